What follows belongs to an exercise in optimizing a design on an open flow for small area, a short achievable clock period and few clock cycles per item; a production flow would make more cautious choices.
Where RTL was checked, it was by simulation tests only, not by an equivalence proof against the original.
The runs stand in the order in which they began. Some may have run side by side, so a run need not build on the results above it, and the first need not be the original design.
Some runs may be left out. An edit can pass the tests and still lose a function that they never use.
The RTL of runs 2, 4, 6, 20 and 21 was laid out without a check of its function.
No driver is modelled on the clock port, so clocking that relies on it looks cheaper here than on a real chip.
Power is estimated from default activity; no workload was simulated.

## design/flow/config.mk

```make
export PLATFORM = sky130hd
export DESIGN_NAME = top
export DESIGN_NICKNAME = top
export VERILOG_FILES = /design/flow/design.v
export SDC_FILE = /design/flow/constraint.sdc
export NUM_CORES = 4
export LEC_CHECK = 0
export CAP_MARGIN = 20
export CORE_MARGIN = 2
export CORE_UTILIZATION = 40
export SLEW_MARGIN = 20
```

## design/flow/constraint.sdc

```tcl
create_clock -name core_clock -period 3.5 [get_ports {clk}]
set_input_delay 0.7000 -clock core_clock [delete_from_list [all_inputs] [get_ports {clk}]]
set_output_delay 0.7000 -clock core_clock [all_outputs]
set_load 0.01 [all_outputs]
```

## design/flow/design.v

```verilog
`default_nettype none
module fifo #(
    DEPTH_BITS = 2,
    WIDTH = 8
) (
    input wire clk,
    input wire rst,
    input wire             in_valid,
    input wire [WIDTH-1:0] in_data,
    output reg             in_ready,
    output reg             out_valid,
    output reg [WIDTH-1:0] out_data,
    input wire             out_ready
);
    reg [WIDTH-1:0] buffer [1<<DEPTH_BITS];
    reg [DEPTH_BITS:0] write_addr;
    reg [DEPTH_BITS:0] read_addr;
    wire in_transfer = in_valid && in_ready;
    wire out_transfer = out_valid && out_ready;
    wire [DEPTH_BITS:0] write_limit = read_addr ^ (1 << DEPTH_BITS);
    assign in_ready = write_addr != write_limit;
    assign out_valid = read_addr != write_addr;
    assign out_data = buffer[read_addr[DEPTH_BITS-1:0]];
    always @(posedge clk) begin
        if (rst) begin
            read_addr <= 0;
            write_addr <= 0;
        end else begin
            if (in_transfer) begin
                buffer[write_addr[DEPTH_BITS-1:0]] <= in_data;
                write_addr <= write_addr + 1'b1;
            end
            if (out_transfer) begin
                read_addr <= read_addr + 1'b1;
            end
        end
    end
endmodule
module multiplier #(
    WIDTH = 4
) (
    input wire clk,
    input wire rst,
    input wire               in_valid,
    input wire [2*WIDTH-1:0] in_data,
    output reg               in_ready,
    output reg               out_valid,
    output reg [2*WIDTH-1:0] out_data,
    input wire               out_ready
);
    reg [2*WIDTH-1:0] acc;
    reg [2*WIDTH-1:0] a;
    reg [  WIDTH-1:0] b;
    wire [WIDTH-1:0] in_a;
    wire [WIDTH-1:0] in_b;
    assign {in_b, in_a} = in_data;
    wire done = b == 0;
    assign out_data = acc;
    assign out_valid = (!in_ready) && done;
    always @(posedge clk) begin
        if (b[0]) begin
            acc <= acc + a;
        end
        b <= b >> 1;
        a <= a << 1;
        if (in_ready && in_valid) begin
            {a, b} <= in_a < in_b ? {in_b, in_a} : {in_a, in_b};
            acc <= 0;
            in_ready <= 0;
        end
        if (out_ready && out_valid) begin
            in_ready <= 1;
        end
        if (rst) begin
            in_ready <= 1;
            acc <= 0;
        end
    end
endmodule
module lane #(
    WIDTH = 4,
    DEPTH_BITS = 2
) (
    input wire clk,
    input wire rst,
    input wire               in_valid,
    input wire [2*WIDTH-1:0] in_data,
    output reg               in_ready,
    output reg               out_valid,
    output reg [2*WIDTH-1:0] out_data,
    input wire               out_ready
);
    wire               mult_in_valid;
    wire [2*WIDTH-1:0] mult_in_data;
    wire               mult_in_ready;
    wire               mult_out_valid;
    wire [2*WIDTH-1:0] mult_out_data;
    wire               mult_out_ready;
    fifo #(.WIDTH(2*WIDTH), .DEPTH_BITS(DEPTH_BITS)) in_fifo (
        .clk(clk),
        .rst(rst),
        .in_valid(in_valid),
        .in_data(in_data),
        .in_ready(in_ready),
        .out_valid(mult_in_valid),
        .out_data(mult_in_data),
        .out_ready(mult_in_ready)
    );
    fifo #(.WIDTH(2*WIDTH), .DEPTH_BITS(DEPTH_BITS)) out_fifo (
        .clk(clk),
        .rst(rst),
        .out_valid(out_valid),
        .out_data(out_data),
        .out_ready(out_ready),
        .in_valid(mult_out_valid),
        .in_data(mult_out_data),
        .in_ready(mult_out_ready)
    );
    multiplier #(.WIDTH(WIDTH)) multiplier (
        .clk(clk),
        .rst(rst),
        .in_valid(mult_in_valid),
        .in_data(mult_in_data),
        .in_ready(mult_in_ready),
        .out_valid(mult_out_valid),
        .out_data(mult_out_data),
        .out_ready(mult_out_ready)
    );
endmodule
module top #(
    WIDTH = 4
) (
    input wire clk,
    input wire rst,
    input wire               in_valid,
    input wire [WIDTH*4-1:0] in_data,
    output reg               in_ready,
    output reg               out_valid,
    output reg [WIDTH*4-1:0] out_data,
    input wire               out_ready
);
    wire fifo_out_valid;
    wire fifo_in_ready;
    wire               lane_in_valid;
    wire [WIDTH*4-1:0] lane_in_data;
    wire [        1:0] lane_in_ready;
    wire [        1:0] lane_out_valid;
    wire [WIDTH*4-1:0] lane_out_data;
    wire               lane_out_ready;
    assign lane_in_valid = fifo_out_valid & (&lane_in_ready);
    assign lane_out_ready = fifo_in_ready & (&lane_out_valid);
    fifo #(.WIDTH(WIDTH*4)) input_fifo (
        .clk(clk), .rst(rst),
        .in_valid(in_valid),
        .in_data(in_data),
        .in_ready(in_ready),
        .out_valid(fifo_out_valid),
        .out_data(lane_in_data),
        .out_ready(&lane_in_ready)
    );
    lane lane [1:0] (
        .clk(clk), .rst(rst),
        .in_valid(lane_in_valid),
        .in_data(lane_in_data),
        .in_ready(lane_in_ready),
        .out_valid(lane_out_valid),
        .out_data(lane_out_data),
        .out_ready(lane_out_ready)
    );
    fifo #(.WIDTH(WIDTH*4)) output_fifo (
        .clk(clk), .rst(rst),
        .in_valid(&lane_out_valid),
        .in_data(lane_out_data),
        .in_ready(fifo_in_ready),
        .out_valid(out_valid),
        .out_data(out_data),
        .out_ready(out_ready)
    );
endmodule
```

## design/flow/run.sh

```bash
#!/bin/bash
# synth_recipe.tcl (not shown) runs the flow's synth.tcl, then flattens the netlist and writes it again
# the make line also repeats each setting of config.mk as NAME=value (left out here)
make -C /OpenROAD-flow-scripts/flow DESIGN_CONFIG=/design/flow/config.mk WORK_HOME=/design/flow/orfs CLKGATE_MAP_FILE= SYNTH_SCRIPT=/design/flow/synth_recipe.tcl finish
```

==> run summary, run 1 <==
* Critical Path RT at 3.89 ns
* TritonCTS Buffers at 37
* CP arrival at 3.26 ns
* Slew @ Worst Pin at 0.885 ns
* TritonRoute pass-1 iters at 4
* Final antenna-violating net count at 0
* Avg Inst Size Synth at 16.6 µm²
* Sequential area share after synthesis at 68.2%
* Io pins at 38
* Die Ht at 191 µm
* Ys Warns at 11
* Diode count at 0
* Cts repair resizes at 0
* Net count after synthesis at 912
* Root Buffer: clkbuf_16
* Worst R2R Path Depth at 7
* Filler cells at 2987
* RSZ-0062 raised after global routing: false
* TritonCTS clock tree: built
* Most common cell in the netlist: edfxtp_1
* Routed vias/inst at 4.92
* Largest net degree at the start of global routing at 32
* Critical path launch point type: flop
* Mapped Cells at 840
* R2R setup slack at 0.62 ns
* Clock Skew at 0.00806 ns
* FFs w/ async S/R, synth at 0%
* Synth unique cells at 44
* Total grt overflow at 0
* Detailed Route WL at 22400 µm
* Final setup violation count at 0
* DIE WIDTH at 191 µm
* Drt wl/cell at 16.2 µm
* Die area at 0.0363 mm²
* Final slew viol count at 0
* Cell taking the most area after synthesis: edfxtp_1
* Vias in the first global route at 7108
* Initial DRC count at 287
* Status: finished clean
* Power Dens Cells at 754 mW/mm²
* Share of layout cells above drive strength 1 at 12.6%
* Crit. End Element: flop
* Vias post-DR at 6800
* Leakage power at 5.57 nW
* Clock-pin slew on the worst setup and hold paths at 0.06 ns
* Crit path time final at 2.88 ns
* WS Path Type: reg2reg
* Hold-fix buffers, CTS at 0
* Worst-path fanout max at 8
* Worst hold path endpoint: lane[1].multiplier.b[0]$_DFF_P_
* F_max at 348 MHz
* GP Congestion at 0.756
* Dpl hpwl at 14600 µm
* Max cap viols at 0
* Synth top cells by count: edfxtp_1, dfxtp_1, nor2_1
* Nets at 971
* First-pass GRT wire length at 36700 µm
* Row Count at 68
* Top cells by area, synth: edfxtp_1, dfxtp_1, mux4_2
* Peak VDD IR at 0.349 mV
* Clk sinks at 346
* Synth Cell Area at 0.0139 mm²
* P&R area growth vs syn at 14.7%
* Relative slew slack at 41.0%
* Final cycle utilization of the critical path at 82.2%
* Number of I/O port buffers at 37
* Initial Util at 40.5%
* Setup TNS at 0 ns
* Top FF cell, synth: edfxtp_1
* Hold Path Depth at 2
* Core Box Area at 0.0344 mm²
* DP Cell Count at 1315
* Reg2reg end: lane[0].multiplier.a[2]$_DFF_P_
* Max clock buf depth at 3
* Tot GR Track Use at 12.6%
* Drc violations at 0
* Final cell count without fillers at 1383
* Final hold vios at 0
* Number of setup buffers added after CTS at 0
* Clock Latency Late Sink at 0.50 ns
* H-Tree Depth at 2
* Post-synth top area share at 55.3%
* Initial antenna violation count at 0
* Yosys reg bits at 346
* Hold Startpoint: lane[1].multiplier.b[1]$_DFF_P_
* Post-synth EDFFs at 256
* Min-Delay Path Class: reg2reg
[routing by layer]
layer | GRT usage, % | part of all wire (%)
met2 | 21.7 | 49
met5 | 0 | 0
met4 | 3.25 | 1.8
met1 | 16.5 | 46
met3 | 2.36 | 3.5
[per-stage QoR]
| step | total power [W] | cell area, µm² | worst slack [ns] | hold WS [ns] | utilization (%) |
|---|---|---|---|---|---|
| final | 0.0120 | 16000 | 0.624 | 0.447 | 46.4 |
| after global routing | 0.0127 | 16000 | 0.425 | 0.491 | 46.4 |
| after CTS | 0.0122 | 16000 | 0.566 | 0.446 | 46.4 |
| after detailed placement | 0.00843 | 14800 | 0.604 | 0.433 | 43.0 |
| after global placement | 0.00837 | 14800 | 0.719 | 0.442 | 43.0 |
| after floorplan | 0.00780 | 13900 | 1.03 | 0.416 | - |
[critical path, cell delays in order (launching register included)]
cell,delay [ns]
dfxtp_1,0.61
mux4_1,0.67
ha_1,0.37
a21oi_1,0.37
nand2_1,0.14
a41o_1,0.33
mux2i_1,0.19
a21oi_1,0.08
[cell families after synthesis]
kind of cell / count (synthesis) / synth area share [%]
buf+inv: 54 / 1.70
simple gates: 181 / 6.33
compound gates: 62 / 2.83
fa+ha+maj: 52 / 4.78
flops: 346 / 68.2
mux: 98 / 13.2
xor+xnor: 47 / 2.96
[state kept, by name, summed over array words and instances, names as in the netlist, 6 cells and up, named ones only]
| name | count |
|---|---|
| lane.multiplier.b | 8 |
| lane.multiplier.a | 16 |
| input_fifo.buffer | 64 |
| lane.in_fifo.write_addr | 6 |
| lane.in_fifo.read_addr | 6 |
| lane.multiplier.acc | 16 |
| output_fifo.buffer | 64 |
| lane.out_fifo.read_addr | 6 |
| lane.in_fifo.buffer | 64 |
| lane.out_fifo.buffer | 64 |
| lane.out_fifo.write_addr | 6 |
[placed cells by master, fill, tap and decap left out, types with 11 or more instances in the layout]
cell / instances
clkbuf_16: 39
clkdlybuf4s50_1: 36
xnor2_1: 30
edfxtp_1: 256
mux2i_1: 33
inv_1: 25
clkbuf_1: 14
nand3_1: 17
mux4_2: 50
ha_1: 50
nand2_1: 29
xor2_1: 17
dfxtp_1: 90
a21oi_1: 25
mux4_1: 14
buf_4: 11
nor2_1: 69
and2_1: 20
[area by class of cell]
class	instances	area, µm²	share of cell area (%)
inverter	26	97.6	0.611
clock buffer	58	1100	6.87
tap	455	569	3.57
multi-input combinational	440	4190	26.2
clock inverter	10	75.1	0.470
timing repair buffer	48	448	2.81
sequential	346	9490	59.4
[power breakdown]
| group | switching [W] | internal (W) |
|---|---|---|
| Sequential | 0.000403 | 0.00507 |
| Combinational | 0.00157 | 0.00128 |
| Clock | 0.00149 | 0.00223 |
[how the worst max path moves through the flow]
stage          from                              end  slack (ns)  depth (start not counted)
3_3_place_gp   flop  lane[1].multiplier.b[1]$_DFF_P_        0.72                          7
5_1_grt        flop  lane[0].multiplier.b[1]$_DFF_P_        0.43                          7
6_report       flop  lane[0].multiplier.a[2]$_DFF_P_        0.62                          7
3_5_place_dp   flop  lane[0].multiplier.a[2]$_DFF_P_        0.60                          7
2_1_floorplan  flop  lane[0].multiplier.a[1]$_DFF_P_        1.03                          9
4_1_cts        flop                      out_data[1]        0.57                          3
Testbench counts, summed over its fixed seeds: cycles 13,946, items 3,200.
==> inputs of run 2 (changes only) <==
==> design/flow/design.v (replaced) <==
`default_nettype none
module top #(
    parameter WIDTH = 4
) (
    input wire clk,
    input wire rst,
    input wire               in_valid,
    input wire [WIDTH*4-1:0] in_data,
    output wire              in_ready,
    output reg               out_valid,
    output reg [WIDTH*4-1:0] out_data,
    input wire               out_ready
);
    wire [WIDTH-1:0] a0 = in_data[WIDTH-1:0];
    wire [WIDTH-1:0] b0 = in_data[2*WIDTH-1:WIDTH];
    wire [WIDTH-1:0] a1 = in_data[3*WIDTH-1:2*WIDTH];
    wire [WIDTH-1:0] b1 = in_data[4*WIDTH-1:3*WIDTH];
    wire [2*WIDTH-1:0] p0 = a0 * b0;
    wire [2*WIDTH-1:0] p1 = a1 * b1;
    assign in_ready = out_ready;
    always @(posedge clk) begin
        if (rst) begin
            out_valid <= 1'b0;
        end else if (out_ready) begin
            out_valid <= in_valid;
        end
        if (out_ready) begin
            out_data <= {p1, p0};
        end
    end
endmodule
==> run 2 against run 1 <==
Effect of this change:
- sequential power decreased by 95%
- critical endpoint is now out_data[14]$_DFFE_PP_
- maximum frequency decreased by 11%
- sequential cell count decreased by 329
- count of clock-buffer cells in the layout decreased by 54
- global-route usage increased by 0.68 points
- synthesized cell count decreased by 85%
- register-to-register slack improved by 2.3 ns
==> run summary, run 2 <==
* Status: finished clean
* Detailed Route WL at 2480 µm
* Largest regs: out_data: 16 flops, out_valid: 1 flops
* Row Count at 21
* Clock Latency Late Sink at 0.28 ns
* Hold-fix buffers, CTS at 0
* TritonCTS clock tree: built
* Clk pwr share at 17.0%
* Critical Path RT at 3.56 ns
* Top cells by area, synth: edfxtp_1, ha_1, fa_1
* Diode count at 0
* Max cap viols at 0
* Final Util at 58.1%
* Top reg by flops: out_data
* Area after DPL at 0.00193 mm²
* Top FF cell, synth: edfxtp_1
* Final antenna-violating net count at 0
* Net count after synthesis at 178
* CP arrival at 3.30 ns
* Crit. End Element: flop
* GP Congestion at 0.706
* Total grt overflow at 0
* F_max at 309 MHz
* DIE WIDTH at 63.3 µm
* Hold Slack at 0.525 ns
* Tot GR Track Use at 13.3%
* Vias post-DR at 1057
* Largest net degree at the start of global routing at 18
* Clock-pin slew on the worst setup and hold paths at 0.10 ns
* Routed vias/inst at 4.70
* Final hold vios at 0
* Cell taking the most area after synthesis: edfxtp_1
* Switching Share at 28.5%
* Peak VDD IR at 0.219 mV
* Drc violations at 0
* Number of setup buffers added after CTS at 0
* Most common cell in the netlist: ha_1
* Die Ht at 63.3 µm
* Sequential area share after synthesis at 35.5%
* Clk sinks at 17
* Drt wl/cell at 11.0 µm
* Leakage power at 0.921 nW
* Final Cell Area at 0.00195 mm²
* Filler cells at 326
* Crit path time final at 3.24 ns
* Final setup violation count at 0
* P&R area growth vs syn at 38.6%
* Yosys reg bits at 17
* DP Cell Count at 221
* H-Tree Depth at 1
* Nets at 232
* Share of layout cells above drive strength 1 at 11.7%
* Post-synth EDFFs at 16
* Synth unique cells at 18
* Worst-path fanout max at 2
* Clock Skew at 0 ns
* Synth top cells by count: ha_1, and2_1, inv_1
* Ys Warns at 1
* Max clock buf depth at 2
* Initial antenna violation count at 0
* Sequential Power Share at 43.2%
* Mapped Cells at 126
* Relative slew slack at 84.1%
* Root Buffer: clkbuf_4
* Multi-input gate area at 833 µm²
* Most frequent cells in the layout: clkdlybuf4s50_1, ha_1, and2_1
* Critical path launch point type: input pin
* Final cycle utilization of the critical path at 92.6%
* Seq. cell area at 500 µm²
* Min-Delay Path Class: reg2reg
* Design Power at 0.000623 W
* Cell internal pwr at 0.000446 W
* Number of I/O port buffers at 37
* Max reg flops at 16
* Slew @ Worst Pin at 0.239 ns
* Core Box Area at 0.00336 mm²
* TritonRoute pass-1 iters at 3
* RSZ-0062 raised after global routing: false
* Vias in the first global route at 1030
* Cts repair resizes at 0
* Power Dens Cells at 319 mW/mm²
* Post-synth top area share at 34.1%
* Initial DRC count at 19
* TritonCTS Buffers at 3
* First-pass GRT wire length at 4220 µm
* Commonest non-fill, non-tap cell in the layout: clkdlybuf4s50_1
* FFs w/ async S/R, synth at 0%
* Die area at 0.00401 mm²
* Final cell count without fillers at 225
* Final slew viol count at 0
* Io pins at 38
* WS Path Type: in2reg
* Dpl hpwl at 2160 µm
* Psw at 0.000178 W
* Avg Inst Size Synth at 11.2 µm²
* Synth Cell Area at 0.00141 mm²
* Initial Util at 41.9%
* Combinational Power Share at 39.9%
run 2: path summary, 6_finish.rpt:
path,startpoint,endpoint,slack [ns],cells past startpoint
worst max-delay path,in_data[15],out_data[14]$_DFFE_PP_,0.26,11
worst min-delay path,out_valid$_SDFFE_PP0P_,out_valid$_SDFFE_PP0P_,0.52,2
worst max register to register,out_valid$_SDFFE_PP0P_,out_valid$_SDFFE_PP0P_,2.90,2
worst min register to register,out_valid$_SDFFE_PP0P_,out_valid$_SDFFE_PP0P_,0.52,2
run 2: cell families (layout without fill, tap and decap cells):
logic type                 after synthesis  in the layout  synth area share (%)
muxes                                    1              1                 0.711
and+or+nand+nor                         33             33                  12.3
adders and majority gates               32             32                  32.7
xor gates and xnor gates                 8              8                  4.97
AOI/OAI and AO/OA                       16             16                  8.44
buffers and inverters                   19             72                  5.33
DFF                                     17             17                  35.5
run 2: final cells by class:
type | count | area share, %
multi-input cells | 90 | 42.7
well taps | 46 | 2.95
clock buffers | 4 | 1.35
inverters | 18 | 3.46
flip-flops and latches | 17 | 25.6
repair buffers | 50 | 24.0
run 2: worst max-delay path, stage by stage:
cell             delay [ns]
clkdlybuf4s50_1        0.49
nand2_1                0.08
fa_1                   0.53
inv_1                  0.05
fa_1                   0.56
inv_1                  0.06
fa_1                   0.44
inv_1                  0.07
a21o_1                 0.11
a21oi_1                0.07
xnor2_1                0.12
run 2: metal layers:
metal / vias up / wire length [µm] / global-route usage, %
met5: - / 0 / 0
met4: 0 / 44 / 5.71
met3: 4 / 118 / 3.04
met2: 29 / 1280 / 23.3
met1: 495 / 1030 / 15.5
li1: 529 / - / -
run 2: metrics by stage:
stage          TNS (ns)  setup slack (ns)
2_1_floorplan         0             0.524
3_3_place_gp     -0.101           -0.0567
3_5_place_dp     -0.196           -0.0738
4_1_cts               0             0.246
5_1_grt               0             0.111
6_report              0             0.260
run 2: power by group through the flow:
stage / logic, W / clock network, W / registers (W)
detailed placement: 0.000252 / 0 / 0.000275
CTS: 0.000253 / 0.000110 / 0.000270
floorplan: 0.000115 / 0 / 0.000291
finish: 0.000248 / 0.000106 / 0.000269
global placement: 0.000249 / 0 / 0.000274
global route: 0.000278 / 0.000117 / 0.000273
==> inputs of run 3 (changes only) <==
--- a/design/flow/design.v
+++ b/design/flow/design.v
@@ -13,8 +13,103 @@
 );
-    wire [WIDTH-1:0] a0 = in_data[WIDTH-1:0];
-    wire [WIDTH-1:0] b0 = in_data[2*WIDTH-1:WIDTH];
-    wire [WIDTH-1:0] a1 = in_data[3*WIDTH-1:2*WIDTH];
-    wire [WIDTH-1:0] b1 = in_data[4*WIDTH-1:3*WIDTH];
-    wire [2*WIDTH-1:0] p0 = a0 * b0;
-    wire [2*WIDTH-1:0] p1 = a1 * b1;
+    wire [3:0] a0 = in_data[3:0];
+    wire [3:0] b0 = in_data[7:4];
+    wire [3:0] a1 = in_data[11:8];
+    wire [3:0] b1 = in_data[15:12];
+    wire [7:0] p0, p1;
+    wire m0_pp00 = a0[0] & b0[0];
+    wire m0_pp01 = a0[0] & b0[1];
+    wire m0_pp02 = a0[0] & b0[2];
+    wire m0_pp03 = a0[0] & b0[3];
+    wire m0_pp10 = a0[1] & b0[0];
+    wire m0_pp11 = a0[1] & b0[1];
+    wire m0_pp12 = a0[1] & b0[2];
+    wire m0_pp13 = a0[1] & b0[3];
+    wire m0_pp20 = a0[2] & b0[0];
+    wire m0_pp21 = a0[2] & b0[1];
+    wire m0_pp22 = a0[2] & b0[2];
+    wire m0_pp23 = a0[2] & b0[3];
+    wire m0_pp30 = a0[3] & b0[0];
+    wire m0_pp31 = a0[3] & b0[1];
+    wire m0_pp32 = a0[3] & b0[2];
+    wire m0_pp33 = a0[3] & b0[3];
+    wire m0_hs0 = m0_pp03 ^ m0_pp12;
+    wire m0_hc0 = m0_pp03 & m0_pp12;
+    wire m0_hs1 = m0_pp13 ^ m0_pp22;
+    wire m0_hc1 = m0_pp13 & m0_pp22;
+    wire m0_hs2 = m0_pp02 ^ m0_pp11;
+    wire m0_hc2 = m0_pp02 & m0_pp11;
+    wire m0_fs3 = m0_hs0 ^ m0_pp21 ^ m0_pp30;
+    wire m0_fc3 = (m0_hs0 & m0_pp21) | (m0_hs0 & m0_pp30) | (m0_pp21 & m0_pp30);
+    wire m0_fs4 = m0_hc0 ^ m0_hs1 ^ m0_pp31;
+    wire m0_fc4 = (m0_hc0 & m0_hs1) | (m0_hc0 & m0_pp31) | (m0_hs1 & m0_pp31);
+    wire m0_fs5 = m0_hc1 ^ m0_pp23 ^ m0_pp32;
+    wire m0_fc5 = (m0_hc1 & m0_pp23) | (m0_hc1 & m0_pp32) | (m0_pp23 & m0_pp32);
+    wire [7:0] m0_ra = {1'b0, m0_fc5, m0_fc4, m0_fc3, m0_hc2, m0_hs2, m0_pp01, m0_pp00};
+    wire [7:0] m0_rb = {1'b0, m0_pp33, m0_fs5, m0_fs4, m0_fs3, m0_pp20, m0_pp10, 1'b0};
+    wire [8:0] m0_c;
+    assign m0_c[0] = 1'b0;
+    assign p0[0] = m0_ra[0] ^ m0_rb[0] ^ m0_c[0];
+    assign m0_c[1] = (m0_ra[0] & m0_rb[0]) | (m0_ra[0] & m0_c[0]) | (m0_rb[0] & m0_c[0]);
+    assign p0[1] = m0_ra[1] ^ m0_rb[1] ^ m0_c[1];
+    assign m0_c[2] = (m0_ra[1] & m0_rb[1]) | (m0_ra[1] & m0_c[1]) | (m0_rb[1] & m0_c[1]);
+    assign p0[2] = m0_ra[2] ^ m0_rb[2] ^ m0_c[2];
+    assign m0_c[3] = (m0_ra[2] & m0_rb[2]) | (m0_ra[2] & m0_c[2]) | (m0_rb[2] & m0_c[2]);
+    assign p0[3] = m0_ra[3] ^ m0_rb[3] ^ m0_c[3];
+    assign m0_c[4] = (m0_ra[3] & m0_rb[3]) | (m0_ra[3] & m0_c[3]) | (m0_rb[3] & m0_c[3]);
+    assign p0[4] = m0_ra[4] ^ m0_rb[4] ^ m0_c[4];
+    assign m0_c[5] = (m0_ra[4] & m0_rb[4]) | (m0_ra[4] & m0_c[4]) | (m0_rb[4] & m0_c[4]);
+    assign p0[5] = m0_ra[5] ^ m0_rb[5] ^ m0_c[5];
+    assign m0_c[6] = (m0_ra[5] & m0_rb[5]) | (m0_ra[5] & m0_c[5]) | (m0_rb[5] & m0_c[5]);
+    assign p0[6] = m0_ra[6] ^ m0_rb[6] ^ m0_c[6];
+    assign m0_c[7] = (m0_ra[6] & m0_rb[6]) | (m0_ra[6] & m0_c[6]) | (m0_rb[6] & m0_c[6]);
+    assign p0[7] = m0_ra[7] ^ m0_rb[7] ^ m0_c[7];
+    assign m0_c[8] = (m0_ra[7] & m0_rb[7]) | (m0_ra[7] & m0_c[7]) | (m0_rb[7] & m0_c[7]);
+    wire m1_pp00 = a1[0] & b1[0];
+    wire m1_pp01 = a1[0] & b1[1];
+    wire m1_pp02 = a1[0] & b1[2];
+    wire m1_pp03 = a1[0] & b1[3];
+    wire m1_pp10 = a1[1] & b1[0];
+    wire m1_pp11 = a1[1] & b1[1];
+    wire m1_pp12 = a1[1] & b1[2];
+    wire m1_pp13 = a1[1] & b1[3];
+    wire m1_pp20 = a1[2] & b1[0];
+    wire m1_pp21 = a1[2] & b1[1];
+    wire m1_pp22 = a1[2] & b1[2];
+    wire m1_pp23 = a1[2] & b1[3];
+    wire m1_pp30 = a1[3] & b1[0];
+    wire m1_pp31 = a1[3] & b1[1];
+    wire m1_pp32 = a1[3] & b1[2];
+    wire m1_pp33 = a1[3] & b1[3];
+    wire m1_hs0 = m1_pp03 ^ m1_pp12;
+    wire m1_hc0 = m1_pp03 & m1_pp12;
+    wire m1_hs1 = m1_pp13 ^ m1_pp22;
+    wire m1_hc1 = m1_pp13 & m1_pp22;
+    wire m1_hs2 = m1_pp02 ^ m1_pp11;
+    wire m1_hc2 = m1_pp02 & m1_pp11;
+    wire m1_fs3 = m1_hs0 ^ m1_pp21 ^ m1_pp30;
+    wire m1_fc3 = (m1_hs0 & m1_pp21) | (m1_hs0 & m1_pp30) | (m1_pp21 & m1_pp30);
+    wire m1_fs4 = m1_hc0 ^ m1_hs1 ^ m1_pp31;
+    wire m1_fc4 = (m1_hc0 & m1_hs1) | (m1_hc0 & m1_pp31) | (m1_hs1 & m1_pp31);
+    wire m1_fs5 = m1_hc1 ^ m1_pp23 ^ m1_pp32;
+    wire m1_fc5 = (m1_hc1 & m1_pp23) | (m1_hc1 & m1_pp32) | (m1_pp23 & m1_pp32);
+    wire [7:0] m1_ra = {1'b0, m1_fc5, m1_fc4, m1_fc3, m1_hc2, m1_hs2, m1_pp01, m1_pp00};
+    wire [7:0] m1_rb = {1'b0, m1_pp33, m1_fs5, m1_fs4, m1_fs3, m1_pp20, m1_pp10, 1'b0};
+    wire [8:0] m1_c;
+    assign m1_c[0] = 1'b0;
+    assign p1[0] = m1_ra[0] ^ m1_rb[0] ^ m1_c[0];
+    assign m1_c[1] = (m1_ra[0] & m1_rb[0]) | (m1_ra[0] & m1_c[0]) | (m1_rb[0] & m1_c[0]);
+    assign p1[1] = m1_ra[1] ^ m1_rb[1] ^ m1_c[1];
+    assign m1_c[2] = (m1_ra[1] & m1_rb[1]) | (m1_ra[1] & m1_c[1]) | (m1_rb[1] & m1_c[1]);
+    assign p1[2] = m1_ra[2] ^ m1_rb[2] ^ m1_c[2];
+    assign m1_c[3] = (m1_ra[2] & m1_rb[2]) | (m1_ra[2] & m1_c[2]) | (m1_rb[2] & m1_c[2]);
+    assign p1[3] = m1_ra[3] ^ m1_rb[3] ^ m1_c[3];
+    assign m1_c[4] = (m1_ra[3] & m1_rb[3]) | (m1_ra[3] & m1_c[3]) | (m1_rb[3] & m1_c[3]);
+    assign p1[4] = m1_ra[4] ^ m1_rb[4] ^ m1_c[4];
+    assign m1_c[5] = (m1_ra[4] & m1_rb[4]) | (m1_ra[4] & m1_c[4]) | (m1_rb[4] & m1_c[4]);
+    assign p1[5] = m1_ra[5] ^ m1_rb[5] ^ m1_c[5];
+    assign m1_c[6] = (m1_ra[5] & m1_rb[5]) | (m1_ra[5] & m1_c[5]) | (m1_rb[5] & m1_c[5]);
+    assign p1[6] = m1_ra[6] ^ m1_rb[6] ^ m1_c[6];
+    assign m1_c[7] = (m1_ra[6] & m1_rb[6]) | (m1_ra[6] & m1_c[6]) | (m1_rb[6] & m1_c[6]);
+    assign p1[7] = m1_ra[7] ^ m1_rb[7] ^ m1_c[7];
+    assign m1_c[8] = (m1_ra[7] & m1_rb[7]) | (m1_ra[7] & m1_c[7]) | (m1_rb[7] & m1_c[7]);
     assign in_ready = out_ready;
==> design/flow/flow/run.sh (new file) <==
#!/bin/bash
# Standard ORFS layout with three changes:
#  - synthesis maps the logic with flow/abc.script instead of ORFS's ABC
#    script (the registers and their names are those of the standard
#    synthesis, which this flow otherwise runs unchanged);
#  - full adders are not extracted into fa/ha cells, so ABC maps the adder
#    trees itself;
#  - the port buffers are plain small buffers, not the delay buffers that
#    buffer_ports picks by default.
set -euo pipefail
W=$PWD
cat > "$W/own_synth.tcl" <<EOT
proc abc {args} {
  set i [lsearch -exact \$args -script]
  if {\$i >= 0} { lset args [expr {\$i + 1}] $W/flow/abc.script }
  yosys abc {*}\$args
}
source $W/synth_recipe.tcl
EOT
bash standard.sh "SYNTH_SCRIPT=$W/own_synth.tcl" "ADDER_MAP_FILE=" \
  "BUFFER_PORTS_ARGS=-buffer_cell sky130_fd_sc_hd__buf_1" finish > flow.log 2>&1
==> design/flow/flow/abc.script (new file) <==
strash
dch
map
topo
upsize
dnsize
==> design/flow/standard.sh (new file) <==
#!/bin/bash
# synth_recipe.tcl (not shown) runs the flow's synth.tcl, then flattens the netlist and writes it again
# the make line also repeats each setting of config.mk as NAME=value (left out here)
make -C /OpenROAD-flow-scripts/flow DESIGN_CONFIG=/design/flow/config.mk WORK_HOME=/design/flow/orfs CLKGATE_MAP_FILE= SYNTH_SCRIPT=/design/flow/synth_recipe.tcl "${@:-finish}"
removed: design/flow/run.sh
==> run 3 against run 2 <==
Effect of this change:
- register-to-register slack is essentially flat
- sequential share of layout area grew 4.6 points
- wire length is 13% higher
- first-iteration DRC count rose by 110%
- clock skew unchanged
- still clean on timing, DRC and antenna
- critical path depth did not move
- synthesized cell count up 51%
- critical path type unchanged
- maximum frequency rose by 51%
==> run summary, run 3 <==
* Status: finished clean
* Crit. End Element: flop
* Worst-path fanout max at 7
* Vias post-DR at 1356
* Mapped Cells at 190
* Total grt overflow at 0
* Cts repair resizes at 0
* Critical Path RT at 3.53 ns
* Clock Latency Late Sink at 0.28 ns
* Final Util at 48.8%
* Final setup violation count at 0
* Commonest non-fill, non-tap cell in the layout: nand2_1
* Die Ht at 63.8 µm
* Final cycle utilization of the critical path at 61.2%
* Sequential area share after synthesis at 35.0%
* Max cap viols at 0
* Final hold vios at 0
* Largest regs: out_data: 16 flops, out_valid: 1 flops
* Filler cells at 352
* Min-Delay Path Class: reg2reg
* Xor-xnor portion of the synthesized cell area at 6.12%
* Initial DRC count at 39
* GP Congestion at 0.806
* RSZ-0062 raised after global routing: false
* Net count after synthesis at 210
* Nets at 252
* Hold-fix buffers, CTS at 0
* Diode count at 0
* Crit path time final at 2.14 ns
* Final slew viol count at 0
* CP arrival at 2.18 ns
* Area after DPL at 0.00163 mm²
* Clock Skew at 0 ns
* Vias in the first global route at 1238
* H-Tree Depth at 1
* Top FF cell, synth: edfxtp_1
* Final cell count without fillers at 277
* Adder-Cell Fraction of Synth Area at 0%
* WS Path Type: in2reg
* Critical path launch point type: input pin
* Ys Warns at 1
* Slew @ Worst Pin at 0.425 ns
* Avg Inst Size Synth at 7.53 µm²
* Synth Area in Simple Gates at 33.2%
* Drc violations at 0
* Clk sinks at 17
* Tot GR Track Use at 15.0%
* Root Buffer: clkbuf_4
* Synth unique cells at 31
* Largest family of logic cells by synthesized area: simple AND/OR/NAND/NOR gates
* Number of setup buffers added after CTS at 0
* Top reg by flops: out_data
* Post-synth top area share at 33.6%
* Detailed Route WL at 2790 µm
* Post-synthesis compound-gate area fraction at 18.7%
* Peak VDD IR at 0.121 mV
* Post-synth EDFFs at 16
* Dpl hpwl at 2330 µm
* Setup TNS at 0 ns
* Routed vias/inst at 4.90
* P&R area growth vs syn at 15.7%
* DIE WIDTH at 63.8 µm
* Share of layout cells above drive strength 1 at 8.23%
* Cell taking the most area after synthesis: edfxtp_1
* Drt wl/cell at 10.1 µm
* Core Box Area at 0.00339 mm²
* TritonCTS clock tree: built
* Initial Util at 42.2%
* Row Count at 21
* Final Cell Area at 0.00165 mm²
* Synth top cells by count: nand2_1, clkinv_1, nor2_1
* Final antenna-violating net count at 0
* Most common cell in the netlist: nand2_1
* Clock-pin slew on the worst setup and hold paths at 0.09 ns
* First-pass GRT wire length at 5090 µm
* Mux cell area share after synthesis at 0.700%
* TritonRoute pass-1 iters at 4
* Max clock buf depth at 2
* Die area at 0.00407 mm²
* F_max at 467 MHz
* Synth Cell Area at 0.00143 mm²
* TritonCTS Buffers at 3
* Top cells by area, synth: edfxtp_1, nand2_1, clkinv_1
* Max reg flops at 16
* Number of I/O port buffers at 37
* Initial antenna violation count at 0
* Yosys reg bits at 17
* Leakage power at 0.652 nW
* Relative slew slack at 71.4%
* Most frequent cells in the layout: nand2_1, buf_1, clkinv_1, nor2_1, edfxtp_1
* Io pins at 38
* DP Cell Count at 273
* Largest net degree at the start of global routing at 19
* Power Dens Cells at 323 mW/mm²
* FFs w/ async S/R, synth at 0%
==> run 3: final cells by class <==
| class | count | area [µm²] | area share, % |
|---|---|---|---|
| flip-flops and latches | 17 | 500 | 30.3 |
| repair buffers | 38 | 146 | 8.85 |
| well taps | 46 | 57.6 | 3.48 |
| clock buffers | 3 | 22.5 | 1.36 |
| inverters | 22 | 82.6 | 4.99 |
| clock inverters | 1 | 5.00 | 0.303 |
| multi-input cells | 150 | 840 | 50.8 |
==> run 3: path summary, 6_finish.rpt <==
path / depth (start not counted) / from / slack, ns / to
worst min register to register: 2 / out_valid$_SDFFE_PP0P_ / 0.51 / out_valid$_SDFFE_PP0P_
worst max register to register: 2 / out_valid$_SDFFE_PP0P_ / 2.91 / out_valid$_SDFFE_PP0P_
worst max-delay path: 11 / in_data[14] / 1.36 / out_data[15]$_DFFE_PP_
worst min-delay path: 2 / out_valid$_SDFFE_PP0P_ / 0.51 / out_valid$_SDFFE_PP0P_
==> run 3: critical path: stages <==
cell	delay, ns
buf_1	0.25
nand2_1	0.14
nand2_2	0.12
nand2_1	0.07
o21ai_2	0.06
nand3_1	0.12
nand3_1	0.14
nand3_2	0.12
a21boi_2	0.23
o21ai_1	0.09
o2bb2ai_1	0.13
==> run 3: stage by stage <==
| step | worst slack [ns] | hold slack [ns] | total power, W |
|---|---|---|---|
| global route | 1.13 | 0.559 | 0.000577 |
| global placement | 1.06 | 0.483 | 0.000442 |
| floorplan | 1.57 | 0.528 | 0.000385 |
| CTS | 1.39 | 0.523 | 0.000540 |
| finish | 1.36 | 0.513 | 0.000534 |
| detailed placement | 1.09 | 0.500 | 0.000442 |
==> run 3: power by group <==
group          switching [W]  leakage (nW)  internal [W]
combinational       0.000113         0.471     0.0000638
clock              0.0000561        0.0177     0.0000423
sequential        0.00000552         0.164      0.000254
total               0.000174         0.652      0.000360
==> run 3: logic make-up after synthesis <==
family | Yosys count
muxes | 1
and+or+nand+nor | 103
AOI/OAI and AO/OA | 36
buffers and inverters | 23
xor gates and xnor gates | 10
DFF | 17
==> run 3: routing by layer <==
| metal | GRT usage [%] | share of wire, % | wire, µm |
|---|---|---|---|
| met1 | 21.3 | 54 | 1500 |
| met3 | 1.23 | 6.0 | 168 |
| met5 | 0 | 0 | 0 |
| met2 | 24.5 | 39 | 1100 |
| met4 | 4.35 | 0.75 | 21 |
Testbench counts for the RTL of run 3, summed over its fixed seeds: cycles 3,208, items 3,200.
==> inputs of run 4 (changes only) <==
--- a/design/flow/design.v
+++ b/design/flow/design.v
@@ -48,20 +48,56 @@
     wire [7:0] m0_rb = {1'b0, m0_pp33, m0_fs5, m0_fs4, m0_fs3, m0_pp20, m0_pp10, 1'b0};
-    wire [8:0] m0_c;
-    assign m0_c[0] = 1'b0;
-    assign p0[0] = m0_ra[0] ^ m0_rb[0] ^ m0_c[0];
-    assign m0_c[1] = (m0_ra[0] & m0_rb[0]) | (m0_ra[0] & m0_c[0]) | (m0_rb[0] & m0_c[0]);
-    assign p0[1] = m0_ra[1] ^ m0_rb[1] ^ m0_c[1];
-    assign m0_c[2] = (m0_ra[1] & m0_rb[1]) | (m0_ra[1] & m0_c[1]) | (m0_rb[1] & m0_c[1]);
-    assign p0[2] = m0_ra[2] ^ m0_rb[2] ^ m0_c[2];
-    assign m0_c[3] = (m0_ra[2] & m0_rb[2]) | (m0_ra[2] & m0_c[2]) | (m0_rb[2] & m0_c[2]);
-    assign p0[3] = m0_ra[3] ^ m0_rb[3] ^ m0_c[3];
-    assign m0_c[4] = (m0_ra[3] & m0_rb[3]) | (m0_ra[3] & m0_c[3]) | (m0_rb[3] & m0_c[3]);
-    assign p0[4] = m0_ra[4] ^ m0_rb[4] ^ m0_c[4];
-    assign m0_c[5] = (m0_ra[4] & m0_rb[4]) | (m0_ra[4] & m0_c[4]) | (m0_rb[4] & m0_c[4]);
-    assign p0[5] = m0_ra[5] ^ m0_rb[5] ^ m0_c[5];
-    assign m0_c[6] = (m0_ra[5] & m0_rb[5]) | (m0_ra[5] & m0_c[5]) | (m0_rb[5] & m0_c[5]);
-    assign p0[6] = m0_ra[6] ^ m0_rb[6] ^ m0_c[6];
-    assign m0_c[7] = (m0_ra[6] & m0_rb[6]) | (m0_ra[6] & m0_c[6]) | (m0_rb[6] & m0_c[6]);
-    assign p0[7] = m0_ra[7] ^ m0_rb[7] ^ m0_c[7];
-    assign m0_c[8] = (m0_ra[7] & m0_rb[7]) | (m0_ra[7] & m0_c[7]) | (m0_rb[7] & m0_c[7]);
+    wire [7:0] m0_g0 = m0_ra & m0_rb;
+    wire [7:0] m0_t0 = m0_ra ^ m0_rb;
+    wire [7:0] m0_g1, m0_t1;
+    assign m0_g1[0] = m0_g0[0];
+    assign m0_t1[0] = m0_t0[0];
+    assign m0_g1[1] = m0_g0[1] | (m0_t0[1] & m0_g0[0]);
+    assign m0_t1[1] = m0_t0[1] & m0_t0[0];
+    assign m0_g1[2] = m0_g0[2] | (m0_t0[2] & m0_g0[1]);
+    assign m0_t1[2] = m0_t0[2] & m0_t0[1];
+    assign m0_g1[3] = m0_g0[3] | (m0_t0[3] & m0_g0[2]);
+    assign m0_t1[3] = m0_t0[3] & m0_t0[2];
+    assign m0_g1[4] = m0_g0[4] | (m0_t0[4] & m0_g0[3]);
+    assign m0_t1[4] = m0_t0[4] & m0_t0[3];
+    assign m0_g1[5] = m0_g0[5] | (m0_t0[5] & m0_g0[4]);
+    assign m0_t1[5] = m0_t0[5] & m0_t0[4];
+    assign m0_g1[6] = m0_g0[6] | (m0_t0[6] & m0_g0[5]);
+    assign m0_t1[6] = m0_t0[6] & m0_t0[5];
+    assign m0_g1[7] = m0_g0[7] | (m0_t0[7] & m0_g0[6]);
+    assign m0_t1[7] = m0_t0[7] & m0_t0[6];
+    wire [7:0] m0_g2, m0_t2;
+    assign m0_g2[0] = m0_g1[0];
+    assign m0_t2[0] = m0_t1[0];
+    assign m0_g2[1] = m0_g1[1];
+    assign m0_t2[1] = m0_t1[1];
+    assign m0_g2[2] = m0_g1[2] | (m0_t1[2] & m0_g1[0]);
+    assign m0_t2[2] = m0_t1[2] & m0_t1[0];
+    assign m0_g2[3] = m0_g1[3] | (m0_t1[3] & m0_g1[1]);
+    assign m0_t2[3] = m0_t1[3] & m0_t1[1];
+    assign m0_g2[4] = m0_g1[4] | (m0_t1[4] & m0_g1[2]);
+    assign m0_t2[4] = m0_t1[4] & m0_t1[2];
+    assign m0_g2[5] = m0_g1[5] | (m0_t1[5] & m0_g1[3]);
+    assign m0_t2[5] = m0_t1[5] & m0_t1[3];
+    assign m0_g2[6] = m0_g1[6] | (m0_t1[6] & m0_g1[4]);
+    assign m0_t2[6] = m0_t1[6] & m0_t1[4];
+    assign m0_g2[7] = m0_g1[7] | (m0_t1[7] & m0_g1[5]);
+    assign m0_t2[7] = m0_t1[7] & m0_t1[5];
+    wire [7:0] m0_g3, m0_t3;
+    assign m0_g3[0] = m0_g2[0];
+    assign m0_t3[0] = m0_t2[0];
+    assign m0_g3[1] = m0_g2[1];
+    assign m0_t3[1] = m0_t2[1];
+    assign m0_g3[2] = m0_g2[2];
+    assign m0_t3[2] = m0_t2[2];
+    assign m0_g3[3] = m0_g2[3];
+    assign m0_t3[3] = m0_t2[3];
+    assign m0_g3[4] = m0_g2[4] | (m0_t2[4] & m0_g2[0]);
+    assign m0_t3[4] = m0_t2[4] & m0_t2[0];
+    assign m0_g3[5] = m0_g2[5] | (m0_t2[5] & m0_g2[1]);
+    assign m0_t3[5] = m0_t2[5] & m0_t2[1];
+    assign m0_g3[6] = m0_g2[6] | (m0_t2[6] & m0_g2[2]);
+    assign m0_t3[6] = m0_t2[6] & m0_t2[2];
+    assign m0_g3[7] = m0_g2[7] | (m0_t2[7] & m0_g2[3]);
+    assign m0_t3[7] = m0_t2[7] & m0_t2[3];
+    assign p0 = m0_t0 ^ {m0_g3[6:0], 1'b0};
     wire m1_pp00 = a1[0] & b1[0];
@@ -96,20 +132,56 @@
     wire [7:0] m1_rb = {1'b0, m1_pp33, m1_fs5, m1_fs4, m1_fs3, m1_pp20, m1_pp10, 1'b0};
-    wire [8:0] m1_c;
-    assign m1_c[0] = 1'b0;
-    assign p1[0] = m1_ra[0] ^ m1_rb[0] ^ m1_c[0];
-    assign m1_c[1] = (m1_ra[0] & m1_rb[0]) | (m1_ra[0] & m1_c[0]) | (m1_rb[0] & m1_c[0]);
-    assign p1[1] = m1_ra[1] ^ m1_rb[1] ^ m1_c[1];
-    assign m1_c[2] = (m1_ra[1] & m1_rb[1]) | (m1_ra[1] & m1_c[1]) | (m1_rb[1] & m1_c[1]);
-    assign p1[2] = m1_ra[2] ^ m1_rb[2] ^ m1_c[2];
-    assign m1_c[3] = (m1_ra[2] & m1_rb[2]) | (m1_ra[2] & m1_c[2]) | (m1_rb[2] & m1_c[2]);
-    assign p1[3] = m1_ra[3] ^ m1_rb[3] ^ m1_c[3];
-    assign m1_c[4] = (m1_ra[3] & m1_rb[3]) | (m1_ra[3] & m1_c[3]) | (m1_rb[3] & m1_c[3]);
-    assign p1[4] = m1_ra[4] ^ m1_rb[4] ^ m1_c[4];
-    assign m1_c[5] = (m1_ra[4] & m1_rb[4]) | (m1_ra[4] & m1_c[4]) | (m1_rb[4] & m1_c[4]);
-    assign p1[5] = m1_ra[5] ^ m1_rb[5] ^ m1_c[5];
-    assign m1_c[6] = (m1_ra[5] & m1_rb[5]) | (m1_ra[5] & m1_c[5]) | (m1_rb[5] & m1_c[5]);
-    assign p1[6] = m1_ra[6] ^ m1_rb[6] ^ m1_c[6];
-    assign m1_c[7] = (m1_ra[6] & m1_rb[6]) | (m1_ra[6] & m1_c[6]) | (m1_rb[6] & m1_c[6]);
-    assign p1[7] = m1_ra[7] ^ m1_rb[7] ^ m1_c[7];
-    assign m1_c[8] = (m1_ra[7] & m1_rb[7]) | (m1_ra[7] & m1_c[7]) | (m1_rb[7] & m1_c[7]);
+    wire [7:0] m1_g0 = m1_ra & m1_rb;
+    wire [7:0] m1_t0 = m1_ra ^ m1_rb;
+    wire [7:0] m1_g1, m1_t1;
+    assign m1_g1[0] = m1_g0[0];
+    assign m1_t1[0] = m1_t0[0];
+    assign m1_g1[1] = m1_g0[1] | (m1_t0[1] & m1_g0[0]);
+    assign m1_t1[1] = m1_t0[1] & m1_t0[0];
+    assign m1_g1[2] = m1_g0[2] | (m1_t0[2] & m1_g0[1]);
+    assign m1_t1[2] = m1_t0[2] & m1_t0[1];
+    assign m1_g1[3] = m1_g0[3] | (m1_t0[3] & m1_g0[2]);
+    assign m1_t1[3] = m1_t0[3] & m1_t0[2];
+    assign m1_g1[4] = m1_g0[4] | (m1_t0[4] & m1_g0[3]);
+    assign m1_t1[4] = m1_t0[4] & m1_t0[3];
+    assign m1_g1[5] = m1_g0[5] | (m1_t0[5] & m1_g0[4]);
+    assign m1_t1[5] = m1_t0[5] & m1_t0[4];
+    assign m1_g1[6] = m1_g0[6] | (m1_t0[6] & m1_g0[5]);
+    assign m1_t1[6] = m1_t0[6] & m1_t0[5];
+    assign m1_g1[7] = m1_g0[7] | (m1_t0[7] & m1_g0[6]);
+    assign m1_t1[7] = m1_t0[7] & m1_t0[6];
+    wire [7:0] m1_g2, m1_t2;
+    assign m1_g2[0] = m1_g1[0];
+    assign m1_t2[0] = m1_t1[0];
+    assign m1_g2[1] = m1_g1[1];
+    assign m1_t2[1] = m1_t1[1];
+    assign m1_g2[2] = m1_g1[2] | (m1_t1[2] & m1_g1[0]);
+    assign m1_t2[2] = m1_t1[2] & m1_t1[0];
+    assign m1_g2[3] = m1_g1[3] | (m1_t1[3] & m1_g1[1]);
+    assign m1_t2[3] = m1_t1[3] & m1_t1[1];
+    assign m1_g2[4] = m1_g1[4] | (m1_t1[4] & m1_g1[2]);
+    assign m1_t2[4] = m1_t1[4] & m1_t1[2];
+    assign m1_g2[5] = m1_g1[5] | (m1_t1[5] & m1_g1[3]);
+    assign m1_t2[5] = m1_t1[5] & m1_t1[3];
+    assign m1_g2[6] = m1_g1[6] | (m1_t1[6] & m1_g1[4]);
+    assign m1_t2[6] = m1_t1[6] & m1_t1[4];
+    assign m1_g2[7] = m1_g1[7] | (m1_t1[7] & m1_g1[5]);
+    assign m1_t2[7] = m1_t1[7] & m1_t1[5];
+    wire [7:0] m1_g3, m1_t3;
+    assign m1_g3[0] = m1_g2[0];
+    assign m1_t3[0] = m1_t2[0];
+    assign m1_g3[1] = m1_g2[1];
+    assign m1_t3[1] = m1_t2[1];
+    assign m1_g3[2] = m1_g2[2];
+    assign m1_t3[2] = m1_t2[2];
+    assign m1_g3[3] = m1_g2[3];
+    assign m1_t3[3] = m1_t2[3];
+    assign m1_g3[4] = m1_g2[4] | (m1_t2[4] & m1_g2[0]);
+    assign m1_t3[4] = m1_t2[4] & m1_t2[0];
+    assign m1_g3[5] = m1_g2[5] | (m1_t2[5] & m1_g2[1]);
+    assign m1_t3[5] = m1_t2[5] & m1_t2[1];
+    assign m1_g3[6] = m1_g2[6] | (m1_t2[6] & m1_g2[2]);
+    assign m1_t3[6] = m1_t2[6] & m1_t2[2];
+    assign m1_g3[7] = m1_g2[7] | (m1_t2[7] & m1_g2[3]);
+    assign m1_t3[7] = m1_t2[7] & m1_t2[3];
+    assign p1 = m1_t0 ^ {m1_g3[6:0], 1'b0};
     assign in_ready = out_ready;
==> design/flow/flow/abc.script (replaced) <==
strash
&get -n
&st
&if -g -K 4
&st
&dch
&nf
&put
buffer
upsize
dnsize
==> run 4 against run 3 <==
Effect of this change:
- still clean on timing, DRC and antenna
- global-route usage shrank 0.34 points
- core utilization shrank 1.4 points
- non-clock buffer count is the same
- synthesized area shrank 5.7%
- total power grew 2.7%
- first-iteration DRC count is the same
- worst hold slack gained 0.0036 ns
- cell count shrank 19%
- maximum frequency shrank 10%
- critical path depth shrank 5
==> run summary, run 4 <==
* Avg Inst Size Synth at 9.63 µm²
* Drc violations at 0
* Max cap viols at 0
* First-pass GRT wire length at 4190 µm
* Largest regs: out_data: 16 flops, out_valid: 1 flops
* Worst-path fanout max at 10
* Net count after synthesis at 160
* Clk sinks at 17
* Final Cell Area at 0.00156 mm²
* Drt wl/cell at 12.3 µm
* Clock Latency Late Sink at 0.28 ns
* Top FF cell, synth: edfxtp_1
* Most frequent cells in the layout: buf_1, nand2_1, edfxtp_1
* Final antenna-violating net count at 0
* TritonCTS Buffers at 3
* Number of setup buffers added after CTS at 0
* Die area at 0.00385 mm²
* Detailed Route WL at 2770 µm
* FFs w/ async S/R, synth at 0%
* Initial DRC count at 39
* Initial antenna violation count at 0
* Mapped Cells at 140
* Core Box Area at 0.00328 mm²
* Synth top cells by count: nand2_1, edfxtp_1, nand4_1
* Clock Skew at 0 ns
* Row Count at 21
* Hold-fix buffers, CTS at 0
* Psw at 0.000175 W
* Dpl hpwl at 2150 µm
* Switching Share at 31.9%
* Crit path time final at 2.38 ns
* WS Path Type: in2reg
* Final hold vios at 0
* Synth unique cells at 31
* Io pins at 38
* Status: finished clean
* Commonest non-fill, non-tap cell in the layout: buf_1
* CP arrival at 2.42 ns
* Final setup violation count at 0
* Max reg flops at 16
* Final slew viol count at 0
* Cell taking the most area after synthesis: edfxtp_1
* Share of layout cells above drive strength 1 at 7.26%
* Max clock buf depth at 2
* Critical path launch point type: input pin
* Area after DPL at 0.00153 mm²
* Most common cell in the netlist: nand2_1
* Post-synth top area share at 35.6%
* TritonCTS clock tree: built
* Diode count at 0
* Power Dens Cells at 352 mW/mm²
* Leakage power at 0.570 nW
* Design Power at 0.000548 W
* Relative slew slack at 72.0%
* Vias post-DR at 1195
* Ys Warns at 1
* TritonRoute pass-1 iters at 4
* Nets at 200
* Yosys reg bits at 17
* Top cells by area, synth: edfxtp_1, nand2_1, xnor2_1
* Initial Util at 41.1%
* Crit. End Element: flop
* Combinational Power Share at 33.2%
* Cts repair resizes at 0
* Clk pwr share at 18.7%
* Peak VDD IR at 0.236 mV
* Setup TNS at 0 ns
* R2R setup slack at 2.91 ns
* H-Tree Depth at 1
* Routed vias/inst at 5.31
* P&R area growth vs syn at 15.4%
* Slew @ Worst Pin at 0.416 ns
* RSZ-0062 raised after global routing: false
* Total grt overflow at 0
* DIE WIDTH at 62.1 µm
* Tot GR Track Use at 14.7%
* Vias in the first global route at 980
* Sequential Power Share at 48.1%
* Cell internal pwr at 0.000373 W
* GP Congestion at 0.823
* F_max at 419 MHz
* Synth Cell Area at 0.00135 mm²
* Post-synth EDFFs at 16
* Root Buffer: clkbuf_4
* Clock-pin slew on the worst setup and hold paths at 0.10 ns
* Min-Delay Path Class: reg2reg
* Top reg by flops: out_data
* Largest net degree at the start of global routing at 18
* Filler cells at 330
* Die Ht at 62.1 µm
* Sequential area share after synthesis at 37.1%
* Critical Path RT at 3.54 ns
* Final cycle utilization of the critical path at 68.1%
* Number of I/O port buffers at 37
run 4: layout make-up:
type	count	area (µm²)	share of cell area [%]
clock buffer	3	22.5	1.45
clock inverter	1	5.00	0.322
multi-input combinational	120	825	53.0
sequential	17	500	32.2
tap	46	57.6	3.70
timing repair buffer	38	146	9.41
run 4: power groups by stage:
stage / Sequential (W) / Combinational (W) / Clock [W]
floorplan: 0.000284 / 0.000111 / 0
global placement: 0.000268 / 0.000178 / 0
detailed placement: 0.000269 / 0.000182 / 0
CTS: 0.000264 / 0.000183 / 0.000108
global route: 0.000267 / 0.000204 / 0.000112
finish: 0.000264 / 0.000182 / 0.000103
run 4: worst max-delay path, stage by stage:
cell and delay, ns:
buf_1 0.33, nand4_1 0.27, xor3_2 0.50, xnor2_1 0.15
o31a_1 0.33, xnor2_1 0.14
run 4: logic make-up after synthesis:
group	Yosys count	synth area share (%)
flops	17	37.1
fa+ha+maj	4	3.15
mux	1	0.742
compound gates	34	18.0
xor+xnor	22	16.7
buf+inv	3	1.76
simple gates	59	22.5
run 4: through the flow:
step | setup slack, ns | utilization, % | std cells | hold WS (ns)
after global placement | 0.941 | 46.6 | 221 | 0.473
after detailed placement | 0.852 | 46.6 | 221 | 0.504
after floorplan | 1.17 | - | 140 | 0.528
after CTS | 1.15 | 47.4 | 225 | 0.530
final | 1.12 | 47.4 | 225 | 0.516
after global routing | 1.03 | 47.4 | 225 | 0.582
run 4: final timing paths:
| check | startpoint | to | cells after the start |
|---|---|---|---|
| setup / recovery | in_data[9] | out_data[14]$_DFFE_PP_ | 6 |
| hold / removal | out_valid$_SDFFE_PP0P_ | out_valid$_SDFFE_PP0P_ | 2 |
| setup reg to reg | out_valid$_SDFFE_PP0P_ | out_valid$_SDFFE_PP0P_ | 2 |
| hold reg to reg | out_valid$_SDFFE_PP0P_ | out_valid$_SDFFE_PP0P_ | 2 |
run 4: per-layer routing:
layer | track usage [%] | up-vias | part of all wire (%)
li1 | - | 624 | -
met4 | 3.65 | 0 | 0.69
met2 | 22.5 | 28 | 44
met3 | 3.73 | 2 | 4.6
met1 | 20.8 | 541 | 51
met5 | 0 | - | 0
==> inputs of run 5 (changes only) <==
==> design/flow/design.v: back to that of run 3 <==
==> design/flow/flow/abc.script (replaced) <==
strash
dch
map
topo
upsize
dnsize
--- a/design/flow/config.mk
+++ b/design/flow/config.mk
@@ -10,2 +10,3 @@
 export CORE_UTILIZATION = 40
+export SETUP_SLACK_MARGIN = 1.75
 export SLEW_MARGIN = 20
==> run 5 against run 4 <==
Effect of this change:
- total power increased by 17%
- maximum frequency grew 28%
- worst setup slack improved by 0.52 ns
- core utilization up 23 points
- synthesized cell count increased by 36%
- sequential cell count stayed put
- cell count grew 36%
- largest power group is now combinational logic
- register-to-register slack barely moved
- global-route usage rose by 5.3 points
==> run summary, run 5 <==
* Avg Inst Size Synth at 7.53 µm²
* Top FF cell, synth: edfxtp_1
* Max clock buf depth at 2
* TritonCTS clock tree: built
* Combinational Power Share at 44.1%
* Final hold vios at 0
* Nets at 280
* Routed vias/inst at 5.35
* Initial Util at 42.2%
* First-pass GRT wire length at 6560 µm
* RSZ-0062 raised after global routing: true
* Relative slew slack at 62.6%
* Clk sinks at 17
* Final Cell Area at 0.00238 mm²
* Crit path cell chain: buf_12 -> nand4_4 -> clkinv_2 -> nand3_2 -> o2bb2ai_2 -> nand2_1 -> nand2_2 -> a21boi_4 -> o21ai_1 -> o2bb2ai_1
* Share of layout cells above drive strength 1 at 45.9%
* P&R area growth vs syn at 66.6%
* Switching Share at 33.6%
* Post-synth EDFFs at 16
* Vias in the first global route at 1490
* Ys Warns at 1
* Hold-fix buffers, CTS at 0
* Final setup violation count at 0
* Setup TNS at 0 ns
* Detailed Route WL at 4170 µm
* Final setup margin at 1.63 ns
* Final cell count without fillers at 305
* Leakage power at 0.998 nW
* Cell internal pwr at 0.000427 W
* Total grt overflow at 0
* Number of I/O port buffers at 37
* Dpl hpwl at 2510 µm
* WS Path Type: in2reg
* Synth unique cells at 31
* Power Dens Cells at 270 mW/mm²
* Min-Delay Path Class: reg2reg
* Largest regs: out_data: 16 flops, out_valid: 1 flops
* Post-synth top area share at 33.6%
* WP buf/inv at 2
* Final slew viol count at 0
* Die area at 0.00407 mm²
* Sequential area share after synthesis at 35.0%
* Initial antenna violation count at 0
* F_max at 535 MHz
* Largest net degree at the start of global routing at 18
* Setup WS pre-CTS at 1.02 ns
* Clock Latency Late Sink at 0.28 ns
* Drt wl/cell at 13.7 µm
* TritonCTS Buffers at 3
* CP arrival at 1.91 ns
* Psw at 0.000216 W
* Max cap viols at 0
* Max reg flops at 16
* Slew @ Worst Pin at 0.556 ns
* Yosys reg bits at 17
* Row Count at 21
* Clock Skew at 0 ns
* Critical Path RT at 3.54 ns
* DP Cell Count at 273
* Vias post-DR at 1632
* Status: finished clean
* Synth top cells by count: nand2_1, clkinv_1, nor2_1
* CP peak stage delay at 0.20 ns
* Cell taking the most area after synthesis: edfxtp_1
* Top reg by flops: out_data
* Most frequent cells in the layout: nand2_1, buf_1, buf_4
* Mapped Cells at 190
* Clock-pin slew on the worst setup and hold paths at 0.09 ns
* Crit. End Element: flop
* Synth Cell Area at 0.00143 mm²
* Diode count at 0
* CP top delay family: compound AO/OA/AOI/OAI gates
* Slowest-stage cell, CP: a21boi_4
* Clk pwr share at 15.5%
* Crit path time final at 1.87 ns
* GP Congestion at 0.820
* Root Buffer: clkbuf_4
* Final cycle utilization of the critical path at 53.4%
* Net count after synthesis at 210
* Core Box Area at 0.00339 mm²
* Tot GR Track Use at 20.0%
* FFs w/ async S/R, synth at 0%
* Drc violations at 0
* Critical path launch point type: input pin
* Top cells by area, synth: edfxtp_1, nand2_1, clkinv_1
* Peak VDD IR at 0.0994 mV
* Initial DRC count at 68
* Final antenna-violating net count at 0
* Worst-path fanout max at 6
* DIE WIDTH at 63.8 µm
* Sequential Power Share at 40.4%
* Commonest non-fill, non-tap cell in the layout: nand2_1
* TritonRoute pass-1 iters at 4
* H-Tree Depth at 1
* Area after DPL at 0.00168 mm²
* Die Ht at 63.8 µm
* Final Util at 70.3%
* Most common cell in the netlist: nand2_1
* Io pins at 38
-- run 5: cell count changes after synthesis, moves of 4 or more --
cell	delta
nand2_1	+26
a22oi_1	-6
nor2_1	+14
nand4_1	-4
o21ai_1	+4
xor2_1	-8
o2bb2ai_1	+4
nand3_1	+8
a22o_1	-4
clkinv_1	+21
a31oi_1	-6
-- run 5: layer usage --
metal  vias to the layer above  share of wire [%]  global-route usage (%)
met3                         4                4.3                    2.29
met1                       748                 45                    27.0
met5                         -                  0                       0
li1                        812                  -                       -
met4                         0               0.82                    7.07
met2                        68                 50                    33.1
-- run 5: per-stage QoR --
step | total power, W | hold slack, ns
6_report | 0.000643 | 0.504
5_1_grt | 0.000684 | 0.547
4_1_cts | 0.000608 | 0.513
3_5_place_dp | 0.000452 | 0.491
3_3_place_gp | 0.000452 | 0.488
2_1_floorplan | 0.000391 | 0.528
-- run 5: repair_timing --
| item | CTS | global route |
|---|---|---|
| gates cloned | 0 | 0 |
| endpoints found under the setup margin | 11 | 9 |
| gates resized for setup | 88 | 44 |
| pin swaps | 25 | 28 |
| buffers inserted | 21 | 7 |
-- run 5: final timing paths --
check | endpoint | slack, ns | cells after the start | start
setup reg to reg | out_valid$_SDFFE_PP0P_ | 2.92 | 2 | out_valid$_SDFFE_PP0P_
setup / recovery | out_data[15]$_DFFE_PP_ | 1.63 | 10 | in_data[8]
hold / removal | out_valid$_SDFFE_PP0P_ | 0.50 | 2 | out_valid$_SDFFE_PP0P_
hold reg to reg | out_valid$_SDFFE_PP0P_ | 0.50 | 2 | out_valid$_SDFFE_PP0P_
-- run 5: cells by family after synthesis --
family	count (synthesis)	synth area share [%]
buffers and inverters	23	6.30
xor gates and xnor gates	10	6.12
AOI/OAI and AO/OA	36	18.7
muxes	1	0.700
DFF	17	35.0
and+or+nand+nor	103	33.2
-- run 5: power by group through the flow --
| stage | Clock, W | Combinational, W | Sequential [W] |
|---|---|---|---|
| 3_5_place_dp | 0 | 0.000186 | 0.000266 |
| 6_report | 0.0000998 | 0.000284 | 0.000260 |
| 4_1_cts | 0.000105 | 0.000242 | 0.000261 |
| 2_1_floorplan | 0 | 0.000112 | 0.000279 |
| 5_1_grt | 0.000114 | 0.000308 | 0.000262 |
| 3_3_place_gp | 0 | 0.000186 | 0.000265 |
-- run 5: final cells by class --
cell class	instances	area, µm²
inverters	22	100
fillers	243	1010
flip-flops and latches	17	500
clock buffers	4	26.3
repair buffers	66	572
well taps	46	57.6
multi-input cells	150	1130
-- run 5: worst min-delay path: cells and delay by family (launching register included) --
kind	cells	cell delay [ns]
DFF	1	0.33
muxes	1	0.06
and+or+nand+nor	1	0.08
Testbench counts for the RTL of run 5, summed over its fixed seeds: cycles 3,208, items 3,200.
==> inputs of run 6 (changes only) <==
==> design/flow/design.v: back to that of run 4 <==
==> design/flow/flow/abc.script (replaced) <==
strash
&get -n
&st
&if -g -K 4
&st
&dch
&nf
&put
buffer
upsize
dnsize
==> run 6 against run 5 <==
Effect of this change:
- register-to-register slack barely moved
- core utilization fell by 7.5 points
- still clean on timing, DRC and antenna
- worst setup slack got worse by 0.25 ns
- clock skew did not move
- first-iteration DRC count fell by 47%
- global-route usage fell by 3.0 points
- combinational power fell by 7%
- critical endpoint is now out_data[6]$_DFFE_PP_
- highest routed layer unchanged
- synthesized cell count fell by 26%
- count of clock-buffer cells in the layout did not move
- wire length fell by 17%
- maximum frequency fell by 12%
==> run summary, run 6 <==
* Vias post-DR at 1354
* Top cells by area, synth: edfxtp_1, nand2_1, xnor2_1
* Initial DRC count at 36
* Final Util at 62.8%
* Status: finished clean
* Max reg flops at 16
* CP arrival at 2.15 ns
* Largest net degree at the start of global routing at 18
* Avg Inst Size Synth at 9.63 µm²
* Metal2 WL at 1690 µm
* Initial antenna violation count at 0
* Initial Util at 41.1%
* Max clock buf depth at 2
* Ys Warns at 1
* Clock Skew at 0 ns
* Die area at 0.00385 mm²
* Mapped Cells at 140
* Final slew viol count at 0
* Final hold vios at 0
* Final setup margin at 1.38 ns
* Dpl hpwl at 2220 µm
* Most common cell in the netlist: nand2_1
* Hold-fix buffers, CTS at 0
* Clk pwr share at 15.4%
* Synth top cells by count: nand2_1, edfxtp_1, nand4_1
* Post-synth EDFFs at 16
* Worst R2R Path Depth at 2
* Clock Latency Late Sink at 0.28 ns
* Commonest non-fill, non-tap cell in the layout: nand2_1
* Yosys reg bits at 17
* WS Path Type: in2reg
* Nets at 218
* Power Dens Cells at 303 mW/mm²
* Diode count at 0
* Io pins at 38
* Sequential Power Share at 42.1%
* Crit path time final at 2.12 ns
* Top FF cell, synth: edfxtp_1
* Drt wl/cell at 14.2 µm
* Switching Share at 30.7%
* Final setup violation count at 0
* Combinational Power Share at 42.5%
* Hold Startpoint: out_valid$_SDFFE_PP0P_
* Hold Path Depth at 2
* Routed vias/inst at 5.57
* Leakage power at 0.800 nW
* Detailed Route WL at 3440 µm
* Critical path launch point type: input pin
* Min-Delay Path Class: reg2reg
* TritonRoute pass-1 iters at 4
* GP Congestion at 0.840
* Worst-path fanout max at 7
* Slew @ Worst Pin at 0.500 ns
* Cell internal pwr at 0.000433 W
* Setup WS pre-CTS at 0.825 ns
* F_max at 473 MHz
* Post-synth top area share at 35.6%
* Design Power at 0.000625 W
* Vias in the first global route at 1071
* Cell taking the most area after synthesis: edfxtp_1
* First-pass GRT wire length at 4840 µm
* TritonCTS clock tree: built
* Row Count at 21
* Net count after synthesis at 160
* Worst R2R Start: out_valid$_SDFFE_PP0P_
* Clock-pin slew on the worst setup and hold paths at 0.08 ns
* Most frequent cells in the layout: nand2_1, buf_1, edfxtp_1
* Sequential area share after synthesis at 37.1%
* Critical path origin: in_data[7]
* Final cycle utilization of the critical path at 60.4%
* Max cap viols at 0
* Synth unique cells at 31
* Die Ht at 62.1 µm
* H-Tree Depth at 1
* Share of layout cells above drive strength 1 at 37.6%
* Drc violations at 0
* Critical Path RT at 3.53 ns
* Setup TNS at 0 ns
* FFs w/ async S/R, synth at 0%
* Largest regs: out_data: 16 flops, out_valid: 1 flops
* Number of I/O port buffers at 37
* Psw at 0.000192 W
* Core Box Area at 0.00328 mm²
* Clk sinks at 17
* DR WL met3 at 189 µm
* Peak VDD IR at 0.111 mV
* Total grt overflow at 0
* RSZ-0062 raised after global routing: true
* Max layer used: met4
* DIE WIDTH at 62.1 µm
* Crit. End Element: flop
* Synth Cell Area at 0.00135 mm²
* P&R area growth vs syn at 53.0%
* Tot GR Track Use at 17.0%
* Top reg by flops: out_data
* Final antenna-violating net count at 0
* Relative slew slack at 66.3%
* Root Buffer: clkbuf_4
* Metal-1 WL at 1540 µm
* TritonCTS Buffers at 3
==> run 6: cell count changes after synthesis, moves of 6 or more <==
cell      previous run  this run
a22oi_1              2         8
nor2_1              21         7
nand2_1             50        24
xor2_1               2        10
nand3_1             12         4
clkinv_1            21         0
a31oi_1              0         6
==> run 6: power by group through the flow <==
stage	Combinational [W]	Sequential [W]	Clock, W
detailed placement	0.000194	0.000268	0
global route	0.000288	0.000266	0.000108
floorplan	0.000124	0.000284	0
global placement	0.000191	0.000268	0
finish	0.000265	0.000263	0.0000964
CTS	0.000237	0.000263	0.000102
==> run 6: final cells by class <==
class	count	area, µm²
Fill cell	275	1220
Multi-Input combinational cell	120	995
Sequential cell	17	500
Timing Repair Buffer	56	484
Tap cell	46	57.6
Clock buffer	4	26.3
==> run 6: stage by stage <==
| step | cells | instance area [µm²] | hold slack (ns) |
|---|---|---|---|
| 2_1_floorplan | 140 | 1420 | 0.528 |
| 3_3_place_gp | 221 | 1590 | 0.472 |
| 3_5_place_dp | 221 | 1590 | 0.491 |
| 4_1_cts | 236 | 1890 | 0.511 |
| 5_1_grt | 243 | 2060 | 0.569 |
| 6_report | 243 | 2060 | 0.500 |
==> run 6: worst max-delay path: stages <==
cell	delay, ns
buf_8	0.09
nand4_1	0.12
buf_4	0.16
xor3_2	0.44
xnor2_1	0.16
o31a_1	0.33
xnor2_1	0.14
==> run 6: timing repair <==
action                                  CTS  global route
setup buffers                            11             6
endpoints found under the setup margin   11            11
gates resized for setup                  61            21
pin swaps                                20            18
cloned                                    0             1
==> run 6: per-layer routing <==
metal,vias to the layer above,global-route usage [%]
met5,-,0
met2,52,26.8
met4,0,6.69
met3,2,2.28
met1,640,23.5
li1,660,-
==> run 6: cell families after synthesis <==
group / after synthesis / share of synthesized area [%]
mux: 1 / 0.742
buf+inv: 3 / 1.76
flops: 17 / 37.1
simple gates: 59 / 22.5
xor+xnor: 22 / 16.7
compound gates: 34 / 18.0
fa+ha+maj: 4 / 3.15
==> run 6: final timing paths <==
kind | endpoint | slack, ns
min | out_valid$_SDFFE_PP0P_ | 0.50
max | out_data[6]$_DFFE_PP_ | 1.38
min reg2reg | out_valid$_SDFFE_PP0P_ | 0.50
max reg2reg | out_valid$_SDFFE_PP0P_ | 2.93
==> inputs of run 7 (changes only) <==
==> design/flow/design.v: back to that of run 3 <==
==> design/flow/flow/abc.script (replaced) <==
strash
&get -n
&st
&if -g -K 4
&st
&dch
&put
map -D 1300
upsize -D 1300
dnsize -D 1300
--- a/design/flow/config.mk
+++ b/design/flow/config.mk
@@ -10,3 +10,2 @@
 export CORE_UTILIZATION = 40
-export SETUP_SLACK_MARGIN = 1.75
 export SLEW_MARGIN = 20
==> run 7 against run 6 <==
Effect of this change:
- global-route usage fell by 3.2 points
- largest power group is now registers
- maximum frequency is 0.24% lower
- worst setup slack got worse by 0.0051 ns
- combinational power decreased by about 40%
- sequential power is essentially flat
- non-clock buffer count fell by 18
- highest routed layer unchanged
- wire length down 33%
- via count is 17% lower
==> run summary, run 7 <==
* Dpl hpwl at 1990 µm
* Sequential area share after synthesis at 39.8%
* Initial DRC count at 19
* WS Path Type: in2reg
* TritonCTS clock tree: built
* Crit path time final at 2.12 ns
* Ys Warns at 1
* Cts repair resizes at 0
* Initial antenna violation count at 0
* Clock Skew at 0 ns
* Max clock buf depth at 2
* RSZ-0062 raised after global routing: false
* Worst-path fanout max at 4
* Crit path cell chain: buf_1 -> clkinv_1 -> o21ai_0 -> nand2_1 -> xnor2_1 -> o21ai_1 -> a21boi_4 -> a21boi_2 -> o21bai_2 -> xnor2_1
* Commonest non-fill, non-tap cell in the layout: nand2_1
* Die Ht at 60.1 µm
* Die area at 0.00361 mm²
* Drc violations at 0
* Clock-pin slew on the worst setup and hold paths at 0.09 ns
* Max reg flops at 16
* Initial Util at 41.6%
* Post-synth EDFFs at 16
* Post-synth top area share at 38.2%
* Critical path launch point type: input pin
* Number of I/O port buffers at 37
* Drt wl/cell at 9.20 µm
* Final setup violation count at 0
* CP dominant cell by count: xnor2_1
* Cell taking the most area after synthesis: edfxtp_1
* Final antenna-violating net count at 0
* Final Cell Area at 0.00148 mm²
* Slowest-stage cell, CP: o21ai_0
* Leakage power at 0.565 nW
* Top cells by area, synth: edfxtp_1, nand2_1, xnor2_1
* Root Buffer: clkbuf_4
* Top reg by flops: out_data
* H-Tree Depth at 1
* CP arrival at 2.16 ns
* Synth top cells by count: nand2_1, clkinv_1, nor2_1
* Clock Latency Late Sink at 0.28 ns
* Most frequent cells in the layout: nand2_1, buf_1, clkinv_1
* Yosys reg bits at 17
* Min-Delay Path Class: reg2reg
* Power Dens Cells at 352 mW/mm²
* TritonCTS Buffers at 3
* Relative slew slack at 81.4%
* Final slew viol count at 0
* Clk sinks at 17
* Number of setup buffers added after CTS at 0
* First-pass GRT wire length at 3820 µm
* Share of layout cells above drive strength 1 at 6.34%
* Io pins at 38
* Mapped Cells at 164
* Synth unique cells at 25
* Crit. End Element: flop
* Max cap viols at 0
* DIE WIDTH at 60.1 µm
* F_max at 472 MHz
* Vias post-DR at 1129
* Critical Path RT at 3.54 ns
* Avg Inst Size Synth at 7.68 µm²
* CP peak stage delay at 0.25 ns
* Total grt overflow at 0
* Vias in the first global route at 991
* Final cycle utilization of the critical path at 60.6%
* Routed vias/inst at 4.53
* Top FF cell, synth: edfxtp_1
* Setup TNS at 0 ns
* Tot GR Track Use at 13.8%
* Area after DPL at 0.00145 mm²
* Peak VDD IR at 0.105 mV
* Largest net degree at the start of global routing at 18
* Synth Cell Area at 0.00126 mm²
* Hold-fix buffers, CTS at 0
* Status: finished clean
* Most common cell in the netlist: nand2_1
* Diode count at 0
* Row Count at 20
* Slew @ Worst Pin at 0.276 ns
* TritonRoute pass-1 iters at 4
* Final hold vios at 0
* FFs w/ async S/R, synth at 0%
* Largest regs: out_data: 16 flops, out_valid: 1 flops
* Nets at 226
* Filler cells at 306
* GP Congestion at 0.921
* P&R area growth vs syn at 17.5%
* Net count after synthesis at 184
* Core Box Area at 0.00303 mm²
* Detailed Route WL at 2290 µm
[run 7: worst paths after layout]
kind,from,slack (ns),end,depth (start not counted)
worst max register to register,out_valid$_SDFFE_PP0P_,2.91,out_valid$_SDFFE_PP0P_,2
worst min-delay path,out_valid$_SDFFE_PP0P_,0.52,out_valid$_SDFFE_PP0P_,2
worst max-delay path,in_data[12],1.38,out_data[14]$_DFFE_PP_,10
worst min register to register,out_valid$_SDFFE_PP0P_,0.52,out_valid$_SDFFE_PP0P_,2
[run 7: cell families after synthesis]
kind of cell	Yosys count	share of synthesized area (%)
buffers and inverters	23	7.16
xor gates and xnor gates	17	11.8
muxes	1	0.795
and+or+nand+nor	80	26.7
DFF	17	39.8
AOI/OAI and AO/OA	26	13.7
[run 7: through the flow]
stage / power (W) / setup WS (ns) / hold slack [ns] / util, % / cells
detailed placement: 0.000426 / 1.07 / 0.509 / 48.0 / 245
finish: 0.000520 / 1.38 / 0.518 / 48.8 / 249
global route: 0.000557 / 1.22 / 0.541 / 48.8 / 249
CTS: 0.000525 / 1.39 / 0.534 / 48.8 / 249
global placement: 0.000422 / 1.14 / 0.473 / 48.0 / 245
floorplan: 0.000378 / 1.41 / 0.528 / - / 164
[run 7: critical path, delay by kind of cell]
family / cells / cell delay (ns)
buffers and inverters: 2 / 0.25
AO/OA/AOI/OAI: 5 / 0.80
AND/OR/NAND/NOR: 1 / 0.10
XOR/XNOR: 2 / 0.32
[run 7: power by group]
part | internal, W | total (W) | switching, W
sequential | 0.000255 | 0.000260 | 0.00000547
clock | 0.0000442 | 0.000100 | 0.0000557
combinational | 0.0000619 | 0.000160 | 0.0000982
total | 0.000361 | 0.000520 | 0.000159
[run 7: cell type report]
class	instances	area [µm²]	share of cell area, %
sequential	17	500	33.8
tap	44	55.1	3.72
inverter	22	82.6	5.58
clock buffer	4	26.3	1.78
timing repair buffer	38	146	9.90
multi-input combinational	124	668	45.2
[run 7: per-layer routing]
metal / track usage [%] / wire (µm)
met3: 1.08 / 159
met5: 0 / 0
met1: 19.3 / 1190
met2: 21.7 / 921
met4: 6.03 / 17
Testbench counts for the RTL of run 7, summed over its fixed seeds: cycles 3,208, items 3,200.
==> inputs of run 8 (changes only) <==
--- a/design/flow/flow/run.sh
+++ b/design/flow/flow/run.sh
@@ -20,2 +20,2 @@
 bash standard.sh "SYNTH_SCRIPT=$W/own_synth.tcl" "ADDER_MAP_FILE=" \
-  "BUFFER_PORTS_ARGS=-buffer_cell sky130_fd_sc_hd__buf_1" finish > flow.log 2>&1
+  "BUFFER_PORTS_ARGS=-buffer_cell sky130_fd_sc_hd__buf_2" finish > flow.log 2>&1
==> run 8 against run 7 <==
Effect of this change:
- worst hold slack lost 0.013 ns
- cell count shrank 0.40%
- combinational power grew 6%
- count of clock-buffer cells in the layout shrank 1
- non-clock buffer count shrank 1
- still clean
- via count grew 1.2%
==> run summary, run 8 <==
* Status: finished clean
* Sequential area share after synthesis at 39.8%
* Final hold vios at 0
* Crit path cell chain: buf_2 -> nand2_1 -> nor2_1 -> nor2_1 -> o21ai_2 -> a21boi_4 -> a21boi_2 -> o21bai_2 -> xnor2_1
* Worst hold path endpoint: out_valid$_SDFFE_PP0P_
* Clock Latency Late Sink at 0.28 ns
* Vias post-DR at 1143
* Row Count at 20
* TritonRoute pass-1 iters at 4
* Leakage power at 0.666 nW
* P&R area growth vs syn at 20.7%
* Final setup violation count at 0
* Design Power at 0.000530 W
* Relative slew slack at 74.0%
* Yosys reg bits at 17
* Final Cell Area at 0.00152 mm²
* Critical Path RT at 3.54 ns
* Critical path launch point type: input pin
* Most frequent cells in the layout: nand2_1, buf_2, clkinv_1
* Drc violations at 0
* Number of I/O port buffers at 37
* Share of layout cells above drive strength 1 at 24.5%
* WS Path Type: in2reg
* GP Congestion at 0.933
* Avg Inst Size Synth at 7.68 µm²
* Worst R2R Start: out_valid$_SDFFE_PP0P_
* Post-synth top area share at 38.2%
* Net count after synthesis at 184
* Die area at 0.00361 mm²
* Reg2reg end: out_valid$_SDFFE_PP0P_
* Area after DPL at 0.00149 mm²
* Cell taking the most area after synthesis: edfxtp_1
* F_max at 485 MHz
* Core Box Area at 0.00303 mm²
* Vias in the first global route at 1002
* Setup WS pre-CTS at 1.13 ns
* Commonest non-fill, non-tap cell in the layout: nand2_1
* Root Buffer: clkbuf_4
* Slowest-stage cell, CP: nor2_1
* Worst-path fanout max at 5
* Crit. End Element: flop
* Most common cell in the netlist: nand2_1
* Final slew viol count at 0
* Tot GR Track Use at 14.4%
* Detailed Route WL at 2410 µm
* Total grt overflow at 0
* CP arrival at 2.11 ns
* Initial Util at 41.6%
* Clock-pin slew on the worst setup and hold paths at 0.10 ns
* Top reg by flops: out_data
* DP Cell Count at 244
* R2R setup slack at 2.92 ns
* Max clock buf depth at 2
* Initial antenna violation count at 0
* DIE WIDTH at 60.1 µm
* Synth top cells by count: nand2_1, clkinv_1, nor2_1
* WP buf/inv at 1
* RSZ-0062 raised after global routing: false
* Synth unique cells at 25
* Top cells by area, synth: edfxtp_1, nand2_1, xnor2_1
* Crit path time final at 2.06 ns
* Cts repair resizes at 0
* Io pins at 38
* Max reg flops at 16
* Largest regs: out_data: 16 flops, out_valid: 1 flops
* Dpl hpwl at 2050 µm
* Power Dens Cells at 349 mW/mm²
* CP top delay family: compound AO/OA/AOI/OAI gates
* Final cycle utilization of the critical path at 58.9%
* Hold Path Depth at 2
* Initial DRC count at 28
* Hold-fix buffers, CTS at 0
* Setup TNS at 0 ns
* TritonCTS Buffers at 3
* Clk sinks at 17
* Min-Delay Path Class: reg2reg
* Clock Skew at 0 ns
* Peak VDD IR at 0.102 mV
* Die Ht at 60.1 µm
* Final antenna-violating net count at 0
* CP dominant cell by count: nor2_1
* H-Tree Depth at 1
* CP peak stage delay at 0.27 ns
* Hold Startpoint: out_valid$_SDFFE_PP0P_
* First-pass GRT wire length at 4000 µm
* Slew @ Worst Pin at 0.390 ns
* Worst R2R Path Depth at 2
* Synth Cell Area at 0.00126 mm²
* Number of setup buffers added after CTS at 0
* Ys Warns at 1
* Post-synth EDFFs at 16
* FFs w/ async S/R, synth at 0%
* Top FF cell, synth: edfxtp_1
* Largest net degree at the start of global routing at 19
* Nets at 225
* Drt wl/cell at 9.71 µm
* Mapped Cells at 164
* Max cap viols at 0
* Routed vias/inst at 4.61
* Diode count at 0
* Final setup margin at 1.44 ns
* Final cell count without fillers at 248
* TritonCTS clock tree: built
[run 8: cell counts after synthesis]
Identical to the previous run, type by type.
[run 8: tightest hold or removal path, delay by kind of cell, from the launching register on]
family,cells,cell delay [ns]
AND/OR/NAND/NOR,1,0.08
multiplexers,1,0.06
flip-flops,1,0.33
[run 8: cell type report]
class | count | area, µm²
fill | 295 | 1510
multi-input combinational | 124 | 668
sequential | 17 | 500
timing repair buffer | 37 | 185
inverter | 22 | 82.6
tap | 44 | 55.1
clock buffer | 3 | 22.5
clock inverter | 1 | 5.00
[run 8: logic make-up after synthesis]
family                    after synthesis  share of synthesized area [%]
xor gates and xnor gates               17                           11.8
muxes                                   1                          0.795
AOI/OAI and AO/OA                      26                           13.7
buffers and inverters                  23                           7.16
and+or+nand+nor                        80                           26.7
DFF                                    17                           39.8
[run 8: power by group]
| group | internal, W | switching (W) |
|---|---|---|
| Sequential | 0.000255 | 0.00000455 |
| Combinational | 0.0000710 | 0.0000992 |
| Clock | 0.0000424 | 0.0000582 |
[run 8: layer usage]
metal | share of wire (%) | GRT usage [%] | routed length, µm | vias up
li1 | - | - | - | 612
met2 | 42 | 23.6 | 1010 | 38
met1 | 51 | 19.4 | 1220 | 491
met4 | 1.0 | 5.71 | 25 | 0
met3 | 6.2 | 1.30 | 149 | 2
met5 | 0 | 0 | 0 | -
[run 8: worst max path at each step]
stage	start	endpoint	slack, ns	cells past startpoint
floorplan	in_data[12]	out_data[14]$_DFFE_PP_	1.41	9
global placement	in_data[12]	out_data[14]$_DFFE_PP_	1.18	10
detailed placement	in_data[12]	out_data[14]$_DFFE_PP_	1.13	10
CTS	in_data[12]	out_data[14]$_DFFE_PP_	1.45	10
global route	in_data[12]	out_data[15]$_DFFE_PP_	1.21	11
finish	in_data[9]	out_data[14]$_DFFE_PP_	1.44	9
[run 8: through the flow]
| stage | util (%) | hold slack, ns |
|---|---|---|
| after floorplan | - | 0.528 |
| after global placement | 49.3 | 0.469 |
| after detailed placement | 49.3 | 0.494 |
| after CTS | 50.2 | 0.515 |
| after global routing | 50.2 | 0.525 |
| final | 50.2 | 0.505 |
==> inputs of run 9 (changes only) <==
--- a/design/flow/config.mk
+++ b/design/flow/config.mk
@@ -10,2 +10,3 @@
 export CORE_UTILIZATION = 40
+export SETUP_SLACK_MARGIN = 1.5
 export SLEW_MARGIN = 20
==> run 9 against run 8 <==
Effect of this change:
- clock power about the same
- worst hold slack gained 0.0046 ns
- total power grew 7.3%
- non-clock buffer count up 3
- core utilization is 8.6 points higher
- cell count grew 1.2%
- sequential power about the same
- synthesized cell count is the same
- register-to-register slack hardly changed
- clock skew unchanged
==> run summary, run 9 <==
* Status: finished clean
* Slew @ Worst Pin at 0.379 ns
* Crit path time final at 1.97 ns
* TritonRoute pass-1 iters at 4
* Clock Skew at 0 ns
* Min-Delay Path Class: reg2reg
* RSZ-0062 raised after global routing: false
* Largest regs: out_data: 16 flops, out_valid: 1 flops
* Ys Warns at 1
* Net count after synthesis at 184
* Max clock buf depth at 2
* Peak VDD IR at 0.108 mV
* Die Ht at 60.1 µm
* Top FF cell, synth: edfxtp_1
* Final antenna-violating net count at 0
* Final setup margin at 1.53 ns
* Share of layout cells above drive strength 1 at 48.8%
* P&R area growth vs syn at 41.3%
* Total grt overflow at 0
* Largest net degree at the start of global routing at 19
* Mapped Cells at 164
* Vias post-DR at 1210
* FFs w/ async S/R, synth at 0%
* Drc violations at 0
* Core Box Area at 0.00303 mm²
* Final slew viol count at 0
* Post-synth top area share at 38.2%
* Setup TNS at 0 ns
* Worst-path fanout max at 4
* Clk sinks at 17
* Drt wl/cell at 10.7 µm
* TritonCTS clock tree: built
* Most frequent cells in the layout: nand2_1, buf_2, edfxtp_1
* Yosys reg bits at 17
* Max cap viols at 0
* Detailed Route WL at 2700 µm
* Critical Path RT at 3.54 ns
* Cell taking the most area after synthesis: edfxtp_1
* Diode count at 0
* CP arrival at 2.01 ns
* Clock-pin slew on the worst setup and hold paths at 0.09 ns
* Post-synth EDFFs at 16
* Nets at 228
* Setup WS pre-CTS at 1.17 ns
* Final cycle utilization of the critical path at 56.2%
* Leakage power at 0.769 nW
* Vias in the first global route at 993
* Io pins at 38
* Root Buffer: clkbuf_4
* Hold-fix buffers, CTS at 0
* Synth top cells by count: nand2_1, clkinv_1, nor2_1
* Slowest-stage cell, CP: or2_1
* Sequential area share after synthesis at 39.8%
* GP Congestion at 0.880
* Top cells by area, synth: edfxtp_1, nand2_1, xnor2_1
* Power Dens Cells at 320 mW/mm²
* CP peak stage delay at 0.23 ns
* Synth Cell Area at 0.00126 mm²
* Avg Inst Size Synth at 7.68 µm²
* Crit. End Element: flop
* Final hold vios at 0
* Most common cell in the netlist: nand2_1
* Synth unique cells at 25
* Dpl hpwl at 2140 µm
* First-pass GRT wire length at 4180 µm
* F_max at 508 MHz
* Clock Latency Late Sink at 0.28 ns
* TritonCTS Buffers at 3
* Initial Util at 41.6%
* Relative slew slack at 74.7%
* DIE WIDTH at 60.1 µm
* Die area at 0.00361 mm²
* Row Count at 20
* Critical path launch point type: input pin
* Max reg flops at 16
* Routed vias/inst at 4.82
* Initial antenna violation count at 0
* WS Path Type: in2reg
* Final setup violation count at 0
* Top reg by flops: out_data
* Commonest non-fill, non-tap cell in the layout: nand2_1
* Number of I/O port buffers at 37
* Initial DRC count at 18
* H-Tree Depth at 1
* Crit path cell chain: buf_2 -> clkinvlp_4 -> o21ai_1 -> nand2_1 -> xnor2_2 -> or2_1 -> a21boi_4 -> o21bai_2 -> xnor2_1
* Tot GR Track Use at 15.4%
## run 9: layout make-up
type                       count  area [µm²]
timing repair buffer          40         218
tap                           44        55.1
sequential                    17         500
fill                         279        1250
multi-input combinational    124         841
inverter                      22         138
clock buffer                   4        26.3
## run 9: metrics by stage
stage          utilization, %  std cells  hold slack, ns  area, µm²  power, W
6_report                 58.7        251           0.509       1780  0.000569
5_1_grt                  58.7        251           0.534       1780  0.000613
4_1_cts                  53.7        248           0.525       1630  0.000550
3_5_place_dp             52.6        244           0.500       1590  0.000451
3_3_place_gp             52.6        244           0.470       1590  0.000445
2_1_floorplan               -        164           0.528       1360  0.000388
## run 9: path summary, 6_finish.rpt
kind | start | to | slack, ns | cells after the start
min | out_valid$_SDFFE_PP0P_ | out_valid$_SDFFE_PP0P_ | 0.51 | 2
max reg2reg | out_valid$_SDFFE_PP0P_ | out_valid$_SDFFE_PP0P_ | 2.91 | 2
min reg2reg | out_valid$_SDFFE_PP0P_ | out_valid$_SDFFE_PP0P_ | 0.51 | 2
max | in_data[10] | out_data[14]$_DFFE_PP_ | 1.53 | 9
## run 9: critical path, delay by kind of cell
| family | cells | cell delay [ns] |
|---|---|---|
| AOI/OAI and AO/OA | 3 | 0.48 |
| and+or+nand+nor | 2 | 0.34 |
| buffers and inverters | 2 | 0.27 |
| xor gates and xnor gates | 2 | 0.22 |
## run 9: report_power, final
part	internal [W]	total [W]	leakage, nW	switching [W]
logic	0.0000895	0.000210	0.590	0.000120
clock network	0.0000442	0.0000985	0.0150	0.0000543
registers	0.000255	0.000260	0.164	0.00000552
total	0.000389	0.000569	0.769	0.000180
## run 9: repair_timing
action / 4_1_cts / 5_1_grt
gates cloned: 0 / 0
pin swaps: 1 / 12
setup buffers: 0 / 3
endpoints found under the setup margin: 3 / 7
resized for setup: 1 / 37
## run 9: cell families after synthesis
family	share of synthesized area (%)
flip-flops	39.8
AND/OR/NAND/NOR	26.7
multiplexers	0.795
XOR/XNOR	11.8
AO/OA/AOI/OAI	13.7
buffers and inverters	7.16
## run 9: layer usage
metal | vias to the layer above | track usage, % | wire, µm
met4 | 0 | 7.62 | 61
li1 | 620 | - | -
met5 | - | 0 | 0
met2 | 47 | 22.5 | 1220
met3 | 6 | 1.30 | 156
met1 | 537 | 22.5 | 1260
==> inputs of run 10 (changes only) <==
==> design/flow/flow/run.sh (replaced) <==
#!/bin/bash
# Standard ORFS layout (standard.sh) with these changes:
#  - synthesis maps the logic with flow/abc.script instead of ORFS's ABC
#    script; everything else in the standard synthesis is unchanged, so the
#    registers and their names are the standard synthesis's;
#  - full adders are not extracted into fa/ha cells, so ABC maps the adder
#    trees itself;
#  - every port gets a plain buf_2 buffer instead of the delay buffer that
#    buffer_ports picks by default, and after global placement
#    (flow/post_gpl.tcl) the output buffers that only drive an output port
#    are made buf_1.
# Each tool's full log is in orfs/logs/; make's output is in flow.log.
set -euo pipefail
W=$PWD
cat > "$W/own_synth.tcl" <<EOT
proc abc {args} {
  set i [lsearch -exact \$args -script]
  if {\$i >= 0} { lset args [expr {\$i + 1}] $W/flow/abc.script }
  yosys abc {*}\$args
}
source $W/synth_recipe.tcl
EOT
bash standard.sh "SYNTH_SCRIPT=$W/own_synth.tcl" "ADDER_MAP_FILE=" \
  "BUFFER_PORTS_ARGS=-buffer_cell sky130_fd_sc_hd__buf_2" \
  "POST_GLOBAL_PLACE_TCL=$W/flow/post_gpl.tcl" finish > flow.log 2>&1
==> design/flow/flow/post_gpl.tcl (new file) <==
# The output ports other than in_ready are driven from registers and have
# slack to spare: their port buffers can be the smallest buffer.
foreach port [get_ports {out_data[*] out_valid}] {
  foreach pin [get_pins -of_objects [get_nets -of_objects $port] -filter "direction == output"] {
    set inst [get_cells -of_objects $pin]
    if {[get_property [get_lib_cells -of_objects $inst] name] eq "sky130_fd_sc_hd__buf_2"} {
      puts "post_gpl: [get_full_name $inst] -> sky130_fd_sc_hd__buf_1"
      replace_cell $inst sky130_fd_sc_hd__buf_1
    }
  }
}
--- a/design/flow/config.mk
+++ b/design/flow/config.mk
@@ -10,3 +10,2 @@
 export CORE_UTILIZATION = 40
-export SETUP_SLACK_MARGIN = 1.5
 export SLEW_MARGIN = 20
==> run 10 against run 9 <==
Effect of this change:
- the run now fails in 3_3_place_gp
- synthesized cell count unchanged
- synthesized area unchanged
==> run summary, run 10 <==
* Top cells by area, synth: edfxtp_1, nand2_1, xnor2_1
* Xor-xnor portion of the synthesized cell area at 11.8%
* Post-synthesis compound-gate area fraction at 13.7%
* Net count after synthesis at 184
* Cell taking the most area after synthesis: edfxtp_1
* Number of I/O port buffers at 37
* Sequential area share after synthesis at 39.8%
* Largest family of logic cells by synthesized area: simple AND/OR/NAND/NOR gates
* Mux cell area share after synthesis at 0.795%
* Status: stopped before the end
* Initial Util at 41.6%
* Synth Cell Area at 0.00126 mm²
* Die Ht at 60.1 µm
* Mapped Cells at 164
* Synth unique cells at 25
* Last stage: 3_3_place_gp
* Most common cell in the netlist: nand2_1
* DIE WIDTH at 60.1 µm
* Run Error: [ERROR STA-0100] unsupported object type Port.
* Io pins at 38
* Synth Area in Simple Gates at 26.7%
* Yosys reg bits at 17
* Ys Warns at 1
* Post-synth top area share at 38.2%
* Row Count at 20
* Post-synth EDFFs at 16
* Adder-Cell Fraction of Synth Area at 0%
* Synth top cells by count: nand2_1, clkinv_1, nor2_1
* FFs w/ async S/R, synth at 0%
* Top FF cell, synth: edfxtp_1
* Avg Inst Size Synth at 7.68 µm²
-- run 10: kinds of logic after synthesis --
family,after synthesis
and+or+nand+nor,80
AOI/OAI and AO/OA,26
buffers and inverters,23
xor gates and xnor gates,17
DFF,17
muxes,1
==> inputs of run 11 (changes only) <==
--- a/design/flow/flow/post_gpl.tcl
+++ b/design/flow/flow/post_gpl.tcl
@@ -3,3 +3,4 @@
 foreach port [get_ports {out_data[*] out_valid}] {
-  foreach pin [get_pins -of_objects [get_nets -of_objects $port] -filter "direction == output"] {
+  set net [get_nets [get_full_name $port]]
+  foreach pin [get_pins -of_objects $net -filter "direction == output"] {
     set inst [get_cells -of_objects $pin]
==> run 11 against run 10 <==
Effect of this change:
- now clean on timing, DRC and antenna
- synthesized area unchanged
- synthesized cell count unchanged
==> run summary, run 11 <==
* Die Ht at 60.1 µm
* CP top delay family: compound AO/OA/AOI/OAI gates
* Die area at 0.00361 mm²
* Top reg by flops: out_data
* Clock Skew at 0 ns
* Avg Inst Size Synth at 7.68 µm²
* Xor-xnor portion of the synthesized cell area at 11.8%
* Drt wl/cell at 9.70 µm
* Max clock buf depth at 2
* Max reg flops at 16
* Final hold vios at 0
* WP buf/inv at 2
* Worst-path fanout max at 4
* Final cycle utilization of the critical path at 58.7%
* WS Path Type: in2reg
* Largest net degree at the start of global routing at 19
* Synth top cells by count: nand2_1, clkinv_1, nor2_1
* RSZ-0062 raised after global routing: false
* Crit. End Element: flop
* Critical Path RT at 3.55 ns
* Ys Warns at 1
* Cts repair resizes at 0
* Crit path cell chain: buf_2 -> clkinv_1 -> o21ai_0 -> nand2_1 -> xnor2_1 -> o21ai_1 -> a21boi_4 -> a21boi_2 -> o21bai_2 -> xnor2_1
* Design Power at 0.000523 W
* Leakage power at 0.618 nW
* CP peak stage delay at 0.23 ns
* Synth unique cells at 25
* Clock-pin slew on the worst setup and hold paths at 0.10 ns
* Status: finished clean
* First-pass GRT wire length at 4110 µm
* Number of setup buffers added after CTS at 0
* Post-synthesis compound-gate area fraction at 13.7%
* P&R area growth vs syn at 19.0%
* Slew @ Worst Pin at 0.384 ns
* Yosys reg bits at 17
* F_max at 487 MHz
* Post-synth top area share at 38.2%
* Clk sinks at 17
* Min-Delay Path Class: reg2reg
* Post-synth EDFFs at 16
* Mux cell area share after synthesis at 0.795%
* Initial antenna violation count at 0
* DIE WIDTH at 60.1 µm
* Tot GR Track Use at 15.0%
* Critical path launch point type: input pin
* Most common cell in the netlist: nand2_1
* Peak VDD IR at 0.103 mV
* Cell taking the most area after synthesis: edfxtp_1
* FFs w/ async S/R, synth at 0%
* Most frequent cells in the layout: nand2_1, clkinv_1, buf_2
* CP dominant cell by count: xnor2_1
* Filler cells at 304
* Power Dens Cells at 349 mW/mm²
* Total grt overflow at 0
* Largest regs: out_data: 16 flops, out_valid: 1 flops
* Max cap viols at 0
* Final antenna-violating net count at 0
* Dpl hpwl at 2030 µm
* Final setup violation count at 0
* Commonest non-fill, non-tap cell in the layout: nand2_1
* Row Count at 20
* Largest family of logic cells by synthesized area: simple AND/OR/NAND/NOR gates
* TritonCTS clock tree: built
* Sequential area share after synthesis at 39.8%
* Initial Util at 41.6%
* Slowest-stage cell, CP: o21ai_0
* Io pins at 38
* Nets at 225
* Clock Latency Late Sink at 0.28 ns
* TritonRoute pass-1 iters at 4
* Setup TNS at 0 ns
* Relative slew slack at 74.4%
* Number of I/O port buffers at 37
* Mapped Cells at 164
* Vias in the first global route at 1010
* Routed vias/inst at 4.60
* Core Box Area at 0.00303 mm²
* Root Buffer: clkbuf_4
* Top FF cell, synth: edfxtp_1
* Synth Area in Simple Gates at 26.7%
* Net count after synthesis at 184
* Hold-fix buffers, CTS at 0
* Initial DRC count at 20
* Vias post-DR at 1141
* Share of layout cells above drive strength 1 at 16.2%
* Detailed Route WL at 2410 µm
* Diode count at 0
* Top cells by area, synth: edfxtp_1, nand2_1, xnor2_1
* Synth Cell Area at 0.00126 mm²
* TritonCTS Buffers at 3
* Final slew viol count at 0
* Adder-Cell Fraction of Synth Area at 0%
* Crit path time final at 2.05 ns
* H-Tree Depth at 1
* CP arrival at 2.10 ns
* Drc violations at 0
==> run 11: cell counts after synthesis <==
Identical to the previous run, type by type.
==> run 11: area by class of cell <==
type	instances	area, µm²	area share (%)
clock buffers	3	22.5	1.50
clock inverters	1	5.00	0.334
inverters	22	82.6	5.51
multi-input cells	124	668	44.6
flip-flops and latches	17	500	33.4
well taps	44	55.1	3.68
repair buffers	37	164	10.9
==> run 11: worst paths after layout <==
| path | slack, ns | cells past startpoint | from | to |
|---|---|---|---|---|
| max reg2reg | 2.92 | 2 | out_valid$_SDFFE_PP0P_ | out_valid$_SDFFE_PP0P_ |
| min reg2reg | 0.51 | 2 | out_valid$_SDFFE_PP0P_ | out_valid$_SDFFE_PP0P_ |
| max | 1.45 | 10 | in_data[12] | out_data[14]$_DFFE_PP_ |
| min | 0.51 | 2 | out_valid$_SDFFE_PP0P_ | out_valid$_SDFFE_PP0P_ |
==> run 11: per-layer routing <==
| layer | vias to the layer above | share of wire (%) | global-route usage [%] |
|---|---|---|---|
| met5 | - | 0 | 0 |
| met3 | 2 | 5.0 | 1.30 |
| li1 | 610 | - | - |
| met4 | 0 | 1.0 | 6.67 |
| met2 | 32 | 42 | 23.8 |
| met1 | 497 | 52 | 20.6 |
==> run 11: per-stage QoR <==
stage	worst slack [ns]	hold slack, ns	std cells	util (%)	cell area, µm²
after floorplan	1.41	0.528	164	-	1260
after global placement	1.18	0.469	244	49.3	1490
after detailed placement	1.15	0.494	244	48.6	1470
after CTS	1.46	0.517	248	49.5	1500
after global routing	1.20	0.528	248	49.5	1500
final	1.45	0.506	248	49.5	1500
==> run 11: worst register-to-register path, stage by stage (launching register included) <==
cell	delay, ns
dfxtp_1	0.32
mux2i_1	0.11
nor2_1	0.05
==> run 11: cell families after synthesis <==
group / Yosys count
xor+xnor: 17
mux: 1
simple gates: 80
compound gates: 26
buf+inv: 23
flops: 17
==> run 11: power by group <==
group          leakage [nW]  internal [W]  switching, W
logic                 0.437     0.0000644     0.0000988
registers             0.164      0.000255    0.00000535
clock network        0.0177     0.0000424     0.0000574
total                 0.618      0.000362      0.000162
==> inputs of run 12 (changes only) <==
==> design/flow/flow/abc.script (replaced) <==
strash
&get -n
&st
&if -g -K 3
&st
&dch
&put
map -D 1300
upsize -D 1300
dnsize -D 1300
==> run 12 against run 11 <==
Effect of this change:
- still clean
- wire length decreased by 0.25%
- clock power about the same
- worst setup slack got worse by 0.047 ns
- worst hold slack worse by 0.0024 ns
- count of clock-buffer cells in the layout increased by 1
- critical endpoint unchanged
- largest power group unchanged
- highest routed layer unchanged
==> run summary, run 12 <==
* Status: finished clean
* Hold Slack at 0.503 ns
* Drc violations at 0
* Synth Cell Area at 0.00123 mm²
* Ys Warns at 1
* Mapped Cells at 160
* Final Cell Area at 0.00146 mm²
* Number of I/O port buffers at 37
* Commonest non-fill, non-tap cell in the layout: nand2_1
* TritonCTS Buffers at 3
* Most common cell in the netlist: nand2_1
* Filler cells at 317
* Clock-pin slew on the worst setup and hold paths at 0.09 ns
* DIE WIDTH at 59.5 µm
* P&R area growth vs syn at 18.2%
* Clock Latency Late Sink at 0.28 ns
* Top reg by flops: out_data
* Cell taking the most area after synthesis: edfxtp_1
* Max reg flops at 16
* Area after DPL at 0.00143 mm²
* Largest regs: out_data: 16 flops, out_valid: 1 flops
* RSZ-0062 raised after global routing: false
* Top FF cell, synth: edfxtp_1
* Worst-path fanout max at 4
* Nets at 221
* Final slew viol count at 0
* FFs w/ async S/R, synth at 0%
* Yosys reg bits at 17
* Post-synth EDFFs at 16
* Crit. End Element: flop
* Final cycle utilization of the critical path at 60.0%
* Leakage power at 0.614 nW
* Number of setup buffers added after CTS at 0
* Row Count at 20
* Synth top cells by count: nand2_1, edfxtp_1, clkinv_1
* Largest net degree at the start of global routing at 19
* Final Util at 48.5%
* WS Path Type: in2reg
* Min-Delay Path Class: reg2reg
* Net count after synthesis at 180
* Critical path launch point type: input pin
* First-pass GRT wire length at 4110 µm
* Final antenna-violating net count at 0
* Detailed Route WL at 2400 µm
* Drt wl/cell at 10.3 µm
* F_max at 476 MHz
* Most frequent cells in the layout: nand2_1, buf_2, buf_1
* Routed vias/inst at 4.81
* Crit path time final at 2.10 ns
* Final setup margin at 1.40 ns
* Vias in the first global route at 986
* Relative slew slack at 73.5%
* Sequential area share after synthesis at 40.6%
* Avg Inst Size Synth at 7.70 µm²
* Initial Util at 41.0%
* Slew @ Worst Pin at 0.398 ns
* Max clock buf depth at 2
* Final setup violation count at 0
* Die Ht at 59.5 µm
* Clk sinks at 17
* Io pins at 38
* Tot GR Track Use at 15.4%
* Hold-fix buffers, CTS at 0
* Setup WS pre-CTS at 1.10 ns
* TritonCTS clock tree: built
* Initial DRC count at 25
* CP arrival at 2.14 ns
* H-Tree Depth at 1
* Cts repair resizes at 0
* Setup TNS at 0 ns
* Total grt overflow at 0
* Peak VDD IR at 0.107 mV
* Final hold vios at 0
* Die area at 0.00354 mm²
* Initial antenna violation count at 0
* Core Box Area at 0.00300 mm²
* Diode count at 0
* Synth unique cells at 26
* Critical Path RT at 3.54 ns
* TritonRoute pass-1 iters at 4
* Top cells by area, synth: edfxtp_1, nand2_1, xor2_1
* Clock Skew at 0 ns
* Dpl hpwl at 2060 µm
* Root Buffer: clkbuf_4
* Vias post-DR at 1121
* Power Dens Cells at 353 mW/mm²
* Post-synth top area share at 39.0%
* Share of layout cells above drive strength 1 at 17.0%
* Max cap viols at 0
run 12: changes by cell type in the layout (fill, tap and decap cells not counted), moves of 4 or more:
cell / delta
xor2_1: +8
clkinv_1: -7
xnor2_1: -7
a21oi_1: -5
inv_2: +4
nor2_1: -4
run 12: worst paths after layout:
kind,start,to,slack (ns),cells after the start
max,in_data[12],out_data[14]$_DFFE_PP_,1.40,11
min,out_valid$_SDFFE_PP0P_,out_valid$_SDFFE_PP0P_,0.50,2
max reg2reg,out_valid$_SDFFE_PP0P_,out_valid$_SDFFE_PP0P_,2.92,2
min reg2reg,out_valid$_SDFFE_PP0P_,out_valid$_SDFFE_PP0P_,0.50,2
run 12: metal layers:
metal  global-route usage [%]  routed length, µm  part of all wire (%)
met4                     6.67                 48                   2.0
met2                     24.0               1070                    44
met3                     2.40                148                   6.2
met5                        0                  0                     0
met1                     21.0               1140                    47
run 12: kinds of logic after synthesis:
group | count (synthesis) | synth area share [%]
AOI/OAI and AO/OA | 23 | 11.7
DFF | 17 | 40.6
muxes | 1 | 0.812
xor gates and xnor gates | 18 | 12.8
and+or+nand+nor | 79 | 27.1
buffers and inverters | 22 | 7.00
run 12: area by class of cell:
class,instances,area (µm²),share of cell area (%)
multi-input combinational,121,646,44.3
sequential,17,500,34.4
timing repair buffer,37,164,11.3
inverter,21,78.8,5.41
tap,33,41.3,2.84
clock buffer,4,26.3,1.80
run 12: per-stage QoR:
stage,total power (W),std cells
finish,0.000514,233
global route,0.000552,233
CTS,0.000518,233
detailed placement,0.000419,229
global placement,0.000422,229
floorplan,0.000367,160
run 12: worst max-delay path: stages:
cell and delay, ns:
buf_2 0.09, clkinv_1 0.10, nor2_1 0.19, nand3_1 0.16, o21ai_0 0.12, o21ai_0 0.17, nand2_1 0.10, nand2_1 0.09
a21boi_2 0.19, o21ai_2 0.08, xor2_1 0.14
run 12: power by group:
| part | leakage, nW | switching (W) | internal [W] |
|---|---|---|---|
| combinational | 0.436 | 0.0000943 | 0.0000587 |
| sequential | 0.164 | 0.00000579 | 0.000255 |
| clock | 0.0150 | 0.0000567 | 0.0000442 |
| total | 0.614 | 0.000157 | 0.000358 |
==> inputs of run 13 (changes only) <==
==> design/flow/flow/abc.script (replaced) <==
strash
&get -n
&st
&if -g -K 5
&st
&dch
&put
map -D 1000
upsize -D 1000
dnsize -D 1000
==> run 13 against run 12 <==
Effect of this change:
- worst hold slack better by 0.0012 ns
- register-to-register slack hardly changed
- sequential power hardly changed
- synthesized cell count is 13% higher
- final area is 7.2% higher
- die area is 6.8% higher
- critical path depth is 9 lower
- worst setup slack better by 0.16 ns
- clock skew stayed put
- first-iteration DRC count grew to 3.0 times the previous value
- sequential cell count stayed put
- cell count is 13% higher
- critical path type is now in2out
==> run summary, run 13 <==
* Status: finished clean
* Cell taking the most area after synthesis: edfxtp_1
* Multi-input gate area at 736 µm²
* CP top delay family: buffers and inverters
* Synth Cell Area at 0.00132 mm²
* Avg Inst Size Synth at 7.35 µm²
* Hold-fix buffers, CTS at 0
* TritonCTS clock tree: built
* Root Buffer: clkbuf_4
* Die Ht at 61.5 µm
* WS Path Type: in2out
* Metal-1 WL at 1040 µm
* TritonRoute pass-1 iters at 4
* Ys Warns at 1
* Row Count at 20
* Crit. End Element: output pin
* Top cells by area, synth: edfxtp_1, nand2_1, nor2_1
* CP peak stage delay at 0.33 ns
* First-pass GRT wire length at 4040 µm
* Leakage power at 0.678 nW
* Filler cells at 313
* Routed vias/inst at 4.84
* Final setup violation count at 0
* Max layer used: met4
* Peak VDD IR at 0.102 mV
* Initial antenna violation count at 0
* Final hold vios at 0
* Critical path launch point type: input pin
* Most common cell in the netlist: nand2_1
* CP arrival at 1.25 ns
* Sequential area share after synthesis at 37.8%
* Vias in the first global route at 1097
* Top reg by flops: out_data
* Largest net degree at the start of global routing at 19
* Total grt overflow at 0
* Relative slew slack at 73.9%
* Core Box Area at 0.00310 mm²
* DIE WIDTH at 61.5 µm
* DR WL met3 at 89 µm
* Seq. cell area at 500 µm²
* Initial Util at 42.6%
* F_max at 514 MHz
* Cts repair resizes at 0
* Clk sinks at 17
* Clock Skew at 0 ns
* Top FF cell, synth: edfxtp_1
* Yosys reg bits at 17
* Tot GR Track Use at 14.2%
* Synth top cells by count: nand2_1, nor2_1, clkinv_1
* Number of setup buffers added after CTS at 0
* CP dominant cell by count: buf_2
* Diode count at 0
* Commonest non-fill, non-tap cell in the layout: nand2_1
* Max clock buf depth at 2
* TritonCTS Buffers at 3
* Critical Path RT at 2.80 ns
* Min-Delay Path Class: reg2reg
* RSZ-0062 raised after global routing: false
* Metal2 WL at 1330 µm
* Clock Latency Late Sink at 0.28 ns
* Net count after synthesis at 200
* Nets at 241
* Crit path time final at 1.95 ns
* Drt wl/cell at 9.44 µm
* WP buf/inv at 2
* FFs w/ async S/R, synth at 0%
* Post-synth EDFFs at 16
* Max cap viols at 0
* Slew @ Worst Pin at 0.392 ns
* P&R area growth vs syn at 18.1%
* Initial DRC count at 76
* Final Util at 50.3%
* Die area at 0.00378 mm²
* Power Dens Cells at 334 mW/mm²
* Drc violations at 0
* Final cycle utilization of the critical path at 55.6%
* Mapped Cells at 180
* Synth unique cells at 26
* Slowest-stage cell, CP: buf_2
* Number of I/O port buffers at 37
* Post-synth top area share at 36.3%
* Final antenna-violating net count at 0
* Largest regs: out_data: 16 flops, out_valid: 1 flops
* H-Tree Depth at 1
* Clock-pin slew on the worst setup and hold paths at 0.09 ns
* Crit path cell chain: buf_2 -> buf_2
* Final slew viol count at 0
* Dpl hpwl at 2060 µm
* Io pins at 38
* Setup TNS at 0 ns
* Most frequent cells in the layout: nand2_1, nor2_1, buf_2
* Vias post-DR at 1278
* Detailed Route WL at 2490 µm
* Worst-path fanout max at 18
* Share of layout cells above drive strength 1 at 18.2%
* Max reg flops at 16
==> run 13: cell count changes after synthesis, sizes merged, moves of 4 or more <==
cell	before	now
nand3	6	14
a21oi	1	6
nand2	51	65
nor2	14	22
a22oi	1	5
o21ai	16	4
xor2	13	4
a21boi	4	0
==> run 13: cell families after synthesis <==
group	synth area share, %
AND/OR/NAND/NOR	36.2
AO/OA/AOI/OAI	12.0
buffers and inverters	6.53
flip-flops	37.8
XOR/XNOR	6.62
multiplexers	0.757
==> run 13: worst paths after layout <==
path                       endpoint  slack [ns]                    from  cells after the start
min reg2reg  out_valid$_SDFFE_PP0P_        0.50  out_valid$_SDFFE_PP0P_                      2
max reg2reg  out_valid$_SDFFE_PP0P_        2.92  out_valid$_SDFFE_PP0P_                      2
max                        in_ready        1.55               out_ready                      2
min          out_valid$_SDFFE_PP0P_        0.50  out_valid$_SDFFE_PP0P_                      2
==> run 13: metrics by stage <==
step	std cells	hold WS, ns	power, W	setup WS [ns]	instance area [µm²]
finish	264	0.504	0.000521	1.55	1560
floorplan	180	0.528	0.000374	1.65	1320
global placement	260	0.469	0.000429	1.40	1560
global route	264	0.533	0.000555	1.50	1560
CTS	264	0.514	0.000529	1.53	1560
detailed placement	260	0.491	0.000426	1.38	1530
==> run 13: worst min-delay path, stage by stage (launching register included) <==
cell and delay [ns]:
dfxtp_1 0.33, mux2i_1 0.06, nor2_1 0.08
==> run 13: power by group <==
group | switching, W | total [W] | leakage (nW) | internal [W]
combinational | 0.0000994 | 0.000161 | 0.497 | 0.0000618
sequential | 0.00000563 | 0.000259 | 0.164 | 0.000253
clock | 0.0000586 | 0.000101 | 0.0177 | 0.0000424
total | 0.000164 | 0.000521 | 0.678 | 0.000357
==> run 13: routing by layer <==
metal  GRT usage (%)  vias up
met4            6.38        0
met3            1.26        4
met1            14.9      571
met2            28.1       27
met5               0        -
li1                -      676
==> run 13: cell type report <==
class	count	share of cell area, %
clock inverters	1	0.321
multi-input cells	141	47.1
well taps	44	3.53
inverters	21	5.05
clock buffers	3	1.44
repair buffers	37	10.5
flip-flops and latches	17	32.1
==> inputs of run 14 (changes only) <==
--- a/design/flow/flow/run.sh
+++ b/design/flow/flow/run.sh
@@ -8,5 +8,5 @@
 #  - every port gets a plain buf_2 buffer instead of the delay buffer that
-#    buffer_ports picks by default, and after global placement
-#    (flow/post_gpl.tcl) the output buffers that only drive an output port
-#    are made buf_1.
+#    buffer_ports picks by default; after global placement flow/post_gpl.tcl
+#    makes the buffers of ports with slack to spare buf_1, and out_ready's,
+#    which drives every register enable and in_ready, buf_4.
 # Each tool's full log is in orfs/logs/; make's output is in flow.log.
==> design/flow/flow/post_gpl.tcl (replaced) <==
# Port buffers, after global placement. buffer_ports gave every port a buf_2.
proc port_buffer {port} {
  set net [get_nets [get_full_name $port]]
  foreach pin [get_pins -of_objects $net] {
    set inst [get_cells -of_objects $pin]
    set cell [get_property [get_lib_cells -of_objects $inst] name]
    if {[string match sky130_fd_sc_hd__buf_* $cell]} { return $inst }
  }
  return ""
}
proc set_port_buffer {ports cell} {
  foreach port [get_ports $ports] {
    set inst [port_buffer $port]
    if {$inst ne ""} {
      puts "post_gpl: [get_full_name $port]: [get_full_name $inst] -> $cell"
      replace_cell $inst $cell
    }
  }
}
# The outputs driven straight from registers, and the inputs that only feed
# out_valid's register, have slack to spare: the smallest buffer will do.
set_port_buffer {out_data[*] out_valid rst in_valid} sky130_fd_sc_hd__buf_1
# out_ready drives every register's enable and, through in_ready's buffer,
# the in_ready port: a stronger buffer shortens the out_ready-to-in_ready path.
set_port_buffer {out_ready} sky130_fd_sc_hd__buf_4
==> run 14 against run 13 <==
Effect of this change:
- synthesized cell count did not move
- worst hold slack improved by 0.014 ns
- combinational power barely moved
- first-iteration DRC count fell by 17%
- worst setup slack improved by 0.13 ns
- global-route usage fell by 0.12 points
- critical path type is now in2reg
- largest cell class unchanged
- largest power group unchanged
- highest routed layer unchanged
==> run summary, run 14 <==
* Status: finished clean
* Vias post-DR at 1260
* Commonest non-fill, non-tap cell in the layout: nand2_1
* Vias in the first global route at 1093
* Row Count at 20
* Max clock buf depth at 2
* Final hold vios at 0
* Share of layout cells above drive strength 1 at 17.3%
* Number of setup buffers added after CTS at 0
* Yosys reg bits at 17
* Number of I/O port buffers at 37
* H-Tree Depth at 1
* TritonRoute pass-1 iters at 4
* Diode count at 0
* Root Buffer: clkbuf_4
* Min-Delay Path Class: reg2reg
* Cell taking the most area after synthesis: edfxtp_1
* Crit. End Element: flop
* Top cells by area, synth: edfxtp_1, nand2_1, nor2_1
* Filler cells at 330
* Drt wl/cell at 9.23 µm
* Final cell count without fillers at 264
* Leakage power at 0.673 nW
* Detailed Route WL at 2440 µm
* Peak VDD IR at 0.103 mV
* WS Path Type: in2reg
* Relative slew slack at 81.7%
* FFs w/ async S/R, synth at 0%
* Core Box Area at 0.00310 mm²
* Critical Path RT at 3.54 ns
* DIE WIDTH at 61.5 µm
* Final cycle utilization of the critical path at 51.9%
* Synth Cell Area at 0.00132 mm²
* Setup WS pre-CTS at 1.39 ns
* Max reg flops at 16
* First-pass GRT wire length at 4000 µm
* Die Ht at 61.5 µm
* Clock Latency Late Sink at 0.28 ns
* Initial Util at 42.6%
* Slew @ Worst Pin at 0.275 ns
* Drc violations at 0
* Final setup violation count at 0
* Top reg by flops: out_data
* CP arrival at 1.86 ns
* Final slew viol count at 0
* Clock-pin slew on the worst setup and hold paths at 0.09 ns
* Critical path launch point type: input pin
* Most common cell in the netlist: nand2_1
* Mapped Cells at 180
* Cts repair resizes at 0
* Clock Skew at 0 ns
* Power Dens Cells at 333 mW/mm²
* TritonCTS clock tree: built
* Final setup margin at 1.68 ns
* Total grt overflow at 0
* Initial DRC count at 63
* Initial antenna violation count at 0
* Hold-fix buffers, CTS at 0
* TritonCTS Buffers at 3
* Avg Inst Size Synth at 7.35 µm²
* F_max at 551 MHz
* Ys Warns at 1
* Sequential area share after synthesis at 37.8%
* Max cap viols at 0
* Dpl hpwl at 2070 µm
* Hold Slack at 0.518 ns
* Nets at 241
* Crit path time final at 1.82 ns
* Post-synth top area share at 36.3%
* Top FF cell, synth: edfxtp_1
* Most frequent cells in the layout: nand2_1, nor2_1, buf_1
* Die area at 0.00378 mm²
* Post-synth EDFFs at 16
* Final antenna-violating net count at 0
* Synth unique cells at 26
* Routed vias/inst at 4.77
* Setup TNS at 0 ns
* Largest net degree at the start of global routing at 19
* Net count after synthesis at 200
* DP Cell Count at 260
* Io pins at 38
* Largest regs: out_data: 16 flops, out_valid: 1 flops
* P&R area growth vs syn at 18.1%
* Tot GR Track Use at 14.1%
* Synth top cells by count: nand2_1, nor2_1, clkinv_1
* Clk sinks at 17
* RSZ-0062 raised after global routing: false
* Worst-path fanout max at 5
-- run 14: final timing paths --
kind	startpoint	to	cells after the start	slack (ns)
max reg2reg	out_valid$_SDFFE_PP0P_	out_valid$_SDFFE_PP0P_	2	2.91
min reg2reg	out_valid$_SDFFE_PP0P_	out_valid$_SDFFE_PP0P_	2	0.52
max	in_data[8]	out_data[14]$_DFFE_PP_	10	1.68
min	out_valid$_SDFFE_PP0P_	out_valid$_SDFFE_PP0P_	2	0.52
-- run 14: routing by layer --
layer	wire [µm]	global-route usage [%]	up-vias
li1	-	-	674
met1	996	14.4	555
met2	1310	28.3	27
met3	95	1.26	4
met4	36	6.38	0
met5	0	0	-
-- run 14: cells by family after synthesis --
family                 Yosys count  synth area share [%]
AO/OA/AOI/OAI                   23                  12.0
XOR/XNOR                        10                  6.62
buffers and inverters           22                  6.53
flip-flops                      17                  37.8
multiplexers                     1                 0.757
AND/OR/NAND/NOR                107                  36.2
-- run 14: area by class of cell --
class	count	area [µm²]	share of cell area, %
Clock buffer	3	22.5	1.44
Clock inverter	1	5.00	0.321
Sequential cell	17	500	32.1
Tap cell	44	55.1	3.53
Timing Repair Buffer	37	164	10.5
Inverter	21	78.8	5.05
Multi-Input combinational cell	141	736	47.1
-- run 14: per-stage QoR --
stage | total power, W | instance area [µm²] | util [%]
after global placement | 0.000429 | 1560 | 50.1
after CTS | 0.000528 | 1560 | 50.3
after detailed placement | 0.000426 | 1530 | 49.4
after floorplan | 0.000374 | 1320 | -
final | 0.000520 | 1560 | 50.3
after global routing | 0.000556 | 1560 | 50.3
-- run 14: report_power, final --
part,internal [W],switching (W),total (W)
logic,0.0000619,0.0000993,0.000161
registers,0.000253,0.00000550,0.000259
clock network,0.0000424,0.0000575,0.0000999
-- run 14: critical path, stage by stage --
cell and delay, ns:
buf_2 0.12, nand2_1 0.13, nor2_2 0.06, nor2_1 0.14, clkinv_1 0.10, a21oi_1 0.19, nand2_1 0.11, nand3_2 0.11
o2bb2ai_1 0.12, nand2_1 0.07
==> inputs of run 15 (changes only) <==
--- a/design/flow/flow/run.sh
+++ b/design/flow/flow/run.sh
@@ -24,2 +24,3 @@
   "BUFFER_PORTS_ARGS=-buffer_cell sky130_fd_sc_hd__buf_2" \
-  "POST_GLOBAL_PLACE_TCL=$W/flow/post_gpl.tcl" finish > flow.log 2>&1
+  "POST_GLOBAL_PLACE_TCL=$W/flow/post_gpl.tcl" \
+  "SETUP_SLACK_MARGIN=1.75" "SETUP_MOVE_SEQUENCE=sizeup,swap" finish > flow.log 2>&1
==> run 15 against run 14 <==
Effect of this change:
- via count rose by 1.7%
- count of clock-buffer cells in the layout is the same
- wire length grew 23%
- register-to-register slack is essentially flat
- sequential power about the same
- die area is the same
- total power is 13% higher
- synthesized area unchanged
- maximum frequency rose by 5.8%
- global-route usage rose by 2.6 points
- worst hold slack better by 0.0086 ns
- critical endpoint is now in_ready
==> run summary, run 15 <==
* Status: finished clean
* Dpl hpwl at 2370 µm
* Root Buffer: clkbuf_4
* Worst-path fanout max at 18
* RSZ-0062 raised after global routing: true
* TritonCTS Buffers at 3
* GRT Max-Usage Layer: met2
* Cell taking the most area after synthesis: edfxtp_1
* Setup WS pre-CTS at 1.37 ns
* F_max at 582 MHz
* CP top delay family: buffers and inverters
* Synth top cells by count: nand2_1, nor2_1, clkinv_1
* Die area at 0.00378 mm²
* Hold-fix buffers, CTS at 0
* Max reg flops at 16
* Io pins at 38
* Clock Latency Late Sink at 0.30 ns
* Crit path time final at 1.72 ns
* GR Util met3 at 2.73%
* Critical Path RT at 2.80 ns
* WP buf/inv at 2
* Avg Inst Size Synth at 7.35 µm²
* Drc violations at 0
* Grt met2 use at 27.8%
* Top FF cell, synth: edfxtp_1
* FFs w/ async S/R, synth at 0%
* Crit. End Element: output pin
* Top cells by area, synth: edfxtp_1, nand2_1, nor2_1
* Slowest-stage cell, CP: buf_8
* Sequential area share after synthesis at 37.8%
* Nets at 241
* Critical path launch point type: input pin
* Total grt overflow at 0
* Diode count at 0
* Final slew viol count at 0
* Final setup margin at 1.78 ns
* Synth Cell Area at 0.00132 mm²
* Core Box Area at 0.00310 mm²
* Grt met1 use at 22.5%
* Commonest non-fill, non-tap cell in the layout: nand2_1
* Synth unique cells at 26
* Clock Skew at 0 ns
* Min-Delay Path Class: reg2reg
* DIE WIDTH at 61.5 µm
* Yosys reg bits at 17
* Tot GR Track Use at 16.7%
* Vias in the first global route at 1123
* Crit path cell chain: buf_8 -> buf_2
* Peak VDD IR at 0.162 mV
* Final cell count without fillers at 264
* Share of layout cells above drive strength 1 at 45.9%
* Largest regs: out_data: 16 flops, out_valid: 1 flops
* Leakage power at 0.867 nW
* Hold Slack at 0.527 ns
* Row Count at 20
* Setup TNS at 0 ns
* TritonCTS clock tree: built
* Top reg by flops: out_data
* First-pass GRT wire length at 4740 µm
* Clk sinks at 17
* Final antenna-violating net count at 0
* Final setup violation count at 0
* Ys Warns at 1
* Number of I/O port buffers at 37
* Initial Util at 42.6%
* Final hold vios at 0
* Most common cell in the netlist: nand2_1
* Net count after synthesis at 200
* Clock-pin slew on the worst setup and hold paths at 0.12 ns
* Post-synth EDFFs at 16
* Vias post-DR at 1282
* Routed vias/inst at 4.86
* TritonRoute pass-1 iters at 4
* CP peak stage delay at 0.16 ns
* WS Path Type: in2out
* Initial antenna violation count at 0
* Mapped Cells at 180
* Drt wl/cell at 11.4 µm
* Die Ht at 61.5 µm
* Final cycle utilization of the critical path at 49.1%
* Max cap viols at 0
* H-Tree Depth at 1
* Post-synth top area share at 36.3%
* Largest net degree at the start of global routing at 19
* Power Dens Cells at 297 mW/mm²
* Most frequent cells in the layout: nand2_1, buf_1, nand2_4
* P&R area growth vs syn at 50.0%
* Detailed Route WL at 3000 µm
* Initial DRC count at 30
* DP Cell Count at 260
* Slew @ Worst Pin at 0.454 ns
* Relative slew slack at 69.6%
* CP arrival at 1.02 ns
* Max clock buf depth at 2
[run 15: cell counts after synthesis]
No cell type changed its count.
[run 15: kinds of logic (layout without fill, tap and decap cells)]
logic type      after synthesis  count (layout)  synth area share (%)
xor+xnor                     10              10                  6.62
buf+inv                      22              62                  6.53
flops                        17              17                  37.8
simple gates                107             107                  36.2
mux                           1               1                 0.757
compound gates               23              23                  12.0
[run 15: what timing repair did]
item / 4_1_cts / 5_1_grt
setup buffers: 0 / 0
endpoints found under the hold margin: 0 / 0
setup endpoints to repair: 3 / 8
resized for setup: 7 / 64
pin swaps: 2 / 26
[run 15: path summary, 6_finish.rpt]
path / start / endpoint / slack (ns) / cells after the start
setup / recovery: out_ready / in_ready / 1.78 / 2
hold / removal: out_valid$_SDFFE_PP0P_ / out_valid$_SDFFE_PP0P_ / 0.53 / 2
setup reg to reg: out_valid$_SDFFE_PP0P_ / out_valid$_SDFFE_PP0P_ / 2.91 / 2
hold reg to reg: out_valid$_SDFFE_PP0P_ / out_valid$_SDFFE_PP0P_ / 0.53 / 2
[run 15: final cells by class]
cell class                      instances  area [µm²]
Clock buffer                            3        22.5
Clock inverter                          1        5.00
Fill cell                             301        1120
Inverter                               21        88.8
Multi-Input combinational cell        141        1080
Sequential cell                        17         500
Tap cell                               44        55.1
Timing Repair Buffer                   37         233
[run 15: stage by stage]
step | area, µm² | total power, W | util, %
5_1_grt | 1980 | 0.000626 | 63.9
4_1_cts | 1780 | 0.000568 | 57.3
2_1_floorplan | 1520 | 0.000392 | -
6_report | 1980 | 0.000590 | 63.9
3_5_place_dp | 1730 | 0.000454 | 55.8
3_3_place_gp | 1750 | 0.000456 | 56.5
[run 15: power breakdown]
part / switching [W] / internal, W / total, W
sequential: 0.00000568 / 0.000253 / 0.000259
combinational: 0.000132 / 0.0000879 / 0.000220
clock: 0.0000688 / 0.0000425 / 0.000111
[run 15: metal layers]
layer,vias up,part of all wire [%],wire [µm]
li1,674,-,-
met1,574,46,1390
met2,30,49,1470
met3,4,4.1,123
met4,0,0.93,28
met5,-,0,0
==> inputs of run 16 (changes only) <==
--- a/design/flow/flow/run.sh
+++ b/design/flow/flow/run.sh
@@ -24,3 +24,2 @@
   "BUFFER_PORTS_ARGS=-buffer_cell sky130_fd_sc_hd__buf_2" \
-  "POST_GLOBAL_PLACE_TCL=$W/flow/post_gpl.tcl" \
-  "SETUP_SLACK_MARGIN=1.75" "SETUP_MOVE_SEQUENCE=sizeup,swap" finish > flow.log 2>&1
+  "POST_GLOBAL_PLACE_TCL=$W/flow/post_gpl.tcl" finish > flow.log 2>&1
--- a/design/flow/config.mk
+++ b/design/flow/config.mk
@@ -9,3 +9,4 @@
 export CORE_MARGIN = 2
-export CORE_UTILIZATION = 40
+export CORE_UTILIZATION = 65
+export PLACE_DENSITY = 0.75
 export SLEW_MARGIN = 20
==> run 16 against run 15 <==
Effect of this change:
- combinational power is 25% lower
- worst setup slack worse by 0.22 ns
- total power is 13% lower
- worst hold slack worse by 0.017 ns
- wire length is 18% lower
- die area is 36% lower
- synthesized cell count stayed put
- sequential power hardly changed
- sequential cell count stayed put
- final area is 22% lower
==> run summary, run 16 <==
* Die Ht at 49.1 µm
* TritonCTS Buffers at 3
* Top FF cell, synth: edfxtp_1
* Sequential area share after synthesis at 37.8%
* Yosys reg bits at 17
* Final hold vios at 0
* Avg Inst Size Synth at 7.35 µm²
* Tot GR Track Use at 23.1%
* Post-synth top area share at 36.3%
* FFs w/ async S/R, synth at 0%
* Min-Delay Path Class: reg2reg
* Xor-xnor portion of the synthesized cell area at 6.62%
* Max reg flops at 16
* H-Tree Depth at 1
* Relative slew slack at 80.1%
* Number of I/O port buffers at 37
* Vias post-DR at 1285
* Post-synthesis compound-gate area fraction at 12.0%
* F_max at 517 MHz
* First-pass GRT wire length at 4390 µm
* Diode count at 0
* Post-synth EDFFs at 16
* Power Dens Cells at 334 mW/mm²
* TritonCTS clock tree: built
* Synth Area in Simple Gates at 36.2%
* Root Buffer: clkbuf_4
* Worst hold path endpoint: out_valid$_SDFFE_PP0P_
* Setup TNS at 0 ns
* Detailed Route WL at 2460 µm
* Hold Startpoint: out_valid$_SDFFE_PP0P_
* Clk sinks at 17
* TritonRoute pass-1 iters at 4
* Reg2reg end: out_valid$_SDFFE_PP0P_
* Peak VDD IR at 0.214 mV
* Max clock buf depth at 2
* Initial antenna violation count at 0
* Area after DPL at 0.00151 mm²
* Initial DRC count at 37
* Vias in the first global route at 1108
* Share of layout cells above drive strength 1 at 16.8%
* Leakage power at 0.671 nW
* R2R setup slack at 2.92 ns
* Die area at 0.00241 mm²
* Top cells by area, synth: edfxtp_1, nand2_1, nor2_1
* Hold-fix buffers, CTS at 0
* Drc violations at 0
* Worst-path fanout max at 4
* Ys Warns at 1
* Clock-pin slew on the worst setup and hold paths at 0.08 ns
* Critical path launch point type: input pin
* Mux cell area share after synthesis at 0.757%
* Hold Path Depth at 2
* Mapped Cells at 180
* Routed vias/inst at 5.20
* Io pins at 38
* Cell taking the most area after synthesis: edfxtp_1
* Slew @ Worst Pin at 0.299 ns
* WS Path Type: in2reg
* Most common cell in the netlist: nand2_1
* Nets at 241
* Worst R2R Path Depth at 2
* Status: finished clean
* Synth unique cells at 26
* Crit path time final at 1.93 ns
* Clock Skew at 0 ns
* P&R area growth vs syn at 16.4%
* Initial Util at 68.1%
* Total grt overflow at 0
* Final Cell Area at 0.00154 mm²
* Largest regs: out_data: 16 flops, out_valid: 1 flops
* DIE WIDTH at 49.1 µm
* Net count after synthesis at 200
* Largest family of logic cells by synthesized area: simple AND/OR/NAND/NOR gates
* Synth top cells by count: nand2_1, nor2_1, clkinv_1
* Max cap viols at 0
* Most frequent cells in the layout: nand2_1, nor2_1, buf_1
* Number of setup buffers added after CTS at 0
* Filler cells at 152
* Top reg by flops: out_data
* Adder-Cell Fraction of Synth Area at 0%
* Final antenna-violating net count at 0
* CP arrival at 1.95 ns
* Critical Path RT at 3.52 ns
* Final cycle utilization of the critical path at 55.3%
* Core Box Area at 0.00194 mm²
* Final setup violation count at 0
* Largest net degree at the start of global routing at 19
* Drt wl/cell at 9.95 µm
* Commonest non-fill, non-tap cell in the layout: nand2_1
* Crit. End Element: flop
* RSZ-0062 raised after global routing: false
* Row Count at 16
* Dpl hpwl at 2180 µm
* Synth Cell Area at 0.00132 mm²
* Final slew viol count at 0
* Worst R2R Start: out_valid$_SDFFE_PP0P_
* Clock Latency Late Sink at 0.26 ns
* Cts repair resizes at 0
run 16: per-stage QoR:
stage | total power (W) | std cells | hold WS [ns] | setup WS, ns | util (%)
floorplan | 0.000374 | 180 | 0.528 | 1.65 | -
global placement | 0.000425 | 243 | 0.468 | 1.44 | 79.0
detailed placement | 0.000429 | 243 | 0.490 | 1.28 | 77.9
CTS | 0.000517 | 247 | 0.509 | 1.57 | 79.3
global route | 0.000548 | 247 | 0.576 | 1.45 | 79.3
finish | 0.000514 | 247 | 0.510 | 1.57 | 79.3
run 16: worst max path at each step:
stage / from / endpoint / slack [ns]
after detailed placement: in_data[5] / out_data[6]$_DFFE_PP_ / 1.28
final: in_data[4] / out_data[6]$_DFFE_PP_ / 1.57
after floorplan: in_data[4] / out_data[6]$_DFFE_PP_ / 1.65
after global placement: in_data[4] / out_data[6]$_DFFE_PP_ / 1.44
after CTS: in_data[5] / out_data[6]$_DFFE_PP_ / 1.57
after global routing: in_data[5] / out_data[6]$_DFFE_PP_ / 1.45
run 16: power breakdown:
group | total (W) | internal [W] | switching, W | leakage [nW]
Sequential | 0.000259 | 0.000253 | 0.00000578 | 0.164
Combinational | 0.000165 | 0.0000619 | 0.000103 | 0.492
Clock | 0.0000908 | 0.0000440 | 0.0000468 | 0.0150
Total | 0.000514 | 0.000359 | 0.000155 | 0.671
run 16: logic make-up (layout without fill, tap and decap cells):
group	Yosys count	after routing
DFF	17	17
muxes	1	1
and+or+nand+nor	107	107
xor gates and xnor gates	10	10
AOI/OAI and AO/OA	23	23
buffers and inverters	22	62
run 16: area by class of cell:
cell class | instances | area (µm²) | area share (%)
Clock buffer | 4 | 26.3 | 1.71
Tap cell | 27 | 33.8 | 2.20
Sequential cell | 17 | 500 | 32.5
Inverter | 21 | 78.8 | 5.12
Timing Repair Buffer | 37 | 164 | 10.7
Multi-Input combinational cell | 141 | 736 | 47.8
run 16: worst max-delay path, cell delays in order:
cell	delay [ns]
buf_2	0.12
and2_1	0.19
nand3_1	0.10
clkinv_1	0.08
nand2_1	0.08
nand2_1	0.10
nand2_1	0.12
nand4_2	0.14
nand3_2	0.11
o2bb2ai_1	0.14
nand2_1	0.09
run 16: layer usage:
metal,vias to the layer above,global-route usage [%],routed length (µm)
met5,-,0,0
met4,0,5.71,10
met3,2,2.15,143
met2,37,39.2,1130
met1,568,31.7,1170
li1,678,-,-
==> inputs of run 17 (changes only) <==
--- a/design/flow/config.mk
+++ b/design/flow/config.mk
@@ -9,4 +9,4 @@
 export CORE_MARGIN = 2
-export CORE_UTILIZATION = 65
-export PLACE_DENSITY = 0.75
+export CORE_UTILIZATION = 50
+export PLACE_DENSITY = 0.65
 export SLEW_MARGIN = 20
==> run 17 against run 16 <==
Effect of this change:
- worst hold slack gained 0.0053 ns
- combinational power is essentially flat
- cell count grew 1.2%
- via count shrank 3.8%
- non-clock buffer count is the same
- maximum frequency grew 5.7%
- core utilization shrank 17 points
- clock power grew 22%
- register-to-register slack is essentially flat
- worst setup slack gained 0.10 ns
==> run summary, run 17 <==
* Psw at 0.000174 W
* Row Count at 18
* Sequential area share after synthesis at 37.8%
* Mapped Cells at 180
* Synth Cell Area at 0.00132 mm²
* Critical path launch point type: input pin
* Top reg by flops: out_data
* FFs w/ async S/R, synth at 0%
* Final hold vios at 0
* Critical Path RT at 3.56 ns
* Die Ht at 55.4 µm
* Ys Warns at 1
* Cell taking the most area after synthesis: edfxtp_1
* Largest regs: out_data: 16 flops, out_valid: 1 flops
* Leakage power at 0.673 nW
* Largest net degree at the start of global routing at 19
* CP dominant cell by count: nand2_1
* Max clock buf depth at 2
* Worst R2R Start: out_valid$_SDFFE_PP0P_
* Crit path time final at 1.83 ns
* Final slew viol count at 0
* Sequential Power Share at 48.7%
* Synth top cells by count: nand2_1, nor2_1, clkinv_1
* Most common cell in the netlist: nand2_1
* Setup TNS at 0 ns
* Total grt overflow at 0
* Routed vias/inst at 4.94
* Vias post-DR at 1236
* First-pass GRT wire length at 4610 µm
* Critical path origin: in_data[5]
* Post-synth top area share at 36.3%
* TritonCTS clock tree: built
* Clock-pin slew on the worst setup and hold paths at 0.11 ns
* Number of I/O port buffers at 37
* Synth unique cells at 26
* Cts repair resizes at 0
* Worst Setup EP: out_data[6]$_DFFE_PP_
* TritonRoute pass-1 iters at 4
* Crit. End Element: flop
* CP top delay family: simple AND/OR/NAND/NOR gates
* Detailed Route WL at 2490 µm
* Slew @ Worst Pin at 0.287 ns
* Max reg flops at 16
* Peak VDD IR at 0.230 mV
* Clock Skew at 0 ns
* Diode count at 0
* Final Util at 61.8%
* Io pins at 38
* Initial Util at 52.9%
* Clk pwr share at 20.8%
* Net count after synthesis at 200
* Max cap viols at 0
* Post-synth EDFFs at 16
* Clk sinks at 17
* Reg2reg end: out_valid$_SDFFE_PP0P_
* Hold-fix buffers, CTS at 0
* Core Box Area at 0.00250 mm²
* Slowest-stage cell, CP: nor2_1
* Die area at 0.00307 mm²
* RSZ-0062 raised after global routing: false
* F_max at 546 MHz
* Top FF cell, synth: edfxtp_1
* Final antenna-violating net count at 0
* Number of setup buffers added after CTS at 0
* Commonest non-fill, non-tap cell in the layout: nand2_1
* Drc violations at 0
* CP peak stage delay at 0.17 ns
* Status: finished clean
* Final setup violation count at 0
* DIE WIDTH at 55.4 µm
* Final setup margin at 1.67 ns
* Relative slew slack at 80.9%
* Worst-path fanout max at 6
* Combinational Power Share at 30.4%
* Yosys reg bits at 17
* Vias in the first global route at 1120
* CP arrival at 1.89 ns
* WP buf/inv at 3
* TritonCTS Buffers at 3
* H-Tree Depth at 1
* Share of layout cells above drive strength 1 at 17.3%
* Clock Latency Late Sink at 0.30 ns
* P&R area growth vs syn at 16.7%
* Most frequent cells in the layout: nand2_1, nor2_1, buf_1
* Avg Inst Size Synth at 7.35 µm²
* Multi-input gate area at 736 µm²
* R2R setup slack at 2.92 ns
* Setup WS pre-CTS at 1.34 ns
* Nets at 241
* Worst R2R Path Depth at 2
* Drt wl/cell at 9.96 µm
* Seq. cell area at 500 µm²
* Tot GR Track Use at 18.2%
* WS Path Type: in2reg
* Filler cells at 224
* Top cells by area, synth: edfxtp_1, nand2_1, nor2_1
* Initial antenna violation count at 0
* Switching Share at 32.7%
* Root Buffer: clkbuf_4
* Min-Delay Path Class: reg2reg
* Power Dens Cells at 344 mW/mm²
* Initial DRC count at 31
* Cell internal pwr at 0.000358 W
* Crit path cell chain: buf_2 -> nand2_1 -> clkinv_1 -> nor2_1 -> clkinv_1 -> nand2_1 -> nand2_1 -> nand3_1 -> nand4_2 -> nand3_2 -> o2bb2ai_1 -> nand2_1
* Final cycle utilization of the critical path at 52.3%
* Dpl hpwl at 2100 µm
* CP Depth at 12
run 17: cell counts after synthesis:
No cell type changed its count.
run 17: area by class of cell:
class	instances	area share, %
clock buffers	3	1.46
well taps	30	2.43
flip-flops and latches	17	32.4
multi-input cells	141	47.6
repair buffers	37	10.6
inverters	21	5.11
clock inverters	1	0.324
run 17: cells by family (layout without fill, tap and decap cells):
family	count (synthesis)	after routing	share of synthesized area [%]
AND/OR/NAND/NOR	107	107	36.2
AO/OA/AOI/OAI	23	23	12.0
buffers and inverters	22	62	6.53
flip-flops	17	17	37.8
XOR/XNOR	10	10	6.62
multiplexers	1	1	0.757
run 17: per-stage QoR:
stage / cell area (µm²) / cells / power, W / hold WS, ns
2_1_floorplan: 1320 / 180 / 0.000374 / 0.528
6_report: 1540 / 250 / 0.000532 / 0.515
3_3_place_gp: 1540 / 246 / 0.000427 / 0.471
4_1_cts: 1540 / 250 / 0.000537 / 0.532
3_5_place_dp: 1520 / 246 / 0.000427 / 0.506
5_1_grt: 1540 / 250 / 0.000569 / 0.526
run 17: worst reg2reg max path, cell delays in order (launching register included):
cell,delay [ns]
dfxtp_1,0.33
mux2i_1,0.12
nor2_1,0.05
run 17: routing by layer:
metal  GRT usage (%)  routed length (µm)
met5               0                   0
met4            5.23                  35
met3            4.22                 169
met2            28.9                1110
met1            24.8                1180
run 17: worst min path at each step:
stage,startpoint,to,slack [ns],cells past startpoint
2_1_floorplan,out_valid$_SDFFE_PP0P_,out_valid$_SDFFE_PP0P_,0.53,2
3_3_place_gp,out_valid$_SDFFE_PP0P_,out_valid$_SDFFE_PP0P_,0.47,2
3_5_place_dp,out_valid$_SDFFE_PP0P_,out_valid$_SDFFE_PP0P_,0.51,2
4_1_cts,out_valid$_SDFFE_PP0P_,out_valid$_SDFFE_PP0P_,0.53,2
5_1_grt,rst,out_valid$_SDFFE_PP0P_,0.53,2
6_report,out_valid$_SDFFE_PP0P_,out_valid$_SDFFE_PP0P_,0.51,2
run 17: power by group through the flow:
stage | combinational [W] | sequential (W) | clock [W]
after global routing | 0.000185 | 0.000262 | 0.000123
after CTS | 0.000163 | 0.000260 | 0.000114
after global placement | 0.000164 | 0.000263 | 0
after detailed placement | 0.000163 | 0.000264 | 0
after floorplan | 0.0000955 | 0.000278 | 0
final | 0.000162 | 0.000259 | 0.000111
==> inputs of run 18 (changes only) <==
==> design/flow/flow/abc.script (replaced) <==
strash
&get -n
&st
&if -g -K 5
&st
&dch
&put
map -D 1100
upsize -D 1100
dnsize -D 1100
--- a/design/flow/config.mk
+++ b/design/flow/config.mk
@@ -9,4 +9,3 @@
 export CORE_MARGIN = 2
-export CORE_UTILIZATION = 50
-export PLACE_DENSITY = 0.65
+export CORE_UTILIZATION = 40
 export SLEW_MARGIN = 20
==> run 18 against run 17 <==
Effect of this change:
- highest routed layer unchanged
- largest power group unchanged
- die area rose by 22%
- still clean
- register-to-register slack barely moved
- maximum frequency shrank 2.1%
==> run summary, run 18 <==
* Clock Skew at 0 ns
* Hold-fix buffers, CTS at 0
* Vias in the first global route at 1131
* Clock Latency Late Sink at 0.28 ns
* Core Box Area at 0.00308 mm²
* P&R area growth vs syn at 18.3%
* Design Power at 0.000531 W
* Top cells by area, synth: edfxtp_1, nand2_1, clkinv_1
* Row Count at 20
* Drc violations at 0
* Reg2reg end: out_valid$_SDFFE_PP0P_
* Worst-path fanout max at 4
* Sequential area share after synthesis at 38.2%
* Largest regs: out_data: 16 flops, out_valid: 1 flops
* Drt wl/cell at 9.49 µm
* Final hold vios at 0
* Post-synth top area share at 36.7%
* CP arrival at 1.91 ns
* Status: finished clean
* Final setup violation count at 0
* TritonCTS clock tree: built
* F_max at 535 MHz
* Diode count at 0
* Worst R2R Path Depth at 2
* Max clock buf depth at 2
* Initial antenna violation count at 0
* Die area at 0.00375 mm²
* Crit path time final at 1.87 ns
* Worst R2R Start: out_valid$_SDFFE_PP0P_
* Cell taking the most area after synthesis: edfxtp_1
* Initial Util at 42.5%
* Vias post-DR at 1210
* FFs w/ async S/R, synth at 0%
* Root Buffer: clkbuf_4
* WS Path Type: in2reg
* Max cap viols at 0
* Synth Cell Area at 0.00131 mm²
* Dpl hpwl at 2160 µm
* Setup TNS at 0 ns
* Peak VDD IR at 0.120 mV
* Synth unique cells at 23
* Share of layout cells above drive strength 1 at 17.0%
* Final setup margin at 1.63 ns
* Most common cell in the netlist: nand2_1
* Detailed Route WL at 2540 µm
* Critical Path RT at 3.54 ns
* Slew @ Worst Pin at 0.266 ns
* Critical path origin: in_data[0]
* Total grt overflow at 0
* Synth top cells by count: nand2_1, clkinv_1, nor2_1
* Cts repair resizes at 0
* Clock-pin slew on the worst setup and hold paths at 0.09 ns
* RSZ-0062 raised after global routing: false
* Final antenna-violating net count at 0
* Mapped Cells at 183
* DIE WIDTH at 61.2 µm
* Die Ht at 61.2 µm
* Post-synth EDFFs at 16
* Top FF cell, synth: edfxtp_1
* Max reg flops at 16
* TritonRoute pass-1 iters at 6
* H-Tree Depth at 1
* Hold Path Depth at 2
* Hold Startpoint: out_valid$_SDFFE_PP0P_
* Clk sinks at 17
* Most frequent cells in the layout: nand2_1, clkinv_1, buf_1
* Top reg by flops: out_data
* Final slew viol count at 0
* Routed vias/inst at 4.53
* Yosys reg bits at 17
* Critical path launch point type: input pin
* Leakage power at 0.683 nW
* Ys Warns at 1
* Initial DRC count at 22
* First-pass GRT wire length at 4360 µm
* Number of I/O port buffers at 37
* Largest net degree at the start of global routing at 19
* TritonCTS Buffers at 3
* Filler cells at 321
* Relative slew slack at 82.1%
* Crit. End Element: flop
* Commonest non-fill, non-tap cell in the layout: nand2_1
* Io pins at 38
* Nets at 244
* R2R setup slack at 2.92 ns
* Net count after synthesis at 203
* Tot GR Track Use at 15.3%
* Setup WS pre-CTS at 1.32 ns
* Final cycle utilization of the critical path at 53.4%
* Power Dens Cells at 343 mW/mm²
* Avg Inst Size Synth at 7.15 µm²
* Worst hold path endpoint: out_valid$_SDFFE_PP0P_
* Min-Delay Path Class: reg2reg
* Number of setup buffers added after CTS at 0
==> run 18: through the flow <==
step                      util (%)  instances  hold slack, ns  area, µm²
final                         50.3        267           0.508       1550
after floorplan                  -        183           0.528       1310
after global placement        50.1        263           0.469       1540
after global routing          50.3        267           0.550       1550
after CTS                     50.3        267           0.514       1550
after detailed placement      49.4        263           0.488       1520
==> run 18: layout make-up <==
cell class / count / area (µm²) / area share (%)
clock inverters: 1 / 5.00 / 0.323
flip-flops and latches: 17 / 500 / 32.3
well taps: 44 / 55.1 / 3.56
multi-input cells: 137 / 696 / 44.9
clock buffers: 3 / 22.5 / 1.46
inverters: 28 / 105 / 6.79
repair buffers: 37 / 164 / 10.6
==> run 18: worst max-delay path by stage <==
stage | to | depth (start not counted)
2_1_floorplan | out_data[14]$_DFFE_PP_ | 11
3_3_place_gp | out_data[14]$_DFFE_PP_ | 12
3_5_place_dp | out_data[14]$_DFFE_PP_ | 12
4_1_cts | out_data[14]$_DFFE_PP_ | 12
5_1_grt | out_data[14]$_DFFE_PP_ | 12
6_report | out_data[6]$_DFFE_PP_ | 12
==> run 18: where the power goes <==
group          internal [W]  switching (W)  total, W
sequential         0.000255     0.00000591  0.000261
combinational     0.0000619       0.000105  0.000166
clock             0.0000424      0.0000619  0.000104
==> run 18: cells by family (layout without fill, tap and decap cells) <==
family | count (synthesis) | in the layout | share of synthesized area [%]
flip-flops | 17 | 17 | 38.2
XOR/XNOR | 14 | 14 | 10.5
AO/OA/AOI/OAI | 19 | 19 | 9.46
multiplexers | 1 | 1 | 0.765
AND/OR/NAND/NOR | 103 | 103 | 32.4
buffers and inverters | 29 | 69 | 8.60
==> run 18: critical path, stage by stage <==
cell and delay (ns):
buf_2 0.12, nand2_1 0.08, clkinv_1 0.09, nand2_1 0.10, nand2_2 0.08, xor2_2 0.19
nand2_1 0.12, o2111ai_2 0.16, nand3_2 0.10, nand2_1 0.05, o21ai_1 0.06, nand2_1 0.06
==> run 18: metal layers <==
layer | vias up | wire [µm] | global-route usage [%] | share of wire, %
met5 | - | 0 | 0 | 0
met4 | 0 | 27 | 5.59 | 1.1
met3 | 2 | 78 | 1.47 | 3.1
met2 | 18 | 1280 | 29.0 | 50
met1 | 527 | 1150 | 17.6 | 45
li1 | 663 | - | - | -
==> inputs of run 19 (changes only) <==
==> design/flow/flow/abc.script (replaced) <==
strash
&get -n
&st
&if -g -K 3
&st
&dch
&put
map -D 1000
upsize -D 1000
dnsize -D 1000
==> run 19 against run 18 <==
Effect of this change:
- still clean on timing, DRC and antenna
- sequential cell count unchanged
- sequential power about the same
- clock power decreased by 8%
- core utilization decreased by 1.8 points
- global-route usage decreased by 0.49 points
- sequential share of layout area decreased by 0.89 points
- first-iteration DRC count increased by 68%
- final area increased by 2.8%
- register-to-register slack about the same
- worst hold slack got worse by 0.0061 ns
- critical endpoint unchanged
- highest routed layer unchanged
==> run summary, run 19 <==
* Vias in the first global route at 1075
* Die Ht at 62.1 µm
* Critical path launch point type: input pin
* Crit. End Element: flop
* Slew @ Worst Pin at 0.332 ns
* Area after DPL at 0.00157 mm²
* Final Cell Area at 0.00159 mm²
* RSZ-0062 raised after global routing: false
* Detailed Route WL at 2640 µm
* Top FF cell, synth: edfxtp_1
* Initial DRC count at 37
* Number of setup buffers added after CTS at 0
* Core Box Area at 0.00328 mm²
* Diode count at 0
* Initial Util at 41.1%
* Row Count at 21
* Top cells by area, synth: edfxtp_1, nand2_1, nand3_1
* Leakage power at 0.743 nW
* Largest family of logic cells by synthesized area: simple AND/OR/NAND/NOR gates
* Synth unique cells at 22
* Clock Latency Late Sink at 0.27 ns
* Number of I/O port buffers at 37
* Filler cells at 351
* Synth Area in Simple Gates at 37.8%
* Ys Warns at 1
* Max reg flops at 16
* Final Util at 48.5%
* Top reg by flops: out_data
* Root Buffer: clkbuf_4
* Largest net degree at the start of global routing at 19
* R2R setup slack at 2.92 ns
* Hold-fix buffers, CTS at 0
* Hold Path Depth at 2
* F_max at 528 MHz
* Cts repair resizes at 0
* Worst hold path endpoint: out_valid$_SDFFE_PP0P_
* Net count after synthesis at 208
* Post-synth top area share at 35.6%
* Most frequent cells in the layout: nand2_1, buf_1, nand3_1, buf_2, edfxtp_1
* Clock Skew at 0 ns
* Design Power at 0.000525 W
* Initial antenna violation count at 0
* Relative slew slack at 77.7%
* Final hold vios at 0
* Tot GR Track Use at 14.8%
* Synth Cell Area at 0.00135 mm²
* Power Dens Cells at 330 mW/mm²
* Dpl hpwl at 2260 µm
* Clk sinks at 17
* Share of layout cells above drive strength 1 at 13.2%
* Post-synth EDFFs at 16
* Status: finished clean
* Most common cell in the netlist: nand2_1
* Largest regs: out_data: 16 flops, out_valid: 1 flops
* Peak VDD IR at 0.0882 mV
* Mapped Cells at 188
* TritonCTS clock tree: built
* Avg Inst Size Synth at 7.19 µm²
* Xor-xnor portion of the synthesized cell area at 9.07%
* Max clock buf depth at 2
* Clock-pin slew on the worst setup and hold paths at 0.08 ns
* Reg2reg end: out_valid$_SDFFE_PP0P_
* Synth top cells by count: nand2_1, nand3_1, edfxtp_1
* Critical Path RT at 3.54 ns
* Total grt overflow at 0
* WS Path Type: in2reg
* Routed vias/inst at 4.70
* Worst R2R Path Depth at 2
* Sequential area share after synthesis at 37.0%
* Mux cell area share after synthesis at 0.741%
* Yosys reg bits at 17
* Final slew viol count at 0
* Nets at 249
* DIE WIDTH at 62.1 µm
* Die area at 0.00386 mm²
* Worst-path fanout max at 4
* FFs w/ async S/R, synth at 0%
* Adder-Cell Fraction of Synth Area at 0%
* Cell taking the most area after synthesis: edfxtp_1
* Max cap viols at 0
* TritonRoute pass-1 iters at 4
* Drc violations at 0
* Drt wl/cell at 9.64 µm
* Io pins at 38
* Setup TNS at 0 ns
* Final cycle utilization of the critical path at 54.2%
* Crit path time final at 1.90 ns
* Hold Startpoint: out_valid$_SDFFE_PP0P_
* H-Tree Depth at 1
* First-pass GRT wire length at 4730 µm
* Post-synthesis compound-gate area fraction at 9.26%
* Final antenna-violating net count at 0
* Final setup violation count at 0
* TritonCTS Buffers at 3
* Worst R2R Start: out_valid$_SDFFE_PP0P_
* Min-Delay Path Class: reg2reg
* P&R area growth vs syn at 17.8%
* Vias post-DR at 1288
* CP arrival at 1.93 ns
* Commonest non-fill, non-tap cell in the layout: nand2_1
## run 19: changes by cell type in the layout (fill, tap and decap cells not counted), moves of 7 or more
cell,before,now
a21oi_1,8,0
clkinv_1,22,12
nand2_1,68,75
nand3_1,10,17
nand4_1,0,10
nor2_1,18,9
## run 19: area by class of cell
cell class	count	area (µm²)	share of cell area [%]
Sequential cell	17	500	31.4
Tap cell	46	57.6	3.62
Inverter	20	75.1	4.72
Timing Repair Buffer	37	164	10.3
Clock buffer	4	26.3	1.65
Multi-Input combinational cell	150	768	48.3
## run 19: cell families (layout without fill, tap and decap cells)
kind of cell              after synthesis  in the layout
buffers and inverters                  21             61
AOI/OAI and AO/OA                      18             18
and+or+nand+nor                       117            117
xor gates and xnor gates               14             14
DFF                                    17             17
muxes                                   1              1
## run 19: metrics by stage
step	instances	hold slack, ns	setup slack [ns]
global placement	270	0.481	1.34
global route	274	0.543	1.38
finish	274	0.502	1.60
floorplan	188	0.528	1.63
CTS	274	0.515	1.63
detailed placement	270	0.494	1.33
## run 19: critical path, cell delays in order
cell and delay [ns]:
buf_2 0.10, clkinv_1 0.12, o21ai_1 0.21, o21a_1 0.21, nand3_1 0.09, nand3_1 0.13, nand3_2 0.09, nand2_1 0.09
nand2_1 0.07, nand3_1 0.07, nand2_1 0.05
## run 19: worst max path at each step
stage | startpoint | end | cells after the start | slack [ns]
after global routing | in_data[13] | out_data[15]$_DFFE_PP_ | 12 | 1.38
after global placement | in_data[7] | out_data[6]$_DFFE_PP_ | 11 | 1.34
after CTS | in_data[7] | out_data[6]$_DFFE_PP_ | 11 | 1.63
after detailed placement | in_data[7] | out_data[6]$_DFFE_PP_ | 11 | 1.33
final | in_data[7] | out_data[6]$_DFFE_PP_ | 11 | 1.60
after floorplan | in_data[7] | out_data[6]$_DFFE_PP_ | 10 | 1.63
## run 19: metal layers
metal  share of wire [%]  GRT usage [%]  routed length [µm]
met5                   0              0                   0
met4                0.57           5.83                  15
met3                 4.6           2.54                 121
met2                  40           20.9                1070
met1                  54           22.4                1440
## run 19: report_power, final
| part | switching, W | internal [W] |
|---|---|---|
| clock | 0.0000516 | 0.0000441 |
| sequential | 0.00000517 | 0.000254 |
| combinational | 0.000108 | 0.0000626 |
==> inputs of run 20 (changes only) <==
--- a/design/flow/design.v
+++ b/design/flow/design.v
@@ -34,16 +34,16 @@
     wire m0_pp33 = a0[3] & b0[3];
-    wire m0_hs0 = m0_pp03 ^ m0_pp12;
-    wire m0_hc0 = m0_pp03 & m0_pp12;
-    wire m0_hs1 = m0_pp13 ^ m0_pp22;
-    wire m0_hc1 = m0_pp13 & m0_pp22;
-    wire m0_hs2 = m0_pp02 ^ m0_pp11;
-    wire m0_hc2 = m0_pp02 & m0_pp11;
-    wire m0_fs3 = m0_hs0 ^ m0_pp21 ^ m0_pp30;
-    wire m0_fc3 = (m0_hs0 & m0_pp21) | (m0_hs0 & m0_pp30) | (m0_pp21 & m0_pp30);
-    wire m0_fs4 = m0_hc0 ^ m0_hs1 ^ m0_pp31;
-    wire m0_fc4 = (m0_hc0 & m0_hs1) | (m0_hc0 & m0_pp31) | (m0_hs1 & m0_pp31);
-    wire m0_fs5 = m0_hc1 ^ m0_pp23 ^ m0_pp32;
-    wire m0_fc5 = (m0_hc1 & m0_pp23) | (m0_hc1 & m0_pp32) | (m0_pp23 & m0_pp32);
-    wire [7:0] m0_ra = {1'b0, m0_fc5, m0_fc4, m0_fc3, m0_hc2, m0_hs2, m0_pp01, m0_pp00};
-    wire [7:0] m0_rb = {1'b0, m0_pp33, m0_fs5, m0_fs4, m0_fs3, m0_pp20, m0_pp10, 1'b0};
+    wire m0_fs0 = m0_pp02 ^ m0_pp11 ^ m0_pp20;
+    wire m0_fc0 = (m0_pp02 & m0_pp11) | (m0_pp02 & m0_pp20) | (m0_pp11 & m0_pp20);
+    wire m0_fs1 = m0_pp03 ^ m0_pp12 ^ m0_pp21;
+    wire m0_fc1 = (m0_pp03 & m0_pp12) | (m0_pp03 & m0_pp21) | (m0_pp12 & m0_pp21);
+    wire m0_fs2 = m0_pp13 ^ m0_pp22 ^ m0_pp31;
+    wire m0_fc2 = (m0_pp13 & m0_pp22) | (m0_pp13 & m0_pp31) | (m0_pp22 & m0_pp31);
+    wire m0_fs3 = m0_fc0 ^ m0_fs1 ^ m0_pp30;
+    wire m0_fc3 = (m0_fc0 & m0_fs1) | (m0_fc0 & m0_pp30) | (m0_fs1 & m0_pp30);
+    wire m0_fs4 = m0_fc2 ^ m0_pp23 ^ m0_pp32;
+    wire m0_fc4 = (m0_fc2 & m0_pp23) | (m0_fc2 & m0_pp32) | (m0_pp23 & m0_pp32);
+    wire m0_fs5 = m0_fc3 ^ m0_fc1 ^ m0_fs2;
+    wire m0_fc5 = (m0_fc3 & m0_fc1) | (m0_fc3 & m0_fs2) | (m0_fc1 & m0_fs2);
+    wire [7:0] m0_ra = {1'b0, m0_fc4, m0_fc5, m0_fs5, m0_fs3, m0_fs0, m0_pp01, m0_pp00};
+    wire [7:0] m0_rb = {1'b0, m0_pp33, m0_fs4, 1'b0, 1'b0, 1'b0, m0_pp10, 1'b0};
     wire [8:0] m0_c;
@@ -82,16 +82,16 @@
     wire m1_pp33 = a1[3] & b1[3];
-    wire m1_hs0 = m1_pp03 ^ m1_pp12;
-    wire m1_hc0 = m1_pp03 & m1_pp12;
-    wire m1_hs1 = m1_pp13 ^ m1_pp22;
-    wire m1_hc1 = m1_pp13 & m1_pp22;
-    wire m1_hs2 = m1_pp02 ^ m1_pp11;
-    wire m1_hc2 = m1_pp02 & m1_pp11;
-    wire m1_fs3 = m1_hs0 ^ m1_pp21 ^ m1_pp30;
-    wire m1_fc3 = (m1_hs0 & m1_pp21) | (m1_hs0 & m1_pp30) | (m1_pp21 & m1_pp30);
-    wire m1_fs4 = m1_hc0 ^ m1_hs1 ^ m1_pp31;
-    wire m1_fc4 = (m1_hc0 & m1_hs1) | (m1_hc0 & m1_pp31) | (m1_hs1 & m1_pp31);
-    wire m1_fs5 = m1_hc1 ^ m1_pp23 ^ m1_pp32;
-    wire m1_fc5 = (m1_hc1 & m1_pp23) | (m1_hc1 & m1_pp32) | (m1_pp23 & m1_pp32);
-    wire [7:0] m1_ra = {1'b0, m1_fc5, m1_fc4, m1_fc3, m1_hc2, m1_hs2, m1_pp01, m1_pp00};
-    wire [7:0] m1_rb = {1'b0, m1_pp33, m1_fs5, m1_fs4, m1_fs3, m1_pp20, m1_pp10, 1'b0};
+    wire m1_fs0 = m1_pp02 ^ m1_pp11 ^ m1_pp20;
+    wire m1_fc0 = (m1_pp02 & m1_pp11) | (m1_pp02 & m1_pp20) | (m1_pp11 & m1_pp20);
+    wire m1_fs1 = m1_pp03 ^ m1_pp12 ^ m1_pp21;
+    wire m1_fc1 = (m1_pp03 & m1_pp12) | (m1_pp03 & m1_pp21) | (m1_pp12 & m1_pp21);
+    wire m1_fs2 = m1_pp13 ^ m1_pp22 ^ m1_pp31;
+    wire m1_fc2 = (m1_pp13 & m1_pp22) | (m1_pp13 & m1_pp31) | (m1_pp22 & m1_pp31);
+    wire m1_fs3 = m1_fc0 ^ m1_fs1 ^ m1_pp30;
+    wire m1_fc3 = (m1_fc0 & m1_fs1) | (m1_fc0 & m1_pp30) | (m1_fs1 & m1_pp30);
+    wire m1_fs4 = m1_fc2 ^ m1_pp23 ^ m1_pp32;
+    wire m1_fc4 = (m1_fc2 & m1_pp23) | (m1_fc2 & m1_pp32) | (m1_pp23 & m1_pp32);
+    wire m1_fs5 = m1_fc3 ^ m1_fc1 ^ m1_fs2;
+    wire m1_fc5 = (m1_fc3 & m1_fc1) | (m1_fc3 & m1_fs2) | (m1_fc1 & m1_fs2);
+    wire [7:0] m1_ra = {1'b0, m1_fc4, m1_fc5, m1_fs5, m1_fs3, m1_fs0, m1_pp01, m1_pp00};
+    wire [7:0] m1_rb = {1'b0, m1_pp33, m1_fs4, 1'b0, 1'b0, 1'b0, m1_pp10, 1'b0};
     wire [8:0] m1_c;
==> design/flow/flow/abc.script (replaced) <==
strash
&get -n
&st
&if -g -K 6
&st
&dch
&put
map -D 800
upsize -D 800
dnsize -D 800
==> run 20 against run 19 <==
Effect of this change:
- still clean on timing, DRC and antenna
- combinational power rose by 9%
- maximum frequency rose by 5.7%
- register-to-register slack barely moved
- clock power rose by 0.8%
- synthesized area rose by 5.1%
- via count rose by 12%
- wire length rose by 15%
- non-clock buffer count did not move
==> run summary, run 20 <==
* Ys Warns at 1
* DIE WIDTH at 63.6 µm
* Sequential area share after synthesis at 35.2%
* Number of setup buffers added after CTS at 0
* Dpl hpwl at 2490 µm
* Clock-pin slew on the worst setup and hold paths at 0.08 ns
* Filler cells at 375
* F_max at 557 MHz
* Critical Path RT at 3.53 ns
* Synth unique cells at 34
* Clk pwr share at 17.9%
* H-Tree Depth at 1
* RSZ-0062 raised after global routing: false
* Post-synth top area share at 33.8%
* Root Buffer: clkbuf_4
* First-pass GRT wire length at 5330 µm
* Total grt overflow at 0
* Avg Inst Size Synth at 7.44 µm²
* Cell taking the most area after synthesis: edfxtp_1
* Setup TNS at 0 ns
* Die Ht at 63.6 µm
* TritonCTS clock tree: built
* Power Dens Cells at 324 mW/mm²
* Share of layout cells above drive strength 1 at 13.0%
* Max cap viols at 0
* Worst-path fanout max at 7
* Sequential Power Share at 47.6%
* Psw at 0.000176 W
* Initial DRC count at 49
* Final slew viol count at 0
* Clock Skew at 0 ns
* Drc violations at 0
* Vias in the first global route at 1228
* Largest regs: out_data: 16 flops, out_valid: 1 flops
* Top cells by area, synth: edfxtp_1, nand2_1, nand3_1
* WS Path Type: in2reg
* Clk sinks at 17
* Clock Latency Late Sink at 0.27 ns
* CP arrival at 1.82 ns
* Diode count at 0
* Final hold vios at 0
* Hold-fix buffers, CTS at 0
* Synth top cells by count: nand2_1, nand3_1, edfxtp_1
* Final cycle utilization of the critical path at 51.3%
* Max reg flops at 16
* Nets at 252
* Initial antenna violation count at 0
* Final antenna-violating net count at 0
* Hold Slack at 0.502 ns
* Most frequent cells in the layout: nand2_1, buf_1, nand3_1
* Combinational Power Share at 34.5%
* Tot GR Track Use at 16.4%
* Io pins at 38
* Cts repair resizes at 0
* Slew @ Worst Pin at 0.325 ns
* Status: finished clean
* Row Count at 21
* Leakage power at 0.737 nW
* Detailed Route WL at 3030 µm
* Number of I/O port buffers at 37
* Die area at 0.00404 mm²
* Relative slew slack at 78.1%
* Commonest non-fill, non-tap cell in the layout: nand2_1
* Routed vias/inst at 5.22
* Synth Cell Area at 0.00142 mm²
* Vias post-DR at 1447
* Core Box Area at 0.00336 mm²
* Switching Share at 32.7%
* Largest net degree at the start of global routing at 19
* Cell internal pwr at 0.000362 W
* TritonRoute pass-1 iters at 4
* Mapped Cells at 191
* Top FF cell, synth: edfxtp_1
* Min-Delay Path Class: reg2reg
* Final setup violation count at 0
* Initial Util at 42.2%
* Most common cell in the netlist: nand2_1
* Peak VDD IR at 0.101 mV
* Crit path time final at 1.79 ns
* FFs w/ async S/R, synth at 0%
* Drt wl/cell at 10.9 µm
* P&R area growth vs syn at 16.9%
* Critical path launch point type: input pin
* Net count after synthesis at 211
* TritonCTS Buffers at 3
* Post-synth EDFFs at 16
* Top reg by flops: out_data
* Max clock buf depth at 2
* Crit. End Element: flop
* Yosys reg bits at 17
run 20: cell count changes after synthesis, sizes merged, moves of 3 or more:
| cell | change |
|---|---|
| nand2 | +4 |
| and2 | +3 |
| o2bb2ai | +3 |
| inv | -8 |
| nand4 | +4 |
| a21oi | +8 |
| o21a | -3 |
| o21ai | -3 |
| xnor2 | -6 |
| clkinv | -7 |
run 20: area by class of cell:
type,instances,area [µm²],area share (%)
multi-input cells,168,893,53.8
flip-flops and latches,17,500,30.1
repair buffers,37,164,9.87
well taps,46,57.6,3.47
clock buffers,4,26.3,1.58
inverters,5,18.8,1.13
run 20: stage by stage:
stage | total power (W) | area (µm²) | worst slack [ns] | util (%) | instances
2_1_floorplan | 0.000385 | 1420 | 1.72 | - | 191
3_3_place_gp | 0.000446 | 1660 | 1.48 | 49.2 | 273
3_5_place_dp | 0.000447 | 1630 | 1.41 | 48.6 | 273
4_1_cts | 0.000545 | 1660 | 1.69 | 49.4 | 277
5_1_grt | 0.000581 | 1660 | 1.50 | 49.4 | 277
6_report | 0.000538 | 1660 | 1.71 | 49.4 | 277
run 20: cells by family after synthesis:
family                 synth area share [%]
AND/OR/NAND/NOR                        43.3
AO/OA/AOI/OAI                          12.0
flip-flops                             35.2
XOR/XNOR                               6.87
buffers and inverters                  1.85
multiplexers                          0.705
run 20: worst max-delay path, cell delays in order:
cell and delay [ns]:
buf_2 0.14, nand4_1 0.17, nand2_1 0.11, nand2_2 0.07
clkinv_1 0.06, nand3_1 0.17, nand3_1 0.17, o211ai_1 0.09
o2bb2ai_1 0.14
run 20: final timing paths:
kind / startpoint / end / slack [ns] / depth (start not counted)
max: in_data[13] / out_data[13]$_DFFE_PP_ / 1.71 / 9
min: out_valid$_SDFFE_PP0P_ / out_valid$_SDFFE_PP0P_ / 0.50 / 2
max reg2reg: out_valid$_SDFFE_PP0P_ / out_valid$_SDFFE_PP0P_ / 2.92 / 2
min reg2reg: out_valid$_SDFFE_PP0P_ / out_valid$_SDFFE_PP0P_ / 0.50 / 2
run 20: power by group through the flow:
stage | clock network (W) | logic [W] | registers (W)
floorplan | 0 | 0.000110 | 0.000275
global placement | 0 | 0.000186 | 0.000260
detailed placement | 0 | 0.000185 | 0.000262
CTS | 0.000102 | 0.000186 | 0.000257
global route | 0.000111 | 0.000210 | 0.000260
finish | 0.0000965 | 0.000186 | 0.000256
run 20: routing by layer:
metal | GRT usage [%] | vias up | share of wire [%]
met5 | 0 | - | 0
met3 | 1.07 | 2 | 6.8
li1 | - | 771 | -
met2 | 23.8 | 54 | 41
met4 | 7.34 | 0 | 1.1
met1 | 24.9 | 620 | 51
==> inputs of run 21 (changes only) <==
==> design/flow/design.v (replaced) <==
`default_nettype none
module top #(
    parameter WIDTH = 4
) (
    input wire clk,
    input wire rst,
    input wire               in_valid,
    input wire [WIDTH*4-1:0] in_data,
    output wire              in_ready,
    output reg               out_valid,
    output reg [WIDTH*4-1:0] out_data,
    input wire               out_ready
);
    wire [3:0] a0 = in_data[3:0];
    wire [3:0] b0 = in_data[7:4];
    wire [3:0] a1 = in_data[11:8];
    wire [3:0] b1 = in_data[15:12];
    wire [7:0] p0, p1;
    wire [5:0] t0 = {2'b00, a0} + {1'b0, a0, 1'b0};
    wire [5:0] t1 = {2'b00, a1} + {1'b0, a1, 1'b0};
    function [5:0] dig(input [3:0] a, input [5:0] t, input [1:0] d);
        case (d)
            2'd0: dig = 6'd0;
            2'd1: dig = {2'b00, a};
            2'd2: dig = {1'b0, a, 1'b0};
            default: dig = t;
        endcase
    endfunction
    wire [5:0] l0 = dig(a0, t0, b0[1:0]);
    wire [5:0] h0 = dig(a0, t0, b0[3:2]);
    assign p0 = {2'b00, l0} + {h0, 2'b00};
    wire [5:0] l1 = dig(a1, t1, b1[1:0]);
    wire [5:0] h1 = dig(a1, t1, b1[3:2]);
    assign p1 = {2'b00, l1} + {h1, 2'b00};
    assign in_ready = out_ready;
    always @(posedge clk) begin
        if (rst) begin
            out_valid <= 1'b0;
        end else if (out_ready) begin
            out_valid <= in_valid;
        end
        if (out_ready) begin
            out_data <= {p1, p0};
        end
    end
endmodule
==> design/flow/flow/abc.script (replaced) <==
strash
&get -n
&st
&if -g -K 4
&st
&dch
&put
map -a -D 1000
upsize -D 1000
dnsize -D 1000
==> run 21 against run 20 <==
Effect of this change:
- sequential power up 2%
- synthesized area is 11% lower
- clock power up 9.8%
- critical endpoint is now out_data[15]$_DFFE_PP_
- wire length shrank 8.5%
- combinational power decreased by 9.7%
- worst setup slack worse by 0.27 ns
- sequential share of layout area grew 3.1 points
- final area fell by 9.2%
==> run summary, run 21 <==
* Top cells by area, synth: edfxtp_1, nand2_1, xor2_1
* Most common cell in the netlist: nand2_1
* Avg Inst Size Synth at 7.88 µm²
* Status: finished clean
* Yosys reg bits at 17
* Power Dens Cells at 355 mW/mm²
* CP arrival at 2.12 ns
* H-Tree Depth at 1
* Tot GR Track Use at 17.2%
* Most frequent cells in the layout: nand2_1, buf_1, clkinv_1, buf_2, edfxtp_1
* Clk pwr share at 19.8%
* Setup WS pre-CTS at 1.14 ns
* Drt wl/cell at 11.3 µm
* Initial Util at 41.9%
* Sequential area share after synthesis at 39.4%
* Max cap viols at 0
* Top reg by flops: out_data
* WS Path Type: in2reg
* Slew @ Worst Pin at 0.349 ns
* Vias post-DR at 1209
* Clock-pin slew on the worst setup and hold paths at 0.10 ns
* Cts repair resizes at 0
* Die area at 0.00364 mm²
* Io pins at 38
* Nets at 222
* Final hold vios at 0
* FFs w/ async S/R, synth at 0%
* Crit path time final at 2.07 ns
* Synth Cell Area at 0.00127 mm²
* Grt met2 use at 27.0%
* Critical path launch point type: input pin
* Min-Delay Path Class: reg2reg
* Final setup margin at 1.43 ns
* Mapped Cells at 161
* GR Util met3 at 3.46%
* Final slew viol count at 0
* Final cycle utilization of the critical path at 59.0%
* TritonCTS Buffers at 3
* TritonRoute pass-1 iters at 4
* Initial DRC count at 35
* Total grt overflow at 0
* Synth top cells by count: nand2_1, clkinv_1, edfxtp_1
* Diode count at 0
* Number of I/O port buffers at 37
* Final setup violation count at 0
* Critical Path RT at 3.56 ns
* GRT Max-Usage Layer: met2
* Root Buffer: clkbuf_4
* Net count after synthesis at 181
* Worst-path fanout max at 7
* Initial antenna violation count at 0
* Final Cell Area at 0.00151 mm²
* Post-synth EDFFs at 16
* TritonCTS clock tree: built
* Setup TNS at 0 ns
* F_max at 484 MHz
* First-pass GRT wire length at 4660 µm
* Switching Share at 32.9%
* Leakage power at 0.593 nW
* Max clock buf depth at 2
* Sequential Power Share at 48.7%
* Dpl hpwl at 2250 µm
* Largest net degree at the start of global routing at 19
* Area after DPL at 0.00148 mm²
* Post-synth top area share at 37.9%
* Vias in the first global route at 1098
* Drc violations at 0
* Routed vias/inst at 4.93
* Grt met1 use at 22.7%
* Number of setup buffers added after CTS at 0
* Final antenna-violating net count at 0
* Combinational Power Share at 31.4%
* Row Count at 20
* Clock Skew at 0 ns
* Largest regs: out_data: 16 flops, out_valid: 1 flops
* Synth unique cells at 31
* Peak VDD IR at 0.181 mV
* P&R area growth vs syn at 18.8%
* Max reg flops at 16
* Share of layout cells above drive strength 1 at 17.4%
* RSZ-0062 raised after global routing: false
* Cell internal pwr at 0.000358 W
* Cell taking the most area after synthesis: edfxtp_1
* Crit. End Element: flop
* Relative slew slack at 76.6%
* Commonest non-fill, non-tap cell in the layout: nand2_1
* Core Box Area at 0.00303 mm²
* Psw at 0.000176 W
* DIE WIDTH at 60.3 µm
* Die Ht at 60.3 µm
* Clock Latency Late Sink at 0.29 ns
* Top FF cell, synth: edfxtp_1
* Detailed Route WL at 2770 µm
* Clk sinks at 17
* Ys Warns at 1
* Hold-fix buffers, CTS at 0
run 21: changes by cell type after synthesis, moves of 6 or more:
| cell | change |
|---|---|
| nand2_1 | -45 |
| clkinv_1 | +12 |
| nand3_1 | -12 |
| nand4_1 | -12 |
| xnor2_1 | +6 |
run 21: path summary, 6_finish.rpt:
kind,depth (start not counted),start,endpoint,slack [ns]
setup / recovery,10,in_data[10],out_data[15]$_DFFE_PP_,1.43
hold / removal,2,out_valid$_SDFFE_PP0P_,out_valid$_SDFFE_PP0P_,0.50
setup reg to reg,2,out_valid$_SDFFE_PP0P_,out_valid$_SDFFE_PP0P_,2.92
hold reg to reg,2,out_valid$_SDFFE_PP0P_,out_valid$_SDFFE_PP0P_,0.50
run 21: logic make-up after synthesis:
family                 count (synthesis)  share of synthesized area (%)
AND/OR/NAND/NOR                       64                           22.3
multiplexers                           1                          0.789
buffers and inverters                 24                           7.40
AO/OA/AOI/OAI                         38                           17.8
XOR/XNOR                              17                           12.3
flip-flops                            17                           39.4
run 21: power groups by stage:
stage | Sequential [W] | Combinational [W] | Clock [W]
floorplan | 0.000280 | 0.0000963 | 0
global placement | 0.000264 | 0.000171 | 0
detailed placement | 0.000266 | 0.000168 | 0
CTS | 0.000261 | 0.000169 | 0.000113
global route | 0.000263 | 0.000191 | 0.000120
finish | 0.000261 | 0.000168 | 0.000106
run 21: cell type report:
cell class | count | area [µm²]
Fill cell | 310 | 1520
Tap cell | 44 | 55.1
Timing Repair Buffer | 37 | 164
Clock inverter | 1 | 5.00
Multi-Input combinational cell | 120 | 674
Inverter | 23 | 86.3
Sequential cell | 17 | 500
Clock buffer | 3 | 22.5
run 21: critical path, cell delays in order:
cell and delay, ns:
buf_2 0.15, o21ai_1 0.24, a21oi_1 0.15, inv_1 0.09
a31oi_1 0.10, nor2_1 0.19, clkinv_1 0.13, nand4_1 0.11
nand2_1 0.08, a22o_1 0.19
run 21: stage by stage:
stage / utilization, % / hold slack, ns / total power, W / std cells
2_1_floorplan: - / 0.528 / 0.000376 / 161
3_3_place_gp: 49.6 / 0.470 / 0.000435 / 241
3_5_place_dp: 48.9 / 0.490 / 0.000434 / 241
4_1_cts: 49.8 / 0.516 / 0.000543 / 245
5_1_grt: 49.8 / 0.532 / 0.000574 / 245
6_report: 49.8 / 0.504 / 0.000535 / 245
run 21: layer usage:
layer	up-vias	part of all wire, %
li1	633	-
met1	536	48
met2	34	44
met3	6	5.8
met4	0	1.6
met5	-	0
==> inputs of run 22 (changes only) <==
==> design/flow/design.v: back to that of run 3 <==
--- a/design/flow/flow/run.sh
+++ b/design/flow/flow/run.sh
@@ -6,3 +6,4 @@
 #  - full adders are not extracted into fa/ha cells, so ABC maps the adder
-#    trees itself;
+#    trees itself, and ABC sizes the logic for inputs driven by buf_2, the
+#    port buffer used below;
 #  - every port gets a plain buf_2 buffer instead of the delay buffer that
@@ -23,2 +24,3 @@
 bash standard.sh "SYNTH_SCRIPT=$W/own_synth.tcl" "ADDER_MAP_FILE=" \
+  "ABC_DRIVER_CELL=sky130_fd_sc_hd__buf_2" \
   "BUFFER_PORTS_ARGS=-buffer_cell sky130_fd_sc_hd__buf_2" \
==> design/flow/flow/abc.script (replaced) <==
strash
&get -n
&st
&if -g -K 5
&st
&dch
&put
map -D 1000
buffer -p
upsize -D 1000
dnsize -D 1000
==> run 22 against run 21 <==
Effect of this change:
- wire length fell by 11%
- via count grew 3.7%
- final area about the same
- clock skew unchanged
- still clean on timing, DRC and antenna
- synthesized cell count increased by 12%
- sequential cell count stayed put
- clock power about the same
- total power fell by 3.4%
- register-to-register slack got worse by 0.02 ns
- count of clock-buffer cells in the layout increased by 1
==> run summary, run 22 <==
* Initial DRC count at 32
* Sequential Power Share at 50.2%
* Reg2reg end: out_valid$_SDFFE_PP0P_
* Design Power at 0.000516 W
* Sequential area share after synthesis at 39.4%
* Dpl hpwl at 2020 µm
* Largest regs: out_data: 16 flops, out_valid: 1 flops
* Critical Path RT at 3.56 ns
* DIE WIDTH at 60.3 µm
* P&R area growth vs syn at 18.7%
* Post-synth top area share at 37.9%
* Final cycle utilization of the critical path at 53.5%
* Hold Startpoint: out_valid$_SDFFE_PP0P_
* Top reg by flops: out_data
* Worst R2R Path Depth at 2
* Io pins at 38
* Setup TNS at 0 ns
* Leakage power at 0.724 nW
* Slew @ Worst Pin at 0.312 ns
* Row Count at 20
* Routed vias/inst at 4.75
* Cell taking the most area after synthesis: edfxtp_1
* Die Ht at 60.3 µm
* Crit. End Element: flop
* Total grt overflow at 0
* CP arrival at 1.93 ns
* Psw at 0.000160 W
* R2R setup slack at 2.90 ns
* Vias in the first global route at 1068
* Worst hold path endpoint: out_valid$_SDFFE_PP0P_
* Number of I/O port buffers at 37
* Commonest non-fill, non-tap cell in the layout: nand2_1
* TritonCTS clock tree: built
* Detailed Route WL at 2460 µm
* Critical path launch point type: input pin
* Initial Util at 41.9%
* Final hold vios at 0
* Mapped Cells at 180
* Cell internal pwr at 0.000356 W
* Synth top cells by count: nand2_1, nor2_1, inv_1
* Clk sinks at 17
* Hold Path Depth at 2
* Clock Latency Late Sink at 0.28 ns
* Switching Share at 31.0%
* TritonRoute pass-1 iters at 4
* Final setup violation count at 0
* Crit path time final at 1.87 ns
* Diode count at 0
* Relative slew slack at 79.2%
* Drt wl/cell at 9.30 µm
* Status: finished clean
* Nets at 241
* Final antenna-violating net count at 0
* Largest net degree at the start of global routing at 19
* Top cells by area, synth: edfxtp_1, nand2_1, nor2_1
* H-Tree Depth at 1
* Worst R2R Start: out_valid$_SDFFE_PP0P_
* Root Buffer: clkbuf_4
* First-pass GRT wire length at 4260 µm
* F_max at 534 MHz
* Power Dens Cells at 343 mW/mm²
* WS Path Type: in2reg
* Yosys reg bits at 17
* Synth Cell Area at 0.00127 mm²
* Worst-path fanout max at 5
* Most common cell in the netlist: nand2_1
* Drc violations at 0
* Tot GR Track Use at 15.2%
* Die area at 0.00364 mm²
* Final slew viol count at 0
* Cts repair resizes at 0
* Avg Inst Size Synth at 7.05 µm²
* Clk pwr share at 20.2%
* Share of layout cells above drive strength 1 at 10.0%
* Core Box Area at 0.00303 mm²
* Net count after synthesis at 200
* Initial antenna violation count at 0
* Max cap viols at 0
* Max reg flops at 16
* Clock-pin slew on the worst setup and hold paths at 0.11 ns
* RSZ-0062 raised after global routing: false
* Post-synth EDFFs at 16
* Vias post-DR at 1254
* Max clock buf depth at 2
* Clock Skew at 0 ns
* FFs w/ async S/R, synth at 0%
* Number of setup buffers added after CTS at 0
* Min-Delay Path Class: reg2reg
* Combinational Power Share at 29.6%
* Synth unique cells at 21
* Top FF cell, synth: edfxtp_1
* Most frequent cells in the layout: nand2_1, nor2_1, inv_1
* Ys Warns at 1
* Hold-fix buffers, CTS at 0
* TritonCTS Buffers at 3
* Peak VDD IR at 0.153 mV
[run 22: cell count changes after synthesis, moves of 3 or more]
cell / change
a21oi_1: -7
a22oi_1: +4
clkinv_1: -17
inv_1: +20
inv_2: -5
nand2_1: +34
nand3_1: +8
nor2_1: +7
nor2_2: -3
nor3_1: -4
o211ai_1: -3
o21ai_0: -6
xor2_1: -6
[run 22: worst max-delay path by stage]
stage / startpoint / end / slack (ns) / depth (start not counted)
after global placement: in_data[9] / out_data[14]$_DFFE_PP_ / 1.34 / 12
after floorplan: in_data[14] / out_data[14]$_DFFE_PP_ / 1.64 / 11
after global routing: in_data[9] / out_data[14]$_DFFE_PP_ / 1.42 / 12
final: in_data[9] / out_data[14]$_DFFE_PP_ / 1.63 / 12
after CTS: in_data[9] / out_data[14]$_DFFE_PP_ / 1.63 / 12
after detailed placement: in_data[9] / out_data[14]$_DFFE_PP_ / 1.31 / 12
[run 22: power by group through the flow]
stage	Combinational, W	Sequential [W]	Clock, W
4_1_cts	0.000154	0.000260	0.000110
3_5_place_dp	0.000153	0.000264	0
5_1_grt	0.000176	0.000262	0.000118
3_3_place_gp	0.000157	0.000263	0
2_1_floorplan	0.0000875	0.000278	0
6_report	0.000153	0.000259	0.000104
[run 22: metrics by stage]
| step | cells | utilization (%) | area [µm²] | setup WS (ns) | hold slack (ns) |
|---|---|---|---|---|---|
| final | 264 | 49.8 | 1510 | 1.63 | 0.526 |
| after global routing | 264 | 49.8 | 1510 | 1.42 | 0.549 |
| after global placement | 260 | 49.6 | 1500 | 1.34 | 0.470 |
| after CTS | 264 | 49.8 | 1510 | 1.63 | 0.539 |
| after detailed placement | 260 | 48.9 | 1480 | 1.31 | 0.510 |
| after floorplan | 180 | - | 1270 | 1.64 | 0.528 |
[run 22: layer usage]
metal	global-route usage, %	part of all wire [%]	vias to the layer above
met3	2.16	5.1	2
met4	5.71	1.2	0
met2	25.2	43	32
met5	0	0	-
li1	-	-	672
met1	20.2	51	548
[run 22: kinds of logic after synthesis]
| family | Yosys count | share of synthesized area [%] |
|---|---|---|
| AND/OR/NAND/NOR | 107 | 34.4 |
| XOR/XNOR | 10 | 6.90 |
| multiplexers | 1 | 0.789 |
| flip-flops | 17 | 39.4 |
| AO/OA/AOI/OAI | 23 | 11.6 |
| buffers and inverters | 22 | 6.81 |
[run 22: layout make-up]
type | count | area [µm²]
Fill cell | 317 | 1520
Multi-Input combinational cell | 141 | 682
Sequential cell | 17 | 500
Timing Repair Buffer | 37 | 164
Inverter | 21 | 78.8
Tap cell | 44 | 55.1
Clock buffer | 4 | 26.3
[run 22: critical path: stages]
cell	delay (ns)
buf_2	0.13
nand2_1	0.13
nand2_1	0.06
o21ai_1	0.14
inv_1	0.07
nand2_1	0.09
nand2_1	0.07
nand2_1	0.10
nand4_1	0.12
nand3_1	0.14
o2bb2ai_1	0.12
nand2_1	0.06
Testbench counts for the RTL of run 22, summed over its fixed seeds: cycles 3,208, items 3,200.
==> inputs of run 23 (changes only) <==
==> design/flow/flow/abc.script (replaced) <==
strash
&get -n
&st
&if -g -K 5
&st
&dch -f
&put
map -D 1050
upsize -D 1050
dnsize -D 1050
==> run 23 against run 22 <==
Effect of this change:
- via count shrank 4.6%
- register-to-register slack about the same
- total power shrank 0.40%
- worst setup slack worse by 0.020 ns
- cell count down 5.3%
- die area shrank 1.8%
==> run summary, run 23 <==
* Status: finished clean
* WP buf/inv at 2
* Clk sinks at 17
* P&R area growth vs syn at 18.0%
* Critical path launch point type: input pin
* Ys Warns at 1
* Diode count at 0
* F_max at 528 MHz
* Number of setup buffers added after CTS at 0
* Sequential Power Share at 50.5%
* H-Tree Depth at 1
* Slew @ Worst Pin at 0.275 ns
* Psw at 0.000158 W
* Crit. End Element: flop
* CP top delay family: simple AND/OR/NAND/NOR gates
* Hold Path Depth at 2
* Final hold vios at 0
* Routed vias/inst at 4.78
* Worst-path fanout max at 4
* Total grt overflow at 0
* Largest net degree at the start of global routing at 19
* Commonest non-fill, non-tap cell in the layout: nand2_1
* Drc violations at 0
* Yosys reg bits at 17
* RSZ-0062 raised after global routing: false
* Final antenna-violating net count at 0
* Worst R2R Path Depth at 2
* CP arrival at 1.94 ns
* Most frequent cells in the layout: nand2_1, nor2_1, buf_1
* Top reg by flops: out_data
* Largest regs: out_data: 16 flops, out_valid: 1 flops
* Final setup margin at 1.61 ns
* Most common cell in the netlist: nand2_1
* TritonRoute pass-1 iters at 4
* Cts repair resizes at 0
* Io pins at 38
* FFs w/ async S/R, synth at 0%
* Drt wl/cell at 9.42 µm
* Mapped Cells at 177
* First-pass GRT wire length at 4060 µm
* Tot GR Track Use at 14.3%
* Vias post-DR at 1196
* Detailed Route WL at 2350 µm
* TritonCTS Buffers at 3
* Row Count at 20
* Max cap viols at 0
* Net count after synthesis at 197
* Relative slew slack at 81.7%
* Die Ht at 59.8 µm
* Min-Delay Path Class: reg2reg
* Dpl hpwl at 1950 µm
* Vias in the first global route at 1034
* Synth top cells by count: nand2_1, nor2_1, edfxtp_1
* Critical Path RT at 3.55 ns
* Initial Util at 41.4%
* TritonCTS clock tree: built
* CP Depth at 14
* Share of layout cells above drive strength 1 at 10.6%
* Filler cells at 311
* Cell taking the most area after synthesis: edfxtp_1
* Clock Skew at 0 ns
* Top FF cell, synth: edfxtp_1
* Crit path cell chain: buf_2 -> nand2_1 -> nor2_1 -> inv_2 -> nand2_1 -> nand3_1 -> o211ai_1 -> nand2_1 -> nand3_1 -> nand2_1 -> nand2_1 -> nand2_1 -> nand2_1 -> nand2_1
* WS Path Type: in2reg
* Final Cell Area at 0.00147 mm²
* Synth Cell Area at 0.00124 mm²
* Number of I/O port buffers at 37
* Hold-fix buffers, CTS at 0
* Post-synth EDFFs at 16
* Final setup violation count at 0
* Final cycle utilization of the critical path at 54.1%
* Root Buffer: clkbuf_4
* CP peak stage delay at 0.18 ns
* Combinational Power Share at 29.8%
* Synth unique cells at 19
* Initial DRC count at 41
* Max reg flops at 16
* Multi-input gate area at 683 µm²
* Die area at 0.00357 mm²
* Crit path time final at 1.89 ns
* Avg Inst Size Synth at 7.03 µm²
* Initial antenna violation count at 0
* Sequential area share after synthesis at 40.2%
* Clk pwr share at 19.7%
* Final slew viol count at 0
* Peak VDD IR at 0.179 mV
* Setup WS pre-CTS at 1.31 ns
* Slowest-stage cell, CP: nor2_1
* Leakage power at 0.691 nW
* Setup TNS at 0 ns
* Nets at 238
* Clock-pin slew on the worst setup and hold paths at 0.10 ns
* Area after DPL at 0.00144 mm²
* Top cells by area, synth: edfxtp_1, nand2_1, nor2_1
* Cell internal pwr at 0.000356 W
* Max clock buf depth at 2
* Clock Latency Late Sink at 0.27 ns
* Power Dens Cells at 350 mW/mm²
* DIE WIDTH at 59.8 µm
* Switching Share at 30.8%
* Seq. cell area at 500 µm²
* Core Box Area at 0.00300 mm²
* CP dominant cell by count: nand2_1
* Post-synth top area share at 38.6%
## run 23: path summary, 6_finish.rpt
path,from,end,slack (ns)
worst max-delay path,in_data[7],out_data[6]$_DFFE_PP_,1.61
worst min register to register,out_valid$_SDFFE_PP0P_,out_valid$_SDFFE_PP0P_,0.52
worst min-delay path,out_valid$_SDFFE_PP0P_,out_valid$_SDFFE_PP0P_,0.52
worst max register to register,out_valid$_SDFFE_PP0P_,out_valid$_SDFFE_PP0P_,2.90
## run 23: logic make-up (layout without fill, tap and decap cells)
logic type / Yosys count / in the layout / share of synthesized area (%)
and+or+nand+nor: 117 / 117 / 37.2
DFF: 17 / 17 / 40.2
AOI/OAI and AO/OA: 15 / 15 / 8.45
buffers and inverters: 15 / 55 / 4.83
xor gates and xnor gates: 12 / 12 / 8.45
muxes: 1 / 1 / 0.805
## run 23: power by group through the flow
| stage | combinational [W] | clock (W) | sequential, W |
|---|---|---|---|
| detailed placement | 0.000153 | 0 | 0.000265 |
| floorplan | 0.0000885 | 0 | 0.000279 |
| CTS | 0.000154 | 0.000107 | 0.000260 |
| finish | 0.000153 | 0.000101 | 0.000260 |
| global placement | 0.000158 | 0 | 0.000264 |
| global route | 0.000175 | 0.000115 | 0.000262 |
## run 23: worst reg2reg max path: stages, from the launching register on
cell     delay [ns]
dfxtp_1        0.32
mux2i_1        0.13
nor2_1         0.05
## run 23: final cells by class
type	instances	share of cell area, %
timing repair buffer	37	11.2
multi-input combinational	145	46.5
inverter	14	3.58
sequential	17	34.1
clock buffer	4	1.79
tap	33	2.81
## run 23: through the flow
step | power, W | hold slack, ns | util, % | instances
final | 0.000514 | 0.521 | 48.9 | 250
after global routing | 0.000552 | 0.550 | 48.9 | 250
after CTS | 0.000521 | 0.533 | 48.9 | 250
after detailed placement | 0.000418 | 0.512 | 48.0 | 246
after global placement | 0.000422 | 0.469 | 48.7 | 246
after floorplan | 0.000367 | 0.528 | - | 177
## run 23: metal layers
layer | wire length [µm] | vias up | GRT usage [%] | share of wire (%)
li1 | - | 664 | - | -
met1 | 1170 | 498 | 19.0 | 50
met2 | 1010 | 34 | 23.9 | 43
met3 | 173 | 0 | 4.55 | 7.3
met4 | 0 | 0 | 0.952 | 0
met5 | 0 | - | 0 | 0
==> inputs of run 24 (changes only) <==
==> design/flow/flow/abc.script (replaced) <==
strash
&get -n
&st
&if -g -K 5
&st
&dch
&put
map -D 1000
upsize -D 1000
dnsize -D 1000
==> run 24 against run 23 <==
Effect of this change:
- critical path type unchanged
- wire length up 0.89%
- synthesized cell count is 1.7% higher
- final area up 3.7%
==> run summary, run 24 <==
* Status: finished clean
* Nets at 241
* Synth unique cells at 25
* FFs w/ async S/R, synth at 0%
* Final cycle utilization of the critical path at 52.4%
* Yosys reg bits at 17
* Drt wl/cell at 9.00 µm
* Initial DRC count at 33
* Largest regs: out_data: 16 flops, out_valid: 1 flops
* DIE WIDTH at 60.6 µm
* P&R area growth vs syn at 18.6%
* Clock-pin slew on the worst setup and hold paths at 0.09 ns
* Hold Slack at 0.510 ns
* Peak VDD IR at 0.188 mV
* Clock Latency Late Sink at 0.29 ns
* Commonest non-fill, non-tap cell in the layout: nand2_1
* Ys Warns at 1
* Most frequent cells in the layout: nand2_1, nor2_1, buf_1
* Clk pwr share at 19.8%
* Filler cells at 324
* Final hold vios at 0
* Tot GR Track Use at 14.6%
* Dpl hpwl at 1970 µm
* Min-Delay Path Class: reg2reg
* CP arrival at 1.89 ns
* Core Box Area at 0.00305 mm²
* Io pins at 38
* Hold-fix buffers, CTS at 0
* Largest net degree at the start of global routing at 19
* Diode count at 0
* First-pass GRT wire length at 4090 µm
* Avg Inst Size Synth at 7.12 µm²
* Cell taking the most area after synthesis: edfxtp_1
* Clock Skew at 0 ns
* Switching Share at 31.2%
* Detailed Route WL at 2380 µm
* Drc violations at 0
* WS Path Type: in2reg
* TritonRoute pass-1 iters at 4
* Number of setup buffers added after CTS at 0
* Synth Cell Area at 0.00128 mm²
* Crit. End Element: flop
* Combinational Power Share at 30.1%
* Top FF cell, synth: edfxtp_1
* Power Dens Cells at 340 mW/mm²
* Clk sinks at 17
* TritonCTS Buffers at 3
* Critical path launch point type: input pin
* Cell internal pwr at 0.000355 W
* Initial Util at 42.0%
* RSZ-0062 raised after global routing: false
* Initial antenna violation count at 0
* Sequential Power Share at 50.1%
* F_max at 545 MHz
* Leakage power at 0.667 nW
* Most common cell in the netlist: nand2_1
* Number of I/O port buffers at 37
* Synth top cells by count: nand2_1, nor2_1, clkinv_1
* Design Power at 0.000517 W
* Max reg flops at 16
* Final slew viol count at 0
* Total grt overflow at 0
* Sequential area share after synthesis at 39.0%
* Multi-input gate area at 696 µm²
* Cts repair resizes at 0
* Critical Path RT at 3.55 ns
* Final antenna-violating net count at 0
* Vias in the first global route at 1051
* Worst-path fanout max at 4
* Vias post-DR at 1218
* Share of layout cells above drive strength 1 at 13.6%
* TritonCTS clock tree: built
* Routed vias/inst at 4.61
* Max clock buf depth at 2
* Post-synth EDFFs at 16
* Die Ht at 60.6 µm
* Top cells by area, synth: edfxtp_1, nand2_1, nor2_1
* Crit path time final at 1.83 ns
* Root Buffer: clkbuf_4
* Mapped Cells at 180
* Seq. cell area at 500 µm²
* Row Count at 20
* Max cap viols at 0
* Die area at 0.00368 mm²
* Top reg by flops: out_data
* Slew @ Worst Pin at 0.263 ns
* H-Tree Depth at 1
* Psw at 0.000161 W
* Net count after synthesis at 200
* Post-synth top area share at 37.5%
* Setup TNS at 0 ns
* Relative slew slack at 82.5%
* Final setup violation count at 0
## run 24: cell types whose count changed in the layout (fill, tap and decap cells not counted), moves of 3 or more
| cell | delta |
|---|---|
| clkinv_1 | +5 |
| a22oi_1 | +3 |
| nor2_1 | +3 |
| nand2_1 | -20 |
| o211ai_1 | -4 |
| a21oi_1 | +4 |
| nand2_2 | +3 |
## run 24: worst paths after layout
| path | endpoint | slack [ns] | cells after the start | start |
|---|---|---|---|---|
| hold reg to reg | out_valid$_SDFFE_PP0P_ | 0.51 | 2 | out_valid$_SDFFE_PP0P_ |
| setup / recovery | out_data[6]$_DFFE_PP_ | 1.67 | 11 | in_data[4] |
| hold / removal | out_valid$_SDFFE_PP0P_ | 0.51 | 2 | out_valid$_SDFFE_PP0P_ |
| setup reg to reg | out_valid$_SDFFE_PP0P_ | 2.92 | 2 | out_valid$_SDFFE_PP0P_ |
## run 24: cells by family (layout without fill, tap and decap cells)
family / after synthesis / after routing / share of synthesized area, %
flip-flops: 17 / 17 / 39.0
buffers and inverters: 22 / 62 / 6.73
multiplexers: 1 / 1 / 0.781
AND/OR/NAND/NOR: 107 / 107 / 34.8
XOR/XNOR: 10 / 10 / 6.83
AO/OA/AOI/OAI: 23 / 23 / 11.8
## run 24: layout make-up
| cell class | count | area share [%] |
|---|---|---|
| Clock buffer | 3 | 1.48 |
| Clock inverter | 1 | 0.329 |
| Inverter | 21 | 5.18 |
| Multi-Input combinational cell | 141 | 45.7 |
| Sequential cell | 17 | 32.9 |
| Tap cell | 44 | 3.62 |
| Timing Repair Buffer | 37 | 10.8 |
## run 24: power groups by stage
stage / registers, W / logic [W] / clock network (W)
final: 0.000259 / 0.000156 / 0.000102
after global routing: 0.000262 / 0.000180 / 0.000113
after CTS: 0.000259 / 0.000157 / 0.000107
after detailed placement: 0.000263 / 0.000156 / 0
after global placement: 0.000263 / 0.000161 / 0
after floorplan: 0.000278 / 0.0000905 / 0
## run 24: layer usage
layer | GRT usage, % | share of wire, % | vias to the layer above
met5 | 0 | 0 | -
met3 | 5.76 | 6.0 | 2
met4 | 2.17 | 0.34 | 0
met2 | 23.7 | 43 | 28
met1 | 18.9 | 51 | 520
li1 | - | - | 668
## run 24: stage by stage
stage	std cells	util, %	worst slack [ns]	instance area, µm²
floorplan	180	-	1.64	1280
global placement	260	49.6	1.35	1520
detailed placement	260	48.9	1.34	1490
CTS	264	49.8	1.66	1520
global route	264	49.8	1.43	1520
finish	264	49.8	1.67	1520
## run 24: critical path, stage by stage
cell,delay [ns]
buf_2,0.12
and2_1,0.17
nand3_1,0.09
clkinv_1,0.09
nand2_1,0.08
nand2_1,0.09
nand2_1,0.09
nand4_1,0.12
nand3_1,0.13
o2bb2ai_1,0.12
nand2_1,0.06
==> inputs of run 25 (changes only) <==
--- a/design/flow/flow/run.sh
+++ b/design/flow/flow/run.sh
@@ -26,2 +26,3 @@
   "BUFFER_PORTS_ARGS=-buffer_cell sky130_fd_sc_hd__buf_2" \
-  "POST_GLOBAL_PLACE_TCL=$W/flow/post_gpl.tcl" finish > flow.log 2>&1
+  "POST_GLOBAL_PLACE_TCL=$W/flow/post_gpl.tcl" \
+  "SETUP_SLACK_MARGIN=1.68" "SETUP_MOVE_SEQUENCE=sizeup,swap" finish > flow.log 2>&1
==> run 25 against run 24 <==
Effect of this change:
- maximum frequency is 2.7% higher
- core utilization is 13 points higher
- synthesized cell count stayed put
- register-to-register slack worse by 0.02 ns
- sequential cell count stayed put
- non-clock buffer count stayed put
- clock power hardly changed
- worst setup slack better by 0.049 ns
- clock skew stayed put
- largest power group unchanged
==> run summary, run 25 <==
* Post-synth EDFFs at 16
* Synth unique cells at 25
* Nets at 241
* Final setup violation count at 0
* Sequential Power Share at 45.1%
* Most frequent cells in the layout: nand2_1, nand2_2, buf_1
* DR WL met3 at 112 µm
* Critical path origin: in_data[2]
* Initial antenna violation count at 0
* Reg2reg end: out_valid$_SDFFE_PP0P_
* Clock Latency Late Sink at 0.28 ns
* Clk sinks at 17
* Largest regs: out_data: 16 flops, out_valid: 1 flops
* CP arrival at 1.83 ns
* Worst-path fanout max at 6
* DIE WIDTH at 60.6 µm
* Psw at 0.000197 W
* Leakage power at 0.796 nW
* Crit. End Element: flop
* Final cycle utilization of the critical path at 51.0%
* Worst R2R Start: out_valid$_SDFFE_PP0P_
* Drc violations at 0
* Most common cell in the netlist: nand2_1
* RSZ-0062 raised after global routing: true
* WS Path Type: in2reg
* Io pins at 38
* Die Ht at 60.6 µm
* First-pass GRT wire length at 4640 µm
* Final Util at 63.1%
* Core Box Area at 0.00305 mm²
* Crit path cell chain: buf_6 -> a22oi_2 -> nor2_2 -> nand2_2 -> nand2_2 -> nand2_2 -> nand4_1 -> nand3_2 -> o2bb2ai_2 -> nand2_1
* Initial DRC count at 38
* Critical path launch point type: input pin
* P&R area growth vs syn at 50.2%
* Metal2 WL at 1430 µm
* TritonCTS clock tree: built
* TritonCTS Buffers at 3
* Largest net degree at the start of global routing at 19
* Switching Share at 34.1%
* Clk pwr share at 17.9%
* Critical Path RT at 3.54 ns
* Ys Warns at 1
* Share of layout cells above drive strength 1 at 44.5%
* Net count after synthesis at 200
* Crit path time final at 1.79 ns
* TritonRoute pass-1 iters at 4
* Vias in the first global route at 1103
* Slowest-stage cell, CP: a22oi_2
* Status: finished clean
* Max cap viols at 0
* Total grt overflow at 0
* CP top delay family: simple AND/OR/NAND/NOR gates
* Row Count at 20
* Combinational Power Share at 37.0%
* Peak VDD IR at 0.158 mV
* Final antenna-violating net count at 0
* Tot GR Track Use at 16.8%
* Relative slew slack at 77.9%
* Hold Slack at 0.520 ns
* Final hold vios at 0
* Sequential area share after synthesis at 39.0%
* CP peak stage delay at 0.26 ns
* Top FF cell, synth: edfxtp_1
* Dpl hpwl at 2290 µm
* Power Dens Cells at 299 mW/mm²
* Root Buffer: clkbuf_4
* Clock-pin slew on the worst setup and hold paths at 0.09 ns
* Worst Setup EP: out_data[6]$_DFFE_PP_
* Setup TNS at 0 ns
* F_max at 560 MHz
* Hold Startpoint: out_valid$_SDFFE_PP0P_
* Avg Inst Size Synth at 7.12 µm²
* Synth top cells by count: nand2_1, nor2_1, clkinv_1
* Final Cell Area at 0.00193 mm²
* Area after DPL at 0.00169 mm²
* Number of I/O port buffers at 37
* R2R setup slack at 2.90 ns
* CP Depth at 10
* Filler cells at 287
* Synth Cell Area at 0.00128 mm²
* Max clock buf depth at 2
* Detailed Route WL at 2930 µm
* Vias post-DR at 1290
* Final slew viol count at 0
* WP buf/inv at 1
* Top reg by flops: out_data
* Diode count at 0
* Cell taking the most area after synthesis: edfxtp_1
* Cell internal pwr at 0.000380 W
* CP dominant cell by count: nand2_2
* Worst R2R Path Depth at 2
* Yosys reg bits at 17
* Drt wl/cell at 11.1 µm
* Max reg flops at 16
* Top cells by area, synth: edfxtp_1, nand2_1, nor2_1
* Slew @ Worst Pin at 0.330 ns
* Min-Delay Path Class: reg2reg
* Commonest non-fill, non-tap cell in the layout: nand2_1
* H-Tree Depth at 1
* Post-synth top area share at 37.5%
* Initial Util at 42.0%
* Die area at 0.00368 mm²
* Metal-1 WL at 1350 µm
* Routed vias/inst at 4.89
* Max layer used: met4
* Mapped Cells at 180
* Clock Skew at 0 ns
* FFs w/ async S/R, synth at 0%
-- run 25: cell counts after synthesis --
Identical to the previous run, type by type.
-- run 25: cell type report --
cell class | instances | area (µm²) | share of cell area, %
flip-flops and latches | 17 | 500 | 26.0
clock inverters | 1 | 5.00 | 0.260
well taps | 44 | 55.1 | 2.86
multi-input cells | 141 | 1030 | 53.4
clock buffers | 3 | 22.5 | 1.17
inverters | 21 | 87.6 | 4.55
repair buffers | 37 | 228 | 11.8
-- run 25: worst reg2reg max path: cells and delay by family, from the launching register on --
family           cells  cell delay [ns]
DFF                  1             0.32
muxes                1             0.13
and+or+nand+nor      1             0.05
-- run 25: power by group through the flow --
stage / combinational [W] / clock [W] / sequential [W]
2_1_floorplan: 0.000107 / 0 / 0.000278
3_3_place_gp: 0.000186 / 0 / 0.000264
3_5_place_dp: 0.000184 / 0 / 0.000265
4_1_cts: 0.000186 / 0.000111 / 0.000261
5_1_grt: 0.000237 / 0.000115 / 0.000263
6_report: 0.000213 / 0.000103 / 0.000260
-- run 25: stage by stage --
| step | power, W | worst slack, ns | cells |
|---|---|---|---|
| 2_1_floorplan | 0.000385 | 1.67 | 180 |
| 3_3_place_gp | 0.000450 | 1.33 | 260 |
| 3_5_place_dp | 0.000449 | 1.32 | 260 |
| 4_1_cts | 0.000557 | 1.67 | 264 |
| 5_1_grt | 0.000615 | 1.63 | 264 |
| 6_report | 0.000577 | 1.71 | 264 |
-- run 25: timing repair --
item / CTS / global route
resized for setup: 3 / 68
pin swaps: 0 / 21
hold buffers: 0 / 0
buffers inserted: 0 / 0
endpoints found under the setup margin: 3 / 6
-- run 25: how the worst min path moves through the flow --
stage                              to  slack, ns  depth (start not counted)
6_report       out_valid$_SDFFE_PP0P_       0.52                          2
4_1_cts        out_valid$_SDFFE_PP0P_       0.53                          2
5_1_grt        out_valid$_SDFFE_PP0P_       0.57                          2
3_5_place_dp   out_valid$_SDFFE_PP0P_       0.51                          2
2_1_floorplan  out_valid$_SDFFE_PP0P_       0.53                          2
3_3_place_gp   out_valid$_SDFFE_PP0P_       0.47                          2
-- run 25: cell families (layout without fill, tap and decap cells) --
| group | count (synthesis) | count (layout) | share of synthesized area (%) |
|---|---|---|---|
| compound gates | 23 | 23 | 11.8 |
| xor+xnor | 10 | 10 | 6.83 |
| buf+inv | 22 | 62 | 6.73 |
| flops | 17 | 17 | 39.0 |
| mux | 1 | 1 | 0.781 |
| simple gates | 107 | 107 | 34.8 |
-- run 25: layer usage --
| layer | global-route usage (%) | vias up |
|---|---|---|
| met1 | 22.4 | 584 |
| met3 | 3.20 | 4 |
| met2 | 27.5 | 28 |
| met4 | 5.59 | 0 |
| met5 | 0 | - |
| li1 | - | 674 |
==> inputs of run 26 (changes only) <==
--- a/design/flow/flow/run.sh
+++ b/design/flow/flow/run.sh
@@ -27,2 +27,2 @@
   "POST_GLOBAL_PLACE_TCL=$W/flow/post_gpl.tcl" \
-  "SETUP_SLACK_MARGIN=1.68" "SETUP_MOVE_SEQUENCE=sizeup,swap" finish > flow.log 2>&1
+  "SETUP_SLACK_MARGIN=1.72" "SETUP_MOVE_SEQUENCE=sizeup,swap" finish > flow.log 2>&1
--- a/design/flow/flow/post_gpl.tcl
+++ b/design/flow/flow/post_gpl.tcl
@@ -24,2 +24,2 @@
 # the in_ready port: a stronger buffer shortens the out_ready-to-in_ready path.
-set_port_buffer {out_ready} sky130_fd_sc_hd__buf_4
+set_port_buffer {out_ready} sky130_fd_sc_hd__buf_6
==> run 26 against run 25 <==
Effect of this change:
- cell count unchanged
- count of clock-buffer cells in the layout up 1
- register-to-register slack about the same
- clock power up 6%
- synthesized cell count unchanged
- non-clock buffer count unchanged
- largest cell class unchanged
- via count down 0.16%
- synthesized area unchanged
- critical endpoint unchanged
- total power up 0.63%
- highest routed layer unchanged
==> run summary, run 26 <==
* Critical path launch point type: input pin
* RSZ-0062 raised after global routing: true
* Initial antenna violation count at 0
* Synth Area in Simple Gates at 34.8%
* Power Dens Cells at 301 mW/mm²
* Leakage power at 0.785 nW
* Nets at 241
* Top cells by area, synth: edfxtp_1, nand2_1, nor2_1
* Drt wl/cell at 10.7 µm
* Max clock buf depth at 2
* Most frequent cells in the layout: nand2_1, nand2_2, buf_1
* Avg Inst Size Synth at 7.12 µm²
* Routed vias/inst at 4.88
* Vias post-DR at 1288
* Mux cell area share after synthesis at 0.780%
* Peak VDD IR at 0.146 mV
* Io pins at 38
* WP buf/inv at 2
* Commonest non-fill, non-tap cell in the layout: nand2_1
* Largest regs: out_data: 16 flops, out_valid: 1 flops
* Slowest-stage cell, CP: o21ai_4
* Number of setup buffers added after CTS at 0
* F_max at 569 MHz
* Final antenna-violating net count at 0
* Critical Path RT at 3.55 ns
* CP dominant cell by count: nand2_2
* Total grt overflow at 0
* Crit. End Element: flop
* Synth unique cells at 25
* Hold-fix buffers, CTS at 0
* DIE WIDTH at 60.6 µm
* FFs w/ async S/R, synth at 0%
* TritonCTS Buffers at 3
* Clock-pin slew on the worst setup and hold paths at 0.10 ns
* Top FF cell, synth: edfxtp_1
* Final hold vios at 0
* Xor-xnor portion of the synthesized cell area at 6.83%
* Worst-path fanout max at 6
* Largest family of logic cells by synthesized area: simple AND/OR/NAND/NOR gates
* Synth top cells by count: nand2_1, nor2_1, clkinv_1
* Die Ht at 60.6 µm
* Dpl hpwl at 2150 µm
* TritonCTS clock tree: built
* CP peak stage delay at 0.19 ns
* H-Tree Depth at 1
* Setup TNS at 0 ns
* Vias in the first global route at 1090
* Most common cell in the netlist: nand2_1
* Min-Delay Path Class: reg2reg
* Slew @ Worst Pin at 0.336 ns
* Top reg by flops: out_data
* Final Util at 63.1%
* Sequential area share after synthesis at 39.0%
* Largest net degree at the start of global routing at 19
* Row Count at 20
* Clk sinks at 17
* Yosys reg bits at 17
* Initial DRC count at 31
* Root Buffer: clkbuf_4
* Number of I/O port buffers at 37
* Clock Skew at 0 ns
* Crit path time final at 1.76 ns
* Clock Latency Late Sink at 0.29 ns
* Post-synth EDFFs at 16
* Core Box Area at 0.00305 mm²
* Post-synthesis compound-gate area fraction at 11.8%
* Status: finished clean
* Hold Slack at 0.515 ns
* TritonRoute pass-1 iters at 4
* WS Path Type: in2reg
* Final cycle utilization of the critical path at 50.2%
* Drc violations at 0
* Ys Warns at 1
* Final setup violation count at 0
* Initial Util at 42.0%
* Tot GR Track Use at 16.5%
* Share of layout cells above drive strength 1 at 41.8%
* Synth Cell Area at 0.00128 mm²
* Crit path cell chain: buf_2 -> nand2_4 -> o21ai_4 -> inv_2 -> nand2_2 -> nand2_2 -> nand2_2 -> nand4_1 -> nand3_2 -> o2bb2ai_2 -> nand2_1
* Detailed Route WL at 2840 µm
* First-pass GRT wire length at 4550 µm
* P&R area growth vs syn at 50.2%
* Post-synth top area share at 37.5%
* Max reg flops at 16
* Adder-Cell Fraction of Synth Area at 0%
* Cell taking the most area after synthesis: edfxtp_1
* Final slew viol count at 0
* Die area at 0.00368 mm²
* Diode count at 0
* CP arrival at 1.81 ns
* CP top delay family: simple AND/OR/NAND/NOR gates
* Max cap viols at 0
* Filler cells at 283
* Net count after synthesis at 200
* Design Power at 0.000580 W
* Mapped Cells at 180
* Relative slew slack at 77.6%
==> run 26: cell types whose count changed in the layout (fill, tap and decap cells not counted), moves of 2 or more <==
cell      delta
buf_4        +5
clkbuf_4     -5
nand2_1      +4
nand2_2      -3
buf_12       +2
buf_6        -2
nor2_2       -2
nor2_4       +2
==> run 26: power breakdown <==
| part | total (W) | switching (W) | leakage, nW | internal, W |
|---|---|---|---|---|
| clock | 0.000109 | 0.0000650 | 0.0150 | 0.0000443 |
| combinational | 0.000212 | 0.000126 | 0.607 | 0.0000861 |
| sequential | 0.000259 | 0.00000601 | 0.164 | 0.000253 |
==> run 26: logic make-up after synthesis <==
logic type / after synthesis
flip-flops: 17
AO/OA/AOI/OAI: 23
buffers and inverters: 22
AND/OR/NAND/NOR: 107
multiplexers: 1
XOR/XNOR: 10
==> run 26: layout make-up <==
cell class	instances	area [µm²]	area share (%)
timing repair buffer	37	245	12.7
sequential	17	500	26.0
clock buffer	4	26.3	1.36
inverter	21	88.8	4.61
tap	44	55.1	2.86
multi-input combinational	141	1010	52.5
==> run 26: stage by stage <==
stage	cells	worst slack, ns	area [µm²]
finish	264	1.74	1930
global route	264	1.62	1930
CTS	264	1.73	1750
detailed placement	260	1.32	1710
global placement	260	1.33	1730
floorplan	180	1.67	1490
==> run 26: layer usage <==
metal | part of all wire [%] | up-vias | wire [µm] | GRT usage [%]
met5 | 0 | - | 0 | 0
met4 | 0.99 | 0 | 28 | 4.66
met3 | 3.9 | 4 | 112 | 3.20
met2 | 47 | 35 | 1330 | 25.0
met1 | 48 | 575 | 1360 | 23.9
li1 | - | 674 | - | -
==> run 26: path summary, 6_finish.rpt <==
kind	to	slack (ns)	depth (start not counted)	startpoint
worst min register to register	out_valid$_SDFFE_PP0P_	0.51	2	out_valid$_SDFFE_PP0P_
worst min-delay path	out_valid$_SDFFE_PP0P_	0.51	2	out_valid$_SDFFE_PP0P_
worst max register to register	out_valid$_SDFFE_PP0P_	2.91	2	out_valid$_SDFFE_PP0P_
worst max-delay path	out_data[6]$_DFFE_PP_	1.74	11	in_data[7]
==> run 26: repair_timing <==
| item | 4_1_cts | 5_1_grt |
|---|---|---|
| gates cloned | 0 | 0 |
| endpoints found under the setup margin | 3 | 6 |
| endpoints found under the hold margin | 0 | 0 |
| pin swaps | 2 | 20 |
| resized for setup | 8 | 56 |
==> run 26: tightest hold or removal path, stage by stage, from the launching register on <==
cell	delay, ns
dfxtp_1	0.34
mux2i_1	0.07
nor2_1	0.08
==> inputs of run 27 (changes only) <==
--- a/design/flow/flow/run.sh
+++ b/design/flow/flow/run.sh
@@ -23,6 +23,10 @@
 EOT
-bash standard.sh "SYNTH_SCRIPT=$W/own_synth.tcl" "ADDER_MAP_FILE=" \
-  "ABC_DRIVER_CELL=sky130_fd_sc_hd__buf_2" \
-  "BUFFER_PORTS_ARGS=-buffer_cell sky130_fd_sc_hd__buf_2" \
-  "POST_GLOBAL_PLACE_TCL=$W/flow/post_gpl.tcl" \
-  "SETUP_SLACK_MARGIN=1.72" "SETUP_MOVE_SEQUENCE=sizeup,swap" finish > flow.log 2>&1
+args=("SYNTH_SCRIPT=$W/own_synth.tcl" "ADDER_MAP_FILE="
+  "ABC_DRIVER_CELL=sky130_fd_sc_hd__buf_2"
+  "BUFFER_PORTS_ARGS=-buffer_cell sky130_fd_sc_hd__buf_2"
+  "POST_GLOBAL_PLACE_TCL=$W/flow/post_gpl.tcl")
+bash standard.sh "${args[@]}" place > flow.log 2>&1
+# From clock tree synthesis on, with the placement known, repair timing by
+# upsizing gates only, aiming for setup slack of at least 1.68 ns.
+bash standard.sh "${args[@]}" "SETUP_SLACK_MARGIN=1.68" \
+  "SETUP_MOVE_SEQUENCE=sizeup,swap" finish >> flow.log 2>&1
--- a/design/flow/flow/post_gpl.tcl
+++ b/design/flow/flow/post_gpl.tcl
@@ -24,2 +24,2 @@
 # the in_ready port: a stronger buffer shortens the out_ready-to-in_ready path.
-set_port_buffer {out_ready} sky130_fd_sc_hd__buf_6
+set_port_buffer {out_ready} sky130_fd_sc_hd__buf_4
==> run 27 against run 26 <==
Effect of this change:
- critical path depth increased by 1
- synthesized cell count unchanged
- global-route usage decreased by 1.9 points
- largest cell class unchanged
- clock power decreased by 5%
- highest routed layer unchanged
- still clean
==> run summary, run 27 <==
* RSZ-0062 raised after global routing: true
* Dpl hpwl at 1970 µm
* Min-Delay Path Class: reg2reg
* Post-synth EDFFs at 16
* First-pass GRT wire length at 4080 µm
* Vias post-DR at 1318
* Total grt overflow at 0
* Power Dens Cells at 306 mW/mm²
* Final Util at 60.7%
* Final hold vios at 0
* Grt met2 use at 23.5%
* Critical path launch point type: input pin
* Crit path time final at 1.77 ns
* Number of I/O port buffers at 37
* Tot GR Track Use at 14.5%
* Most common cell in the netlist: nand2_1
* Drt wl/cell at 11.2 µm
* Clock-pin slew on the worst setup and hold paths at 0.09 ns
* Synth unique cells at 25
* H-Tree Depth at 1
* Share of layout cells above drive strength 1 at 43.2%
* Most frequent cells in the layout: nand2_1, nand2_2, buf_1
* Die Ht at 60.6 µm
* Top reg by flops: out_data
* Slew @ Worst Pin at 0.313 ns
* Diode count at 0
* Status: finished clean
* Initial antenna violation count at 0
* TritonCTS clock tree: built
* Leakage power at 0.798 nW
* Final slew viol count at 0
* CP arrival at 1.83 ns
* Final cycle utilization of the critical path at 50.7%
* Clock Skew at 0 ns
* Peak VDD IR at 0.191 mV
* Worst-path fanout max at 4
* Net count after synthesis at 200
* Detailed Route WL at 2960 µm
* Post-synth top area share at 37.5%
* DIE WIDTH at 60.6 µm
* Initial DRC count at 21
* Synth Cell Area at 0.00128 mm²
* GR Util met3 at 5.76%
* Initial Util at 42.0%
* Core Box Area at 0.00305 mm²
* Final antenna-violating net count at 0
* Ys Warns at 1
* Sequential area share after synthesis at 39.0%
* Max clock buf depth at 2
* WS Path Type: in2reg
* Max cap viols at 0
* Routed vias/inst at 4.99
* Hold Slack at 0.510 ns
* Io pins at 38
* Die area at 0.00368 mm²
* Top FF cell, synth: edfxtp_1
* Vias in the first global route at 1049
* F_max at 563 MHz
* Clk sinks at 17
* Yosys reg bits at 17
* GRT Max-Usage Layer: met2
* Largest net degree at the start of global routing at 19
* Top cells by area, synth: edfxtp_1, nand2_1, nor2_1
* Row Count at 20
* Nets at 241
* Synth top cells by count: nand2_1, nor2_1, clkinv_1
* Mapped Cells at 180
* TritonRoute pass-1 iters at 4
* TritonCTS Buffers at 3
* Grt met1 use at 18.9%
* Avg Inst Size Synth at 7.12 µm²
* Final setup violation count at 0
* Critical Path RT at 3.56 ns
* Setup TNS at 0 ns
* Commonest non-fill, non-tap cell in the layout: nand2_1
* FFs w/ async S/R, synth at 0%
* Max reg flops at 16
* Clock Latency Late Sink at 0.29 ns
* Drc violations at 0
* P&R area growth vs syn at 44.6%
* Root Buffer: clkbuf_4
* Cell taking the most area after synthesis: edfxtp_1
* Relative slew slack at 79.1%
* Largest regs: out_data: 16 flops, out_valid: 1 flops
* Crit. End Element: flop
==> run 27: cell counts after synthesis <==
No cell type changed its count.
==> run 27: critical path, cell delays in order <==
cell and delay, ns:
buf_4 0.13, nand2_2 0.10, nor2_4 0.06, nor2_4 0.13, inv_2 0.04, nand2_2 0.07, nand2_2 0.08, nand2_2 0.08
nand4_1 0.14, nand3_2 0.13, o2bb2ai_2 0.11, nand2_1 0.06
==> run 27: cell families (layout without fill, tap and decap cells) <==
family	after synthesis	after routing	share of synthesized area, %
DFF	17	17	39.0
and+or+nand+nor	107	107	34.8
AOI/OAI and AO/OA	23	23	11.8
muxes	1	1	0.781
xor gates and xnor gates	10	10	6.83
buffers and inverters	22	62	6.73
==> run 27: area by class of cell <==
class	instances	area [µm²]
clock buffers	3	22.5
clock inverters	1	5.00
fillers	282	1200
inverters	21	78.8
multi-input cells	141	950
flip-flops and latches	17	500
well taps	44	55.1
repair buffers	37	243
==> run 27: repair_timing <==
action / in CTS / in global routing
resized for setup: 1 / 115
endpoints found under the setup margin: 1 / 8
pin swaps: 0 / 33
buffers inserted: 0 / 0
hold buffers: 0 / 0
cloned: 0 / 0
==> run 27: layer usage <==
metal	vias up	share of wire (%)
li1	670	-
met1	598	42
met2	40	50
met3	10	5.9
met4	0	2.1
met5	-	0
==> run 27: stage by stage <==
stage	instances	cell area [µm²]	total power [W]	setup WS (ns)
2_1_floorplan	180	1280	0.000369	1.64
3_3_place_gp	260	1520	0.000424	1.35
3_5_place_dp	260	1490	0.000420	1.34
4_1_cts	264	1530	0.000525	1.68
5_1_grt	264	1850	0.000603	1.62
6_report	264	1850	0.000568	1.73
==> run 27: worst paths after layout <==
path,cells after the start,slack [ns],start,end
max,12,1.73,in_data[12],out_data[14]$_DFFE_PP_
min,2,0.51,out_valid$_SDFFE_PP0P_,out_valid$_SDFFE_PP0P_
max reg2reg,2,2.92,out_valid$_SDFFE_PP0P_,out_valid$_SDFFE_PP0P_
min reg2reg,2,0.51,out_valid$_SDFFE_PP0P_,out_valid$_SDFFE_PP0P_
==> run 27: power breakdown <==
group	switching, W	internal, W	total [W]
combinational	0.000123	0.0000825	0.000206
sequential	0.00000564	0.000253	0.000259
clock	0.0000610	0.0000426	0.000104
==> inputs of run 28 (changes only) <==
--- a/design/flow/flow/run.sh
+++ b/design/flow/flow/run.sh
@@ -29,4 +29,4 @@
 # From clock tree synthesis on, with the placement known, repair timing by
-# upsizing gates only, aiming for setup slack of at least 1.68 ns.
-bash standard.sh "${args[@]}" "SETUP_SLACK_MARGIN=1.68" \
+# upsizing gates only, aiming for setup slack of at least 1.72 ns.
+bash standard.sh "${args[@]}" "SETUP_SLACK_MARGIN=1.72" \
   "SETUP_MOVE_SEQUENCE=sizeup,swap" finish >> flow.log 2>&1
--- a/design/flow/flow/post_gpl.tcl
+++ b/design/flow/flow/post_gpl.tcl
@@ -24,2 +24,2 @@
 # the in_ready port: a stronger buffer shortens the out_ready-to-in_ready path.
-set_port_buffer {out_ready} sky130_fd_sc_hd__buf_4
+set_port_buffer {out_ready} sky130_fd_sc_hd__buf_6
==> run 28 against run 27 <==
Effect of this change:
- synthesized cell count unchanged
- sequential cell count unchanged
- clock power about the same
- total power up 0.43%
- critical path depth down 2
- global-route usage up 1.2 points
- die area unchanged
- wire length up 0.54%
- worst setup slack better by 0.030 ns
- first-iteration DRC count down 24%
- largest power group unchanged
- highest routed layer unchanged
==> run summary, run 28 <==
* Sequential area share after synthesis at 39.0%
* Worst R2R Start: out_valid$_SDFFE_PP0P_
* Slew @ Worst Pin at 0.348 ns
* Core Box Area at 0.00305 mm²
* Slowest-stage cell, CP: nor2_1
* Total grt overflow at 0
* Top FF cell, synth: edfxtp_1
* Relative slew slack at 76.8%
* Final setup violation count at 0
* Number of I/O port buffers at 37
* Worst Setup EP: out_data[6]$_DFFE_PP_
* Root Buffer: clkbuf_4
* Most frequent cells in the layout: nand2_1, nand2_2, buf_1
* TritonCTS clock tree: built
* Top cells by area, synth: edfxtp_1, nand2_1, nor2_1
* Peak VDD IR at 0.247 mV
* Final cycle utilization of the critical path at 49.8%
* Largest net degree at the start of global routing at 19
* Reg2reg end: out_valid$_SDFFE_PP0P_
* Initial DRC count at 16
* Leakage power at 0.811 nW
* Vias post-DR at 1299
* Worst-path fanout max at 6
* Tot GR Track Use at 15.7%
* Crit path cell chain: buf_4 -> nand2_1 -> nor2_1 -> nor2_1 -> nand2_1 -> nand3_2 -> nand4_1 -> nand3_2 -> o2bb2ai_2 -> nand2_1
* Routed vias/inst at 4.92
* Clock Latency Late Sink at 0.29 ns
* Row Count at 20
* Clock Skew at 0 ns
* Critical Path RT at 3.55 ns
* CP top delay family: simple AND/OR/NAND/NOR gates
* R2R setup slack at 2.91 ns
* CP Depth at 10
* Commonest non-fill, non-tap cell in the layout: nand2_1
* Max clock buf depth at 2
* DIE WIDTH at 60.6 µm
* Ys Warns at 1
* WS Path Type: in2reg
* Critical path origin: in_data[7]
* FFs w/ async S/R, synth at 0%
* Nets at 241
* First-pass GRT wire length at 4450 µm
* Avg Inst Size Synth at 7.12 µm²
* Crit. End Element: flop
* Final slew viol count at 0
* Setup TNS at 0 ns
* Cell taking the most area after synthesis: edfxtp_1
* Synth top cells by count: nand2_1, nor2_1, clkinv_1
* Area after DPL at 0.00150 mm²
* Final hold vios at 0
* Clock-pin slew on the worst setup and hold paths at 0.09 ns
* Number of setup buffers added after CTS at 0
* TritonRoute pass-1 iters at 4
* WP buf/inv at 1
* Io pins at 38
* Post-synth top area share at 37.5%
* Power Dens Cells at 305 mW/mm²
* Post-synth EDFFs at 16
* Die area at 0.00368 mm²
* Status: finished clean
* Hold-fix buffers, CTS at 0
* RSZ-0062 raised after global routing: true
* Synth Cell Area at 0.00128 mm²
* Critical path launch point type: input pin
* Drc violations at 0
* Final antenna-violating net count at 0
* Detailed Route WL at 2970 µm
* Initial antenna violation count at 0
* CP peak stage delay at 0.18 ns
* CP dominant cell by count: nand2_1
* Max cap viols at 0
* Initial Util at 42.0%
* Max reg flops at 16
* Drt wl/cell at 11.3 µm
* Yosys reg bits at 17
* P&R area growth vs syn at 45.9%
* Min-Delay Path Class: reg2reg
* Most common cell in the netlist: nand2_1
* Hold Path Depth at 2
* Top reg by flops: out_data
* CP arrival at 1.80 ns
* Die Ht at 60.6 µm
* Final Cell Area at 0.00187 mm²
* Vias in the first global route at 1126
* Filler cells at 274
* Net count after synthesis at 200
* Largest regs: out_data: 16 flops, out_valid: 1 flops
* F_max at 573 MHz
* TritonCTS Buffers at 3
* Clk sinks at 17
* Mapped Cells at 180
* Synth unique cells at 25
* Crit path time final at 1.74 ns
* H-Tree Depth at 1
* Share of layout cells above drive strength 1 at 44.1%
* Dpl hpwl at 2000 µm
* Worst R2R Path Depth at 2
* Diode count at 0
run 28: cell counts after synthesis:
No cell type changed its count.
run 28: layout make-up:
type                       count  area, µm²  area share [%]
timing repair buffer          37        243            13.0
clock buffer                   3       22.5            1.20
tap                           44       55.1            2.94
inverter                      21       81.3            4.35
sequential                    17        500            26.8
multi-input combinational    141        963            51.5
clock inverter                 1       5.00           0.268
run 28: how the worst min path moves through the flow:
stage                        endpoint                    from
6_report       out_valid$_SDFFE_PP0P_  out_valid$_SDFFE_PP0P_
5_1_grt        out_valid$_SDFFE_PP0P_  out_valid$_SDFFE_PP0P_
4_1_cts        out_valid$_SDFFE_PP0P_  out_valid$_SDFFE_PP0P_
3_5_place_dp   out_valid$_SDFFE_PP0P_  out_valid$_SDFFE_PP0P_
3_3_place_gp   out_valid$_SDFFE_PP0P_  out_valid$_SDFFE_PP0P_
2_1_floorplan  out_valid$_SDFFE_PP0P_  out_valid$_SDFFE_PP0P_
run 28: logic make-up (layout without fill, tap and decap cells):
group | count (synthesis) | after routing | share of synthesized area [%]
simple gates | 107 | 107 | 34.8
mux | 1 | 1 | 0.781
xor+xnor | 10 | 10 | 6.83
compound gates | 23 | 23 | 11.8
buf+inv | 22 | 62 | 6.73
flops | 17 | 17 | 39.0
run 28: worst register-to-register path, cell delays in order, from the launching register on:
cell	delay, ns
dfxtp_1	0.32
mux2i_1	0.12
nor2_1	0.05
run 28: where the power goes:
group          internal [W]  total, W  switching, W
clock             0.0000426  0.000104     0.0000617
combinational     0.0000836  0.000207      0.000124
sequential         0.000253  0.000259    0.00000576
run 28: per-stage QoR:
step	setup slack [ns]	hold slack (ns)	util [%]	cells	power [W]
final	1.76	0.514	61.3	264	0.000571
after floorplan	1.64	0.528	-	180	0.000369
after global routing	1.68	0.553	61.3	264	0.000604
after global placement	1.35	0.469	49.6	260	0.000424
after detailed placement	1.33	0.510	49.1	260	0.000421
after CTS	1.72	0.533	54.1	264	0.000540
run 28: layer usage:
metal  part of all wire [%]  track usage [%]  up-vias
li1                       -                -      671
met1                     44             19.7      584
met2                     49             27.0       36
met3                    5.5             4.48        8
met4                    1.3             3.11        0
met5                      0                0        -
run 28: what timing repair did:
action                                  4_1_cts  5_1_grt
gates resized for setup                      38       77
cloned                                        0        0
pin swaps                                    15       30
endpoints found under the setup margin        2        8
==> inputs of run 29 (changes only) <==
--- a/design/flow/flow/run.sh
+++ b/design/flow/flow/run.sh
@@ -23,10 +23,5 @@
 EOT
-args=("SYNTH_SCRIPT=$W/own_synth.tcl" "ADDER_MAP_FILE="
-  "ABC_DRIVER_CELL=sky130_fd_sc_hd__buf_2"
-  "BUFFER_PORTS_ARGS=-buffer_cell sky130_fd_sc_hd__buf_2"
-  "POST_GLOBAL_PLACE_TCL=$W/flow/post_gpl.tcl")
-bash standard.sh "${args[@]}" place > flow.log 2>&1
-# From clock tree synthesis on, with the placement known, repair timing by
-# upsizing gates only, aiming for setup slack of at least 1.72 ns.
-bash standard.sh "${args[@]}" "SETUP_SLACK_MARGIN=1.72" \
-  "SETUP_MOVE_SEQUENCE=sizeup,swap" finish >> flow.log 2>&1
+bash standard.sh "SYNTH_SCRIPT=$W/own_synth.tcl" "ADDER_MAP_FILE=" \
+  "ABC_DRIVER_CELL=sky130_fd_sc_hd__buf_2" \
+  "BUFFER_PORTS_ARGS=-buffer_cell sky130_fd_sc_hd__buf_2" \
+  "POST_GLOBAL_PLACE_TCL=$W/flow/post_gpl.tcl" finish > flow.log 2>&1
--- a/design/flow/flow/post_gpl.tcl
+++ b/design/flow/flow/post_gpl.tcl
@@ -24,2 +24,2 @@
 # the in_ready port: a stronger buffer shortens the out_ready-to-in_ready path.
-set_port_buffer {out_ready} sky130_fd_sc_hd__buf_6
+set_port_buffer {out_ready} sky130_fd_sc_hd__buf_4
--- a/design/flow/config.mk
+++ b/design/flow/config.mk
@@ -10,2 +10,3 @@
 export CORE_UTILIZATION = 40
+export PLACE_DENSITY = 0.8
 export SLEW_MARGIN = 20
==> run 29 against run 28 <==
Effect of this change:
- sequential share of layout area grew 6.2 points
- worst setup slack lost 0.082 ns
- global-route usage shrank 1.5 points
- sequential power is essentially flat
- sequential cell count is the same
- critical path type unchanged
- die area is the same
- still clean on timing, DRC and antenna
- critical path depth grew 1
- highest routed layer unchanged
- clock skew is the same
==> run summary, run 29 <==
* Status: finished clean
* Cell taking the most area after synthesis: edfxtp_1
* Worst-path fanout max at 4
* Relative slew slack at 81.8%
* Drc violations at 0
* Post-synth EDFFs at 16
* Switching Share at 31.0%
* TritonCTS Buffers at 3
* Multi-input gate area at 696 µm²
* First-pass GRT wire length at 4020 µm
* Largest family of logic cells by synthesized area: simple AND/OR/NAND/NOR gates
* Final Cell Area at 0.00152 mm²
* Clk sinks at 17
* TritonCTS clock tree: built
* Root Buffer: clkbuf_4
* Yosys reg bits at 17
* Synth top cells by count: nand2_1, nor2_1, clkinv_1
* Final hold vios at 0
* Commonest non-fill, non-tap cell in the layout: nand2_1
* WS Path Type: in2reg
* Critical Path RT at 3.54 ns
* Nets at 241
* Largest regs: out_data: 16 flops, out_valid: 1 flops
* Vias in the first global route at 1015
* Largest net degree at the start of global routing at 19
* Setup WS pre-CTS at 1.38 ns
* Max cap viols at 0
* Drt wl/cell at 9.16 µm
* Synth unique cells at 25
* Number of setup buffers added after CTS at 0
* Share of layout cells above drive strength 1 at 13.2%
* P&R area growth vs syn at 18.5%
* Mapped Cells at 180
* Psw at 0.000161 W
* Ys Warns at 1
* Slew @ Worst Pin at 0.272 ns
* Number of I/O port buffers at 37
* Hold-fix buffers, CTS at 0
* Seq. cell area at 500 µm²
* Clock Latency Late Sink at 0.27 ns
* Total grt overflow at 0
* Most frequent cells in the layout: nand2_1, nor2_1, buf_1
* Die Ht at 60.6 µm
* Die area at 0.00368 mm²
* Final antenna-violating net count at 0
* Top cells by area, synth: edfxtp_1, nand2_1, nor2_1
* Vias post-DR at 1233
* Leakage power at 0.665 nW
* DIE WIDTH at 60.6 µm
* Most common cell in the netlist: nand2_1
* Detailed Route WL at 2420 µm
* Net count after synthesis at 200
* Top FF cell, synth: edfxtp_1
* TritonRoute pass-1 iters at 4
* Setup TNS at 0 ns
* Power Dens Cells at 341 mW/mm²
* Xor-xnor portion of the synthesized cell area at 6.83%
* CP arrival at 1.87 ns
* Area after DPL at 0.00149 mm²
* Tot GR Track Use at 14.2%
* Initial DRC count at 30
* Synth Cell Area at 0.00128 mm²
* R2R setup slack at 2.91 ns
* Clk pwr share at 19.7%
* Cts repair resizes at 0
* Filler cells at 329
* Post-synth top area share at 37.5%
* Core Box Area at 0.00305 mm²
* Final slew viol count at 0
* Initial antenna violation count at 0
* Synth Area in Simple Gates at 34.8%
* FFs w/ async S/R, synth at 0%
* Dpl hpwl at 2010 µm
* Sequential area share after synthesis at 39.0%
* Routed vias/inst at 4.67
* F_max at 548 MHz
* Critical path launch point type: input pin
* Adder-Cell Fraction of Synth Area at 0%
* Diode count at 0
* Min-Delay Path Class: reg2reg
* Crit. End Element: flop
* H-Tree Depth at 1
* Final cycle utilization of the critical path at 52.2%
* Max clock buf depth at 2
* Clock-pin slew on the worst setup and hold paths at 0.09 ns
* Avg Inst Size Synth at 7.12 µm²
* Row Count at 20
* Max reg flops at 16
* Final setup violation count at 0
* Mux cell area share after synthesis at 0.780%
* Peak VDD IR at 0.159 mV
* Top reg by flops: out_data
* Io pins at 38
* Cell internal pwr at 0.000357 W
* RSZ-0062 raised after global routing: false
* Combinational Power Share at 30.2%
* Crit path time final at 1.83 ns
* Post-synthesis compound-gate area fraction at 11.8%
* Sequential Power Share at 50.1%
* Clock Skew at 0 ns
* Initial Util at 42.0%
* Final setup margin at 1.67 ns
==> run 29: cell counts after synthesis <==
Identical to the previous run, type by type.
==> run 29: layout make-up <==
cell class	count	share of cell area (%)
inverter	21	5.19
multi-input combinational	141	45.8
tap	44	3.62
timing repair buffer	37	10.8
clock buffer	4	1.73
sequential	17	32.9
==> run 29: stage by stage <==
step / hold slack [ns] / power, W / util [%] / std cells
CTS: 0.523 / 0.000525 / 49.8 / 264
floorplan: 0.528 / 0.000369 / - / 180
global placement: 0.476 / 0.000423 / 49.6 / 260
detailed placement: 0.499 / 0.000422 / 48.9 / 260
global route: 0.551 / 0.000559 / 49.8 / 264
finish: 0.515 / 0.000518 / 49.8 / 264
==> run 29: final timing paths <==
path / cells after the start / end / startpoint
setup / recovery: 11 / out_data[6]$_DFFE_PP_ / in_data[4]
hold / removal: 2 / out_valid$_SDFFE_PP0P_ / out_valid$_SDFFE_PP0P_
hold reg to reg: 2 / out_valid$_SDFFE_PP0P_ / out_valid$_SDFFE_PP0P_
setup reg to reg: 2 / out_valid$_SDFFE_PP0P_ / out_valid$_SDFFE_PP0P_
==> run 29: cells by family after synthesis <==
group | after synthesis
simple gates | 107
compound gates | 23
buf+inv | 22
flops | 17
xor+xnor | 10
mux | 1
==> run 29: layer usage <==
| layer | GRT usage (%) | part of all wire [%] | wire (µm) | vias up |
|---|---|---|---|---|
| met1 | 20.5 | 52 | 1260 | 523 |
| met3 | 1.92 | 5.0 | 122 | 2 |
| met5 | 0 | 0 | 0 | - |
| met2 | 22.1 | 42 | 1010 | 32 |
| li1 | - | - | - | 676 |
| met4 | 4.66 | 1.0 | 25 | 0 |
==> run 29: power by group through the flow <==
stage	sequential (W)	combinational, W	clock [W]
2_1_floorplan	0.000278	0.0000905	0
3_3_place_gp	0.000263	0.000160	0
3_5_place_dp	0.000264	0.000157	0
4_1_cts	0.000260	0.000158	0.000108
5_1_grt	0.000262	0.000179	0.000117
6_report	0.000259	0.000156	0.000102
==> run 29: critical path, stage by stage <==
cell	delay, ns
buf_2	0.12
and2_1	0.17
nand3_1	0.09
clkinv_1	0.08
nand2_1	0.08
nand2_1	0.10
nand2_1	0.11
nand4_1	0.11
nand3_1	0.13
o2bb2ai_1	0.12
nand2_1	0.06
==> inputs of run 30 (changes only) <==
--- a/design/flow/config.mk
+++ b/design/flow/config.mk
@@ -10,3 +10,3 @@
 export CORE_UTILIZATION = 40
-export PLACE_DENSITY = 0.8
+export PLACE_DENSITY = 0.5
 export SLEW_MARGIN = 20
==> run 30 against run 29 <==
Effect of this change:
- still clean on timing, DRC and antenna
- cell count is the same
- maximum frequency shrank 0.31%
- non-clock buffer count is the same
- sequential cell count is the same
- die area is the same
- worst hold slack lost 0.0082 ns
- worst setup slack lost 0.0057 ns
- highest routed layer unchanged
==> run summary, run 30 <==
* Number of setup buffers added after CTS at 0
* Initial Util at 42.0%
* Initial antenna violation count at 0
* Mux cell area share after synthesis at 0.780%
* TritonCTS Buffers at 3
* Worst-path fanout max at 6
* Most common cell in the netlist: nand2_1
* Crit path time final at 1.83 ns
* Post-synth EDFFs at 16
* Total grt overflow at 0
* Cts repair resizes at 0
* TritonCTS clock tree: built
* FFs w/ async S/R, synth at 0%
* Post-synth top area share at 37.5%
* Mapped Cells at 180
* Avg Inst Size Synth at 7.12 µm²
* Vias post-DR at 1243
* Critical Path RT at 3.55 ns
* Hold-fix buffers, CTS at 0
* Hold Slack at 0.507 ns
* Crit. End Element: flop
* Synth Cell Area at 0.00128 mm²
* Tot GR Track Use at 15.4%
* Slew @ Worst Pin at 0.266 ns
* Peak VDD IR at 0.158 mV
* Initial DRC count at 47
* H-Tree Depth at 1
* Max clock buf depth at 2
* Most frequent cells in the layout: nand2_1, nor2_1, buf_1
* Worst R2R Path Depth at 2
* Min-Delay Path Class: reg2reg
* Clock-pin slew on the worst setup and hold paths at 0.10 ns
* Commonest non-fill, non-tap cell in the layout: nand2_1
* Vias in the first global route at 1025
* Dpl hpwl at 2060 µm
* Diode count at 0
* Xor-xnor portion of the synthesized cell area at 6.83%
* Final cycle utilization of the critical path at 52.3%
* Root Buffer: clkbuf_4
* Clk sinks at 17
* Net count after synthesis at 200
* Clock Skew at 0 ns
* Critical path launch point type: input pin
* Share of layout cells above drive strength 1 at 13.2%
* Detailed Route WL at 2540 µm
* Leakage power at 0.665 nW
* Drc violations at 0
* Adder-Cell Fraction of Synth Area at 0%
* Max cap viols at 0
* RSZ-0062 raised after global routing: false
* DIE WIDTH at 60.6 µm
* Cell taking the most area after synthesis: edfxtp_1
* Final slew viol count at 0
* Setup TNS at 0 ns
* Top reg by flops: out_data
* CP arrival at 1.88 ns
* Relative slew slack at 82.3%
* Final setup violation count at 0
* Filler cells at 315
* F_max at 546 MHz
* Post-synthesis compound-gate area fraction at 11.8%
* Io pins at 38
* Ys Warns at 1
* Final antenna-violating net count at 0
* Power Dens Cells at 343 mW/mm²
* WS Path Type: in2reg
* Top cells by area, synth: edfxtp_1, nand2_1, nor2_1
* Top FF cell, synth: edfxtp_1
* Synth unique cells at 25
* Largest regs: out_data: 16 flops, out_valid: 1 flops
* Largest family of logic cells by synthesized area: simple AND/OR/NAND/NOR gates
* Status: finished clean
* Row Count at 20
* First-pass GRT wire length at 4230 µm
* TritonRoute pass-1 iters at 4
* Largest net degree at the start of global routing at 19
* Die area at 0.00368 mm²
* Routed vias/inst at 4.71
* Max reg flops at 16
* Clock Latency Late Sink at 0.28 ns
* Nets at 241
* Synth top cells by count: nand2_1, nor2_1, clkinv_1
* Synth Area in Simple Gates at 34.8%
* Final hold vios at 0
* Number of I/O port buffers at 37
* Core Box Area at 0.00305 mm²
* Drt wl/cell at 9.62 µm
* P&R area growth vs syn at 18.5%
* Hold Path Depth at 2
* Yosys reg bits at 17
* Die Ht at 60.6 µm
* Design Power at 0.000521 W
* Sequential area share after synthesis at 39.0%
run 30: cell counts after synthesis:
No cell type changed its count.
run 30: final timing paths:
check                              start                     end  slack, ns
setup reg to reg  out_valid$_SDFFE_PP0P_  out_valid$_SDFFE_PP0P_       2.91
hold reg to reg   out_valid$_SDFFE_PP0P_  out_valid$_SDFFE_PP0P_       0.51
hold / removal    out_valid$_SDFFE_PP0P_  out_valid$_SDFFE_PP0P_       0.51
setup / recovery              in_data[5]   out_data[6]$_DFFE_PP_       1.67
run 30: per-stage QoR:
step	util, %	area (µm²)	worst slack (ns)	instances
3_5_place_dp	48.9	1490	1.35	260
4_1_cts	49.8	1520	1.67	264
2_1_floorplan	-	1280	1.64	180
6_report	49.8	1520	1.67	264
5_1_grt	49.8	1520	1.48	264
3_3_place_gp	49.6	1520	1.37	260
run 30: report_power, final:
part	total (W)	internal, W	switching (W)
clock	0.000105	0.0000442	0.0000609
sequential	0.000260	0.000253	0.00000651
combinational	0.000156	0.0000597	0.0000967
run 30: per-layer routing:
metal  global-route usage [%]  vias up  wire length [µm]
met5                        0        -                 0
met4                     4.66        0                14
met3                     2.77        2               131
met2                     23.3       37              1070
met1                     22.3      524              1320
li1                         -      680                 -
run 30: area by class of cell:
cell class / count / area (µm²) / share of cell area [%]
inverter: 21 / 78.8 / 5.19
tap: 44 / 55.1 / 3.62
timing repair buffer: 37 / 164 / 10.8
sequential: 17 / 500 / 32.9
multi-input combinational: 141 / 696 / 45.8
clock buffer: 4 / 26.3 / 1.73
run 30: cell families (layout without fill, tap and decap cells):
logic type | count (synthesis) | count (layout)
AND/OR/NAND/NOR | 107 | 107
buffers and inverters | 22 | 62
flip-flops | 17 | 17
multiplexers | 1 | 1
AO/OA/AOI/OAI | 23 | 23
XOR/XNOR | 10 | 10
run 30: worst max-delay path: stages:
cell and delay, ns:
buf_2 0.13, nand2_1 0.10, clkinv_1 0.08, nor2_1 0.16, clkinv_1 0.10, nand2_1 0.06
nand2_1 0.06, nand3_1 0.08, nand4_1 0.10, nand3_1 0.13, o2bb2ai_1 0.12, nand2_1 0.06
==> inputs of run 31 (changes only) <==
--- a/design/flow/flow/run.sh
+++ b/design/flow/flow/run.sh
@@ -26,2 +26,3 @@
   "BUFFER_PORTS_ARGS=-buffer_cell sky130_fd_sc_hd__buf_2" \
-  "POST_GLOBAL_PLACE_TCL=$W/flow/post_gpl.tcl" finish > flow.log 2>&1
+  "POST_GLOBAL_PLACE_TCL=$W/flow/post_gpl.tcl" \
+  "POST_CTS_TCL=$W/flow/post_cts.tcl" finish > flow.log 2>&1
==> design/flow/flow/post_cts.tcl (new file) <==
# After clock tree synthesis, with the placement known: upsize gates on the
# paths with less than 1.74 ns of setup slack, then legalize the placement.
repair_timing -setup -setup_margin 1.74 -sequence sizeup,swap -skip_last_gasp -verbose
detailed_placement
check_placement -verbose
--- a/design/flow/config.mk
+++ b/design/flow/config.mk
@@ -10,3 +10,2 @@
 export CORE_UTILIZATION = 40
-export PLACE_DENSITY = 0.5
 export SLEW_MARGIN = 20
==> run 31 against run 30 <==
Effect of this change:
- non-clock buffer count is the same
- global-route usage grew 0.32 points
- sequential share of layout area shrank 2.1 points
- maximum frequency grew 0.95%
- critical path depth shrank 1
- largest power group unchanged
- wire length shrank 2.0%
- largest cell class unchanged
- combinational power grew 9%
- die area is the same
- count of clock-buffer cells in the layout shrank 1
==> run summary, run 31 <==
* Io pins at 38
* Post-synth top area share at 37.5%
* Critical path origin: in_data[4]
* Area after DPL at 0.00149 mm²
* GRT Max-Usage Layer: met2
* Sequential area share after synthesis at 39.0%
* Clock-pin slew on the worst setup and hold paths at 0.09 ns
* Top FF cell, synth: edfxtp_1
* Vias in the first global route at 1118
* Synth Cell Area at 0.00128 mm²
* Drt wl/cell at 9.42 µm
* Synth top cells by count: nand2_1, nor2_1, clkinv_1
* First-pass GRT wire length at 4410 µm
* TritonCTS clock tree: built
* Grt met1 use at 20.2%
* Die Ht at 60.6 µm
* Top cells by area, synth: edfxtp_1, nand2_1, nor2_1
* Vias post-DR at 1248
* Synth unique cells at 25
* Status: finished clean
* Die area at 0.00368 mm²
* Min-Delay Path Class: reg2reg
* Nets at 241
* Slew @ Worst Pin at 0.306 ns
* WP buf/inv at 2
* DP Cell Count at 260
* Core Box Area at 0.00305 mm²
* Drc violations at 0
* Yosys reg bits at 17
* Grt met2 use at 25.5%
* Setup TNS at 0 ns
* Final cycle utilization of the critical path at 51.8%
* Row Count at 20
* Max cap viols at 0
* Share of layout cells above drive strength 1 at 24.1%
* Avg Inst Size Synth at 7.12 µm²
* Hold Slack at 0.509 ns
* CP arrival at 1.87 ns
* Post-synth EDFFs at 16
* Detailed Route WL at 2490 µm
* Cell taking the most area after synthesis: edfxtp_1
* Diode count at 0
* Tot GR Track Use at 15.7%
* Critical Path RT at 3.55 ns
* Worst R2R Start: out_valid$_SDFFE_PP0P_
* Crit path time final at 1.81 ns
* R2R setup slack at 2.92 ns
* TritonRoute pass-1 iters at 4
* Initial Util at 42.0%
* Clk sinks at 17
* Net count after synthesis at 200
* FFs w/ async S/R, synth at 0%
* Commonest non-fill, non-tap cell in the layout: nand2_1
* CP dominant cell by count: nand2_1
* Crit path cell chain: buf_2 -> and2_1 -> nand3_1 -> clkinv_1 -> nand2_1 -> nand2_1 -> nand2_1 -> nand4_1 -> nand3_2 -> o2bb2ai_1 -> nand2_1
* Clock Skew at 0 ns
* Max reg flops at 16
* CP top delay family: simple AND/OR/NAND/NOR gates
* Power Dens Cells at 327 mW/mm²
* Leakage power at 0.700 nW
* Worst hold path endpoint: out_valid$_SDFFE_PP0P_
* Final cell count without fillers at 264
* Relative slew slack at 79.6%
* P&R area growth vs syn at 26.4%
* Initial antenna violation count at 0
* Final slew viol count at 0
* Most common cell in the netlist: nand2_1
* WS Path Type: in2reg
* Most frequent cells in the layout: nand2_1, buf_1, nor2_1, edfxtp_1
* Number of I/O port buffers at 37
* RSZ-0062 raised after global routing: false
* Dpl hpwl at 1970 µm
* DIE WIDTH at 60.6 µm
* Ys Warns at 1
* Final hold vios at 0
* Top reg by flops: out_data
* Worst-path fanout max at 4
* Initial DRC count at 23
* Hold Path Depth at 2
* Clock Latency Late Sink at 0.29 ns
* Largest net degree at the start of global routing at 19
* Peak VDD IR at 0.189 mV
* Largest regs: out_data: 16 flops, out_valid: 1 flops
* Hold Startpoint: out_valid$_SDFFE_PP0P_
* Routed vias/inst at 4.73
* Slowest-stage cell, CP: and2_1
* Final Cell Area at 0.00162 mm²
* Total grt overflow at 0
* Final antenna-violating net count at 0
* Crit. End Element: flop
* Mapped Cells at 180
* Reg2reg end: out_valid$_SDFFE_PP0P_
* Worst R2R Path Depth at 2
* CP peak stage delay at 0.17 ns
* Critical path launch point type: input pin
* Design Power at 0.000531 W
* Final setup violation count at 0
* GR Util met3 at 5.76%
* F_max at 551 MHz
run 31: cell types whose count changed in the layout (fill, tap and decap cells not counted), moves of 2 or more:
cell / change
clkinv_1: -2
o21ai_1: -3
nand2_1: -7
nand2_2: +4
nand2_4: +3
buf_2: -2
inv_2: +2
nor2_2: +6
nor2_1: -6
nand3_2: +2
nand3_1: -2
o21ai_2: +2
run 31: cell type report:
cell class                 instances  area, µm²
multi-input combinational        141        787
inverter                          21       78.8
clock inverter                     1       5.00
timing repair buffer              37        173
tap                               44       55.1
fill                             311       1430
clock buffer                       3       22.5
sequential                        17        500
run 31: power breakdown:
part	switching, W	total [W]	leakage, nW	internal [W]
combinational	0.000105	0.000170	0.519	0.0000655
sequential	0.00000561	0.000259	0.164	0.000253
clock	0.0000593	0.000102	0.0177	0.0000425
run 31: metrics by stage:
stage	util (%)	setup slack (ns)
global route	53.1	1.46
finish	53.1	1.69
floorplan	-	1.64
global placement	49.6	1.35
detailed placement	48.9	1.34
run 31: cell families (layout without fill, tap and decap cells):
| logic type | Yosys count | count (layout) | synth area share, % |
|---|---|---|---|
| DFF | 17 | 17 | 39.0 |
| and+or+nand+nor | 107 | 107 | 34.8 |
| AOI/OAI and AO/OA | 23 | 23 | 11.8 |
| muxes | 1 | 1 | 0.781 |
| buffers and inverters | 22 | 62 | 6.73 |
| xor gates and xnor gates | 10 | 10 | 6.83 |
run 31: how the worst max path moves through the flow:
stage	slack (ns)	cells after the start	endpoint
final	1.69	11	out_data[6]$_DFFE_PP_
after global routing	1.46	12	out_data[6]$_DFFE_PP_
after detailed placement	1.34	11	out_data[6]$_DFFE_PP_
after global placement	1.35	11	out_data[6]$_DFFE_PP_
after floorplan	1.64	10	out_data[6]$_DFFE_PP_
run 31: routing by layer:
metal / part of all wire, % / wire, µm / vias to the layer above
met2: 44 / 1090 / 30
met3: 5.8 / 145 / 5
met4: 0.64 / 16 / 0
met1: 50 / 1230 / 543
li1: - / - / 670
met5: 0 / 0 / -
run 31: worst min-delay path, cell delays in order (launching register included):
cell,delay [ns]
dfxtp_1,0.34
mux2i_1,0.06
nor2_1,0.07
==> inputs of run 32 (changes only) <==
==> design/flow/flow/post_cts.tcl (replaced) <==
# After clock tree synthesis, with the placement known: upsize gates on the
# paths with less than 1.78 ns of setup slack, then legalize the placement.
repair_timing -setup -setup_margin 1.78 -sequence sizeup,swap -skip_last_gasp -verbose
detailed_placement
check_placement -verbose
--- a/design/flow/flow/post_gpl.tcl
+++ b/design/flow/flow/post_gpl.tcl
@@ -24,2 +24,2 @@
 # the in_ready port: a stronger buffer shortens the out_ready-to-in_ready path.
-set_port_buffer {out_ready} sky130_fd_sc_hd__buf_4
+set_port_buffer {out_ready} sky130_fd_sc_hd__buf_6
==> run 32 against run 31 <==
Effect of this change:
- sequential cell count unchanged
- worst setup slack improved by 0.033 ns
- cell count unchanged
- non-clock buffer count unchanged
- count of clock-buffer cells in the layout unchanged
- first-iteration DRC count decreased by 8.7%
- clock power about the same
- clock skew unchanged
- synthesized area unchanged
- still clean
- global-route usage increased by 1.2 points
- core utilization increased by 4.8 points
- critical path depth unchanged
==> run summary, run 32 <==
* Critical path launch point type: input pin
* Slowest-stage cell, CP: nor2_2
* F_max at 562 MHz
* Clock-pin slew on the worst setup and hold paths at 0.09 ns
* Clock Latency Late Sink at 0.28 ns
* Synth top cells by count: nand2_1, nor2_1, clkinv_1
* Sequential area share after synthesis at 39.0%
* Top FF cell, synth: edfxtp_1
* Crit path cell chain: buf_2 -> nand2_2 -> nor2_2 -> nor2_2 -> nand2_1 -> nand2_2 -> nand2_2 -> nand4_1 -> nand3_2 -> o2bb2ai_1 -> nand2_1
* Die Ht at 60.6 µm
* Ys Warns at 1
* CP dominant cell by count: nand2_2
* Min-Delay Path Class: reg2reg
* Tot GR Track Use at 16.8%
* Avg Inst Size Synth at 7.12 µm²
* Max reg flops at 16
* Core Box Area at 0.00305 mm²
* Largest net degree at the start of global routing at 19
* First-pass GRT wire length at 4740 µm
* CP peak stage delay at 0.14 ns
* Yosys reg bits at 17
* Peak VDD IR at 0.174 mV
* Number of I/O port buffers at 37
* Design Power at 0.000553 W
* Relative slew slack at 79.5%
* Final cycle utilization of the critical path at 50.9%
* Synth Cell Area at 0.00128 mm²
* Final hold vios at 0
* Dpl hpwl at 2000 µm
* TritonRoute pass-1 iters at 5
* Detailed Route WL at 2850 µm
* Row Count at 20
* Initial Util at 42.0%
* P&R area growth vs syn at 37.8%
* Setup WS pre-CTS at 1.33 ns
* Final setup margin at 1.72 ns
* Final Util at 57.9%
* Commonest non-fill, non-tap cell in the layout: nand2_1
* TritonCTS clock tree: built
* Synth unique cells at 25
* DIE WIDTH at 60.6 µm
* Post-synth top area share at 37.5%
* Leakage power at 0.764 nW
* Critical Path RT at 3.55 ns
* Final setup violation count at 0
* Io pins at 38
* Net count after synthesis at 200
* Crit path time final at 1.78 ns
* Nets at 241
* Diode count at 0
* Filler cells at 293
* Vias post-DR at 1287
* Setup TNS at 0 ns
* Drt wl/cell at 10.8 µm
* Hold Slack at 0.514 ns
* Die area at 0.00368 mm²
* CP arrival at 1.83 ns
* Initial antenna violation count at 0
* Initial DRC count at 21
* Most frequent cells in the layout: nand2_1, buf_1, edfxtp_1
* Clk sinks at 17
* Drc violations at 0
* Power Dens Cells at 313 mW/mm²
* FFs w/ async S/R, synth at 0%
* Most common cell in the netlist: nand2_1
* Final antenna-violating net count at 0
* Total grt overflow at 0
* Largest regs: out_data: 16 flops, out_valid: 1 flops
* Vias in the first global route at 1166
* Top reg by flops: out_data
* Max cap viols at 0
* Routed vias/inst at 4.88
* Cell taking the most area after synthesis: edfxtp_1
* Final slew viol count at 0
* Share of layout cells above drive strength 1 at 35.5%
* Slew @ Worst Pin at 0.306 ns
* Crit. End Element: flop
* WS Path Type: in2reg
* RSZ-0062 raised after global routing: false
* Mapped Cells at 180
* Post-synth EDFFs at 16
* Status: finished clean
* Worst-path fanout max at 4
* Top cells by area, synth: edfxtp_1, nand2_1, nor2_1
* Clock Skew at 0 ns
[run 32: final cells by class]
| type | instances | area (µm²) | share of cell area (%) |
|---|---|---|---|
| Multi-Input combinational cell | 141 | 886 | 50.1 |
| Sequential cell | 17 | 500 | 28.3 |
| Timing Repair Buffer | 37 | 219 | 12.4 |
| Inverter | 21 | 78.8 | 4.46 |
| Tap cell | 44 | 55.1 | 3.12 |
| Clock buffer | 3 | 22.5 | 1.27 |
| Clock inverter | 1 | 5.00 | 0.283 |
[run 32: path summary, 6_finish.rpt]
| kind | startpoint | end | slack (ns) | cells past startpoint |
|---|---|---|---|---|
| max reg2reg | out_valid$_SDFFE_PP0P_ | out_valid$_SDFFE_PP0P_ | 2.91 | 2 |
| min | out_valid$_SDFFE_PP0P_ | out_valid$_SDFFE_PP0P_ | 0.51 | 2 |
| min reg2reg | out_valid$_SDFFE_PP0P_ | out_valid$_SDFFE_PP0P_ | 0.51 | 2 |
| max | in_data[11] | out_data[14]$_DFFE_PP_ | 1.72 | 11 |
[run 32: metal layers]
| layer | vias to the layer above | GRT usage, % | share of wire (%) | wire length [µm] |
|---|---|---|---|---|
| met5 | - | 0 | 0 | 0 |
| met4 | 0 | 3.42 | 0.95 | 27 |
| met3 | 4 | 4.48 | 5.0 | 144 |
| met2 | 34 | 30.1 | 50 | 1410 |
| met1 | 578 | 20.4 | 44 | 1270 |
| li1 | 671 | - | - | - |
[run 32: kinds of logic (layout without fill, tap and decap cells)]
logic type | Yosys count | count (layout) | synth area share [%]
simple gates | 107 | 107 | 34.8
buf+inv | 22 | 62 | 6.73
mux | 1 | 1 | 0.781
compound gates | 23 | 23 | 11.8
flops | 17 | 17 | 39.0
xor+xnor | 10 | 10 | 6.83
[run 32: where the power goes]
part | switching (W) | internal [W] | total [W]
Clock | 0.0000588 | 0.0000425 | 0.000101
Combinational | 0.000116 | 0.0000763 | 0.000193
Sequential | 0.00000571 | 0.000253 | 0.000259
[run 32: critical path: cells and delay by family]
| kind | cells | cell delay (ns) |
|---|---|---|
| buffers and inverters | 1 | 0.13 |
| AOI/OAI and AO/OA | 1 | 0.11 |
| and+or+nand+nor | 9 | 0.88 |
[run 32: metrics by stage]
step	area, µm²	instances
2_1_floorplan	1280	180
3_3_place_gp	1520	260
3_5_place_dp	1500	260
5_1_grt	1770	264
6_report	1770	264

==> static timing again, ports no longer ideal <==
How much do the figures lean on ideal ports? The routed layouts below were timed once more, with nothing changed but the port constraints.
Step 1 (the two cells are an assumption about what drives the block):
set clk [get_ports {clk}]
set_driving_cell -lib_cell sky130_fd_sc_hd__clkbuf_16 $clk
set_driving_cell -lib_cell sky130_fd_sc_hd__buf_2 [delete_from_list [all_inputs] $clk]
Step 2 adds t to the input delays and takes it off the output delays; t is the mean of the earliest and latest rising clock arrival at the registers after step 1. Input paths then give back, and output paths get back, about the clock's delay inside the block.
a / b / c = ideal / step 1 / step 2; a / b = the first two.
| run | t, ns | slack for setup (ns) | worst register clock-pin slew, ns |
|---|---|---|---|
| run 1 | 0.548 | 0.624 / 0.581 / 0.624 | 0.06 / 0.06 |
| run 2 | 0.310 | 0.260 / 0.258 / -0.052 | 0.10 / 0.10 |
| run 3 | 0.294 | 1.357 / 1.351 / 1.057 | 0.09 / 0.09 |
| run 4 | 0.305 | 1.116 / 1.117 / 0.812 | 0.10 / 0.10 |
| run 5 | 0.300 | 1.631 / 1.580 / 1.280 | 0.09 / 0.09 |
| run 6 | 0.297 | 1.384 / 1.293 / 0.995 | 0.08 / 0.08 |
| run 7 | 0.297 | 1.379 / 1.372 / 1.075 | 0.09 / 0.09 |
| run 8 | 0.298 | 1.437 / 1.435 / 1.137 | 0.10 / 0.10 |
| run 9 | 0.299 | 1.533 / 1.530 / 1.231 | 0.09 / 0.09 |
| run 11 | 0.297 | 1.445 / 1.438 / 1.140 | 0.10 / 0.10 |
| run 12 | 0.301 | 1.398 / 1.397 / 1.096 | 0.09 / 0.09 |
| run 13 | 0.303 | 1.554 / 1.533 / 1.369 | 0.09 / 0.09 |
| run 14 | 0.301 | 1.684 / 1.670 / 1.384 | 0.09 / 0.09 |
| run 15 | 0.315 | 1.783 / 1.732 / 1.476 | 0.12 / 0.12 |
| run 16 | 0.283 | 1.566 / 1.566 / 1.282 | 0.08 / 0.08 |
| run 17 | 0.318 | 1.670 / 1.664 / 1.353 | 0.11 / 0.11 |
| run 18 | 0.303 | 1.631 / 1.631 / 1.328 | 0.11 / 0.11 |
| run 19 | 0.292 | 1.604 / 1.604 / 1.311 | 0.08 / 0.08 |
| run 20 | 0.293 | 1.706 / 1.679 / 1.410 | 0.09 / 0.09 |
| run 21 | 0.313 | 1.435 / 1.439 / 1.126 | 0.10 / 0.10 |
| run 22 | 0.304 | 1.628 / 1.629 / 1.325 | 0.11 / 0.11 |
| run 23 | 0.295 | 1.608 / 1.603 / 1.308 | 0.10 / 0.10 |
| run 24 | 0.307 | 1.666 / 1.668 / 1.361 | 0.09 / 0.09 |
| run 25 | 0.307 | 1.714 / 1.704 / 1.397 | 0.11 / 0.11 |
| run 26 | 0.313 | 1.743 / 1.719 / 1.408 | 0.11 / 0.11 |
| run 27 | 0.310 | 1.725 / 1.709 / 1.398 | 0.09 / 0.09 |
| run 28 | 0.311 | 1.756 / 1.717 / 1.443 | 0.10 / 0.10 |
| run 29 | 0.298 | 1.674 / 1.670 / 1.379 | 0.10 / 0.10 |
| run 30 | 0.303 | 1.668 / 1.660 / 1.367 | 0.10 / 0.10 |
| run 31 | 0.307 | 1.686 / 1.688 / 1.381 | 0.09 / 0.09 |
| run 32 | 0.304 | 1.719 / 1.710 / 1.405 | 0.09 / 0.09 |
Met with ideal ports but missed after step 2: setup timing in run 2. For run 6, which loses most, drivers alone change the setup slack by -0.091 ns; drivers and shift together by -0.389 ns.
